Context: an optimization exercise on an open-source flow, tuned for small area, a short achievable clock period and few clock cycles. The choices shown serve that exercise and are no tape-out recipe.
The RTL was checked by simulation tests, not by an equivalence proof against the original design.
Runs are listed by start time; runs that overlapped did not see each other's results, and the first one shown may already differ from the original design.
Not every run is shown, and edits may drop behaviour that the tests do not exercise.
Power is estimated from default activity; no workload was simulated.

$ cat flow/design.v
module adder 
	#(parameter WIDTH = 32)
	(
		input			[WIDTH-1:0]			a,
		input			[WIDTH-1:0]			b,
		output		[WIDTH-1:0]			out
	);
	assign out = a + b;
endmodule
module mux2_1
	#(parameter DEPTH = 32)
	(
		input 			[DEPTH-1:0]		in0,
		input				[DEPTH-1:0]		in1,
		input									sel,
		output	reg	[DEPTH-1:0]		out
	);	
	always @(*)
		if (sel)
			out <= in1;
		else
			out <= in0;
endmodule
module mux4_1
	#(parameter DEPTH = 32)
	(
		input			[DEPTH-1:0]			in0,
		input			[DEPTH-1:0]			in1,
		input			[DEPTH-1:0]			in2,
		input			[DEPTH-1:0]			in3,
		input			[1:0]					sel,
		output		[DEPTH-1:0]			out
	);
	assign out = sel[1] ? (sel[0] ? in3 : in2) : (sel[0] ? in1: in0);
endmodule
module register 
		#(parameter BUS_WIDTH = 32)
		(
			input									rst,
			input									clk,
			input									en,
			input			[BUS_WIDTH-1:0]	d,
			output reg	[BUS_WIDTH-1:0]	q
		);
		always @(posedge clk)
			if (rst)
				q <= 0;
			else
				if (en)
					q <= d;
endmodule
module flush_unit
	#(parameter WIDTH = 32)
	(
		input			[WIDTH-1:0]		in,
		input								sel,
		output		[WIDTH-1:0]		out
	);
	assign out = sel ? 1'b0 : in;
endmodule
module forwarding_unit
	#(parameter WIDTH = 32)
	(
		input 			[2:0]			ID_FwdRisk,
		input 			[2:0]			EX_FwdRisk,
		input 			[2:0]			MEM_FwdRisk,
		input 			[2:0]			WB_FwdRisk,
		input				[4:0]			ID_rs1,
		input				[4:0]			ID_rs2,
		input				[4:0]			EX_rd,
		input				[4:0]			MEM_rd,
		input				[4:0]			WB_rd,
		output			[1:0]			FwdA,
		output			[1:0]			FwdB
	);
	wire EX_FwdA = EX_FwdRisk[0]&ID_FwdRisk[2]&(EX_rd != 0)&(ID_rs1 == EX_rd);
	wire EX_FwdB = EX_FwdRisk[0]&ID_FwdRisk[1]&(EX_rd != 0)&(ID_rs2 == EX_rd);
	wire MEM_FwdA = MEM_FwdRisk[0]&ID_FwdRisk[2]&(MEM_rd != 0)&(ID_rs1 == MEM_rd)&~(EX_FwdA);
	wire MEM_FwdB = MEM_FwdRisk[0]&ID_FwdRisk[1]&(MEM_rd != 0)&(ID_rs2 == MEM_rd)&~(EX_FwdB);
	wire WB_FwdA = WB_FwdRisk[0]&ID_FwdRisk[2]&(WB_rd != 0)&(ID_rs1 == WB_rd)&~(EX_FwdA)&~(MEM_FwdA);
	wire WB_FwdB = WB_FwdRisk[0]&ID_FwdRisk[1]&(WB_rd != 0)&(ID_rs2 == WB_rd)&~(EX_FwdB)&~(MEM_FwdB);
	assign FwdA = WB_FwdA ? 2'd3 : (MEM_FwdA ? 2'd2 : (EX_FwdA ? 2'd1 : 2'd0));
	assign FwdB = WB_FwdB ? 2'd3 : (MEM_FwdB ? 2'd2 : (EX_FwdB ? 2'd1 : 2'd0));
endmodule
module stalling_unit
	(
		input					EX_MemRead,
		input		[4:0]		EX_rd,
		input		[4:0]		ID_rs1,
		input		[4:0]		ID_rs2,
		output				MemStall
	);
	assign MemStall = EX_MemRead & (EX_rd == ID_rs1 | EX_rd == ID_rs2);
endmodule	
module branch_prediction_unit
	(
		input clk,
		input rst,
		input	correction,
		input en,
		output reg prediction
	);
	parameter SNT = 2'b00;
	parameter NT = 2'b01;
	parameter BT = 2'b10;
	parameter SBT = 2'b11;
	reg [1:0] state, next_state;
	always @(posedge clk)
		if (rst)
			state <= 0;
		else
			state <= next_state;
	always @(*) begin
		next_state = state;
		prediction = 1'b0;
		case (state)
			SNT: begin
				if (en)
					if (correction)
						next_state = NT;
					else
						next_state = SNT;
				prediction = 0;
			end
			NT: begin
				if (en)
					if (correction)
						next_state = BT;
					else
						next_state = SNT;
				prediction = 0;
			end
			BT: begin
				if (en)
					if (correction)
						next_state = SBT;
					else
						next_state = NT;
				prediction = 1'b1;
			end
			SBT: begin
				if (en)
					if (correction)
						next_state = SBT;
					else
						next_state = BT;
				prediction = 1'b1;
			end
			default: begin
				next_state = SNT;
			end
		endcase
	end
endmodule
module pc_selector 
	#(parameter WIDTH=32)
	(
		input 							ID_Jump,
		input 							ID_Branch,
		input 							IF_Branch,
		input				[1:0]			PCSrc,
		input								ID_prediction,
		input 							ID_correction,
		input 							IF_prediction,
		input 			[WIDTH-1:0] ID_pc,
		input 			[WIDTH-1:0]	ID_imm,
		input 			[WIDTH-1:0]	IF_pc,
		input 			[WIDTH-1:0] IF_imm,
		input 			[WIDTH-1:0] imm_pc,
		input 			[WIDTH-1:0] indirect_pc,
		output reg 		[WIDTH-1:0] pc_in
	);
	always @(*) begin
		if (ID_Jump) begin
			if (PCSrc == 2'b10)
				pc_in = indirect_pc;
			else
				pc_in = imm_pc;
		end
		else begin
			if (ID_Branch & (ID_prediction^ID_correction)) begin
					if (ID_correction)
						pc_in = ID_pc + ID_imm;
					else
						pc_in = ID_pc + 32'd4;
			end
			else
				if (IF_Branch)
					if (IF_prediction)
						pc_in = IF_pc + IF_imm;
					else
						pc_in = IF_pc + 32'd4;
				else
					pc_in = IF_pc + 32'd4;
		end
	end
endmodule
module alu
	#(parameter WIDTH = 32)
	(
		input				[WIDTH-1:0]		a,
		input				[WIDTH-1:0]		b,
		input				[3:0]				ALUOp,
		output	reg	[WIDTH-1:0]		out
	);
	always @(*)
		case (ALUOp)
			0: out = a&b;
			1: out = a|b;
			2: out = a + b;
			3: out = a - b;
			4: out = a^b;
			5: out = a<<(b[4:0]);
			6: out = a>>(b[4:0]);
			7: out = $signed(a)>>>(b[4:0]);
			8:	out = ($signed(a) < $signed(b));
			9: out = (a < b);
			default: out = 0;
		endcase
endmodule
module ImmGen
	(
		input			[31:0]		instr,
		output reg	[31:0]		imm
	);
	always @(*)
		case (instr[6:0])
			7'b1100011: imm <= {{20{instr[31]}}, instr[7], instr[30:25], instr[11:8], 1'b0};
			7'b1100111: imm <= {{21{instr[31]}}, instr[30:20]};
			7'b1101111: imm = {{12{instr[31]}}, instr[19:12], instr[20], instr[30:21], 1'b0};
			7'b0110111: imm <= {instr[31:12], 12'b0};
			7'b0010111: imm <= {instr[31:12], 12'b0};
			7'b0010011: imm <= {{21{instr[31]}}, instr[30:20]};
			7'b0110011: imm <= 32'b0;
			7'b0011011: imm <= {{21{instr[31]}}, instr[30:20]};
			7'b0111011: imm <= 32'b0;
			7'b0000011: imm <= {{21{instr[31]}}, instr[30:20]};
			7'b0100011: imm <= {{21{instr[31]}}, instr[30:25], instr[11:7]};
			default: imm <= 32'b0;
		endcase
endmodule
module comparison_unit
	#(parameter WIDTH = 32)
	(
		input			[WIDTH-1:0]			a,
		input			[WIDTH-1:0]			b,
		input			[2:0]					sel,
		output reg							flag
	);
	always @(*)
		case (sel)
			0: flag <= (a == b);
			1: flag <= (a!=b);
			2: flag <= ($signed(a) < $signed(b));
			3: flag <= (a < b);
			4: flag <= ($signed(a) >= $signed(b));
			5: flag <= (a >= b);
			default: flag <= 0;
		endcase
endmodule
module control
	#(parameter WIDTH = 32, parameter SIGNAL_LEN = 23)
	(
		input			[WIDTH-1:0]			instr,
		output		[SIGNAL_LEN-1:0]	signals
	);
	wire [6:0] opcode = instr[6:0];
	wire [2:0] func3 = instr[14:12];
	wire [6:0] func7 = instr[31:25];
	wire BRANCH = (opcode == 7'b1100011);
	wire BEQ = BRANCH&(func3 == 0);
	wire BNE = BRANCH&(func3 == 3'b001);
	wire BLT = BRANCH&(func3 == 3'b100);
	wire BGE = BRANCH&(func3 == 3'b101);
	wire BLTU = BRANCH&(func3 == 3'b110);
	wire BGEU = BRANCH&(func3 == 3'b111);
	wire JALR = (opcode == 7'b1100111)&(func3 == 0);
	wire JAL = (opcode == 7'b1101111);
	wire LUI = (opcode == 7'b0110111);
	wire AUIPC = (opcode == 7'b0010111);
	wire ARITH_IMM = (opcode == 7'b0010011);
	wire ADDI = ARITH_IMM&(func3 == 0);
	wire SLLI = ARITH_IMM&(func3 == 3'b001);
	wire SLTI = ARITH_IMM&(func3 == 3'b010);
	wire SLTIU = ARITH_IMM&(func3 == 3'b011);
	wire XORI = ARITH_IMM&(func3 == 3'b100);
	wire SRLI = ARITH_IMM&(func3 == 3'b101)&(func7 == 7'b0000000);
	wire SRAI = ARITH_IMM&(func3 == 3'b101)&(func7 == 7'b0100000);
	wire ORI = ARITH_IMM&(func3 == 3'b110);
	wire ANDI = ARITH_IMM&(func3 == 3'b111);
	wire ARITH = (opcode == 7'b0110011);
	wire ADD = ARITH&(func3 == 0)&(func7 == 0);
	wire SUB = ARITH&(func3 == 0)&(func7 == 7'b0100000);
	wire SLL = ARITH&(func3 == 3'b001);
	wire SLT = ARITH&(func3 == 3'b010);
	wire SLTU = ARITH&(func3 == 3'b011);
	wire XOR = ARITH&(func3 == 3'b100);
	wire SRL = ARITH&(func3 == 3'b101)&(func7 == 0);
	wire SRA = ARITH&(func3 == 3'b101)&(func7 == 7'b0100000);
	wire OR = ARITH&(func3 == 3'b110);
	wire AND = ARITH&(func3 == 3'b111);
	wire LOAD = (opcode == 7'b0000011);
	wire LB = LOAD&(func3 == 0);
	wire LH = LOAD&(func3 == 3'b001);
	wire LW = LOAD&(func3 == 3'b010);
	wire LBU = LOAD&(func3 == 3'b100);
	wire LHU = LOAD&(func3 == 3'b101);
	wire STORE = (opcode == 7'b0100011);
	wire SB = STORE&(func3 == 0);
	wire SH = STORE&(func3 == 3'b001);
	wire SW = STORE&(func3 == 3'b010);
	wire RegWrite = JALR|JAL|LUI|AUIPC|ARITH_IMM|ARITH|LOAD;
	wire MemWrite = STORE;
	wire MemRead = LOAD;
	wire [1:0] PCSrc = BRANCH|JAL ? 2'd1 : (JALR ? 2'd2 : 2'd0);
	wire [2:0] ALUSrc = JALR|JAL ? 3'd2 : (LUI ? 3'd5 : (AUIPC ? 3'd3 : (ARITH_IMM|LOAD|STORE ? 3'd1 : (ARITH ? 3'd0 : 3'd0))));
	wire [3:0] ALUOp = (JALR|JAL|LUI|AUIPC|ADDI|ADD|LOAD|STORE) ? 4'b0010 : (SLLI|SLL ? 4'b0101 : (SLTI|SLT ? 4'b1000 : (SLTIU|SLTU ? 4'b1001 : (XORI|XOR ? 4'b0100 : (SRLI|SRL ? 4'b0110 : (SRAI|SRA ? 4'b0111 : (ORI|OR ? 4'b0001 : (ANDI|AND ? 4'b0 : (SUB ? 4'b0011 : 4'b0)))))))));
	wire [2:0] FlagSel = BEQ ? 3'd0 : (BNE ? 3'd1 : (BLT ? 3'd2 : (BGE ? 3'd4 : (BLTU ? 3'd3 : (BGEU ? 3'd5 : 3'd5)))));
	wire [2:0] MemLen = LB|SB ? 3'b001 : (LH|SH ? 3'b010 : (LW|SW ? 3'b011 : (LBU ? 3'b101 : (LHU ? 3'b110 : 3'b000))));
	wire [2:0] FwdRisk = JALR|ARITH_IMM|LOAD ? 3'b101 : (JAL|LUI|AUIPC ? 3'b001 : (ARITH ? 3'b111 : (STORE ? 3'b110 : (BRANCH ? 3'b110 : 3'b0))));
	wire Branch = BRANCH;
	wire Jump = JALR|JAL;
	assign signals = {RegWrite, MemWrite, MemRead, PCSrc, ALUSrc, ALUOp, FlagSel, MemLen, FwdRisk, Branch, Jump}; 
endmodule
module register_file (
	input						clk,
	input			[4:0]		rs1,
	input			[4:0]		rs2,
	input			[4:0]		rd,
	input						RegWrite,
	input			[31:0]	in,
	output		[31:0]	out1,
	output		[31:0]	out2
	);
	wire [31:0] data [31:0];
	assign data[0] = 32'd0;
	genvar i;
	generate
		for (i=1; i<=31; i=i+1) begin : regs
			register register (
				.clk(clk),
				.rst(1'b0),
				.en((rd == i)&RegWrite),
				.d(in&{32{~(i == 0)}}),
				.q(data[i])
			);
		end
	endgenerate
	assign out1 = data[rs1];
	assign out2 = data[rs2];
endmodule
module processor
	#(parameter WIDTH = 32)
	(
		input CLK,
		input RST,
		output [WIDTH-1:0] IF_pc,
		input  [WIDTH-1:0] IF_instr,
		output [WIDTH-1:0] MEM_mem_in,
		output [WIDTH-1:0] MEM_alu_out,
		output  [2:0] 		 MEM_MemLen,
		output 				 MEM_MemRead,
		output 						 MEM_MemWrite,
		input  [WIDTH-1:0] MEM_mem_out
	);
	wire [22:0] ID_preflush;
	wire ID_RegWrite, EX_RegWrite, MEM_RegWrite, WB_RegWrite;
	wire ID_MemWrite, EX_MemWrite, WB_MemWrite;
	wire ID_MemRead, EX_MemRead, WB_MemRead;
	wire [1:0] ID_PCSrc, EX_PCSrc, MEM_PCSrc, WB_PCSrc;
	wire [2:0] ID_ALUSrc, EX_ALUSrc, MEM_ALUSrc, WB_ALUSrc;
	wire [3:0] ID_ALUOp, EX_ALUOp, MEM_ALUOp, WB_ALUOp;
	wire [2:0] ID_FlagSel, EX_FlagSel, MEM_FlagSel, WB_FlagSel;
	wire [2:0] ID_MemLen, EX_MemLen, WB_MemLen;
	wire [2:0] ID_FwdRisk, EX_FwdRisk, MEM_FwdRisk, WB_FwdRisk;
	wire ID_Branch, EX_Branch, MEM_Branch, WB_Branch;
	wire ID_Jump, EX_Jump, MEM_Jump, WB_Jump;
	wire [22:0] ID_signals, EX_signals, MEM_signals, WB_signals;
	assign {ID_RegWrite, ID_MemWrite, ID_MemRead, ID_PCSrc, ID_ALUSrc, ID_ALUOp, ID_FlagSel, ID_MemLen, ID_FwdRisk, ID_Branch, ID_Jump} = ID_signals;
	assign {EX_RegWrite, EX_MemWrite, EX_MemRead, EX_PCSrc, EX_ALUSrc, EX_ALUOp, EX_FlagSel, EX_MemLen, EX_FwdRisk, EX_Branch, EX_Jump} = EX_signals;
	assign {MEM_RegWrite, MEM_MemWrite, MEM_MemRead, MEM_PCSrc, MEM_ALUSrc, MEM_ALUOp, MEM_FlagSel, MEM_MemLen, MEM_FwdRisk, MEM_Branch, MEM_Jump} = MEM_signals;
	assign {WB_RegWrite, WB_MemWrite, WB_MemRead, WB_PCSrc, WB_ALUSrc, WB_ALUOp, WB_FlagSel, WB_MemLen, WB_FwdRisk, WB_Branch, WB_Jump} = WB_signals;
	wire ID_Flush, ID_CompFlag, MemStall;
	wire [1:0] FwdA, FwdB;
	wire [2:0] FlagSel;
	wire [WIDTH-1:0] ID_pc, EX_pc, MEM_pc;
	wire [WIDTH-1:0] pc_in, sequential_pc, imm_pc, indirect_pc, ID_instr;
	wire [WIDTH-1:0] ID_imm, EX_imm;
	wire [WIDTH-1:0] MEM_wb_out;
	wire [WIDTH-1:0] WB_wb_out;
	wire [WIDTH-1:0] ID_reg_out1, ID_reg_out2;
	wire [4:0] ID_rs1, ID_rs2, ID_rd, EX_rd, MEM_rd, WB_rd;
	assign ID_rs1 = ID_instr[19:15];
	assign ID_rs2 = ID_instr[24:20];
	assign ID_rd = ID_instr[11:7];
	wire [WIDTH-1:0] ID_alu_in1, ID_alu_in2, EX_alu_out, EX_alu_in1, EX_alu_in2, alu_in1, alu_in2;
	register PC (
		.rst(RST),
		.en(~MemStall),  
		.clk(CLK),
		.d(pc_in),
		.q(IF_pc)
	);
	adder #(.WIDTH(WIDTH)) sequential_adder (
		.a(IF_pc),
		.b(32'd4),
		.out(sequential_pc)
	);
	wire IF_Branch = (IF_instr[6:0] == 7'b1100011);
	wire [31:0] IF_imm = {{20{IF_instr[31]}}, IF_instr[7], IF_instr[30:25], IF_instr[11:8], 1'b0};
	wire IF_prediction, ID_prediction;
	wire ID_correction = ID_Branch&ID_CompFlag;
	branch_prediction_unit branch_prediction_unit (
		.clk(CLK),
		.rst(RST),
		.en(ID_Branch),
		.correction(ID_correction),
		.prediction(IF_prediction)
	);
	pc_selector #(.WIDTH(32)) pc_selector (
		.ID_Jump(ID_Jump),
		.ID_Branch(ID_Branch),
		.IF_Branch(IF_Branch),
		.PCSrc(ID_PCSrc),
		.ID_prediction(ID_prediction),
		.ID_correction(ID_correction),
		.IF_prediction(IF_prediction),
		.ID_pc(ID_pc),
		.ID_imm(ID_imm),
		.IF_pc(IF_pc),
		.IF_imm(IF_imm),
		.imm_pc(imm_pc),
		.indirect_pc(indirect_pc),
		.pc_in(pc_in)
	);
	register #(.BUS_WIDTH(2*32+1)) IF_ID_register (
		.rst(((ID_correction!=ID_prediction)&ID_Branch)|RST|ID_Jump),  
		.en(~MemStall),  
		.clk(CLK),
		.d({IF_instr, IF_pc, IF_prediction}),
		.q({ID_instr, ID_pc, ID_prediction})
	);
	register_file register_file (
		.clk(CLK),
		.rs1(ID_rs1),
		.rs2(ID_rs2),
		.rd(WB_rd),
		.RegWrite(WB_RegWrite),
		.in(WB_wb_out),
		.out1(ID_reg_out1),
		.out2(ID_reg_out2)
	);
	ImmGen ImmGen (
		.instr(ID_instr),
		.imm(ID_imm)
	);
	mux4_1 FwdA_mux (
		.in0(ID_reg_out1),
		.in1(EX_alu_out),
		.in2(MEM_wb_out),
		.in3(WB_wb_out),
		.sel(FwdA),
		.out(ID_alu_in1)
	);
	mux4_1 FwdB_mux (
		.in0(ID_reg_out2),
		.in1(EX_alu_out),
		.in2(MEM_wb_out),
		.in3(WB_wb_out),
		.sel(FwdB),
		.out(ID_alu_in2)
	);
	adder #(.WIDTH(WIDTH)) immediate_pc_adder (
		.a(ID_pc),
		.b(ID_imm),
		.out(imm_pc)
	);
	adder #(.WIDTH(WIDTH)) indirect_pc_adder (
		.a(ID_imm),
		.b(ID_alu_in1),
		.out(indirect_pc)
	);
	comparison_unit #(.WIDTH(WIDTH)) comparison_unit (
		.a(ID_alu_in1),
		.b(ID_alu_in2),
		.sel(ID_FlagSel),
		.flag(ID_CompFlag)
	);
	control #(.WIDTH(WIDTH), .SIGNAL_LEN(23)) control_unit (
		.instr(ID_instr),
		.signals(ID_preflush)
	);
	flush_unit #(.WIDTH(23)) ID_flush_unit (
		.in(ID_preflush),
		.sel(ID_Flush),
		.out(ID_signals)
	);
	register #(.BUS_WIDTH(4*32+23+5)) ID_EX_register (
		.rst(RST),
		.en(1'b1),
		.clk(CLK),
		.d({ID_pc, ID_imm, ID_alu_in1, ID_alu_in2, ID_rd, ID_signals}),
		.q({EX_pc, EX_imm, EX_alu_in1, EX_alu_in2, EX_rd, EX_signals})
	);
	mux4_1 #(.DEPTH(WIDTH)) alu_muxA (
		.in0(EX_alu_in1),
		.in1(EX_pc),
		.in2(32'b0),
		.in3(32'b0),
		.sel(EX_ALUSrc[2:1]),
		.out(alu_in1)
	);
	mux4_1 #(.DEPTH(WIDTH)) alu_muxB (
		.in0(EX_alu_in2),
		.in1(EX_imm),
		.in2(32'd4),
		.in3(EX_imm),
		.sel(EX_ALUSrc[1:0]),
		.out(alu_in2)
	);
	alu #(.WIDTH(WIDTH)) alu (
		.a(alu_in1),
		.b(alu_in2),
		.ALUOp(EX_ALUOp),
		.out(EX_alu_out)
	);
	register #(.BUS_WIDTH(3*32+23+5)) EX_MEM_register (
		.rst(RST),
		.en(1'b1),
		.clk(CLK),
		.d({EX_pc, EX_alu_out, EX_alu_in2, EX_rd, EX_signals}),
		.q({MEM_pc, MEM_alu_out, MEM_mem_in, MEM_rd, MEM_signals})
	);
	mux2_1 #(.DEPTH(WIDTH)) mem_mux (
		.in0(MEM_alu_out),
		.in1(MEM_mem_out),
		.sel(MEM_MemRead),
		.out(MEM_wb_out)
	);
	register #(.BUS_WIDTH(32+23+5)) MEM_WB_register (
		.rst(RST),
		.en(1'b1),
		.clk(CLK),
		.d({MEM_wb_out, MEM_signals, MEM_rd}),
		.q({WB_wb_out, WB_signals, WB_rd})
	);
	forwarding_unit #(.WIDTH(WIDTH)) forwarding_unit (
		.ID_FwdRisk(ID_FwdRisk),
		.EX_FwdRisk(EX_FwdRisk),
		.MEM_FwdRisk(MEM_FwdRisk),
		.WB_FwdRisk(WB_FwdRisk),
		.ID_rs1(ID_rs1),
		.ID_rs2(ID_rs2),
		.EX_rd(EX_rd),
		.MEM_rd(MEM_rd),
		.WB_rd(WB_rd),
		.FwdA(FwdA),
		.FwdB(FwdB)
	);
	stalling_unit stalling_unit (
		.EX_MemRead(EX_MemRead),
		.EX_rd(EX_rd),
		.ID_rs1(ID_rs1),
		.ID_rs2(ID_rs2),
		.MemStall(MemStall)
	);
	assign ID_Flush = MemStall;
endmodule
$ cat flow/run.sh
#!/bin/bash
# synth_recipe.tcl (not shown) runs the flow's synth.tcl, then flattens the netlist and writes it again
# the make line also repeats each setting of config.mk as NAME=value (left out here)
make -C /OpenROAD-flow-scripts/flow DESIGN_CONFIG=/design/flow/config.mk WORK_HOME=/design/flow/orfs CLKGATE_MAP_FILE= SYNTH_SCRIPT=/design/flow/synth_recipe.tcl finish
$ cat flow/config.mk
export PLATFORM = sky130hd
export DESIGN_NAME = processor
export DESIGN_NICKNAME = processor
export VERILOG_FILES = /design/flow/design.v
export SDC_FILE = /design/flow/constraint.sdc
export NUM_CORES = 4
export LEC_CHECK = 0
export CAP_MARGIN = 20
export CORE_MARGIN = 2
export CORE_UTILIZATION = 30
export PLACE_DENSITY = 0.45
export SLEW_MARGIN = 20
$ cat flow/constraint.sdc
create_clock -name core_clock -period 11.0 [get_ports {CLK}]
set_input_delay 2.2000 -clock core_clock [delete_from_list [all_inputs] [get_ports {CLK}]]
set_output_delay 2.2000 -clock core_clock [all_outputs]
set_load 0.01 [all_outputs]
==> results of run 1 <==
[metal layers]
metal  global-route usage (%)  up-vias  routed length, µm
li1                         -    27100                  -
met2                     50.4     5406             184000
met5                        0        -                121
met4                     21.4       12              32600
met1                     40.3    33700             154000
met3                     10.2     1453              50300
[path summary, 6_finish.rpt]
kind / end / depth (start not counted)
max reg2reg: PC.q[3]$_SDFFE_PP0N_ / 27
min reg2reg: MEM_WB_register.q[27]$_SDFF_PP0_ / 1
min: MEM_WB_register.q[27]$_SDFF_PP0_ / 1
max: PC.q[3]$_SDFFE_PP0N_ / 27
[placed cells by master, fill, tap and decap left out, drive strengths merged, types with 114 or more instances in the layout]
cell,n
a221oi,190
inv,140
clkbuf,193
nor2b,169
nand4,115
nand3,175
a22o,175
edfxtp,992
nor2,492
nand2,571
nor3,114
clkdlybuf4s50,165
o21ai,271
mux2i,125
buf,266
ha,223
a22oi,626
a21oi,429
dfxtp,361
o211ai,129
[final cells by class]
| type | instances | area [µm²] |
|---|---|---|
| Antenna cell | 9 | 22.5 |
| Sequential cell | 1353 | 37000 |
| Clock buffer | 193 | 4190 |
| Multi-Input combinational cell | 4870 | 33400 |
| Tap cell | 3185 | 3990 |
| Fill cell | 23800 | 156000 |
| Timing Repair Buffer | 431 | 3930 |
| Clock inverter | 101 | 1140 |
| Inverter | 136 | 510 |
[metrics by stage]
stage          cells  cell area, µm²
4_1_cts        10300           84000
5_1_grt        10300           84200
2_1_floorplan   6901           72500
6_report       10300           84200
3_3_place_gp    9968           78600
3_5_place_dp    9971           78700
[worst register-to-register path, delay by kind of cell (launching register included)]
family                   cells  cell delay [ns]
flip-flops                   1             0.71
AND/OR/NAND/NOR             10             3.44
AO/OA/AOI/OAI               12             4.12
buffers and inverters        3             0.90
adder cells (fa/ha/maj)      2             0.88
[kinds of logic after synthesis]
logic type                 share of synthesized area [%]
and+or+nand+nor                                     12.5
adders and majority gates                           3.99
muxes                                               1.88
AOI/OAI and AO/OA                                   24.3
xor gates and xnor gates                            2.09
buffers and inverters                               4.14
DFF                                                 51.1
[Yosys cell counts, types with 17 or more instances]
| cell type | instances |
|---|---|
| sky130_fd_sc_hd__a22oi_1 | 624 |
| sky130_fd_sc_hd__edfxtp_1 | 992 |
| sky130_fd_sc_hd__inv_1 | 131 |
| sky130_fd_sc_hd__a31oi_1 | 37 |
| sky130_fd_sc_hd__a311oi_1 | 24 |
| sky130_fd_sc_hd__nor3_1 | 112 |
| sky130_fd_sc_hd__o21ai_0 | 241 |
| sky130_fd_sc_hd__nor2b_1 | 169 |
| sky130_fd_sc_hd__o211ai_1 | 129 |
| sky130_fd_sc_hd__and2_1 | 34 |
| sky130_fd_sc_hd__nand2_1 | 571 |
| sky130_fd_sc_hd__xor2_1 | 69 |
| sky130_fd_sc_hd__a21o_1 | 86 |
| sky130_fd_sc_hd__ha_1 | 223 |
| sky130_fd_sc_hd__buf_2 | 65 |
| sky130_fd_sc_hd__o221ai_1 | 24 |
| sky130_fd_sc_hd__nand2b_1 | 36 |
| sky130_fd_sc_hd__nor2_1 | 484 |
| sky130_fd_sc_hd__a22o_1 | 175 |
| sky130_fd_sc_hd__and3_1 | 34 |
| sky130_fd_sc_hd__o22ai_1 | 60 |
| sky130_fd_sc_hd__o31ai_1 | 24 |
| sky130_fd_sc_hd__a21oi_1 | 379 |
| sky130_fd_sc_hd__a211o_1 | 17 |
| sky130_fd_sc_hd__xnor2_1 | 101 |
| sky130_fd_sc_hd__o21bai_1 | 26 |
| sky130_fd_sc_hd__clkbuf_1 | 329 |
| sky130_fd_sc_hd__a211oi_1 | 70 |
| sky130_fd_sc_hd__nand4_1 | 115 |
| sky130_fd_sc_hd__nand3_1 | 175 |
| sky130_fd_sc_hd__mux2i_1 | 125 |
| sky130_fd_sc_hd__buf_1 | 60 |
| sky130_fd_sc_hd__o21a_1 | 38 |
| sky130_fd_sc_hd__nor4_1 | 44 |
| sky130_fd_sc_hd__o21ai_1 | 29 |
| sky130_fd_sc_hd__buf_4 | 76 |
| sky130_fd_sc_hd__or3_1 | 26 |
| sky130_fd_sc_hd__a222oi_1 | 61 |
| sky130_fd_sc_hd__dfxtp_1 | 361 |
| sky130_fd_sc_hd__a221oi_1 | 189 |
| sky130_fd_sc_hd__a21oi_2 | 50 |
[report_power, final]
| part | switching (mW) | leakage, nW | internal [mW] |
|---|---|---|---|
| logic | 1.12 | 14.8 | 0.485 |
| clock network | 2.40 | 2.59 | 3.08 |
| registers | 0.0684 | 11.8 | 5.46 |
| total | 3.59 | 29.2 | 9.02 |
==> out/qor.tcl, run 1 <==
set qor(critPathCaptureType) {flip-flop}
set qor(synthDistinctLibCells) 108
set qor(synth.avg_cell_area_um2) 10.5
set qor(grt_start_max_net_pins) 92
set qor(design.portCount) 167
set qor(timing_worst_setup_path_type) {reg -> reg}
set qor(synth_top_flop_cell) {sky130_fd_sc_hd__edfxtp_1}
set qor(globalRouteOverflowTotal) 0
set qor(postRouteWirelength_um) 420000
set qor(min-delay-start) {EX_MEM_register.q[22]$_SDFF_PP0_}
set qor(core_area_um2) 240000
set qor(max-cap-violations) 0
set qor(cts_resized) 0
set qor(timing_max_transition_violations_final) 0
set qor(max_slew.worst_pin.slew_ns) 1.24
set qor(post-cts-setup-buffers) 0
set qor(die_width_um) 496
set qor(cts_buffer_depth) 3
set qor(part_of_the_yosys_area_used_for_sequential_elements_pct) 51.1
set qor(status) {finished clean}
set qor(antenna_found_initial) 31
set qor(worst-endpoint-required_ns) 11.75
set qor(tritoncts) {built}
set qor(post_drt_via_cell_ratio) 6.58
set qor(global_route.usage.total_pct) 33.0
set qor(layout_top_registers) {register_file.regs.register.q x992, ID_EX_register.q x147, EX_MEM_register.q x76}
set qor(clock_latency_reported_for_the_late_side_of_the_worst_skew_pair_ns) 0.88
set qor(route.vias.total) 67700
set qor(timing.critical_path.slowest_stage_cell) {sky130_fd_sc_hd__a31oi_1}
set qor(powerDensity_nw_per_um2) 150
set qor(fraction_of_final_layout_cells_sized_beyond_drive_strength_1_pct) 11.0
set qor(achievable-frequency_mhz) 98.3
set qor(postSynthRegisterBits) 1353
set qor(first_global_vias) 63700
set qor(remaining_drc_errors) 0
set qor(layout_setup_ws_ns) 0.825
set qor(netlist.top_cell.by_area) {sky130_fd_sc_hd__edfxtp_1}
set qor(synth.area.top_cells) {sky130_fd_sc_hd__edfxtp_1 (41%), sky130_fd_sc_hd__dfxtp_1 (10%), sky130_fd_sc_hd__a22oi_1 (6.5%), sky130_fd_sc_hd__ha_1 (3.9%), sky130_fd_sc_hd__nand2_1 (3.0%)}
set qor(cts_num_sinks) 1353
set qor(start_util_pct) 30.2
set qor(syn-instance-count) 6901
set qor(final_min_period_over_clock_period_pct) 92.5
set qor(port_buffers) 166
set qor(p_total_mw) 12.6
set qor(chipHeight_um) 496
set qor(cts_inserted_buffers) 160
set qor(rsz0062_at_grt) {no}
set qor(dpl_worst_slack_ns) 1.27
set qor(synth-async-reset-ratio_pct) 0
set qor(cts.root.buffer_cell) {sky130_fd_sc_hd__clkbuf_16}
set qor(r2r_start) {ID_EX_register.q[16]$_SDFF_PP0_}
set qor(synth_enable_flop_cells) 992
set qor(worst_setup_hold_path_clk_slew_ns) 0.06
set qor(num-nets-final) 7246
set qor(synth_warnings) 12
set qor(r2r_slack_ns) 0.83
set qor(drt_iter0_markers) 12300
set qor(ant_nets) 0
set qor(timing.slew.headroom_pct) 17.2
set qor(drt_first_pass_iters) 14
set qor(std_cell_rows) 180
set qor(final-hold-violation-count) 0
set qor(gpl.final_weighted_congestion) 1.01
set qor(timing.final.setup_violations) 0
set qor(largest_register) {register_file.regs.register.q}
set qor(cp_buf_inv_count) 3
set qor(total_die_area_um2) 246000
set qor(yosys.area.top_type_share_pct) 41.1
set qor(final.setup.tns_ns) 0
set qor(max-vdd-ir-drop_mv) 0.125
set qor(post_synth_instance_area_um2) 72500
set qor(grt_pass1_wl_um) 558000
set qor(p_leak_nw) 29.2
set qor(final.min_clock_period_ns) 10.17
set qor(largest_fanout_on_the_critical_path) 83
set qor(worst_hold_slack_ns) 0.454
set qor(startpoint) {ID_EX_register.q[16]$_SDFF_PP0_}
set qor(cts_max_level) 4
set qor(path_type_of_the_worst_min_delay_path) {reg -> reg}
set qor(crit_family) {compound AO/OA/AOI/OAI gates}
set qor(syn_to_final_growth_pct) 16.2
set qor(routed_wire_length_per_instance_um) 40.9
set qor(postLayoutCoreUtil_pct) 35.0
set qor(arrival_ns) 10.93
set qor(maximum_single_stage_delay_on_the_critical_path_ns) 0.98
set qor(skew_ns) 0.0811
set qor(critPathLaunchType) {flip-flop}
set qor(place.detailed.hpwl_um) 274000
set qor(largest_register_ffs) 992
set qor(hold_buffers) 0
Testbench counts, summed over its fixed seeds: cycles 34,034.
==> run 2, diff against run 1 <==
==> flow/design.v (replaced) <==
module register_file (
	input				clk,
	input		[4:0]	rs1,
	input		[4:0]	rs2,
	input		[4:0]	rd,
	input				we,
	input		[31:0]	in,
	output		[31:0]	out1,
	output		[31:0]	out2
	);
	wire [31:0] data [31:0];
	assign data[0] = 32'd0;
	genvar i;
	generate
		for (i = 1; i <= 31; i = i + 1) begin : regs
			reg [31:0] q;
			always @(posedge clk)
				if (we && rd == i)
					q <= in;
			assign data[i] = q;
		end
	endgenerate
	assign out1 = data[rs1];
	assign out2 = data[rs2];
endmodule
module processor
	#(parameter WIDTH = 32)
	(
		input CLK,
		input RST,
		output [WIDTH-1:0] IF_pc,
		input  [WIDTH-1:0] IF_instr,
		output [WIDTH-1:0] MEM_mem_in,
		output [WIDTH-1:0] MEM_alu_out,
		output  [2:0] 		 MEM_MemLen,
		output 				 MEM_MemRead,
		output 						 MEM_MemWrite,
		input  [WIDTH-1:0] MEM_mem_out
	);
	reg  [31:2] pc;       
	reg         xv;       
	reg  [31:0] ir;       
	reg  [31:2] xpc;      
	reg  [31:0] xa, xb;   
	assign IF_pc = {pc, 2'b00};
	wire [6:0] op = ir[6:0];
	wire [2:0] f3 = ir[14:12];
	wire [4:0] rd = ir[11:7];
	wire is_ctl   = op[6];                        
	wire is_br    = op[6] & ~op[2];
	wire is_jalr  = op[6] & op[2] & ~op[3];
	wire is_mem   = ~op[6] & ~op[4];              
	wire is_ld    = is_mem & ~op[5];
	wire is_st    = is_mem & op[5];
	wire is_u     = ~op[6] & op[4] & op[2];       
	wire is_lui   = is_u & op[5];
	wire is_auipc = is_u & ~op[5];
	wire is_alu   = ~op[6] & op[4] & ~op[2];      
	wire is_op    = is_alu & op[5];
	wire x_pred = ir[31];                         
	wire [31:0] imm_i = {{20{ir[31]}}, ir[31:20]};
	wire [31:0] imm_s = {{20{ir[31]}}, ir[31:25], ir[11:7]};
	wire [31:0] imm_b = {{19{ir[31]}}, ir[31], ir[7], ir[30:25], ir[11:8], 1'b0};
	wire [31:0] imm_u = {ir[31:12], 12'b0};
	wire [31:0] addr = xa + ((op[5] & ~op[2]) ? imm_s : imm_i);
	wire [31:0] alu_a = is_ctl | is_auipc ? {xpc, 2'b00} : (is_lui ? 32'd0 : xa);
	wire [31:0] imm_x = is_ctl ? ((is_br & ~x_pred) ? imm_b : 32'd4) : (op[2] ? imm_u : imm_i);
	wire [31:0] alu_b = is_op ? xb : imm_x;
	wire [2:0] fn = is_alu ? f3 : 3'b000;
	wire sub = (is_op & ir[30] & (fn == 3'b000)) | (fn[2:1] == 2'b01);
	wire [32:0] sum = {1'b0, alu_a} + {1'b0, alu_b ^ {32{sub}}} + {32'd0, sub};
	wire sltu = ~sum[32];
	wire slt = (alu_a[31] ^ alu_b[31]) ? alu_a[31] : sum[31];
	wire left = ~fn[2];
	wire [31:0] a_rev;
	genvar gi;
	generate
		for (gi = 0; gi < 32; gi = gi + 1) begin : rev_in
			assign a_rev[gi] = alu_a[31-gi];
		end
	endgenerate
	wire [31:0] sh_in = left ? a_rev : alu_a;
	wire sh_fill = ~left & ir[30] & alu_a[31];
	wire [32:0] sh_full = $signed({sh_fill, sh_in}) >>> alu_b[4:0];
	wire [31:0] sh_r = sh_full[31:0];
	wire [31:0] sh_rev;
	generate
		for (gi = 0; gi < 32; gi = gi + 1) begin : rev_out
			assign sh_rev[gi] = sh_r[31-gi];
		end
	endgenerate
	reg [31:0] alu_out;
	always @(*)
		case (fn)
			3'b000: alu_out = sum[31:0];
			3'b001: alu_out = sh_rev;
			3'b010: alu_out = {31'd0, slt};
			3'b011: alu_out = {31'd0, sltu};
			3'b100: alu_out = alu_a ^ alu_b;
			3'b101: alu_out = sh_r;
			3'b110: alu_out = alu_a | alu_b;
			default: alu_out = alu_a & alu_b;
		endcase
	wire [31:0] wb = is_ld ? MEM_mem_out : alu_out;
	wire x_we = xv & (rd != 5'd0) & ~is_br & ~is_st;
	wire eq  = (xa == xb);
	wire ltu = (xa < xb);
	wire lt  = ($signed(xa) < $signed(xb));
	wire cond = (f3[2] ? (f3[1] ? ltu : lt) : eq) ^ f3[0];
	wire redirect = xv & ((is_br & (cond ^ x_pred)) | is_jalr);
	wire [31:2] x_target = is_jalr ? addr[31:2] : sum[31:2];
	assign MEM_alu_out  = addr;
	assign MEM_mem_in   = xb;
	assign MEM_MemLen   = {f3[2], f3[1:0] + 2'd1};
	assign MEM_MemRead  = xv & is_ld;
	assign MEM_MemWrite = xv & is_st;
	wire [31:0] fi = IF_instr;
	wire f_jal = fi[6] & fi[3];
	wire f_br  = fi[6] & ~fi[2];
	wire f_taken = f_jal | (f_br & fi[31]);
	wire [31:2] f_imm_b = {{19{fi[31]}}, fi[31], fi[7], fi[30:25], fi[11:9]};
	wire [31:2] f_imm_j = {{11{fi[31]}}, fi[31], fi[19:12], fi[20], fi[30:22]};
	wire [31:2] f_inc = f_taken ? (f_jal ? f_imm_j : f_imm_b) : 30'd1;
	wire [31:2] f_next = pc + f_inc;
	wire [31:0] rf1, rf2;
	register_file register_file (
		.clk(CLK),
		.rs1(fi[19:15]),
		.rs2(fi[24:20]),
		.rd(rd),
		.we(x_we),
		.in(wb),
		.out1(rf1),
		.out2(rf2)
	);
	wire fwd1 = x_we & (rd == fi[19:15]);
	wire fwd2 = x_we & (rd == fi[24:20]);
	always @(posedge CLK) begin
		if (RST) begin
			pc <= 30'd0;
			xv <= 1'b0;
		end else begin
			pc <= redirect ? x_target : f_next;
			xv <= ~redirect;
		end
		ir  <= fi;
		xpc <= pc;
		xa  <= fwd1 ? wb : rf1;
		xb  <= fwd2 ? wb : rf2;
	end
endmodule
==> out/qor.tcl, run 2 <==
set qor(status) {finished clean}
set qor(max-vdd-ir-drop_mv) 0.165 ;# +32%
set qor(min-delay-start) {pc[9]$_SDFF_PP0_}
set qor(layout_setup_ws_ns) 2.90 ;# +2.08 ns
set qor(cts_resized) 0 ;# unchanged
set qor(clock_latency_reported_for_the_late_side_of_the_worst_skew_pair_ns) 0.83 ;# -0.05 ns
set qor(timing_worst_setup_path_type) {reg -> out}
set qor(synth.avg_cell_area_um2) 11.7 ;# +11%
set qor(place.detailed.hpwl_um) 219000 ;# -20%
set qor(total_die_area_um2) 200000 ;# -19%
set qor(grt_pass1_wl_um) 459000 ;# -18%
set qor(tritoncts) {built}
set qor(cts_max_level) 4 ;# unchanged
set qor(start_util_pct) 30.2 ;# +0.031 points
set qor(route.vias.total) 54200 ;# -20%
set qor(rsz0062_at_grt) {no}
set qor(post_drt_via_cell_ratio) 6.82 ;# +3.6%
set qor(final_min_period_over_clock_period_pct) 73.6 ;# -19 points
set qor(timing.reg2reg.worst_path_depth) 16 ;# -41%
set qor(synth.area.top_cells) {sky130_fd_sc_hd__edfxtp_1 (51%), sky130_fd_sc_hd__a22oi_1 (7.2%), sky130_fd_sc_hd__dfxtp_1 (5.3%), sky130_fd_sc_hd__ha_1 (4.0%), sky130_fd_sc_hd__a22o_1 (3.0%)}
set qor(worst-endpoint-required_ns) 8.80 ;# -2.95 ns
set qor(path_type_of_the_worst_min_delay_path) {reg -> reg}
set qor(synth-async-reset-ratio_pct) 0 ;# unchanged
set qor(max-cap-violations) 0 ;# unchanged
set qor(synth_enable_flop_cells) 992 ;# unchanged
set qor(global_route.usage.total_pct) 34.0 ;# +0.98 points
set qor(core_area_um2) 195000 ;# -19%
set qor(first_global_vias) 50400 ;# -21%
set qor(critPathLaunchType) {flip-flop}
set qor(r2r_slack_ns) 3.28 ;# +2.45 ns
set qor(power_share_of_the_sequential_group_pct) 41.9 ;# -1.9 points
set qor(final.setup.tns_ns) 0 ;# unchanged
set qor(p_clk_share_pct) 35.3 ;# -8.2 points
set qor(largest_register) {register_file.regs.q}
set qor(yosys.area.top_type_share_pct) 50.7 ;# +9.6 points
set qor(timing_max_transition_violations_final) 0 ;# unchanged
set qor(cell_internal_pwr_mw) 8.70 ;# -3.6%
set qor(synth_commonest_cells) {sky130_fd_sc_hd__edfxtp_1 (992), sky130_fd_sc_hd__a22oi_1 (562), sky130_fd_sc_hd__nand2_1 (372), sky130_fd_sc_hd__clkbuf_1 (267), sky130_fd_sc_hd__nor2_1 (251)}
set qor(post-synth-top-count-cell) {sky130_fd_sc_hd__edfxtp_1}
set qor(skew_ns) 0.0604 ;# -0.0207 ns
set qor(cts.root.buffer_cell) {sky130_fd_sc_hd__clkbuf_16}
set qor(cell_chain_of_the_critical_path) {buf_4 -> nand2b_1 -> mux2_2 -> ha_1 -> fa_1 -> a211oi_1 -> o21ai_0 -> a2111oi_1 -> a2111oi_2 -> a31oi_1 -> o31ai_1 -> o211a_1 -> o211ai_1 -> clkdlybuf4s50_1}
set qor(layout_top_registers) {register_file.regs.q x992, xa x32, xb x32}
set qor(p_leak_nw) 24.0 ;# -18%
set qor(p_total_mw) 12.9 ;# +2.6%
set qor(filler_cell_count) 19100 ;# -20%
set qor(ff_latch_area_um2) 32900 ;# -11%
set qor(routed_wire_length_per_instance_um) 44.1 ;# +7.8%
set qor(layout_commonest_cell) {sky130_fd_sc_hd__edfxtp_1}
set qor(whs_endpoint) {xpc[9]$_DFF_P_}
set qor(cts_inserted_buffers) 133 ;# -17%
set qor(std_cell_rows) 162 ;# -10%
set qor(final.min_clock_period_ns) 8.10 ;# -2.08 ns
set qor(power.switching_fraction_pct) 32.8 ;# +4.3 points
set qor(gpl.final_weighted_congestion) 1.04 ;# +3.0%
set qor(postSynthRegisterBits) 1147 ;# -15%
set qor(synth_top_flop_cell) {sky130_fd_sc_hd__edfxtp_1}
set qor(switchingPower_mw) 4.24 ;# +18%
set qor(globalRouteOverflowTotal) 0 ;# unchanged
set qor(dpl_worst_slack_ns) 3.72 ;# +2.45 ns
set qor(antenna_found_initial) 20 ;# -35%
set qor(max_slew.worst_pin.slew_ns) 1.29 ;# +0.0468 ns
set qor(chipHeight_um) 447 ;# -9.8%
set qor(hold_buffers) 0 ;# unchanged
set qor(port_buffers) 162 ;# -2.4%
set qor(mostFrequentLayoutCells) {sky130_fd_sc_hd__edfxtp_1 (992), sky130_fd_sc_hd__a22oi_1 (562), sky130_fd_sc_hd__nand2_1 (372)}
set qor(timing.slew.headroom_pct) 13.7 ;# -3.5 points
set qor(powerDensity_nw_per_um2) 187 ;# +25%
set qor(r2r_start) {ir[2]$_DFF_P_}
set qor(postRouteWirelength_um) 351000 ;# -17%
set qor(cts_num_sinks) 1147 ;# -15%
set qor(netlist.top_cell.by_area) {sky130_fd_sc_hd__edfxtp_1}
set qor(final-hold-violation-count) 0 ;# unchanged
set qor(power_frac_comb_pct) 22.8 ;# +10 points
set qor(fraction_of_final_layout_cells_sized_beyond_drive_strength_1_pct) 12.0 ;# +0.98 points
set qor(post-cts-setup-buffers) 0 ;# unchanged
set qor(num-nets-final) 5472 ;# -24%
set qor(remaining_drc_errors) 0 ;# unchanged
set qor(drt_iter0_markers) 10200 ;# -17%
set qor(multi_input_area_um2) 24800 ;# -26%
set qor(arrival_ns) 5.90 ;# -5.03 ns
set qor(synth_warnings) 2 ;# -10
set qor(worst_hold_slack_ns) 0.387 ;# -0.0675 ns
set qor(critPathCaptureType) {primary output}
set qor(syn-instance-count) 5047 ;# -27%
set qor(regToRegEndpoint) {register_file.regs[9].q[13]$_DFFE_PP_}
set qor(syn_to_final_growth_pct) 17.9
set qor(cp_buf_inv_count) 2 ;# -1
set qor(timing.final.setup_violations) 0 ;# unchanged
set qor(achievable-frequency_mhz) 124 ;# +26%
set qor(crit_family) {compound AO/OA/AOI/OAI gates}
set qor(maximum_single_stage_delay_on_the_critical_path_ns) 0.78 ;# -0.20 ns
set qor(ant_nets) 0 ;# unchanged
set qor(drt_first_pass_iters) 9 ;# -5
set qor(worst_setup_hold_path_clk_slew_ns) 0.06 ;# about the same
set qor(grt_start_max_net_pins) 80 ;# -13%
set qor(worstHoldPathCells) 0 ;# -1
set qor(post_synth_instance_area_um2) 58800 ;# -19%
set qor(largest_register_ffs) 992 ;# unchanged
set qor(design.portCount) 167 ;# unchanged
set qor(largest_fanout_on_the_critical_path) 24 ;# -71%
set qor(die_width_um) 447 ;# -9.8%
set qor(synthDistinctLibCells) 104 ;# -3.7%
set qor(part_of_the_yosys_area_used_for_sequential_elements_pct) 55.9 ;# +4.9 points
set qor(timing.critical_path.slowest_stage_cell) {sky130_fd_sc_hd__a2111oi_1}
set qor(cts_buffer_depth) 3 ;# unchanged
-- run 2: layout make-up --
| type | instances | area share, % |
|---|---|---|
| antenna | 8 | 0.0289 |
| clock buffer | 163 | 5.07 |
| clock inverter | 71 | 1.21 |
| inverter | 152 | 0.825 |
| multi-input combinational | 3385 | 35.8 |
| sequential | 1147 | 47.4 |
| tap | 2624 | 4.74 |
| timing repair buffer | 397 | 4.92 |
-- run 2: stage by stage --
| step | instances | utilization, % | instance area (µm²) |
|---|---|---|---|
| global route | 7939 | 35.6 | 69300 |
| floorplan | 5048 | - | 58800 |
| global placement | 7702 | 33.3 | 64800 |
| CTS | 7938 | 35.6 | 69300 |
| detailed placement | 7704 | 33.3 | 64900 |
| finish | 7947 | 35.6 | 69300 |
-- run 2: cells by family (layout without fill, tap and decap cells) --
kind of cell	count (synthesis)	count (layout)	synth area share (%)
buffers and inverters	516	783	3.47
adders and majority gates	190	190	4.08
other	1	10	0.00638
muxes	24	24	0.528
xor gates and xnor gates	116	116	1.73
and+or+nand+nor	1140	1140	9.42
AOI/OAI and AO/OA	1913	1913	24.8
DFF	1147	1147	55.9
-- run 2: per-layer routing --
metal / track usage [%] / vias up / part of all wire, %
met3: 9.78 / 1179 / 13
met5: 0.171 / - / 0.036
met4: 19.1 / 14 / 6.7
li1: - / 20900 / -
met1: 44.5 / 27300 / 38
met2: 50.1 / 4802 / 42
-- run 2: worst max path at each step --
stage | from | endpoint | slack [ns] | cells after the start
finish | ir[5]$_DFF_P_ | MEM_alu_out[30] | 2.90 | 14
global route | ir[5]$_DFF_P_ | MEM_alu_out[30] | 2.66 | 15
CTS | ir[5]$_DFF_P_ | MEM_alu_out[30] | 2.90 | 14
detailed placement | ir[2]$_DFF_P_ | register_file.regs[26].q[26]$_DFFE_PP_ | 3.72 | 17
global placement | ir[2]$_DFF_P_ | register_file.regs[26].q[26]$_DFFE_PP_ | 3.66 | 17
floorplan | ir[2]$_DFF_P_ | MEM_alu_out[30] | 4.09 | 18
-- run 2: worst reg2reg max path, cell delays in order (launching register included) --
cell and delay [ns]:
sky130_fd_sc_hd__dfxtp_2 0.32, sky130_fd_sc_hd__buf_4 0.33, sky130_fd_sc_hd__and4bb_2 0.39, sky130_fd_sc_hd__buf_4 0.53
sky130_fd_sc_hd__o211a_1 0.35, sky130_fd_sc_hd__or2_2 0.82, sky130_fd_sc_hd__xnor2_1 0.18, sky130_fd_sc_hd__ha_1 0.40
sky130_fd_sc_hd__a21oi_1 0.32, sky130_fd_sc_hd__nand3_1 0.12, sky130_fd_sc_hd__nor4_1 0.64, sky130_fd_sc_hd__a2111oi_4 0.22
sky130_fd_sc_hd__nor2_1 0.16, sky130_fd_sc_hd__xor2_1 0.44, sky130_fd_sc_hd__o221ai_1 0.21, sky130_fd_sc_hd__o21ai_1 1.03
sky130_fd_sc_hd__inv_1 0.77
-- run 2: power by group through the flow --
stage	Sequential (mW)	Clock [mW]	Combinational, mW
global route	5.42	4.74	3.06
floorplan	5.41	0	1.42
global placement	5.51	0	2.83
detailed placement	5.51	0	2.83
CTS	5.42	4.59	2.84
finish	5.42	4.56	2.95
Testbench counts for the RTL of run 2, summed over its fixed seeds: cycles 32,867.
==> run 3, diff against run 2 <==
--- a/flow/design.v
+++ b/flow/design.v
@@ -42,6 +42,7 @@
 	reg  [31:0] ir;       
 	reg  [31:2] xpc;      
 	reg  [31:0] xa, xb;   
+	reg  [4:0]  xlo;      
 	assign IF_pc = {pc, 2'b00};
 	wire [6:0] op = ir[6:0];
 	wire [2:0] f3 = ir[14:12];
@@ -57,12 +58,11 @@
 	wire is_auipc = is_u & ~op[5];
 	wire is_alu   = ~op[6] & op[4] & ~op[2];      
 	wire is_op    = is_alu & op[5];
-	wire x_pred = ir[31];                         
+	wire x_pred = ir[31] | ir[12];                
 	wire [31:0] imm_i = {{20{ir[31]}}, ir[31:20]};
-	wire [31:0] imm_s = {{20{ir[31]}}, ir[31:25], ir[11:7]};
 	wire [31:0] imm_b = {{19{ir[31]}}, ir[31], ir[7], ir[30:25], ir[11:8], 1'b0};
 	wire [31:0] imm_u = {ir[31:12], 12'b0};
-	wire [31:0] addr = xa + ((op[5] & ~op[2]) ? imm_s : imm_i);
+	wire [31:0] addr = xa + {{20{ir[31]}}, ir[31:25], xlo};
 	wire [31:0] alu_a = is_ctl | is_auipc ? {xpc, 2'b00} : (is_lui ? 32'd0 : xa);
 	wire [31:0] imm_x = is_ctl ? ((is_br & ~x_pred) ? imm_b : 32'd4) : (op[2] ? imm_u : imm_i);
 	wire [31:0] alu_b = is_op ? xb : imm_x;
@@ -117,7 +117,7 @@
 	wire [31:0] fi = IF_instr;
 	wire f_jal = fi[6] & fi[3];
 	wire f_br  = fi[6] & ~fi[2];
-	wire f_taken = f_jal | (f_br & fi[31]);
+	wire f_taken = f_jal | (f_br & (fi[31] | fi[12]));
 	wire [31:2] f_imm_b = {{19{fi[31]}}, fi[31], fi[7], fi[30:25], fi[11:9]};
 	wire [31:2] f_imm_j = {{11{fi[31]}}, fi[31], fi[19:12], fi[20], fi[30:22]};
 	wire [31:2] f_inc = f_taken ? (f_jal ? f_imm_j : f_imm_b) : 30'd1;
@@ -144,6 +144,7 @@
 			xv <= ~redirect;
 		end
 		ir  <= fi;
+		xlo <= (fi[5] & ~fi[2]) ? fi[11:7] : fi[24:20];
 		xpc <= pc;
 		xa  <= fwd1 ? wb : rf1;
 		xb  <= fwd2 ? wb : rf2;
--- a/flow/config.mk
+++ b/flow/config.mk
@@ -7,6 +7,7 @@
 export LEC_CHECK = 0
 export CAP_MARGIN = 20
 export CORE_MARGIN = 2
-export CORE_UTILIZATION = 30
-export PLACE_DENSITY = 0.45
+export CORE_UTILIZATION = 70
+export PLACE_DENSITY = 0.8
+export SETUP_SLACK_MARGIN = 5
 export SLEW_MARGIN = 20
==> out/qor.tcl, run 3 <==
set qor(globalRouteOverflowTotal) 156
set qor(hold_buffers) 0 ;# unchanged
set qor(gpl.final_weighted_congestion) 1.14 ;# +9.3%
set qor(syn-instance-count) 4806 ;# -4.8%
set qor(postSynthRegisterBits) 1152 ;# +0.44%
set qor(post-synth-top-count-cell) {sky130_fd_sc_hd__edfxtp_1}
set qor(dpl_worst_slack_ns) 3.95 ;# +0.227 ns
set qor(grt_start_max_net_pins) 67
set qor(error) {[ERROR GRT-0232] Routing congestion too high. Check the congestion heatmap in the GUI.}
set qor(synth.area.top_cells) {sky130_fd_sc_hd__edfxtp_1 (51%), sky130_fd_sc_hd__dfxtp_1 (5.5%), sky130_fd_sc_hd__a22oi_1 (4.8%), sky130_fd_sc_hd__a22o_1 (4.5%), sky130_fd_sc_hd__a221oi_1 (4.4%)}
set qor(cts_num_sinks) 1152 ;# +0.44%
set qor(std_cell_rows) 105 ;# -35%
set qor(design.portCount) 167 ;# unchanged
set qor(place.detailed.hpwl_um) 164000 ;# -25%
set qor(part_of_the_yosys_area_used_for_sequential_elements_pct) 57.0 ;# +1.0 points
set qor(synth_enable_flop_cells) 992 ;# unchanged
set qor(synth.avg_cell_area_um2) 12.1 ;# +3.4%
set qor(cts.root.buffer_cell) {sky130_fd_sc_hd__clkbuf_16}
set qor(placedInstanceArea_um2) 61500 ;# -5.3%
set qor(synth_commonest_cells) {sky130_fd_sc_hd__edfxtp_1 (992), sky130_fd_sc_hd__a22oi_1 (367), sky130_fd_sc_hd__a22o_1 (297), sky130_fd_sc_hd__a221oi_1 (288), sky130_fd_sc_hd__a21oi_1 (276)}
set qor(synthDistinctLibCells) 96 ;# -7.7%
set qor(cts_max_level) 3 ;# -1
set qor(cts_buffer_depth) 3 ;# unchanged
set qor(pin_ending_the_worst_setup_path_after_global_route_repair) {MEM_alu_out[29]}
set qor(synth_warnings) 2 ;# unchanged
set qor(port_buffers) 162 ;# unchanged
set qor(die_width_um) 292 ;# -35%
set qor(post_synth_instance_area_um2) 57900 ;# -1.5%
set qor(yosys.area.top_type_share_pct) 51.4 ;# +0.77 points
set qor(cts_inserted_buffers) 106 ;# -20%
set qor(netlist.top_cell.by_area) {sky130_fd_sc_hd__edfxtp_1}
set qor(global_route.usage.total_pct) 86.9
set qor(worst_endpoint_kind) {primary output}
set qor(synth-async-reset-ratio_pct) 0 ;# unchanged
set qor(outcome.stop_stage) {5_1_grt}
set qor(chipHeight_um) 292 ;# -35%
set qor(synth_top_flop_cell) {sky130_fd_sc_hd__edfxtp_1}
set qor(start_util_pct) 70.7 ;# +40 points
set qor(status) {aborted with a tool error}
## run 3: power by group through the flow
stage	sequential [mW]	combinational [mW]	clock [mW]
2_1_floorplan	5.40	1.35	0
3_3_place_gp	5.52	2.37	0
3_5_place_dp	5.52	2.42	0
4_1_cts	5.43	2.52	3.84
## run 3: logic make-up after synthesis
| group | count (synthesis) | share of synthesized area, % |
|---|---|---|
| AND/OR/NAND/NOR | 902 | 7.90 |
| other | 1 | 0.00647 |
| multiplexers | 62 | 1.16 |
| XOR/XNOR | 115 | 1.74 |
| buffers and inverters | 498 | 3.43 |
| flip-flops | 1152 | 57.0 |
| AO/OA/AOI/OAI | 1886 | 24.7 |
| adder cells (fa/ha/maj) | 190 | 4.14 |
## run 3: worst min path at each step
stage / from / endpoint / slack [ns] / cells after the start
detailed placement: pc[28]$_SDFF_PP0_ / xpc[28]$_DFF_P_ / 0.37 / 0
floorplan: pc[10]$_SDFF_PP0_ / xpc[10]$_DFF_P_ / 0.40 / 0
CTS: pc[28]$_SDFF_PP0_ / xpc[28]$_DFF_P_ / 0.38 / 0
global placement: pc[28]$_SDFF_PP0_ / xpc[28]$_DFF_P_ / 0.37 / 0
## run 3: per-stage QoR
stage          total power, mW  hold slack (ns)  std cells
2_1_floorplan             6.75            0.397       4807
3_3_place_gp              7.89            0.370       5849
3_5_place_dp              7.94            0.367       5849
4_1_cts                   11.8            0.375       6068
## run 3: timing repair
item                       CTS
gates cloned                 5
setup buffers               18
gates resized for setup     65
setup endpoints to repair  736
pin swaps                   12
## run 3: per-layer routing
metal / GRT overflow / GRT usage (%)
met1: 10 / 86.3
met2: 67 / 95.8
met3: 18 / 80.7
met4: 56 / 84.1
met5: 5 / 63.4
Testbench counts for the RTL of run 3, summed over its fixed seeds: cycles 32,266.
==> run 4, diff against run 3 <==
--- a/flow/config.mk
+++ b/flow/config.mk
@@ -7,7 +7,7 @@
 export LEC_CHECK = 0
 export CAP_MARGIN = 20
 export CORE_MARGIN = 2
-export CORE_UTILIZATION = 70
-export PLACE_DENSITY = 0.8
+export CORE_UTILIZATION = 55
+export PLACE_DENSITY = 0.65
 export SETUP_SLACK_MARGIN = 5
 export SLEW_MARGIN = 20
==> out/qor.tcl, run 4 <==
set qor(syn-instance-count) 4806 ;# unchanged
set qor(start_util_pct) 55.3 ;# -15 points
set qor(grt_start_max_net_pins) 78
set qor(path_type_of_the_worst_min_delay_path) {reg -> reg}
set qor(fraction_of_final_layout_cells_sized_beyond_drive_strength_1_pct) 13.3
set qor(first_global_vias) 49100
set qor(postSynthRegisterBits) 1152 ;# unchanged
set qor(cp_buf_inv_count) 4
set qor(global_route.usage.total_pct) 53.9
set qor(core_area_um2) 105000
set qor(achievable-frequency_mhz) 163
set qor(powerDensity_nw_per_um2) 185
set qor(synth.area.top_cells) {sky130_fd_sc_hd__edfxtp_1 (51%), sky130_fd_sc_hd__dfxtp_1 (5.5%), sky130_fd_sc_hd__a22oi_1 (4.8%), sky130_fd_sc_hd__a22o_1 (4.5%), sky130_fd_sc_hd__a221oi_1 (4.4%)}
set qor(timing.slew.headroom_pct) 4.14
set qor(gpl.final_weighted_congestion) 1.09 ;# -4.1%
set qor(timing_max_transition_violations_final) 0
set qor(met1_usage_pct) 61.8
set qor(cts_max_level) 3 ;# unchanged
set qor(largest_fanout_on_the_critical_path) 40
set qor(r2r_start) {ir[6]$_DFF_P_}
set qor(critical-path-top-cell-by-count) {sky130_fd_sc_hd__buf_4}
set qor(rsz0062_at_grt) {yes}
set qor(worst_hold_slack_ns) 0.381
set qor(post_synth_instance_area_um2) 57900 ;# unchanged
set qor(final-hold-violation-count) 0
set qor(synth_top_flop_cell) {sky130_fd_sc_hd__edfxtp_1}
set qor(layout_top_registers) {register_file.regs.q x992, xa x32, xb x32}
set qor(worst_setup_hold_path_clk_slew_ns) 0.06
set qor(p_total_mw) 12.4
set qor(worst_setup_path_endpoint) {register_file.regs[1].q[21]$_DFFE_PP_}
set qor(timing_worst_setup_path_type) {reg -> reg}
set qor(netlist.top_cell.by_area) {sky130_fd_sc_hd__edfxtp_1}
set qor(skew_ns) 0.0334
set qor(ff_latch_area_um2) 33000
set qor(cts_num_sinks) 1152 ;# unchanged
set qor(postRouteWirelength_um) 300000
set qor(largest_register_ffs) 992
set qor(met2_usage_pct) 75.6
set qor(port_buffers) 162 ;# unchanged
set qor(arrival_ns) 6.63
set qor(yosys.area.top_type_share_pct) 51.4 ;# unchanged
set qor(max-cap-violations) 0
set qor(cts.root.buffer_cell) {sky130_fd_sc_hd__clkbuf_16}
set qor(total_die_area_um2) 108000
set qor(global_route.peak_usage_layer) {met2}
set qor(synth_commonest_cells) {sky130_fd_sc_hd__edfxtp_1 (992), sky130_fd_sc_hd__a22oi_1 (367), sky130_fd_sc_hd__a22o_1 (297), sky130_fd_sc_hd__a221oi_1 (288), sky130_fd_sc_hd__a21oi_1 (276)}
set qor(globalRouteOverflowTotal) 0
set qor(synth_warnings) 2 ;# unchanged
set qor(timing.reg2reg.worst_path_depth) 17
set qor(grt_pass1_wl_um) 397000
set qor(power_share_of_the_sequential_group_pct) 43.9
set qor(critPathLaunchType) {flip-flop}
set qor(layout_commonest_cell) {sky130_fd_sc_hd__edfxtp_1}
set qor(cell_internal_pwr_mw) 8.45
set qor(part_of_the_yosys_area_used_for_sequential_elements_pct) 57.0 ;# unchanged
set qor(drt_first_pass_iters) 12
set qor(drt_iter0_markers) 13400
set qor(cts_buffer_depth) 3 ;# unchanged
set qor(synth_enable_flop_cells) 992 ;# unchanged
set qor(post-synth-top-count-cell) {sky130_fd_sc_hd__edfxtp_1}
set qor(maximum_single_stage_delay_on_the_critical_path_ns) 0.76
set qor(cell_chain_of_the_critical_path) {buf_4 -> a21oi_4 -> buf_4 -> a221oi_2 -> inv_1 -> ha_1 -> and4_1 -> o2111ai_1 -> a211o_1 -> and2_1 -> o31ai_2 -> a31oi_1 -> o21bai_1 -> xor2_1 -> a211oi_2 -> o21ai_2 -> buf_4}
set qor(clock_latency_reported_for_the_late_side_of_the_worst_skew_pair_ns) 0.73
set qor(synth.avg_cell_area_um2) 12.1 ;# unchanged
set qor(final_min_period_over_clock_period_pct) 55.8
set qor(place.detailed.hpwl_um) 174000 ;# +6.5%
set qor(logic_depth_of_the_worst_path_buffers_included) 17
set qor(power_frac_comb_pct) 23.2
set qor(syn_to_final_growth_pct) 15.6
set qor(post_drt_via_cell_ratio) 8.31
set qor(power.switching_fraction_pct) 31.8
set qor(r2r_slack_ns) 4.86
set qor(cts_inserted_buffers) 112 ;# +5.7%
set qor(max-vdd-ir-drop_mv) 0.191
set qor(startpoint) {ir[6]$_DFF_P_}
set qor(design.portCount) 167 ;# unchanged
set qor(crit_family) {compound AO/OA/AOI/OAI gates}
set qor(ant_nets) 0
set qor(routed_wire_length_per_instance_um) 46.3
set qor(p_clk_share_pct) 32.9
set qor(timing.critical_path.slowest_stage_cell) {sky130_fd_sc_hd__a221oi_2}
set qor(tritoncts) {built}
set qor(synth-async-reset-ratio_pct) 0 ;# unchanged
set qor(route.vias.total) 53800
set qor(std_cell_rows) 119 ;# +13%
set qor(num-nets-final) 5226
set qor(worst-endpoint-required_ns) 11.49
set qor(chipHeight_um) 329 ;# +13%
set qor(filler_cell_count) 8187
set qor(p_leak_nw) 23.0
set qor(synthDistinctLibCells) 96 ;# unchanged
set qor(global_route.usage.met3_pct) 25.9
set qor(switchingPower_mw) 3.94
set qor(remaining_drc_errors) 0
set qor(regToRegEndpoint) {register_file.regs[1].q[21]$_DFFE_PP_}
set qor(dpl_worst_slack_ns) 3.91 ;# -0.0373 ns
set qor(critPathCaptureType) {flip-flop}
set qor(layout_setup_ws_ns) 4.86
set qor(die_width_um) 329 ;# +13%
set qor(final.min_clock_period_ns) 6.14
set qor(multi_input_area_um2) 24200
set qor(final.setup.tns_ns) 0
set qor(timing.final.setup_violations) 0
set qor(largest_register) {register_file.regs.q}
set qor(antenna_found_initial) 19
set qor(status) {finished clean}
set qor(mostFrequentLayoutCells) {sky130_fd_sc_hd__edfxtp_1 (992), sky130_fd_sc_hd__a22oi_1 (366), sky130_fd_sc_hd__a22o_1 (297)}
set qor(max_slew.worst_pin.slew_ns) 1.43
==> run 4: cell type report <==
| cell class | instances | share of cell area (%) |
|---|---|---|
| Sequential cell | 1152 | 49.3 |
| Multi-Input combinational cell | 3160 | 36.2 |
| Timing Repair Buffer | 383 | 5.08 |
| Clock buffer | 153 | 4.76 |
| Tap cell | 1391 | 2.60 |
| Clock inverter | 54 | 0.989 |
| Inverter | 152 | 0.908 |
| Timing Repair inverter | 9 | 0.0935 |
| Antenna cell | 16 | 0.0598 |
==> run 4: cell families (layout without fill, tap and decap cells) <==
logic type	after synthesis	count (layout)	synth area share (%)
compound gates	1886	1889	24.7
flops	1152	1152	57.0
simple gates	902	902	7.90
buf+inv	498	751	3.43
fa+ha+maj	190	190	4.14
xor+xnor	115	115	1.74
mux	62	62	1.16
other cells	1	18	0.00647
==> run 4: worst min path at each step <==
stage,start,to,slack (ns),cells after the start
2_1_floorplan,pc[10]$_SDFF_PP0_,xpc[10]$_DFF_P_,0.40,0
3_3_place_gp,pc[19]$_SDFF_PP0_,xpc[19]$_DFF_P_,0.38,0
3_5_place_dp,pc[19]$_SDFF_PP0_,xpc[19]$_DFF_P_,0.38,0
4_1_cts,pc[19]$_SDFF_PP0_,xpc[19]$_DFF_P_,0.39,0
5_1_grt,pc[19]$_SDFF_PP0_,xpc[19]$_DFF_P_,0.39,0
6_report,pc[19]$_SDFF_PP0_,xpc[19]$_DFF_P_,0.38,0
==> run 4: worst reg2reg max path, stage by stage (launching register included) <==
cell	delay, ns
sky130_fd_sc_hd__dfxtp_2	0.31
sky130_fd_sc_hd__buf_4	0.45
sky130_fd_sc_hd__a21oi_4	0.25
sky130_fd_sc_hd__buf_4	0.35
sky130_fd_sc_hd__a221oi_2	0.76
sky130_fd_sc_hd__inv_1	0.17
sky130_fd_sc_hd__ha_1	0.42
sky130_fd_sc_hd__and4_1	0.32
sky130_fd_sc_hd__o2111ai_1	0.18
sky130_fd_sc_hd__a211o_1	0.32
sky130_fd_sc_hd__and2_1	0.21
sky130_fd_sc_hd__o31ai_2	0.36
sky130_fd_sc_hd__a31oi_1	0.26
sky130_fd_sc_hd__o21bai_1	0.24
sky130_fd_sc_hd__xor2_1	0.48
sky130_fd_sc_hd__a211oi_2	0.26
sky130_fd_sc_hd__o21ai_2	0.21
sky130_fd_sc_hd__buf_4	0.35
==> run 4: through the flow <==
step / utilization, % / cells / instance area, µm²
3_5_place_dp: 59.2 / 6188 / 62000
6_report: 63.9 / 6470 / 66900
4_1_cts: 63.4 / 6432 / 66500
3_3_place_gp: 59.2 / 6187 / 62000
5_1_grt: 63.8 / 6458 / 66900
2_1_floorplan: - / 4807 / 57900
==> run 4: power groups by stage <==
stage               combinational (mW)  clock, mW  sequential [mW]
finish                            2.87       4.08             5.44
global route                      2.93       4.21             5.43
CTS                               2.64       4.05             5.42
detailed placement                2.50          0             5.52
global placement                  2.47          0             5.52
floorplan                         1.35          0             5.40
==> run 4: metal layers <==
metal / up-vias / part of all wire (%)
li1: 20100 / -
met1: 25500 / 31
met2: 6138 / 40
met3: 2013 / 18
met4: 22 / 11
met5: - / 0.14
==> run 4: what timing repair did <==
action / CTS / global route
pin swaps: 20 / 14
buffers inserted: 29 / 11
resized for setup: 85 / 46
hold buffers: 0 / 0
gates cloned: 8 / 5
setup endpoints to repair: 770 / 615
==> run 5, diff against run 4 <==
==> flow/design.v (replaced) <==
module register_file (
	input				clk,
	input		[4:0]	rs1,
	input		[4:0]	rs2,
	input		[4:0]	rd,
	input				we,
	input		[31:0]	in,
	output		[31:0]	out1,
	output		[31:0]	out2
	);
	wire [31:0] data [31:0];
	assign data[0] = 32'd0;
	genvar i;
	generate
		for (i = 1; i <= 31; i = i + 1) begin : regs
			reg [31:0] q;
			always @(posedge clk)
				if (we && rd == i)
					q <= in;
			assign data[i] = q;
		end
	endgenerate
	assign out1 = data[rs1];
	assign out2 = data[rs2];
endmodule
module processor
	#(parameter WIDTH = 32)
	(
		input CLK,
		input RST,
		output [WIDTH-1:0] IF_pc,
		input  [WIDTH-1:0] IF_instr,
		output [WIDTH-1:0] MEM_mem_in,
		output [WIDTH-1:0] MEM_alu_out,
		output  [2:0] 		 MEM_MemLen,
		output 				 MEM_MemRead,
		output 						 MEM_MemWrite,
		input  [WIDTH-1:0] MEM_mem_out
	);
	reg  [31:2] pc;       
	reg         xv;       
	reg  [31:0] ir;       
	reg  [31:2] xpc;      
	reg  [31:0] xa, xb;   
	reg  [4:0]  xlo;      
	reg b_reg, b_immi, b_immu, b_immb, b_four;   
	reg a_reg, a_pc;                              
	reg sub;                                      
	reg r_add, r_sll, r_slt, r_sltu, r_xor, r_srl, r_or, r_and;   
	reg sh_arith;                                 
	reg x_ld, x_st, x_br, x_jalr, x_wr, x_pred;
	assign IF_pc = {pc, 2'b00};
	wire [2:0] f3 = ir[14:12];
	wire [4:0] rd = ir[11:7];
	wire [31:0] imm_i = {{20{ir[31]}}, ir[31:20]};
	wire [31:0] imm_b = {{19{ir[31]}}, ir[31], ir[7], ir[30:25], ir[11:8], 1'b0};
	wire [31:0] imm_u = {ir[31:12], 12'b0};
	wire [31:0] addr = xa + {{20{ir[31]}}, ir[31:25], xlo};
	wire [31:0] alu_a = ({32{a_reg}} & xa) | ({32{a_pc}} & {xpc, 2'b00});
	wire [31:0] alu_b = ({32{b_reg}} & xb) | ({32{b_immi}} & imm_i) | ({32{b_immu}} & imm_u) |
	                    ({32{b_immb}} & imm_b) | {29'd0, b_four, 2'b00};
	wire [32:0] sum = {1'b0, alu_a} + {1'b0, alu_b ^ {32{sub}}} + {32'd0, sub};
	wire sltu = ~sum[32];
	wire slt = (xa[31] ^ alu_b[31]) ? xa[31] : sum[31];
	wire [31:0] a_rev;
	genvar gi;
	generate
		for (gi = 0; gi < 32; gi = gi + 1) begin : rev_in
			assign a_rev[gi] = xa[31-gi];
		end
	endgenerate
	wire [31:0] sh_in = r_sll ? a_rev : xa;
	wire sh_fill = sh_arith & xa[31];
	wire [32:0] sh_full = $signed({sh_fill, sh_in}) >>> alu_b[4:0];
	wire [31:0] sh_r = sh_full[31:0];
	wire [31:0] sh_rev;
	generate
		for (gi = 0; gi < 32; gi = gi + 1) begin : rev_out
			assign sh_rev[gi] = sh_r[31-gi];
		end
	endgenerate
	wire [31:0] alu_out = ({32{r_add}} & sum[31:0]) |
	                      ({32{r_sll}} & sh_rev) |
	                      ({32{r_srl}} & sh_r) |
	                      {31'd0, (r_slt & slt) | (r_sltu & sltu)} |
	                      ({32{r_xor}} & (xa ^ alu_b)) |
	                      ({32{r_or}} & (xa | alu_b)) |
	                      ({32{r_and}} & (xa & alu_b));
	wire [31:0] wb = x_ld ? MEM_mem_out : alu_out;
	wire x_we = xv & x_wr;
	wire eq  = (xa == xb);
	wire ltu = (xa < xb);
	wire lt  = ($signed(xa) < $signed(xb));
	wire cond = (f3[2] ? (f3[1] ? ltu : lt) : eq) ^ f3[0];
	wire redirect = xv & ((x_br & (cond ^ x_pred)) | x_jalr);
	wire [31:2] x_target = x_jalr ? addr[31:2] : sum[31:2];
	assign MEM_alu_out  = addr;
	assign MEM_mem_in   = xb;
	assign MEM_MemLen   = {f3[2], f3[1:0] + 2'd1};
	assign MEM_MemRead  = xv & x_ld;
	assign MEM_MemWrite = xv & x_st;
	wire [31:0] fi = IF_instr;
	wire [6:0] fop = fi[6:0];
	wire [2:0] ff3 = fi[14:12];
	wire f_ctl   = fop[6];                          
	wire f_br    = fop[6] & ~fop[2];
	wire f_jal   = fop[6] & fop[3];
	wire f_jalr  = fop[6] & fop[2] & ~fop[3];
	wire f_mem   = ~fop[6] & ~fop[4];               
	wire f_ld    = f_mem & ~fop[5];
	wire f_st    = f_mem & fop[5];
	wire f_u     = ~fop[6] & fop[4] & fop[2];       
	wire f_auipc = f_u & ~fop[5];
	wire f_alu   = ~fop[6] & fop[4] & ~fop[2];      
	wire f_op    = f_alu & fop[5];
	wire f_pred  = f_br & (fi[31] | fi[12]);
	wire f_taken = f_jal | f_pred;
	wire [2:0] fn = f_alu ? ff3 : 3'b000;
	wire [31:2] f_imm_b = {{19{fi[31]}}, fi[31], fi[7], fi[30:25], fi[11:9]};
	wire [31:2] f_imm_j = {{11{fi[31]}}, fi[31], fi[19:12], fi[20], fi[30:22]};
	wire [31:2] f_inc = f_taken ? (f_jal ? f_imm_j : f_imm_b) : 30'd1;
	wire [31:2] f_next = pc + f_inc;
	wire [31:0] rf1, rf2;
	register_file register_file (
		.clk(CLK),
		.rs1(fi[19:15]),
		.rs2(fi[24:20]),
		.rd(rd),
		.we(x_we),
		.in(wb),
		.out1(rf1),
		.out2(rf2)
	);
	wire fwd1 = x_we & (rd == fi[19:15]);
	wire fwd2 = x_we & (rd == fi[24:20]);
	always @(posedge CLK) begin
		if (RST) begin
			pc <= 30'd0;
			xv <= 1'b0;
		end else begin
			pc <= redirect ? x_target : f_next;
			xv <= ~redirect;
		end
		ir  <= fi;
		xlo <= (fop[5] & ~fop[2]) ? fi[11:7] : fi[24:20];
		xpc <= pc;
		xa  <= fwd1 ? wb : rf1;
		xb  <= fwd2 ? wb : rf2;
		b_reg  <= f_op;
		b_immi <= f_alu & ~fop[5];
		b_immu <= f_u;
		b_immb <= f_br & ~f_pred;
		b_four <= f_ctl & ~(f_br & ~f_pred);
		a_reg  <= f_alu;
		a_pc   <= f_ctl | f_auipc;
		sub    <= (f_op & fi[30] & (fn == 3'b000)) | (fn[2:1] == 2'b01);
		r_add  <= (fn == 3'b000);
		r_sll  <= (fn == 3'b001);
		r_slt  <= (fn == 3'b010);
		r_sltu <= (fn == 3'b011);
		r_xor  <= (fn == 3'b100);
		r_srl  <= (fn == 3'b101);
		r_or   <= (fn == 3'b110);
		r_and  <= (fn == 3'b111);
		sh_arith <= fi[30];
		x_ld   <= f_ld;
		x_st   <= f_st;
		x_br   <= f_br;
		x_jalr <= f_jalr;
		x_wr   <= ~f_br & ~f_st & (fi[11:7] != 5'd0);
		x_pred <= f_pred;
	end
endmodule
==> flow/flow/run.sh (new file) <==
#!/bin/bash
set -euo pipefail
bash standard.sh SETUP_SLACK_MARGIN=7 \
	"BUFFER_PORTS_ARGS=-buffer_cell sky130_fd_sc_hd__buf_4" \
	finish > flow.log 2>&1
==> flow/standard.sh (new file) <==
#!/bin/bash
# synth_recipe.tcl (not shown) runs the flow's synth.tcl, then flattens the netlist and writes it again
# the make line also repeats each setting of config.mk as NAME=value (left out here)
make -C /OpenROAD-flow-scripts/flow DESIGN_CONFIG=/design/flow/config.mk WORK_HOME=/design/flow/orfs CLKGATE_MAP_FILE= SYNTH_SCRIPT=/design/flow/synth_recipe.tcl "${@:-finish}"
--- a/flow/config.mk
+++ b/flow/config.mk
@@ -11,3 +11,4 @@
 export PLACE_DENSITY = 0.65
 export SETUP_SLACK_MARGIN = 5
 export SLEW_MARGIN = 20
+export TNS_END_PERCENT = 5
removed: flow/run.sh
==> out/qor.tcl, run 5 <==
set qor(chipHeight_um) 329 ;# about the same
set qor(grt_start_max_net_pins) 49 ;# -37%
set qor(fraction_of_final_layout_cells_sized_beyond_drive_strength_1_pct) 22.9 ;# +9.6 points
set qor(synth_warnings) 2 ;# unchanged
set qor(synth.area.top_cells) {sky130_fd_sc_hd__edfxtp_1 (51%), sky130_fd_sc_hd__dfxtp_1 (6.1%), sky130_fd_sc_hd__a22oi_1 (5.4%), sky130_fd_sc_hd__a22o_1 (4.4%), sky130_fd_sc_hd__ha_1 (4.0%)}
set qor(min-delay-start) {pc[6]$_SDFF_PP0_}
set qor(p_total_mw) 12.2 ;# -1.5%
set qor(die_width_um) 329 ;# about the same
set qor(final-hold-violation-count) 0 ;# unchanged
set qor(critPathCaptureType) {primary output}
set qor(syn-instance-count) 4698 ;# -2.2%
set qor(achievable-frequency_mhz) 177 ;# +8.9%
set qor(timing_max_transition_violations_final) 0 ;# unchanged
set qor(layout_commonest_cell) {sky130_fd_sc_hd__edfxtp_1}
set qor(cell_chain_of_the_critical_path) {ha_4 -> inv_2 -> fa_2 -> nor2b_2 -> o31a_1 -> o2111ai_2 -> a41oi_2 -> o21a_1 -> o41ai_4 -> nor2b_1 -> nor2_1 -> xnor2_1 -> buf_4}
set qor(num-nets-final) 5282 ;# +1.1%
set qor(r2r_start) {b_immi$_DFF_P_}
set qor(p_leak_nw) 24.6 ;# +6.8%
set qor(timing.slew.headroom_pct) 3.01 ;# -1.1 points
set qor(cts.root.buffer_cell) {sky130_fd_sc_hd__clkbuf_16}
set qor(postSynthRegisterBits) 1169 ;# +1.5%
set qor(cts_max_level) 3 ;# unchanged
set qor(worst_setup_hold_path_clk_slew_ns) 0.06 ;# about the same
set qor(post_synth_instance_area_um2) 58000 ;# about the same
set qor(post_drt_via_cell_ratio) 8.24 ;# -0.86%
set qor(largest_fanout_on_the_critical_path) 2 ;# -95%
set qor(cp_buf_inv_count) 2 ;# -2
set qor(final_min_period_over_clock_period_pct) 51.2 ;# -4.6 points
set qor(ant_nets) 0 ;# unchanged
set qor(tritoncts) {built}
set qor(global_route.usage.total_pct) 53.4 ;# -0.46 points
set qor(largest_register) {register_file.regs.q}
set qor(synth_top_flop_cell) {sky130_fd_sc_hd__edfxtp_1}
set qor(port_buffers) 162 ;# unchanged
set qor(powerDensity_nw_per_um2) 175 ;# -5.6%
set qor(hold_buffers) 0 ;# unchanged
set qor(max-vdd-ir-drop_mv) 0.155 ;# -19%
set qor(r2r_slack_ns) 6.02 ;# +1.16 ns
set qor(yosys.area.top_type_share_pct) 51.4 ;# about the same
set qor(path_type_of_the_worst_min_delay_path) {reg -> reg}
set qor(globalRouteOverflowTotal) 0 ;# unchanged
set qor(timing.reg2reg.worst_path_depth) 17 ;# unchanged
set qor(regToRegEndpoint) {register_file.regs[18].q[15]$_DFFE_PP_}
set qor(route.vias.total) 53800 ;# +0.026%
set qor(synthDistinctLibCells) 89 ;# -7.3%
set qor(part_of_the_yosys_area_used_for_sequential_elements_pct) 57.5 ;# +0.55 points
set qor(grt_pass1_wl_um) 395000 ;# -0.65%
set qor(cts_num_sinks) 1169 ;# +1.5%
set qor(drt_iter0_markers) 12600 ;# -5.5%
set qor(synth.avg_cell_area_um2) 12.3 ;# +2.4%
set qor(first_global_vias) 48900 ;# -0.43%
set qor(drt_first_pass_iters) 13 ;# +1
set qor(final.setup.tns_ns) 0 ;# unchanged
set qor(core_area_um2) 105000 ;# +0.14%
set qor(rsz0062_at_grt) {yes}
set qor(clock_latency_reported_for_the_late_side_of_the_worst_skew_pair_ns) 0.74 ;# about the same
set qor(timing_worst_setup_path_type) {reg -> out}
set qor(whs_endpoint) {xpc[6]$_DFF_P_}
set qor(mostFrequentLayoutCells) {sky130_fd_sc_hd__edfxtp_1 (992), sky130_fd_sc_hd__buf_4 (451), sky130_fd_sc_hd__a22oi_1 (415)}
set qor(syn_to_final_growth_pct) 20.5
set qor(worstHoldPathCells) 0 ;# unchanged
set qor(status) {finished clean}
set qor(netlist.top_cell.by_area) {sky130_fd_sc_hd__edfxtp_1}
set qor(worst-endpoint-required_ns) 8.80 ;# -2.69 ns
set qor(timing.final.setup_violations) 0 ;# unchanged
set qor(skew_ns) 0.0339 ;# +0.000425 ns
set qor(synth_commonest_cells) {sky130_fd_sc_hd__edfxtp_1 (992), sky130_fd_sc_hd__a22oi_1 (419), sky130_fd_sc_hd__a22o_1 (292), sky130_fd_sc_hd__clkbuf_1 (273), sky130_fd_sc_hd__a221oi_1 (264)}
set qor(maximum_single_stage_delay_on_the_critical_path_ns) 0.35 ;# -0.41 ns
set qor(ff_latch_area_um2) 33400 ;# +1.2%
set qor(arrival_ns) 3.44 ;# -3.19 ns
set qor(antenna_found_initial) 14 ;# -5
set qor(total_die_area_um2) 108000 ;# about the same
set qor(post-synth-top-count-cell) {sky130_fd_sc_hd__edfxtp_1}
set qor(gpl.final_weighted_congestion) 1.08 ;# -1.6%
set qor(max-cap-violations) 0 ;# unchanged
set qor(place.detailed.hpwl_um) 172000 ;# -1.5%
set qor(design.portCount) 167 ;# unchanged
set qor(crit_family) {compound AO/OA/AOI/OAI gates}
set qor(final_design_area_no_fill_um2) 69800 ;# +4.3%
set qor(final.min_clock_period_ns) 5.64 ;# -0.502 ns
set qor(layout_top_registers) {register_file.regs.q x992, xa x32, xb x32}
set qor(synth-async-reset-ratio_pct) 0 ;# unchanged
set qor(max_slew.worst_pin.slew_ns) 1.44 ;# +0.0169 ns
set qor(multi_input_area_um2) 25500 ;# +5.4%
set qor(std_cell_rows) 119 ;# unchanged
set qor(remaining_drc_errors) 0 ;# unchanged
set qor(filler_cell_count) 7787 ;# -4.9%
set qor(largest_register_ffs) 992 ;# unchanged
set qor(timing.critical_path.slowest_stage_cell) {sky130_fd_sc_hd__dfxtp_4}
set qor(start_util_pct) 55.2 ;# about the same
set qor(critPathLaunchType) {flip-flop}
set qor(postLayoutCoreUtil_pct) 66.5 ;# +2.7 points
set qor(routed_wire_length_per_instance_um) 45.4 ;# -1.9%
set qor(cts_buffer_depth) 3 ;# unchanged
set qor(postRouteWirelength_um) 297000 ;# -1.1%
set qor(placedInstanceArea_um2) 62100 ;# about the same
set qor(numPlacedInstances) 6103 ;# -1.4%
set qor(synth_enable_flop_cells) 992 ;# unchanged
set qor(finish.cell_count_without_fillers) 6528 ;# +0.90%
set qor(cts_inserted_buffers) 115 ;# +2.7%
==> run 5: cells by family after synthesis <==
family                     share of synthesized area [%]
AOI/OAI and AO/OA                                   22.7
DFF                                                 57.5
adders and majority gates                           4.14
muxes                                               2.60
xor gates and xnor gates                            1.69
buffers and inverters                               3.16
other                                            0.00647
and+or+nand+nor                                     8.15
==> run 5: where the power goes <==
group | switching, mW | internal, mW | total (mW)
logic | 1.75 | 0.992 | 2.74
clock network | 1.79 | 2.31 | 4.11
registers | 0.201 | 5.16 | 5.36
total | 3.74 | 8.46 | 12.2
==> run 5: final cells by class <==
| class | count | share of cell area (%) |
|---|---|---|
| well taps | 1391 | 2.49 |
| clock buffers | 138 | 4.39 |
| clock inverters | 79 | 1.15 |
| diodes | 11 | 0.0394 |
| inverters | 149 | 0.846 |
| repair buffers | 528 | 6.65 |
| flip-flops and latches | 1169 | 47.8 |
| repair inverters | 4 | 0.0394 |
| multi-input cells | 3059 | 36.5 |
==> run 5: worst register-to-register path, cell delays in order, from the launching register on <==
cell and delay, ns:
sky130_fd_sc_hd__dfxtp_4 0.37, sky130_fd_sc_hd__buf_4 0.16, sky130_fd_sc_hd__a22oi_2 0.10, sky130_fd_sc_hd__nand2_4 0.09, sky130_fd_sc_hd__buf_12 0.15, sky130_fd_sc_hd__clkinvlp_4 0.16, sky130_fd_sc_hd__buf_12 0.17, sky130_fd_sc_hd__xnor2_4 0.27
sky130_fd_sc_hd__ha_4 0.26, sky130_fd_sc_hd__a211o_1 0.29, sky130_fd_sc_hd__a21o_1 0.19, sky130_fd_sc_hd__a32oi_2 0.23, sky130_fd_sc_hd__o21ai_0 0.21, sky130_fd_sc_hd__a21oi_1 0.24, sky130_fd_sc_hd__o21bai_1 0.10, sky130_fd_sc_hd__xor2_1 0.60
sky130_fd_sc_hd__a21oi_1 0.36, sky130_fd_sc_hd__nor2_4 0.69
==> run 5: through the flow <==
| stage | hold slack, ns | setup slack, ns |
|---|---|---|
| after floorplan | 0.397 | 6.04 |
| after global placement | 0.393 | 4.62 |
| after detailed placement | 0.385 | 4.57 |
| after CTS | 0.394 | 5.35 |
| after global routing | 0.399 | 5.28 |
| final | 0.400 | 5.36 |
==> run 5: worst max-delay path by stage <==
stage	startpoint	end	slack [ns]	cells past startpoint
global placement	ir[11]$_DFF_P_	register_file.regs[31].q[26]$_DFFE_PP_	4.62	16
detailed placement	ir[11]$_DFF_P_	register_file.regs[2].q[26]$_DFFE_PP_	4.57	16
global route	xa[0]$_DFF_P_	MEM_alu_out[20]	5.28	13
CTS	xa[2]$_DFF_P_	MEM_alu_out[20]	5.35	12
finish	xa[0]$_DFF_P_	MEM_alu_out[20]	5.36	13
floorplan	IF_instr[12]	pc[23]$_SDFF_PP0_	6.04	13
==> run 5: layer usage <==
| metal | global-route usage [%] | part of all wire (%) |
|---|---|---|
| met5 | 1.69 | 0.16 |
| met4 | 43.0 | 11 |
| met3 | 26.6 | 18 |
| met2 | 74.6 | 40 |
| met1 | 61.8 | 31 |
==> run 5: what timing repair did <==
action,in CTS,in global routing
cloned,10,7
setup endpoints to repair,1090,1120
hold endpoints to repair,0,0
pin swaps,60,73
setup buffers,74,102
gates resized for setup,248,180
Testbench counts for the RTL of run 5, summed over its fixed seeds: cycles 32,266.
==> run 6, diff against run 5 <==
==> flow/run.sh (new file) <==
#!/bin/bash
# synth_recipe.tcl (not shown) runs the flow's synth.tcl, then flattens the netlist and writes it again
# the make line also repeats each setting of config.mk as NAME=value (left out here)
make -C /OpenROAD-flow-scripts/flow DESIGN_CONFIG=/design/flow/config.mk WORK_HOME=/design/flow/orfs CLKGATE_MAP_FILE= SYNTH_SCRIPT=/design/flow/synth_recipe.tcl finish
--- a/flow/config.mk
+++ b/flow/config.mk
@@ -8,6 +8,8 @@
 export CAP_MARGIN = 20
 export CORE_MARGIN = 2
 export CORE_UTILIZATION = 55
+export CTS_CLUSTER_DIAMETER = 100
+export CTS_CLUSTER_SIZE = 25
 export PLACE_DENSITY = 0.65
 export SETUP_SLACK_MARGIN = 5
 export SLEW_MARGIN = 20
removed: flow/flow/run.sh
removed: flow/standard.sh
==> out/qor.tcl, run 6 <==
set qor(status) {finished clean}
set qor(layout_setup_ws_ns) 4.78 ;# -0.580 ns
set qor(ant_nets) 0 ;# unchanged
set qor(met3_wirelength_um) 50100 ;# -7.2%
set qor(timing.final.setup_violations) 0 ;# unchanged
set qor(synth.avg_cell_area_um2) 12.3 ;# unchanged
set qor(r2r_start) {b_immi$_DFF_P_}
set qor(dpl_worst_slack_ns) 4.29 ;# -0.282 ns
set qor(final.min_clock_period_ns) 6.22 ;# +0.580 ns
set qor(yosys.area.top_type_share_pct) 51.4 ;# unchanged
set qor(post-synth-top-count-cell) {sky130_fd_sc_hd__edfxtp_1}
set qor(arrival_ns) 6.80 ;# +3.36 ns
set qor(synth_top_flop_cell) {sky130_fd_sc_hd__edfxtp_1}
set qor(synth_commonest_cells) {sky130_fd_sc_hd__edfxtp_1 (992), sky130_fd_sc_hd__a22oi_1 (419), sky130_fd_sc_hd__a22o_1 (292), sky130_fd_sc_hd__clkbuf_1 (273), sky130_fd_sc_hd__a221oi_1 (264)}
set qor(max-vdd-ir-drop_mv) 0.185 ;# +19%
set qor(tritoncts) {built}
set qor(syn_to_final_growth_pct) 10.9
set qor(highest-signal-layer) {met5}
set qor(worst_setup_path_endpoint) {xa[0]$_DFF_P_}
set qor(cts_max_level) 2 ;# -1
set qor(cts_num_sinks) 1169 ;# unchanged
set qor(powerDensity_nw_per_um2) 158 ;# -9.8%
set qor(gpl.final_weighted_congestion) 1.04 ;# -3.3%
set qor(remaining_drc_errors) 0 ;# unchanged
set qor(final-hold-violation-count) 0 ;# unchanged
set qor(layout_top_registers) {register_file.regs.q x992, xa x32, xb x32}
set qor(design.portCount) 167 ;# unchanged
set qor(global_route.usage.total_pct) 51.7 ;# -1.8 points
set qor(largest_register) {register_file.regs.q}
set qor(max-cap-violations) 0 ;# unchanged
set qor(globalRouteOverflowTotal) 0 ;# unchanged
set qor(worst-endpoint-required_ns) 11.58 ;# +2.78 ns
set qor(final.setup.tns_ns) 0 ;# unchanged
set qor(critPathLaunchType) {input port}
set qor(switchingPower_mw) 3.24 ;# -14%
set qor(drt_iter0_markers) 12300 ;# -2.4%
set qor(route.vias.total) 51800 ;# -3.7%
set qor(netlist.top_cell.by_area) {sky130_fd_sc_hd__edfxtp_1}
set qor(antenna_found_initial) 17 ;# +3
set qor(min-delay-start) {pc[23]$_SDFF_PP0_}
set qor(startpoint) {IF_instr[15]}
set qor(max_slew.worst_pin.slew_ns) 1.33 ;# -0.117 ns
set qor(drt_first_pass_iters) 14 ;# +1
set qor(port_buffers) 162 ;# unchanged
set qor(largest_fanout_on_the_critical_path) 14 ;# +12
set qor(synth_warnings) 2 ;# unchanged
set qor(num-nets-final) 5043 ;# -4.5%
set qor(cts_inserted_buffers) 56 ;# -51%
set qor(detailroute.wirelength.met2_um) 115000 ;# -2.9%
set qor(chipHeight_um) 329 ;# unchanged
set qor(cell_internal_pwr_mw) 6.90 ;# -19%
set qor(post_drt_via_cell_ratio) 8.34 ;# +1.2%
set qor(timing.reg2reg.worst_path_depth) 16 ;# -1
set qor(final_min_period_over_clock_period_pct) 56.5 ;# +5.3 points
set qor(grt_pass1_wl_um) 382000 ;# -3.2%
set qor(largest_register_ffs) 992 ;# unchanged
set qor(power.switching_fraction_pct) 31.9 ;# +1.3 points
set qor(met1_length_um) 90300 ;# -0.56%
set qor(r2r_slack_ns) 5.07 ;# -0.95 ns
set qor(timing_max_transition_violations_final) 0 ;# unchanged
set qor(syn-instance-count) 4698 ;# unchanged
set qor(rsz0062_at_grt) {yes}
set qor(fraction_of_final_layout_cells_sized_beyond_drive_strength_1_pct) 10.3 ;# -13 points
set qor(timing.slew.headroom_pct) 10.9 ;# +7.9 points
set qor(achievable-frequency_mhz) 161 ;# -9.3%
set qor(core_area_um2) 105000 ;# unchanged
set qor(power_share_of_the_sequential_group_pct) 52.9 ;# +9.0 points
set qor(post_synth_instance_area_um2) 58000 ;# unchanged
set qor(std_cell_rows) 119 ;# unchanged
set qor(first_global_vias) 47600 ;# -2.5%
set qor(layout_commonest_cell) {sky130_fd_sc_hd__edfxtp_1}
set qor(critPathCaptureType) {flip-flop}
set qor(timing_worst_setup_path_type) {in -> reg}
set qor(cts.root.buffer_cell) {sky130_fd_sc_hd__clkbuf_16}
set qor(p_leak_nw) 21.9 ;# -11%
set qor(synthDistinctLibCells) 89 ;# unchanged
set qor(postRouteWirelength_um) 286000 ;# -3.6%
set qor(die_width_um) 329 ;# unchanged
set qor(start_util_pct) 55.2 ;# unchanged
set qor(mostFrequentLayoutCells) {sky130_fd_sc_hd__edfxtp_1 (992), sky130_fd_sc_hd__a22oi_1 (419), sky130_fd_sc_hd__a22o_1 (292)}
set qor(path_type_of_the_worst_min_delay_path) {reg -> reg}
set qor(place.detailed.hpwl_um) 169000 ;# -1.4%
set qor(clock_latency_reported_for_the_late_side_of_the_worst_skew_pair_ns) 0.76 ;# +0.02 ns
set qor(postSynthRegisterBits) 1169 ;# unchanged
set qor(regToRegEndpoint) {register_file.regs[29].q[30]$_DFFE_PP_}
set qor(power_frac_comb_pct) 22.9 ;# +0.4 points
set qor(synth-async-reset-ratio_pct) 0 ;# unchanged
set qor(total_die_area_um2) 108000 ;# unchanged
set qor(worst_setup_hold_path_clk_slew_ns) 0.10 ;# +0.04 ns
set qor(synth.area.top_cells) {sky130_fd_sc_hd__edfxtp_1 (51%), sky130_fd_sc_hd__dfxtp_1 (6.1%), sky130_fd_sc_hd__a22oi_1 (5.4%), sky130_fd_sc_hd__a22o_1 (4.4%), sky130_fd_sc_hd__ha_1 (4.0%)}
set qor(routed_wire_length_per_instance_um) 46.0 ;# +1.3%
set qor(grt_start_max_net_pins) 60 ;# +22%
set qor(synth_enable_flop_cells) 992 ;# unchanged
set qor(p_clk_share_pct) 24.2 ;# -9.4 points
set qor(part_of_the_yosys_area_used_for_sequential_elements_pct) 57.5 ;# unchanged
set qor(cts_buffer_depth) 3 ;# unchanged
set qor(skew_ns) 0.0534 ;# +0.0195 ns
## run 6: cell counts after synthesis
Identical to the previous run, type by type.
## run 6: kinds of logic after synthesis
| family | Yosys count | share of synthesized area, % |
|---|---|---|
| AOI/OAI and AO/OA | 1680 | 22.7 |
| DFF | 1169 | 57.5 |
| and+or+nand+nor | 961 | 8.15 |
| buffers and inverters | 474 | 3.16 |
| adders and majority gates | 190 | 4.14 |
| xor gates and xnor gates | 112 | 1.69 |
| muxes | 111 | 2.60 |
| other | 1 | 0.00647 |
## run 6: worst min-delay path by stage
stage / to / cells after the start
2_1_floorplan: xpc[10]$_DFF_P_ / 0
3_3_place_gp: xpc[23]$_DFF_P_ / 0
3_5_place_dp: xpc[23]$_DFF_P_ / 0
4_1_cts: xpc[23]$_DFF_P_ / 0
5_1_grt: xpc[23]$_DFF_P_ / 0
6_report: xpc[23]$_DFF_P_ / 0
## run 6: what timing repair did
action,4_1_cts,5_1_grt
setup endpoints to repair,117,262
gates resized for setup,52,4
pin swaps,8,0
hold buffers,0,0
buffers inserted,6,0
cloned,1,0
## run 6: final cells by class
cell class	count	area [µm²]
flip-flops and latches	1169	33400
repair buffers	354	3080
well taps	1391	1740
inverters	149	566
multi-input cells	3057	23800
clock inverters	12	179
diodes	14	35.0
clock buffers	67	1470
fillers	8364	40700
## run 6: critical path, stage by stage
cell and delay, ns:
sky130_fd_sc_hd__clkdlybuf4s50_1 0.95, sky130_fd_sc_hd__nand2b_1 0.94, sky130_fd_sc_hd__nor2_4 0.21, sky130_fd_sc_hd__buf_4 0.34, sky130_fd_sc_hd__buf_4 0.32, sky130_fd_sc_hd__a22o_1 0.28, sky130_fd_sc_hd__a221oi_1 0.23, sky130_fd_sc_hd__nand4_1 0.16
sky130_fd_sc_hd__nor3_1 1.03, sky130_fd_sc_hd__o2bb2ai_1 0.09
## run 6: power by group through the flow
| stage | sequential [mW] | clock, mW | combinational, mW |
|---|---|---|---|
| 2_1_floorplan | 5.35 | 0 | 1.14 |
| 3_3_place_gp | 5.45 | 0 | 2.16 |
| 3_5_place_dp | 5.45 | 0 | 2.18 |
| 4_1_cts | 5.34 | 2.42 | 2.21 |
| 5_1_grt | 5.35 | 2.56 | 2.41 |
| 6_report | 5.36 | 2.45 | 2.33 |
## run 6: stage by stage
step	cells	power (mW)	util (%)	hold WS [ns]	cell area, µm²
after CTS	6198	9.97	61.1	0.389	64200
after detailed placement	6112	7.62	59.4	0.375	62300
after global routing	6200	10.3	61.2	0.394	64200
final	6213	10.1	61.2	0.383	64300
after global placement	6112	7.61	59.4	0.370	62300
after floorplan	4699	6.50	-	0.397	58000
## run 6: metal layers
metal	track usage, %	vias up
li1	-	19400
met1	60.9	24800
met3	24.0	1733
met4	40.1	22
met2	72.9	5828
met5	1.02	-
==> run 7, diff against run 6 <==
==> flow/flow/run.sh (new file) <==
#!/bin/bash
set -euo pipefail
bash standard.sh SETUP_SLACK_MARGIN=6 \
	"BUFFER_PORTS_ARGS=-buffer_cell sky130_fd_sc_hd__buf_2" \
	finish > flow.log 2>&1
==> flow/standard.sh (new file) <==
#!/bin/bash
# synth_recipe.tcl (not shown) runs the flow's synth.tcl, then flattens the netlist and writes it again
# the make line also repeats each setting of config.mk as NAME=value (left out here)
make -C /OpenROAD-flow-scripts/flow DESIGN_CONFIG=/design/flow/config.mk WORK_HOME=/design/flow/orfs CLKGATE_MAP_FILE= SYNTH_SCRIPT=/design/flow/synth_recipe.tcl "${@:-finish}"
removed: flow/run.sh
==> out/qor.tcl, run 7 <==
set qor(achievable-frequency_mhz) 175 ;# +8.9%
set qor(final_min_period_over_clock_period_pct) 51.9 ;# -4.6 points
set qor(yosys.area.top_type_share_pct) 51.4 ;# unchanged
set qor(gpl.final_weighted_congestion) 1.05 ;# +1.0%
set qor(synth_commonest_cells) {sky130_fd_sc_hd__edfxtp_1 (992), sky130_fd_sc_hd__a22oi_1 (419), sky130_fd_sc_hd__a22o_1 (292), sky130_fd_sc_hd__clkbuf_1 (273), sky130_fd_sc_hd__a221oi_1 (264)}
set qor(final.min_clock_period_ns) 5.71 ;# -0.510 ns
set qor(core_area_um2) 105000 ;# unchanged
set qor(max_slew.worst_pin.slew_ns) 1.33 ;# +0.00538 ns
set qor(tritoncts) {built}
set qor(grt_start_max_net_pins) 45 ;# -25%
set qor(crit_family) {compound AO/OA/AOI/OAI gates}
set qor(std_cell_rows) 119 ;# unchanged
set qor(start_util_pct) 55.2 ;# unchanged
set qor(r2r_slack_ns) 5.49 ;# +0.42 ns
set qor(skew_ns) 0.0632 ;# +0.00981 ns
set qor(final.setup.tns_ns) 0 ;# unchanged
set qor(hold_buffers) 0 ;# unchanged
set qor(die_width_um) 329 ;# unchanged
set qor(synth_top_flop_cell) {sky130_fd_sc_hd__edfxtp_1}
set qor(synth_warnings) 2 ;# unchanged
set qor(num-nets-final) 5069 ;# +0.52%
set qor(cell_chain_of_the_critical_path) {ha_4 -> inv_2 -> fa_2 -> nor2b_2 -> o31a_1 -> o2111ai_4 -> a41oi_2 -> o21a_1 -> o41ai_4 -> nor2b_1 -> nor2_1 -> xnor2_1 -> buf_2}
set qor(postRouteWirelength_um) 287000 ;# +0.18%
set qor(post-synth-top-count-cell) {sky130_fd_sc_hd__edfxtp_1}
set qor(cts.root.buffer_cell) {sky130_fd_sc_hd__clkbuf_16}
set qor(timing.slew.headroom_pct) 10.5 ;# -0.36 points
set qor(path_type_of_the_worst_min_delay_path) {reg -> reg}
set qor(postSynthRegisterBits) 1169 ;# unchanged
set qor(timing.critical_path.slowest_stage_cell) {sky130_fd_sc_hd__dfxtp_4}
set qor(globalRouteOverflowTotal) 0 ;# unchanged
set qor(worst_setup_hold_path_clk_slew_ns) 0.11 ;# about the same
set qor(clock_latency_reported_for_the_late_side_of_the_worst_skew_pair_ns) 0.76 ;# about the same
set qor(route.vias.total) 51700 ;# -0.20%
set qor(synth-async-reset-ratio_pct) 0 ;# unchanged
set qor(rsz0062_at_grt) {yes}
set qor(regToRegEndpoint) {register_file.regs[31].q[8]$_DFFE_PP_}
set qor(max-vdd-ir-drop_mv) 0.139 ;# -25%
set qor(layout_top_registers) {register_file.regs.q x992, xa x32, xb x32}
set qor(synth.avg_cell_area_um2) 12.3 ;# unchanged
set qor(largest_fanout_on_the_critical_path) 3 ;# -11
set qor(global_route.peak_usage_layer) {met2}
set qor(timing_worst_setup_path_type) {reg -> out}
set qor(ant_nets) 0 ;# unchanged
set qor(post_drt_via_cell_ratio) 8.30 ;# -0.47%
set qor(min-delay-start) {pc[23]$_SDFF_PP0_}
set qor(place.detailed.hpwl_um) 171000 ;# +1.0%
set qor(global_route.usage.met3_pct) 23.7 ;# -0.31 points
set qor(fraction_of_final_layout_cells_sized_beyond_drive_strength_1_pct) 15.5 ;# +5.2 points
set qor(final-hold-violation-count) 0 ;# unchanged
set qor(mostFrequentLayoutCells) {sky130_fd_sc_hd__edfxtp_1 (992), sky130_fd_sc_hd__a22oi_1 (419), sky130_fd_sc_hd__a22o_1 (292)}
set qor(arrival_ns) 3.51 ;# -3.29 ns
set qor(max-cap-violations) 0 ;# unchanged
set qor(syn-instance-count) 4698 ;# unchanged
set qor(met2_usage_pct) 72.4 ;# -0.54 points
set qor(total_die_area_um2) 108000 ;# unchanged
set qor(drt_first_pass_iters) 11 ;# -3
set qor(cts_buffer_depth) 3 ;# unchanged
set qor(critPathCaptureType) {primary output}
set qor(synth_enable_flop_cells) 992 ;# unchanged
set qor(timing_max_transition_violations_final) 0 ;# unchanged
set qor(worst-endpoint-required_ns) 8.80 ;# -2.78 ns
set qor(largest_register) {register_file.regs.q}
set qor(drt_iter0_markers) 11700 ;# -5.1%
set qor(cts_inserted_buffers) 56 ;# unchanged
set qor(post_synth_instance_area_um2) 58000 ;# unchanged
set qor(layout_setup_ws_ns) 5.29 ;# +0.510 ns
set qor(cp_buf_inv_count) 2 ;# -1
set qor(critPathLaunchType) {flip-flop}
set qor(port_buffers) 162 ;# unchanged
set qor(powerDensity_nw_per_um2) 158 ;# +0.15%
set qor(syn_to_final_growth_pct) 10.7
set qor(p_leak_nw) 22.2 ;# +1.2%
set qor(first_global_vias) 47500 ;# -0.15%
set qor(antenna_found_initial) 19 ;# +2
set qor(layout_commonest_cell) {sky130_fd_sc_hd__edfxtp_1}
set qor(whs_endpoint) {xpc[23]$_DFF_P_}
set qor(numPlacedInstances) 6106 ;# -0.098%
set qor(met1_usage_pct) 60.6 ;# -0.24 points
set qor(design.portCount) 167 ;# unchanged
set qor(chipHeight_um) 329 ;# unchanged
set qor(worstHoldPathCells) 0 ;# unchanged
set qor(synthDistinctLibCells) 89 ;# unchanged
set qor(cts_num_sinks) 1169 ;# unchanged
set qor(dpl_worst_slack_ns) 4.72 ;# +0.434 ns
set qor(maximum_single_stage_delay_on_the_critical_path_ns) 0.37 ;# -0.66 ns
set qor(part_of_the_yosys_area_used_for_sequential_elements_pct) 57.5 ;# unchanged
set qor(finish.cell_count_without_fillers) 6230 ;# +0.27%
set qor(remaining_drc_errors) 0 ;# unchanged
set qor(r2r_start) {ir[8]$_DFF_P_}
set qor(grt_pass1_wl_um) 382000 ;# about the same
set qor(status) {finished clean}
set qor(timing.reg2reg.worst_path_depth) 16 ;# unchanged
set qor(largest_register_ffs) 992 ;# unchanged
set qor(placedInstanceArea_um2) 61500 ;# -1.3%
set qor(postLayoutCoreUtil_pct) 61.1 ;# -0.11 points
set qor(global_route.usage.total_pct) 51.7 ;# about the same
set qor(netlist.top_cell.by_area) {sky130_fd_sc_hd__edfxtp_1}
set qor(synth.area.top_cells) {sky130_fd_sc_hd__edfxtp_1 (51%), sky130_fd_sc_hd__dfxtp_1 (6.1%), sky130_fd_sc_hd__a22oi_1 (5.4%), sky130_fd_sc_hd__a22o_1 (4.4%), sky130_fd_sc_hd__ha_1 (4.0%)}
set qor(timing.final.setup_violations) 0 ;# unchanged
set qor(cts_max_level) 2 ;# unchanged
set qor(final_design_area_no_fill_um2) 64200 ;# -0.18%
set qor(routed_wire_length_per_instance_um) 46.0 ;# about the same
==> run 7: worst max-delay path by stage <==
| stage | cells after the start | startpoint | endpoint |
|---|---|---|---|
| finish | 13 | xa[0]$_DFF_P_ | MEM_alu_out[20] |
| global route | 13 | xa[0]$_DFF_P_ | MEM_alu_out[20] |
| CTS | 11 | xa[4]$_DFF_P_ | MEM_alu_out[13] |
| detailed placement | 16 | b_immi$_DFF_P_ | register_file.regs[11].q[28]$_DFFE_PP_ |
| global placement | 16 | b_immi$_DFF_P_ | register_file.regs[17].q[28]$_DFFE_PP_ |
| floorplan | 14 | IF_instr[6] | pc[26]$_SDFF_PP0_ |
==> run 7: power by group <==
part           switching, mW  internal (mW)
clock network           1.48          0.959
registers              0.181           5.15
logic                   1.62          0.738
==> run 7: layer usage <==
metal / share of wire (%) / vias to the layer above
li1: - / 19500
met1: 31 / 24700
met2: 40 / 5710
met3: 17 / 1782
met4: 11 / 30
met5: 0.21 / -
==> run 7: timing repair <==
action                                 in CTS  in global routing
buffers inserted                           22                 14
gates resized for setup                    85                 72
setup endpoints to repair                 726                641
endpoints found under the hold margin       0                  0
cloned                                      2                  1
pin swaps                                  20                 27
==> run 7: final cells by class <==
| type | instances | area (µm²) |
|---|---|---|
| antenna | 6 | 15.0 |
| clock buffer | 66 | 1440 |
| sequential | 1169 | 33400 |
| tap | 1391 | 1740 |
| inverter | 149 | 569 |
| fill | 8410 | 40800 |
| multi-input combinational | 3057 | 24300 |
| timing repair buffer | 380 | 2560 |
| clock inverter | 12 | 174 |
==> run 7: logic make-up (layout without fill, tap and decap cells) <==
kind of cell             Yosys count  in the layout  share of synthesized area, %
XOR/XNOR                         112            112                          1.69
AND/OR/NAND/NOR                  961            961                          8.15
multiplexers                     111            111                          2.60
other                              1              8                       0.00647
AO/OA/AOI/OAI                   1680           1681                          22.7
buffers and inverters            474            607                          3.16
flip-flops                      1169           1169                          57.5
adder cells (fa/ha/maj)          190            190                          4.14
==> run 7: metrics by stage <==
stage               power (mW)  hold WS [ns]
floorplan                 6.50         0.397
global placement          7.50         0.380
detailed placement        7.51         0.378
CTS                       9.89         0.391
global route              10.3         0.402
finish                    10.1         0.392
==> run 7: worst reg2reg max path, stage by stage (launching register included) <==
cell and delay [ns]:
sky130_fd_sc_hd__dfxtp_1 0.55, sky130_fd_sc_hd__a22oi_1 0.19, sky130_fd_sc_hd__nand2_1 0.13, sky130_fd_sc_hd__buf_6 0.32, sky130_fd_sc_hd__inv_4 0.29, sky130_fd_sc_hd__xnor2_1 0.30
sky130_fd_sc_hd__inv_1 0.09, sky130_fd_sc_hd__fa_1 0.46, sky130_fd_sc_hd__nand2b_1 0.20, sky130_fd_sc_hd__a21o_1 0.23, sky130_fd_sc_hd__a21oi_1 0.34, sky130_fd_sc_hd__xor2_1 0.50
sky130_fd_sc_hd__nand2_1 0.13, sky130_fd_sc_hd__o2111ai_1 0.17, sky130_fd_sc_hd__a211oi_1 0.08, sky130_fd_sc_hd__o21bai_1 0.43, sky130_fd_sc_hd__inv_1 0.78
==> run 8, diff against run 7 <==
--- a/flow/design.v
+++ b/flow/design.v
@@ -49,6 +49,13 @@
 	reg r_add, r_sll, r_slt, r_sltu, r_xor, r_srl, r_or, r_and;   
 	reg sh_arith;                                 
 	reg x_ld, x_st, x_br, x_jalr, x_wr, x_pred;
+	reg         mv;       
+	reg  [31:0] maddr;    
+	reg  [31:0] mdata;    
+	reg  [31:0] mres;     
+	reg  [4:0]  mrd;
+	reg  [2:0]  mf3;
+	reg         m_ld, m_st, m_wr;
 	assign IF_pc = {pc, 2'b00};
 	wire [2:0] f3 = ir[14:12];
 	wire [4:0] rd = ir[11:7];
@@ -86,19 +93,19 @@
 	                      ({32{r_xor}} & (xa ^ alu_b)) |
 	                      ({32{r_or}} & (xa | alu_b)) |
 	                      ({32{r_and}} & (xa & alu_b));
-	wire [31:0] wb = x_ld ? MEM_mem_out : alu_out;
-	wire x_we = xv & x_wr;
+	wire [31:0] m_wb = m_ld ? MEM_mem_out : mres;
+	wire m_we = mv & m_wr;
 	wire eq  = (xa == xb);
 	wire ltu = (xa < xb);
 	wire lt  = ($signed(xa) < $signed(xb));
 	wire cond = (f3[2] ? (f3[1] ? ltu : lt) : eq) ^ f3[0];
 	wire redirect = xv & ((x_br & (cond ^ x_pred)) | x_jalr);
 	wire [31:2] x_target = x_jalr ? addr[31:2] : sum[31:2];
-	assign MEM_alu_out  = addr;
-	assign MEM_mem_in   = xb;
-	assign MEM_MemLen   = {f3[2], f3[1:0] + 2'd1};
-	assign MEM_MemRead  = xv & x_ld;
-	assign MEM_MemWrite = xv & x_st;
+	assign MEM_alu_out  = maddr;
+	assign MEM_mem_in   = mdata;
+	assign MEM_MemLen   = {mf3[2], mf3[1:0] + 2'd1};
+	assign MEM_MemRead  = mv & m_ld;
+	assign MEM_MemWrite = mv & m_st;
 	wire [31:0] fi = IF_instr;
 	wire [6:0] fop = fi[6:0];
 	wire [2:0] ff3 = fi[14:12];
@@ -125,27 +132,46 @@
 		.clk(CLK),
 		.rs1(fi[19:15]),
 		.rs2(fi[24:20]),
-		.rd(rd),
-		.we(x_we),
-		.in(wb),
+		.rd(mrd),
+		.we(m_we),
+		.in(m_wb),
 		.out1(rf1),
 		.out2(rf2)
 	);
-	wire fwd1 = x_we & (rd == fi[19:15]);
-	wire fwd2 = x_we & (rd == fi[24:20]);
+	wire x_fw = xv & x_wr;
+	wire fx1 = x_fw & (rd == fi[19:15]);
+	wire fx2 = x_fw & (rd == fi[24:20]);
+	wire fm1 = m_we & (mrd == fi[19:15]);
+	wire fm2 = m_we & (mrd == fi[24:20]);
+	wire f_use1 = ~f_u & ~f_jal;
+	wire f_use2 = f_op | f_st | f_br;
+	wire stall = x_ld & ((fx1 & f_use1) | (fx2 & f_use2));
 	always @(posedge CLK) begin
 		if (RST) begin
 			pc <= 30'd0;
 			xv <= 1'b0;
+			mv <= 1'b0;
 		end else begin
-			pc <= redirect ? x_target : f_next;
-			xv <= ~redirect;
+			if (redirect)
+				pc <= x_target;
+			else if (~stall)
+				pc <= f_next;
+			xv <= ~redirect & ~stall;
+			mv <= xv;
 		end
+		maddr <= addr;
+		mdata <= xb;
+		mres  <= alu_out;
+		mrd   <= rd;
+		mf3   <= f3;
+		m_ld  <= x_ld;
+		m_st  <= x_st;
+		m_wr  <= x_wr;
 		ir  <= fi;
 		xlo <= (fop[5] & ~fop[2]) ? fi[11:7] : fi[24:20];
 		xpc <= pc;
-		xa  <= fwd1 ? wb : rf1;
-		xb  <= fwd2 ? wb : rf2;
+		xa  <= fx1 ? alu_out : (fm1 ? m_wb : rf1);
+		xb  <= fx2 ? alu_out : (fm2 ? m_wb : rf2);
 		b_reg  <= f_op;
 		b_immi <= f_alu & ~fop[5];
 		b_immu <= f_u;
==> flow/flow/run.sh (replaced) <==
#!/bin/bash
set -euo pipefail
bash standard.sh SETUP_SLACK_MARGIN=7 \
	"BUFFER_PORTS_ARGS=-buffer_cell sky130_fd_sc_hd__buf_4" \
	finish > flow.log 2>&1
--- a/flow/config.mk
+++ b/flow/config.mk
@@ -9,7 +9,7 @@
 export CORE_MARGIN = 2
 export CORE_UTILIZATION = 55
 export CTS_CLUSTER_DIAMETER = 100
-export CTS_CLUSTER_SIZE = 25
+export CTS_CLUSTER_SIZE = 20
 export PLACE_DENSITY = 0.65
 export SETUP_SLACK_MARGIN = 5
 export SLEW_MARGIN = 20
==> out/qor.tcl, run 8 <==
set qor(cell_chain_of_the_critical_path) {buf_4 -> nand2b_2 -> nor2_4 -> buf_4 -> a22o_1 -> a221oi_1 -> nand4_1 -> o21ai_0 -> nand2_1 -> nand2_1 -> o21ai_0}
set qor(critPathLaunchType) {input port}
set qor(timing_worst_setup_path_type) {in -> reg}
set qor(start_util_pct) 55.3 ;# +0.071 points
set qor(final.min_clock_period_ns) 5.15 ;# -0.560 ns
set qor(ant_nets) 0 ;# unchanged
set qor(final.setup.tns_ns) 0 ;# unchanged
set qor(post-synth-top-count-cell) {sky130_fd_sc_hd__edfxtp_1}
set qor(worstHoldPathCells) 0 ;# unchanged
set qor(cts_num_sinks) 1277 ;# +9.2%
set qor(routed_wire_length_per_instance_um) 44.3 ;# -3.8%
set qor(max_slew.worst_pin.slew_ns) 1.25 ;# -0.0858 ns
set qor(p_leak_nw) 25.0 ;# +12%
set qor(grt_pass1_wl_um) 395000 ;# +3.2%
set qor(postRouteWirelength_um) 296000 ;# +3.3%
set qor(cts_inserted_buffers) 76 ;# +36%
set qor(tritoncts) {built}
set qor(max-vdd-ir-drop_mv) 0.171 ;# +23%
set qor(die_width_um) 337 ;# +2.5%
set qor(synth_top_flop_cell) {sky130_fd_sc_hd__edfxtp_1}
set qor(syn_to_final_growth_pct) 12.7
set qor(port_buffers) 162 ;# unchanged
set qor(global_route.usage.total_pct) 51.0 ;# -0.66 points
set qor(synth_enable_flop_cells) 992 ;# unchanged
set qor(mostFrequentLayoutCells) {sky130_fd_sc_hd__edfxtp_1 (992), sky130_fd_sc_hd__nand2_1 (447), sky130_fd_sc_hd__a22o_1 (369)}
set qor(powerDensity_nw_per_um2) 168 ;# +6.3%
set qor(antenna_found_initial) 15 ;# -4
set qor(design.portCount) 167 ;# unchanged
set qor(arrival_ns) 5.72 ;# +2.21 ns
set qor(final_min_period_over_clock_period_pct) 46.8 ;# -5.1 points
set qor(timing.final.setup_violations) 0 ;# unchanged
set qor(chipHeight_um) 337 ;# +2.5%
set qor(layout_commonest_cell) {sky130_fd_sc_hd__edfxtp_1}
set qor(synth.avg_cell_area_um2) 12.1 ;# -1.7%
set qor(drt_first_pass_iters) 13 ;# +2
set qor(worst_hold_slack_ns) 0.331 ;# -0.0609 ns
set qor(yosys.area.top_type_share_pct) 48.9 ;# -2.5 points
set qor(synth.area.top_cells) {sky130_fd_sc_hd__edfxtp_1 (49%), sky130_fd_sc_hd__dfxtp_1 (9.4%), sky130_fd_sc_hd__a22o_1 (5.3%), sky130_fd_sc_hd__ha_1 (3.8%), sky130_fd_sc_hd__a22oi_1 (3.7%)}
set qor(timing_max_transition_violations_final) 0 ;# unchanged
set qor(status) {finished clean}
set qor(largest_register_ffs) 992 ;# unchanged
set qor(drt_iter0_markers) 12500 ;# +6.8%
set qor(largest_fanout_on_the_critical_path) 31 ;# +28
set qor(clock_latency_reported_for_the_late_side_of_the_worst_skew_pair_ns) 0.72 ;# -0.04 ns
set qor(syn-instance-count) 5025 ;# +7.0%
set qor(cts_buffer_depth) 3 ;# unchanged
set qor(num-nets-final) 5421 ;# +6.9%
set qor(critPathCaptureType) {flip-flop}
set qor(route.vias.total) 53100 ;# +2.7%
set qor(worst-endpoint-required_ns) 11.57 ;# +2.77 ns
set qor(std_cell_rows) 122 ;# +2.5%
set qor(synth-async-reset-ratio_pct) 0 ;# unchanged
set qor(r2r_start) {xa[31]$_DFF_P_}
set qor(postSynthRegisterBits) 1277 ;# +9.2%
set qor(timing.slew.headroom_pct) 16.0 ;# +5.5 points
set qor(timing.critical_path.slowest_stage_cell) {sky130_fd_sc_hd__o21ai_0}
set qor(maximum_single_stage_delay_on_the_critical_path_ns) 0.86 ;# +0.49 ns
set qor(fraction_of_final_layout_cells_sized_beyond_drive_strength_1_pct) 15.7 ;# +0.16 points
set qor(skew_ns) 0.0508 ;# -0.0124 ns
set qor(min-delay-start) {x_st$_DFF_P_}
set qor(path_type_of_the_worst_min_delay_path) {reg -> reg}
set qor(total_die_area_um2) 113000 ;# +5.1%
set qor(regToRegEndpoint) {pc[6]$_SDFFE_PP0P_}
set qor(achievable-frequency_mhz) 194 ;# +11%
set qor(synth_commonest_cells) {sky130_fd_sc_hd__edfxtp_1 (992), sky130_fd_sc_hd__nand2_1 (453), sky130_fd_sc_hd__a22o_1 (370), sky130_fd_sc_hd__a22oi_1 (302), sky130_fd_sc_hd__clkbuf_1 (300)}
set qor(post_drt_via_cell_ratio) 7.94 ;# -4.3%
set qor(part_of_the_yosys_area_used_for_sequential_elements_pct) 58.3 ;# +0.74 points
set qor(cts_max_level) 3 ;# +1
set qor(timing.reg2reg.worst_path_depth) 12 ;# -4
set qor(rsz0062_at_grt) {yes}
set qor(globalRouteOverflowTotal) 0 ;# unchanged
set qor(max-cap-violations) 0 ;# unchanged
set qor(core_area_um2) 110000 ;# +5.0%
set qor(grt_start_max_net_pins) 66 ;# +47%
set qor(remaining_drc_errors) 0 ;# unchanged
set qor(cts.root.buffer_cell) {sky130_fd_sc_hd__clkbuf_16}
set qor(worst_setup_hold_path_clk_slew_ns) 0.08 ;# -0.03 ns
set qor(whs_endpoint) {m_st$_DFF_P_}
set qor(r2r_slack_ns) 6.35 ;# +0.86 ns
set qor(post_synth_instance_area_um2) 60900 ;# +5.1%
set qor(synth_warnings) 2 ;# unchanged
set qor(largest_register) {register_file.regs.q}
set qor(first_global_vias) 49200 ;# +3.4%
set qor(gpl.final_weighted_congestion) 1.02 ;# -2.5%
set qor(netlist.top_cell.by_area) {sky130_fd_sc_hd__edfxtp_1}
set qor(final-hold-violation-count) 0 ;# unchanged
set qor(synthDistinctLibCells) 89 ;# unchanged
set qor(place.detailed.hpwl_um) 169000 ;# -1.2%
-- run 8: changes by cell type in the layout (fill, tap and decap cells not counted), moves of 94 or more --
cell / delta
sky130_fd_sc_hd__buf_4: +151
sky130_fd_sc_hd__dfxtp_1: +122
sky130_fd_sc_hd__nand2_1: +276
sky130_fd_sc_hd__o21ai_0: +94
sky130_fd_sc_hd__a22oi_1: -119
sky130_fd_sc_hd__nand3_1: -96
sky130_fd_sc_hd__buf_2: -161
-- run 8: cell families (layout without fill, tap and decap cells) --
group	Yosys count	in the layout	synth area share (%)
AOI/OAI and AO/OA	1700	1700	21.6
xor gates and xnor gates	133	133	1.92
adders and majority gates	190	190	3.94
buffers and inverters	510	670	3.25
DFF	1277	1277	58.3
muxes	154	154	3.01
other	1	16	0.00615
and+or+nand+nor	1060	1061	7.98
-- run 8: worst max-delay path, delay by kind of cell --
kind | cells | cell delay [ns]
buffers and inverters | 2 | 0.68
AND/OR/NAND/NOR | 5 | 1.35
AO/OA/AOI/OAI | 4 | 1.45
-- run 8: worst max-delay path by stage --
stage | from | end | slack [ns] | cells past startpoint
finish | IF_instr[20] | xb[23]$_DFF_P_ | 5.85 | 11
global route | IF_instr[12] | pc[30]$_SDFFE_PP0P_ | 5.94 | 17
CTS | IF_instr[12] | pc[30]$_SDFFE_PP0P_ | 6.06 | 17
detailed placement | IF_instr[6] | pc[30]$_SDFFE_PP0P_ | 4.87 | 17
global placement | IF_instr[6] | pc[30]$_SDFFE_PP0P_ | 4.90 | 17
floorplan | IF_instr[12] | pc[30]$_SDFFE_PP0P_ | 5.56 | 17
-- run 8: per-layer routing --
metal | vias to the layer above | share of wire (%) | track usage [%]
met2 | 5694 | 41 | 72.6
li1 | 20300 | - | -
met1 | 25300 | 32 | 59.6
met4 | 12 | 11 | 41.9
met3 | 1831 | 17 | 22.1
met5 | - | 0.082 | 1.06
-- run 8: layout make-up --
class                           count  area, µm²
Antenna cell                       14       35.0
Clock buffer                       87       1960
Clock inverter                     13        223
Fill cell                        8712      41500
Inverter                          170        659
Multi-Input combinational cell   3240      25000
Sequential cell                  1277      35500
Tap cell                         1488       1860
Timing Repair Buffer              400       3470
-- run 8: through the flow --
step	total power [mW]	setup slack, ns	cells	util, %	cell area (µm²)
2_1_floorplan	7.20	5.56	5026	-	61000
3_3_place_gp	8.36	4.90	6486	58.6	64600
3_5_place_dp	8.38	4.87	6486	58.6	64600
4_1_cts	11.3	6.06	6668	62.0	68400
5_1_grt	11.8	5.94	6677	62.3	68700
6_report	11.5	5.85	6689	62.3	68700
-- run 8: repair_timing --
| item | 4_1_cts | 5_1_grt |
|---|---|---|
| pin swaps | 53 | 32 |
| setup endpoints to repair | 127 | 124 |
| buffers inserted | 73 | 7 |
| gates resized for setup | 169 | 50 |
| hold buffers | 0 | 0 |
| gates cloned | 9 | 0 |
-- run 8: power breakdown --
part | switching (mW) | internal (mW) | total, mW
registers | 0.244 | 5.69 | 5.94
logic | 1.76 | 0.845 | 2.61
clock network | 1.65 | 1.33 | 2.98
total | 3.66 | 7.87 | 11.5
Testbench counts for the RTL of run 8, summed over its fixed seeds: cycles 32,761.
==> run 9, diff against run 8 <==
--- a/flow/config.mk
+++ b/flow/config.mk
@@ -7,10 +7,10 @@
 export LEC_CHECK = 0
 export CAP_MARGIN = 20
 export CORE_MARGIN = 2
-export CORE_UTILIZATION = 55
+export CORE_UTILIZATION = 62
 export CTS_CLUSTER_DIAMETER = 100
-export CTS_CLUSTER_SIZE = 20
-export PLACE_DENSITY = 0.65
+export CTS_CLUSTER_SIZE = 25
+export PLACE_DENSITY = 0.72
 export SETUP_SLACK_MARGIN = 5
 export SLEW_MARGIN = 20
 export TNS_END_PERCENT = 5
==> out/qor.tcl, run 9 <==
set qor(status) {finished clean}
set qor(yosys.area.top_type_share_pct) 48.9 ;# unchanged
set qor(synthDistinctLibCells) 89 ;# unchanged
set qor(synth_top_flop_cell) {sky130_fd_sc_hd__edfxtp_1}
set qor(filler_cell_count) 7009 ;# -20%
set qor(critPathLaunchType) {input port}
set qor(globalRouteOverflowTotal) 0 ;# unchanged
set qor(cell_internal_pwr_mw) 7.56 ;# -4.0%
set qor(power_share_of_the_sequential_group_pct) 53.3 ;# +1.8 points
set qor(postRouteWirelength_um) 283000 ;# -4.4%
set qor(max-vdd-ir-drop_mv) 0.190 ;# +11%
set qor(max-cap-violations) 0 ;# unchanged
set qor(cts_inserted_buffers) 60 ;# -21%
set qor(skew_ns) 0.0856 ;# +0.0347 ns
set qor(chipHeight_um) 317 ;# -5.7%
set qor(final.setup.tns_ns) 0 ;# unchanged
set qor(ant_nets) 0 ;# unchanged
set qor(route.vias.total) 53500 ;# +0.80%
set qor(drt_iter0_markers) 12900 ;# +3.3%
set qor(global_route.usage.total_pct) 54.3 ;# +3.3 points
set qor(critPathCaptureType) {flip-flop}
set qor(tritoncts) {built}
set qor(synth_enable_flop_cells) 992 ;# unchanged
set qor(grt_start_max_net_pins) 66 ;# unchanged
set qor(std_cell_rows) 114 ;# -6.6%
set qor(switchingPower_mw) 3.54 ;# -3.3%
set qor(part_of_the_yosys_area_used_for_sequential_elements_pct) 58.3 ;# unchanged
set qor(postSynthRegisterBits) 1277 ;# unchanged
set qor(timing.critical_path.slowest_stage_cell) {sky130_fd_sc_hd__o21ai_0}
set qor(total_die_area_um2) 101000 ;# -11%
set qor(critical-path-top-cell-by-count) {sky130_fd_sc_hd__buf_4}
set qor(core_area_um2) 97000 ;# -12%
set qor(post_synth_instance_area_um2) 60900 ;# unchanged
set qor(power_frac_comb_pct) 23.3 ;# +0.7 points
set qor(gpl.final_weighted_congestion) 1.05 ;# +2.6%
set qor(grt_pass1_wl_um) 382000 ;# -3.2%
set qor(timing.final.setup_violations) 0 ;# unchanged
set qor(synth.area.top_cells) {sky130_fd_sc_hd__edfxtp_1 (49%), sky130_fd_sc_hd__dfxtp_1 (9.4%), sky130_fd_sc_hd__a22o_1 (5.3%), sky130_fd_sc_hd__ha_1 (3.8%), sky130_fd_sc_hd__a22oi_1 (3.7%)}
set qor(cts_buffer_depth) 3 ;# unchanged
set qor(cts.root.buffer_cell) {sky130_fd_sc_hd__clkbuf_16}
set qor(synth_commonest_cells) {sky130_fd_sc_hd__edfxtp_1 (992), sky130_fd_sc_hd__nand2_1 (453), sky130_fd_sc_hd__a22o_1 (370), sky130_fd_sc_hd__a22oi_1 (302), sky130_fd_sc_hd__clkbuf_1 (300)}
set qor(clock_latency_reported_for_the_late_side_of_the_worst_skew_pair_ns) 0.80 ;# +0.08 ns
set qor(layout_commonest_cell) {sky130_fd_sc_hd__edfxtp_1}
set qor(path_type_of_the_worst_min_delay_path) {reg -> reg}
set qor(netlist.top_cell.by_area) {sky130_fd_sc_hd__edfxtp_1}
set qor(final_min_period_over_clock_period_pct) 45.4 ;# -1.4 points
set qor(largest_register_ffs) 992 ;# unchanged
set qor(rsz0062_at_grt) {yes}
set qor(syn_to_final_growth_pct) 11.1
set qor(start_util_pct) 62.8 ;# +7.5 points
set qor(timing_worst_setup_path_type) {in -> reg}
set qor(synth_warnings) 2 ;# unchanged
set qor(worst-endpoint-required_ns) 11.59 ;# +0.02 ns
set qor(power.switching_fraction_pct) 31.9 ;# +0.15 points
set qor(port_buffers) 162 ;# unchanged
set qor(syn-instance-count) 5025 ;# unchanged
set qor(place.detailed.hpwl_um) 160000 ;# -5.2%
set qor(mostFrequentLayoutCells) {sky130_fd_sc_hd__edfxtp_1 (992), sky130_fd_sc_hd__nand2_1 (450), sky130_fd_sc_hd__a22o_1 (369), sky130_fd_sc_hd__buf_4 (369), sky130_fd_sc_hd__a22oi_1 (301)}
set qor(die_width_um) 317 ;# -5.7%
set qor(synth-async-reset-ratio_pct) 0 ;# unchanged
set qor(powerDensity_nw_per_um2) 164 ;# -2.3%
set qor(worst_setup_hold_path_clk_slew_ns) 0.10 ;# +0.02 ns
set qor(design.portCount) 167 ;# unchanged
set qor(placedInstanceArea_um2) 64400 ;# -0.34%
set qor(timing.slew.headroom_pct) 7.00 ;# -9.1 points
set qor(final.min_clock_period_ns) 4.99 ;# -0.155 ns
set qor(synth.avg_cell_area_um2) 12.1 ;# unchanged
set qor(timing_max_transition_violations_final) 0 ;# unchanged
set qor(p_leak_nw) 24.7 ;# -1.1%
set qor(p_total_mw) 11.1 ;# -3.7%
set qor(post_drt_via_cell_ratio) 8.29 ;# +4.4%
set qor(cts_max_level) 2 ;# -1
set qor(final_design_area_no_fill_um2) 67700 ;# -1.4%
set qor(fraction_of_final_layout_cells_sized_beyond_drive_strength_1_pct) 14.8 ;# -0.87 points
set qor(max_slew.worst_pin.slew_ns) 1.38 ;# +0.134 ns
set qor(final-hold-violation-count) 0 ;# unchanged
set qor(cell_chain_of_the_critical_path) {buf_4 -> nand2b_4 -> nor2_4 -> buf_4 -> buf_4 -> a22o_1 -> a221oi_1 -> nand4_1 -> o21ai_0 -> nand2_1 -> nand2_1 -> o21ai_0}
set qor(hold_buffers) 0 ;# unchanged
set qor(post-synth-top-count-cell) {sky130_fd_sc_hd__edfxtp_1}
set qor(largest_register) {register_file.regs.q}
set qor(achievable-frequency_mhz) 200 ;# +3.1%
set qor(first_global_vias) 49300 ;# +0.19%
set qor(maximum_single_stage_delay_on_the_critical_path_ns) 1.09 ;# +0.23 ns
set qor(arrival_ns) 5.58 ;# -0.14 ns
set qor(drt_first_pass_iters) 12 ;# -1
set qor(antenna_found_initial) 14 ;# -1
set qor(cts_num_sinks) 1277 ;# unchanged
set qor(p_clk_share_pct) 23.5 ;# -2.4 points
set qor(largest_fanout_on_the_critical_path) 19 ;# -39%
set qor(remaining_drc_errors) 0 ;# unchanged
set qor(num-nets-final) 5406 ;# -0.28%
set qor(routed_wire_length_per_instance_um) 43.8 ;# -1.0%
[run 9: cell families (layout without fill, tap and decap cells)]
kind of cell / Yosys count / in the layout / synth area share (%)
compound gates: 1700 / 1700 / 21.6
simple gates: 1060 / 1060 / 7.98
other cells: 1 / 15 / 0.00615
mux: 154 / 154 / 3.01
flops: 1277 / 1277 / 58.3
fa+ha+maj: 190 / 190 / 3.94
buf+inv: 510 / 652 / 3.25
xor+xnor: 133 / 133 / 1.92
[run 9: final timing paths]
| check | startpoint | endpoint | slack, ns | cells past startpoint |
|---|---|---|---|---|
| max | IF_instr[24] | xb[26]$_DFF_P_ | 6.01 | 12 |
| max reg2reg | b_immb$_DFF_P_ | xb[28]$_DFF_P_ | 6.25 | 17 |
| min | x_st$_DFF_P_ | m_st$_DFF_P_ | 0.34 | 0 |
| min reg2reg | x_st$_DFF_P_ | m_st$_DFF_P_ | 0.34 | 0 |
[run 9: area by class of cell]
cell class / count / area [µm²] / area share, %
Sequential cell: 1277 / 35500 / 52.5
Multi-Input combinational cell: 3239 / 24800 / 36.6
Timing Repair Buffer: 402 / 3360 / 4.96
Tap cell: 1276 / 1600 / 2.36
Clock buffer: 71 / 1550 / 2.29
Inverter: 170 / 671 / 0.991
Clock inverter: 9 / 175 / 0.259
Antenna cell: 13 / 32.5 / 0.0480
[run 9: per-layer routing]
metal | wire, µm | vias up | track usage, %
met3 | 53400 | 2089 | 27.1
met5 | 437 | - | 1.04
met4 | 34600 | 29 | 47.7
met2 | 110000 | 6189 | 74.8
li1 | - | 20300 | -
met1 | 84100 | 25000 | 62.3
[run 9: worst max-delay path, delay by kind of cell]
family                 cells  cell delay [ns]
AO/OA/AOI/OAI              4             1.69
buffers and inverters      3             0.87
AND/OR/NAND/NOR            5             0.76
[run 9: timing repair]
item,in CTS,in global routing
setup buffers,77,3
cloned,4,0
setup endpoints to repair,127,124
gates resized for setup,140,15
pin swaps,60,7
[run 9: per-stage QoR]
stage	setup WS (ns)	util, %	hold WS (ns)	instances
6_report	6.01	69.8	0.338	6457
5_1_grt	5.90	69.8	0.361	6444
4_1_cts	6.09	69.7	0.342	6441
3_5_place_dp	4.75	66.4	0.319	6280
3_3_place_gp	4.78	66.4	0.319	6280
2_1_floorplan	5.56	-	0.310	5026
[run 9: power groups by stage]
stage / Sequential [mW] / Combinational [mW] / Clock [mW]
finish: 5.91 / 2.58 / 2.60
global route: 5.91 / 2.67 / 2.72
CTS: 5.89 / 2.43 / 2.57
detailed placement: 6.00 / 2.32 / 0
global placement: 6.00 / 2.29 / 0
floorplan: 5.95 / 1.25 / 0
==> run 10, diff against run 9 <==
--- a/flow/design.v
+++ b/flow/design.v
@@ -50,9 +50,8 @@
 	reg sh_arith;                                 
 	reg x_ld, x_st, x_br, x_jalr, x_wr, x_pred;
 	reg         mv;       
-	reg  [31:0] maddr;    
+	reg  [31:0] mval;     
 	reg  [31:0] mdata;    
-	reg  [31:0] mres;     
 	reg  [4:0]  mrd;
 	reg  [2:0]  mf3;
 	reg         m_ld, m_st, m_wr;
@@ -93,7 +92,7 @@
 	                      ({32{r_xor}} & (xa ^ alu_b)) |
 	                      ({32{r_or}} & (xa | alu_b)) |
 	                      ({32{r_and}} & (xa & alu_b));
-	wire [31:0] m_wb = m_ld ? MEM_mem_out : mres;
+	wire [31:0] m_wb = m_ld ? MEM_mem_out : mval;
 	wire m_we = mv & m_wr;
 	wire eq  = (xa == xb);
 	wire ltu = (xa < xb);
@@ -101,7 +100,7 @@
 	wire cond = (f3[2] ? (f3[1] ? ltu : lt) : eq) ^ f3[0];
 	wire redirect = xv & ((x_br & (cond ^ x_pred)) | x_jalr);
 	wire [31:2] x_target = x_jalr ? addr[31:2] : sum[31:2];
-	assign MEM_alu_out  = maddr;
+	assign MEM_alu_out  = mval;
 	assign MEM_mem_in   = mdata;
 	assign MEM_MemLen   = {mf3[2], mf3[1:0] + 2'd1};
 	assign MEM_MemRead  = mv & m_ld;
@@ -159,9 +158,8 @@
 			xv <= ~redirect & ~stall;
 			mv <= xv;
 		end
-		maddr <= addr;
+		mval  <= (x_ld | x_st) ? addr : alu_out;
 		mdata <= xb;
-		mres  <= alu_out;
 		mrd   <= rd;
 		mf3   <= f3;
 		m_ld  <= x_ld;
--- a/flow/config.mk
+++ b/flow/config.mk
@@ -7,10 +7,10 @@
 export LEC_CHECK = 0
 export CAP_MARGIN = 20
 export CORE_MARGIN = 2
-export CORE_UTILIZATION = 62
+export CORE_UTILIZATION = 55
 export CTS_CLUSTER_DIAMETER = 100
 export CTS_CLUSTER_SIZE = 25
-export PLACE_DENSITY = 0.72
+export PLACE_DENSITY = 0.65
 export SETUP_SLACK_MARGIN = 5
 export SLEW_MARGIN = 20
 export TNS_END_PERCENT = 5
==> out/qor.tcl, run 10 <==
set qor(port_buffers) 162 ;# unchanged
set qor(timing_max_transition_violations_final) 0 ;# unchanged
set qor(syn_to_final_growth_pct) 11.5
set qor(cts_buffer_depth) 3 ;# unchanged
set qor(die_width_um) 336 ;# +6.0%
set qor(first_global_vias) 50200 ;# +1.8%
set qor(timing_worst_setup_path_type) {in -> reg}
set qor(cts_inserted_buffers) 60 ;# unchanged
set qor(worst-endpoint-required_ns) 11.69 ;# +0.10 ns
set qor(rsz0062_at_grt) {yes}
set qor(cts.root.buffer_cell) {sky130_fd_sc_hd__clkbuf_16}
set qor(synth-async-reset-ratio_pct) 0 ;# unchanged
set qor(route.vias.total) 53800 ;# +0.49%
set qor(globalRouteOverflowTotal) 0 ;# unchanged
set qor(gpl.final_weighted_congestion) 1.06 ;# +1.3%
set qor(met3_wirelength_um) 50200 ;# -5.8%
set qor(arrival_ns) 5.53 ;# -0.05 ns
set qor(critPathLaunchType) {input port}
set qor(num-nets-final) 5570 ;# +3.0%
set qor(post_drt_via_cell_ratio) 7.89 ;# -4.8%
set qor(p_total_mw) 11.1 ;# -0.10%
set qor(clock_latency_reported_for_the_late_side_of_the_worst_skew_pair_ns) 0.79 ;# about the same
set qor(synth_enable_flop_cells) 992 ;# unchanged
set qor(post_synth_instance_area_um2) 60800 ;# -0.26%
set qor(status) {finished clean}
set qor(core_area_um2) 109000 ;# +13%
set qor(final-hold-violation-count) 0 ;# unchanged
set qor(worst_setup_hold_path_clk_slew_ns) 0.10 ;# about the same
set qor(layout_setup_ws_ns) 6.16 ;# +0.148 ns
set qor(drt_first_pass_iters) 13 ;# +1
set qor(synth_commonest_cells) {sky130_fd_sc_hd__edfxtp_1 (992), sky130_fd_sc_hd__a22oi_1 (900), sky130_fd_sc_hd__nand2_1 (552), sky130_fd_sc_hd__clkbuf_1 (317), sky130_fd_sc_hd__dfxtp_1 (253)}
set qor(detailroute.wirelength.met2_um) 122000 ;# +10%
set qor(final.min_clock_period_ns) 4.84 ;# -0.148 ns
set qor(global_route.usage.total_pct) 51.7 ;# -2.7 points
set qor(timing.final.setup_violations) 0 ;# unchanged
set qor(p_leak_nw) 24.6 ;# -0.40%
set qor(dpl_worst_slack_ns) 5.20 ;# +0.452 ns
set qor(std_cell_rows) 121 ;# +6.1%
set qor(timing.slew.headroom_pct) 21.5 ;# +15 points
set qor(design.portCount) 167 ;# unchanged
set qor(largest_register) {register_file.regs.q}
set qor(largest_fanout_on_the_critical_path) 32 ;# +13
set qor(cts_num_sinks) 1245 ;# -2.5%
set qor(critPathCaptureType) {flip-flop}
set qor(synth_warnings) 2 ;# unchanged
set qor(synthDistinctLibCells) 79 ;# -11%
set qor(netlist.top_cell.by_area) {sky130_fd_sc_hd__edfxtp_1}
set qor(chipHeight_um) 336 ;# +6.0%
set qor(postRouteWirelength_um) 298000 ;# +5.5%
set qor(place.detailed.hpwl_um) 167000 ;# +4.0%
set qor(synth.area.top_cells) {sky130_fd_sc_hd__edfxtp_1 (49%), sky130_fd_sc_hd__a22oi_1 (11%), sky130_fd_sc_hd__dfxtp_1 (8.3%), sky130_fd_sc_hd__ha_1 (3.9%), sky130_fd_sc_hd__nand2_1 (3.4%)}
set qor(yosys.area.top_type_share_pct) 49.0 ;# +0.13 points
set qor(max_slew.worst_pin.slew_ns) 1.18 ;# -0.204 ns
set qor(post-synth-top-count-cell) {sky130_fd_sc_hd__edfxtp_1}
set qor(grt_pass1_wl_um) 400000 ;# +4.7%
set qor(largest_register_ffs) 992 ;# unchanged
set qor(postSynthRegisterBits) 1245 ;# -2.5%
set qor(remaining_drc_errors) 0 ;# unchanged
set qor(final_min_period_over_clock_period_pct) 44.0 ;# -1.3 points
set qor(max-cap-violations) 0 ;# unchanged
set qor(met1_length_um) 94500 ;# +12%
set qor(achievable-frequency_mhz) 206 ;# +3.1%
set qor(finish.cell_count_without_fillers) 6817 ;# +5.6%
set qor(synth_top_flop_cell) {sky130_fd_sc_hd__edfxtp_1}
set qor(cts_max_level) 2 ;# unchanged
set qor(syn-instance-count) 5219 ;# +3.9%
set qor(total_die_area_um2) 113000 ;# +12%
set qor(ant_nets) 0 ;# unchanged
set qor(path_type_of_the_worst_min_delay_path) {reg -> reg}
set qor(start_util_pct) 55.7 ;# -7.1 points
set qor(synth.avg_cell_area_um2) 11.6 ;# -4.0%
set qor(mostFrequentLayoutCells) {sky130_fd_sc_hd__edfxtp_1 (992), sky130_fd_sc_hd__a22oi_1 (898), sky130_fd_sc_hd__nand2_1 (546)}
set qor(final.setup.tns_ns) 0 ;# unchanged
set qor(powerDensity_nw_per_um2) 164 ;# -0.22%
set qor(numPlacedInstances) 6648 ;# +5.9%
set qor(drt_iter0_markers) 12000 ;# -7.3%
set qor(part_of_the_yosys_area_used_for_sequential_elements_pct) 57.4 ;# -0.90 points
set qor(hold_buffers) 0 ;# unchanged
set qor(antenna_found_initial) 12 ;# -2
set qor(highest-signal-layer) {met5}
set qor(routed_wire_length_per_instance_um) 43.8 ;# about the same
set qor(fraction_of_final_layout_cells_sized_beyond_drive_strength_1_pct) 14.6 ;# -0.16 points
set qor(layout_commonest_cell) {sky130_fd_sc_hd__edfxtp_1}
set qor(max-vdd-ir-drop_mv) 0.169 ;# -11%
set qor(grt_start_max_net_pins) 65 ;# -1.5%
set qor(worst_hold_slack_ns) 0.384 ;# +0.0463 ns
set qor(skew_ns) 0.0792 ;# -0.00640 ns
set qor(tritoncts) {built}
-- run 10: metal layers --
metal	track usage, %	vias to the layer above
met3	22.5	1723
met2	73.3	5678
met5	1.45	-
li1	-	20700
met1	61.0	25600
met4	41.0	28
-- run 10: path summary, 6_finish.rpt --
| kind | from | end | slack (ns) | depth (start not counted) |
|---|---|---|---|---|
| worst max-delay path | IF_instr[16] | xa[19]$_DFF_P_ | 6.16 | 11 |
| worst min-delay path | x_st$_DFF_P_ | m_st$_DFF_P_ | 0.38 | 0 |
| worst max register to register | r_sll$_DFF_P_ | mval[7]$_DFF_P_ | 6.39 | 9 |
| worst min register to register | x_st$_DFF_P_ | m_st$_DFF_P_ | 0.38 | 0 |
-- run 10: what timing repair did --
item / CTS / global route
resized for setup: 181 / 17
buffers inserted: 66 / 8
cloned: 5 / 0
endpoints found under the setup margin: 123 / 124
pin swaps: 70 / 24
-- run 10: metrics by stage --
stage	cell area (µm²)	utilization [%]
5_1_grt	67800	62.1
2_1_floorplan	60900	-
6_report	67800	62.1
3_5_place_dp	64300	58.9
3_3_place_gp	64300	58.9
4_1_cts	67600	61.9
-- run 10: cells by family (layout without fill, tap and decap cells) --
logic type | count (synthesis) | in the layout | share of synthesized area (%)
XOR/XNOR | 119 | 119 | 1.72
AND/OR/NAND/NOR | 1242 | 1243 | 9.28
adder cells (fa/ha/maj) | 190 | 190 | 3.95
AO/OA/AOI/OAI | 1733 | 1733 | 20.8
buffers and inverters | 485 | 596 | 3.07
multiplexers | 204 | 204 | 3.82
flip-flops | 1245 | 1245 | 57.4
other | 1 | 11 | 0.00617
-- run 10: area by class of cell --
| cell class | count | area, µm² |
|---|---|---|
| antenna | 9 | 22.5 |
| inverter | 140 | 536 |
| clock inverter | 11 | 213 |
| timing repair buffer | 376 | 3050 |
| sequential | 1245 | 34900 |
| multi-input combinational | 3491 | 25700 |
| tap | 1476 | 1850 |
| clock buffer | 69 | 1540 |
| fill | 8629 | 41400 |
-- run 10: worst max-delay path: stages --
cell,delay (ns)
sky130_fd_sc_hd__buf_4,0.29
sky130_fd_sc_hd__or3b_2,0.61
sky130_fd_sc_hd__nor2_4,0.11
sky130_fd_sc_hd__buf_4,0.77
sky130_fd_sc_hd__a22oi_1,0.18
sky130_fd_sc_hd__nand2_1,0.13
sky130_fd_sc_hd__nor4_1,0.06
sky130_fd_sc_hd__a21oi_1,0.69
sky130_fd_sc_hd__a21oi_1,0.18
sky130_fd_sc_hd__nor2_1,0.15
sky130_fd_sc_hd__a21o_1,0.09
-- run 10: power by group --
part	total, mW	switching [mW]	internal [mW]
Clock	2.62	1.60	1.03
Sequential	5.87	0.309	5.56
Combinational	2.59	1.78	0.818
Total	11.1	3.68	7.40
Testbench counts for the RTL of run 10, summed over its fixed seeds: cycles 32,761.

[port drivers added, routing unchanged]
In the flow no input, the clock included, has a driving cell. The finished layouts below were timed again as built, in two steps.
Step 1 (the two cells are an assumption about what drives the block):
set clk [get_ports {CLK}]
set_driving_cell -lib_cell sky130_fd_sc_hd__clkbuf_16 $clk
set_driving_cell -lib_cell sky130_fd_sc_hd__buf_2 [delete_from_list [all_inputs] $clk]
Step 2 moves the port delays by t, midway between the first and last clock arrival at a register: inputs arrive t later, outputs are due t later. That takes back most of the time a late clock gives input paths.
Slacks: ideal ports / drivers / drivers and shift; pairs: ideal ports / drivers.
| run | t (ns) | setup WS [ns] | slew at the worst register clock pin (ns) |
|---|---|---|---|
| run 1 | 0.938 | 0.825 / 0.825 / 0.825 | 0.07 / 0.07 |
| run 2 | 0.876 | 2.904 / 2.825 / 3.279 | 0.07 / 0.07 |
| run 4 | 0.790 | 4.861 / 4.861 / 4.261 | 0.07 / 0.07 |
| run 5 | 0.798 | 5.363 / 5.291 / 5.222 | 0.07 / 0.07 |
| run 6 | 0.809 | 4.784 / 4.742 / 4.021 | 0.11 / 0.11 |
| run 7 | 0.795 | 5.294 / 5.222 / 4.736 | 0.11 / 0.11 |
| run 8 | 0.772 | 5.854 / 5.901 / 5.129 | 0.09 / 0.09 |
| run 9 | 0.822 | 6.008 / 6.051 / 5.229 | 0.11 / 0.11 |
| run 10 | 0.830 | 6.157 / 6.210 / 5.380 | 0.11 / 0.11 |
After both steps every run listed still meets setup and hold. For run 9, which loses most, drivers alone change the setup slack by +0.043 ns; drivers and shift together by -0.779 ns.
